Background: an optimization exercise with open tools, aiming at a short achievable clock period and few clock cycles. Do not read the settings as production practice. Where RTL was checked, it was by simulation tests only, not by an equivalence proof against the original. The runs stand in the order in which they began. Some may have run side by side, so a run need not build on the results above it, and the first need not be the original design. Some runs may be left out. An edit can pass the tests and still lose a function that they never use. Function not checked in runs 2 to 6, 8, 10 and 12 to 17: the RTL went through the layout flow alone.

**flow/design.v**
```verilog
module ALU(A, B, ALUFun, Sign, Z);
    input [31:0] A, B;
    input [5:0] ALUFun;
    input Sign;
    output reg [31:0] Z;
    wire [31:0] add_out, logic_out, shift_out;
    wire cmp_out;
    wire z, lt;
    ADD add(A, B, ALUFun[0], Sign, z, lt, add_out);
    CMP cmp(A[31], z, lt, ALUFun[3:1], cmp_out);
    LOGIC lgc(A, B, ALUFun[3:2], logic_out);
    SHIFT shift(A[4:0], B, ALUFun[1:0], shift_out);
    always@*
        case (ALUFun[5:4])
            2'b00: Z <= add_out;
            2'b01: Z <= logic_out;
            2'b10: Z <= shift_out;
            default: Z <= {31'b0, cmp_out};
        endcase
endmodule
module ADD(A, B, Fun, Sign, Z, LT, out);
    input [31:0] A, B;
    input Fun;  
    input Sign;
    output Z;
    output LT;
    output [31:0] out;
    assign out = Fun? A - B : A + B;
    assign Z = ~(|out);
    assign LT = (~Sign & (A[31] ^ B[31]))? B[31] : out[31];
endmodule
module CMP(A_31, Z, LT, Fun, out);
    input A_31;
    input Z;
    input LT;
    input [2:0] Fun;  
    output out;
    assign out =
        (Fun[2:0] == 3'b001)? Z :  
        (Fun[2:0] == 3'b000)? ~Z :  
        (Fun[2:0] == 3'b010)? LT:
        (Fun[2:0] == 3'b110)? A_31 | Z :
        (Fun[2:0] == 3'b101)? A_31 :
        ~ (A_31 | Z);
endmodule
module LOGIC(A, B, Fun, out);
    input [31:0] A, B;
    input [1:0] Fun;  
    output [31:0] out;
    assign out =
        (Fun[1:0] == 2'b10)? A & B :
        (Fun[1:0] == 2'b11)? A | B :
        (Fun[1:0] == 2'b01)? A ^ B :
        ~(A | B);
endmodule
module SHIFT(Shamt, B, Fun, out);
    input [4:0] Shamt;  
    input [31:0] B;
    input [1:0] Fun;  
    output [31:0] out;
    wire [31:0] sll_1, sll_2, sll_4, sll_8, sll_16;
    wire [31:0] srl_1, srl_2, srl_4, srl_8, srl_16;
    wire [31:0] sra_1, sra_2, sra_4, sra_8, sra_16;
    assign sll_1 = Shamt[0]? {B[30:0], 1'b0} : B;
    assign sll_2 = Shamt[1]? {sll_1[29:0], 2'b0} : sll_1;
    assign sll_4 = Shamt[2]? {sll_2[27:0], 4'b0} : sll_2;
    assign sll_8 = Shamt[3]? {sll_4[23:0], 8'b0} : sll_4;
    assign sll_16 = Shamt[4]? {sll_8[15:0], 16'b0} : sll_8;
    assign srl_1 = Shamt[0]? {1'b0, B[31:1]} : B;
    assign srl_2 = Shamt[1]? {2'b0, srl_1[31:2]} : srl_1;
    assign srl_4 = Shamt[2]? {4'b0, srl_2[31:4]} : srl_2;
    assign srl_8 = Shamt[3]? {8'b0, srl_4[31:8]} : srl_4;
    assign srl_16 = Shamt[4]? {16'b0, srl_8[31:16]} : srl_8;
    assign sra_1 = Shamt[0]? {{1{B[31]}}, B[31:1]} : B;
    assign sra_2 = Shamt[1]? {{2{B[31]}}, sra_1[31:2]} : sra_1;
    assign sra_4 = Shamt[2]? {{4{B[31]}}, sra_2[31:4]} : sra_2;
    assign sra_8 = Shamt[3]? {{8{B[31]}}, sra_4[31:8]} : sra_4;
    assign sra_16 = Shamt[4]? {{16{B[31]}}, sra_8[31:16]} : sra_8;
    assign out =
        (Fun[1:0] == 2'b00)? sll_16 :
        (Fun[1:0] == 2'b01)? srl_16 :
        sra_16;
endmodule
module Control(OpCode, Funct, IRQ,
    PCSrc, Sign, RegWrite, RegDst, 
    MemRead, MemWrite, MemtoReg, 
    ALUSrc1, ALUSrc2, ExtOp, LuOp, B, J, ALUFun);
    input [5:0] OpCode;
    input [5:0] Funct;
    input IRQ;  
    output [2:0] PCSrc;
    output Sign;
    output RegWrite;
    output [1:0] RegDst;
    output MemRead;
    output MemWrite;
    output [1:0] MemtoReg;
    output ALUSrc1;
    output ALUSrc2;
    output ExtOp;
    output LuOp;
    output reg [5:0] ALUFun;
    output B;
    output J;
    wire exception;
    assign exception = 
        (OpCode == 6'h00 ||
         OpCode == 6'h01 ||
         OpCode == 6'h02 ||
         OpCode == 6'h03 ||
         OpCode == 6'h04 ||
         OpCode == 6'h05 ||
         OpCode == 6'h06 ||
         OpCode == 6'h07 ||
         OpCode == 6'h08 ||
         OpCode == 6'h09 ||
         OpCode == 6'h0a ||
         OpCode == 6'h0b ||
         OpCode == 6'h0c ||
         OpCode == 6'h0f ||
         OpCode == 6'h23 ||
         OpCode == 6'h2b) ? 1'b0 : 1'b1;
    assign PCSrc[2:0] =
        IRQ? 3'b100 :
        exception? 3'b101 :
        (OpCode == 6'h02 ||  
         OpCode == 6'h03)? 3'b010:  
        (OpCode == 6'h00 && (Funct == 6'h08 ||  
                             Funct == 6'h09))? 3'b011:  
        3'b000;
    assign B = 
        (OpCode == 6'h04 ||  
         OpCode == 6'h05 ||  
         OpCode == 6'h06 ||  
         OpCode == 6'h07 ||  
         OpCode == 6'h01);
    assign J = 
        (OpCode == 6'h02 ||  
         OpCode == 6'h03 ||  
        (OpCode == 6'h00 && (Funct == 6'h08 ||  
                             Funct == 6'h09)));  
    assign Sign = 
    	((OpCode == 6'h00 && Funct == 6'h2b) ||  
    	 OpCode == 6'h0b)? 1'b0:  
    	1'b1;
    assign RegWrite =
        (IRQ || exception)? 1'b1:
        (OpCode == 6'h2b ||  
         OpCode == 6'h04 ||  
         OpCode == 6'h05 ||  
         OpCode == 6'h06 ||  
         OpCode == 6'h07 ||  
         OpCode == 6'h01 ||  
         OpCode == 6'h02 ||  
        (OpCode == 6'h00 && Funct == 6'h08))? 1'b0:  
        1'b1;
    assign RegDst[1:0] =
        (IRQ || exception)? 2'b11:
        (OpCode == 6'h03)? 2'b10:  
        (OpCode == 6'h00)? 2'b01:  
        2'b00;
    assign MemRead =
        (OpCode == 6'h23)? 1'b1:  
        1'b0;
    assign MemWrite =
        (OpCode == 6'h2b)? 1'b1:  
        1'b0;
    assign MemtoReg =
        IRQ? 2'b11 :
        (exception ||
        OpCode == 6'h03 ||  
        (OpCode == 6'h00 && Funct == 6'h09))? 2'b10:  
        (OpCode == 6'h23)? 2'b01:  
        2'b00;
    assign ALUSrc1 = 
        (OpCode == 6'h00 && (Funct == 6'h00 ||  
                             Funct == 6'h02 ||  
                             Funct == 6'h03))? 1'b1:  
        1'b0;
    assign ALUSrc2 =
        (OpCode == 6'h00 ||  
         OpCode == 6'h04 ||  
         OpCode == 6'h05 ||  
         OpCode == 6'h06 ||  
         OpCode == 6'h07 ||  
         OpCode == 6'h01)? 1'b0:  
        1'b1;
    assign ExtOp =
        (OpCode == 6'h0c)? 1'b0:  
        1'b1;
    assign LuOp =
        (OpCode == 6'h0f)? 1'b1:  
        1'b0;
    reg [5:0] ALUFunTmp;
    always@(*)
        case(Funct)
            6'h22: ALUFunTmp[5:0] <= 6'b000001;  
            6'h23: ALUFunTmp[5:0] <= 6'b000001;  
            6'h24: ALUFunTmp[5:0] <= 6'b011000;  
            6'h25: ALUFunTmp[5:0] <= 6'b011110;  
            6'h26: ALUFunTmp[5:0] <= 6'b010110;  
            6'h27: ALUFunTmp[5:0] <= 6'b010001;  
            6'h00: ALUFunTmp[5:0] <= 6'b100000;  
            6'h02: ALUFunTmp[5:0] <= 6'b100001;  
            6'h03: ALUFunTmp[5:0] <= 6'b100011;  
            6'h2a: ALUFunTmp[5:0] <= 6'b110101;  
            6'h2b: ALUFunTmp[5:0] <= 6'b110101;  
            default: ALUFunTmp[5:0] <= 6'b000000;
        endcase
    always@(*)
        case(OpCode)
            6'h00: ALUFun[5:0] <= ALUFunTmp;  
            6'h0c: ALUFun[5:0] <= 6'b011000;  
            6'h0a: ALUFun[5:0] <= 6'b110101;  
            6'h0b: ALUFun[5:0] <= 6'b110101;  
            6'h04: ALUFun[5:0] <= 6'b110011;  
            6'h05: ALUFun[5:0] <= 6'b110001;  
            6'h06: ALUFun[5:0] <= 6'b111101;  
            6'h07: ALUFun[5:0] <= 6'b111111;  
            6'h01: ALUFun[5:0] <= 6'b111011;  
            default: ALUFun[5:0] <= 6'b000000;
        endcase
endmodule
module hazard_detection_unit(ID_EX_MemRead,
							ID_EX_RegisterRt,
							IF_ID_RegisterRs,
							IF_ID_RegisterRt,
							stall);
input ID_EX_MemRead;
input [4:0] ID_EX_RegisterRt,IF_ID_RegisterRs,IF_ID_RegisterRt;
output stall;
assign stall = ( ID_EX_MemRead & ( (ID_EX_RegisterRt == IF_ID_RegisterRs) | (ID_EX_RegisterRt == IF_ID_RegisterRt) ) )? 1'b0 : 1'b1;
endmodule
module bypassing_unit(ID_EX_RegisterRs,
					  ID_EX_RegisterRt,
					  EX_MEM_RegisterRd,
					  EX_MEM_RegWrite,
					  MEM_WB_RegisterRd,
					  MEM_WB_RegWrite,
					  ForwardA,
					  ForwardB);
input [4:0] ID_EX_RegisterRs,ID_EX_RegisterRt,EX_MEM_RegisterRd,MEM_WB_RegisterRd;
input EX_MEM_RegWrite,MEM_WB_RegWrite;
output [1:0] ForwardA,ForwardB;
assign ForwardA =    
					( EX_MEM_RegWrite & (EX_MEM_RegisterRd != 5'b0) & (EX_MEM_RegisterRd == ID_EX_RegisterRs) )? 2'b10:
					( MEM_WB_RegWrite & (MEM_WB_RegisterRd != 5'b0) 
						& (MEM_WB_RegisterRd == ID_EX_RegisterRs) )? 2'b01:
					2'b00;
assign ForwardB =	 
					( EX_MEM_RegWrite & (EX_MEM_RegisterRd != 5'b0) & (EX_MEM_RegisterRd == ID_EX_RegisterRt) )? 2'b10:
					( MEM_WB_RegWrite & (MEM_WB_RegisterRd != 5'b0) 
						& (MEM_WB_RegisterRd == ID_EX_RegisterRt) )? 2'b01: 
					2'b00;
endmodule
module RegFile (reset,clk,addr1,data1,addr2,data2,wr,addr3,data3);
input reset,clk;
input wr;
input [4:0] addr1,addr2,addr3;
output [31:0] data1,data2;
input [31:0] data3;
reg [31:0] RF_DATA[31:1];
integer i;
wire byp1 = wr && (addr3 != 5'b0) && (addr3 == addr1);
wire byp2 = wr && (addr3 != 5'b0) && (addr3 == addr2);
assign data1=(addr1==5'b0)?32'b0:byp1?data3:RF_DATA[addr1];	 
assign data2=(addr2==5'b0)?32'b0:byp2?data3:RF_DATA[addr2];
always@(negedge reset or posedge clk) begin
	if(~reset) begin
		for(i=1;i<32;i=i+1) RF_DATA[i]<=32'b0;
	end
	else begin
		if(wr && addr3) RF_DATA[addr3] <= data3;
	end
end
endmodule
module IF_ID_Register(sysclk,reset,IF_Flush,
					IF_ID_Write,IF_PC_plus_4,IF_Instruction,
					ID_Instruction,ID_PC_plus_4);
	input sysclk,reset;
	input IF_Flush;
	input IF_ID_Write;		 
	input [31:0] IF_Instruction;
	input [31:0] IF_PC_plus_4;
	output reg [31:0] ID_Instruction;
	output reg [31:0] ID_PC_plus_4;
	always @(posedge sysclk or negedge reset) begin
		if (~reset) begin
			ID_Instruction <= 32'b0;
		end
		else begin
			if(IF_Flush)	
				ID_Instruction <= 32'b0;
			else begin
				if(IF_ID_Write)		
					ID_Instruction <= IF_Instruction;
			end
			if(IF_ID_Write)
				ID_PC_plus_4 <= IF_PC_plus_4;
		end
	end
endmodule
module ID_EX_Register(sysclk,
					reset,
					wholeSignal,
					IF_ID_RegisterRs,
					IF_ID_RegisterRt,
					IF_ID_RegisterRd,
					input_DataBusA,
					ID_ConBA,
					ID_PC_plus_4,
					ID_DataBusB,
					ID_ALUSrc2,
					ID_LUOut,
					ID_IRQ,
					ID_branchIRQ,
					EX_ctrlSignal,
					WB_ctrlSignal,
					MEM_ctrlSignal,
					Rs,Rt,Rd,
					output_DataBusA,
					EX_ConBA,
					EX_PC_plus_4,
					EX_DataBusB,
					EX_ALUSrc2,
					EX_LUOut,
					EX_IRQ,
					EX_branchIRQ);
	input sysclk,reset;		
	input [15:0] wholeSignal;	 
	input [4:0] IF_ID_RegisterRs,IF_ID_RegisterRt,IF_ID_RegisterRd;
	input [31:0] input_DataBusA; 
	input [31:0] ID_ConBA,ID_PC_plus_4,ID_DataBusB;
	input ID_ALUSrc2;
	input [31:0] ID_LUOut;
	input ID_IRQ;
	input [1:0] ID_branchIRQ;
	output reg [31:0] EX_ConBA,EX_PC_plus_4;
	output reg [10:0] EX_ctrlSignal;
	output reg [1:0] MEM_ctrlSignal;
	output reg [2:0] WB_ctrlSignal;
	output reg [4:0] Rs,Rt,Rd;
	output reg [31:0] output_DataBusA,EX_DataBusB;
	output reg EX_ALUSrc2;
	output reg [31:0] EX_LUOut;
	output reg EX_IRQ;
	output reg [1:0] EX_branchIRQ;
	always @(posedge sysclk or negedge reset) begin
		if (~reset) begin
			EX_ctrlSignal <= 11'b0;
			MEM_ctrlSignal <= 2'b0;
			WB_ctrlSignal <= 3'b0;
			Rs <= 5'b0;
			Rt <= 5'b0; 
			Rd <= 5'b0;
			output_DataBusA <= 32'b0;
			EX_ConBA <= 32'b0;
			EX_DataBusB <= 32'b0;
			EX_ALUSrc2 <= 0;
			EX_LUOut <= 32'b0;
			EX_IRQ <= 1'b0;
			EX_branchIRQ <= 2'b0;
		end
		else begin
			EX_ctrlSignal <= wholeSignal[10:0];
			MEM_ctrlSignal <= wholeSignal[12:11];
			WB_ctrlSignal <= wholeSignal[15:13];
			Rs <= IF_ID_RegisterRs;
			Rt <= IF_ID_RegisterRt;
			Rd <= IF_ID_RegisterRd;
			output_DataBusA <= input_DataBusA;
			EX_ConBA <= ID_ConBA;
			EX_PC_plus_4 <= ID_PC_plus_4;
			EX_DataBusB <= ID_DataBusB;
			EX_ALUSrc2 <= ID_ALUSrc2;
			EX_LUOut <= ID_LUOut;
			EX_IRQ <= ID_IRQ;
			EX_branchIRQ <= ID_branchIRQ;
		end
	end
endmodule
module EX_MEM_Register(sysclk,
						reset,
						ID_EX_WB_ctrlSignal,
						ID_EX_MEM_ctrlSignal,
						EX_DataBusB,
						EX_ALUOut,
						EX_AddrC,
						EX_PC_plus_4,
						EX_IRQ,
						EX_branchIRQ,
						EX_B,
						MEM_ALUOut,
						WB_ctrlSignal,
						MEM_ctrlSignal,
						EX_MEM_RegisterRd,
						MEM_DataBusB,
						MEM_PC_plus_4,
						MEM_IRQ,
						MEM_branchIRQ,
						MEM_B);
	input sysclk,reset;		
	input [1:0] ID_EX_MEM_ctrlSignal;
	input [2:0] ID_EX_WB_ctrlSignal;
	input [31:0] EX_DataBusB,EX_ALUOut,EX_PC_plus_4;
	input [4:0] EX_AddrC;
	input EX_IRQ;
	input [1:0] EX_branchIRQ;
	input EX_B;
	output reg [31:0] MEM_ALUOut,MEM_DataBusB;
	output reg [31:0] MEM_PC_plus_4;
	output reg [1:0] MEM_ctrlSignal;
	output reg [2:0] WB_ctrlSignal;
	output reg [4:0] EX_MEM_RegisterRd;
	output reg MEM_IRQ;
	output reg [1:0] MEM_branchIRQ;
	output reg MEM_B;
	always @(posedge sysclk or negedge reset) begin
		if (~reset) begin
			EX_MEM_RegisterRd <= 5'b0;
			MEM_ALUOut <= 32'b0;
			MEM_DataBusB <= 32'b0;
			MEM_ctrlSignal <= 2'b0;
			WB_ctrlSignal <= 3'b0;
			MEM_IRQ <= 1'b0;
			MEM_branchIRQ <= 2'b0;
			MEM_B <= 1'b0;
		end
		else begin
			EX_MEM_RegisterRd <= EX_AddrC;
			MEM_ALUOut <= EX_ALUOut;
			MEM_DataBusB <= EX_DataBusB;
			MEM_ctrlSignal <= ID_EX_MEM_ctrlSignal;
			WB_ctrlSignal <= ID_EX_WB_ctrlSignal;
			MEM_PC_plus_4 <= EX_PC_plus_4;
			MEM_IRQ <= EX_IRQ;
			MEM_branchIRQ <= EX_branchIRQ;
			MEM_B <= EX_B;
		end
	end
endmodule
module MEM_WB_Register(sysclk,
						reset,
						MEM_RegWrite,
						MEM_DataBusC,
						EX_MEM_RegisterRd,
						MEM_IRQ,
						WB_RegWrite,
						WB_DataBusC,
						MEM_WB_RegisterRd,
						WB_IRQ);
	input sysclk,reset;	
	input MEM_RegWrite;
	input [31:0] MEM_DataBusC;
	input [4:0] EX_MEM_RegisterRd;
	input MEM_IRQ;
	output reg WB_RegWrite;
	output reg [31:0] WB_DataBusC;
	output reg [4:0] MEM_WB_RegisterRd;
	output reg WB_IRQ;
	always @(posedge sysclk or negedge reset) begin
		if (~reset) begin
			WB_RegWrite <= 1'b0;
			MEM_WB_RegisterRd <= 5'b0;
			WB_DataBusC <= 32'b0;
			WB_IRQ <= 0;
		end
		else begin
			WB_RegWrite <= MEM_RegWrite;
			MEM_WB_RegisterRd <= EX_MEM_RegisterRd;
			WB_DataBusC <= MEM_DataBusC;
			WB_IRQ <= MEM_IRQ;
		end
	end
endmodule
module PipelineCpu (reset, clk, PerData, IRQ, MEM_MemRead, MEM_MemWrite, MEM_ALUOut, MEM_DataBusB, PC_31,
                    PC, IF_Instruction);
    input reset;
    input clk;
    input IRQ;
    output [31:0] MEM_ALUOut;
    parameter ILLOP = 32'h80000004;  
    parameter XADR = 32'h80000008;  
    wire ID_Flush,IF_Flush;
    wire stall;   
    wire lu_go;   
    output reg [31:0] PC;
    reg [31:0] PC_next;
    always @(posedge clk or negedge reset) begin
        if (~reset)
            PC <= 32'h80000000;
        else if(stall)
            PC <= PC_next;
    end
    output PC_31;
    assign PC_31 = PC[31];
    wire [31:0] PC_plus_4;
    assign PC_plus_4 = {PC[31], PC[30:0] + 31'd4};
    input [31:0] IF_Instruction;
    wire [31:0] ID_Instruction;
    wire [31:0] ID_PC_plus_4;
    IF_ID_Register RegisterI(.sysclk(clk),
                            .reset(reset),
                            .IF_Flush(IF_Flush | IRQ),
                            .IF_ID_Write(stall),
                            .IF_PC_plus_4(PC_plus_4),
                            .IF_Instruction(IF_Instruction),
                            .ID_Instruction(ID_Instruction),
                            .ID_PC_plus_4(ID_PC_plus_4));
    wire [31:0] DataBusA;
    wire [31:0] DataBusB;
    wire [31:0] WB_DataBusC;
    wire [4:0] Rd;
    wire [4:0] Rt;
    wire [4:0] Rs;
    wire [4:0] Shamt;
    wire [15:0] Imm16;
    wire [25:0] ID_JT;
    wire [5:0] OpCode;
    wire [5:0] Funct;
    assign Rd = ID_Instruction[15:11];
    assign Rt = ID_Instruction[20:16];
    assign Rs = ID_Instruction[25:21];
    assign Imm16 = ID_Instruction[15:0];
    assign ID_JT = ID_Instruction[25:0];
    assign Shamt = ID_Instruction[10:6];
    assign OpCode = ID_Instruction[31:26];
    assign Funct = ID_Instruction[5:0];
    wire [2:0] Initial_PCSrc;
    wire [1:0] RegDst;
    wire RegWrite;
    wire ALUSrc1;
    wire ALUSrc2;
    wire [5:0] ALUFun;
    wire Sign;
    wire MemWrite;
    wire MemRead;
    wire [1:0] MemtoReg;
    wire ExtOp;
    wire LUOp;
    wire B;
    wire J;
    Control ctrl(
        .OpCode(OpCode),
        .Funct(Funct),
        .IRQ(IRQ),
        .PCSrc(Initial_PCSrc),
        .ALUSrc1(ALUSrc1),
        .ALUSrc2(ALUSrc2),
        .RegDst(RegDst),
        .RegWrite(RegWrite),
        .ALUFun(ALUFun),
        .Sign(Sign),
        .MemWrite(MemWrite),
        .MemRead(MemRead),
        .MemtoReg(MemtoReg),
        .ExtOp(ExtOp),
        .LuOp(LUOp),
        .B(B),
        .J(J));
    wire [2:0] WB_ctrlSignal;
    wire [1:0] MEM_ctrlSignal;
    wire [10:0] EX_ctrlSignal;
    wire [15:0] whole_ctrlSignal;
    assign EX_ctrlSignal = {B,J,Sign,ALUFun,RegDst};
    assign MEM_ctrlSignal = {MemRead,MemWrite};
    assign WB_ctrlSignal = {MemtoReg,RegWrite};
    assign whole_ctrlSignal = {WB_ctrlSignal,MEM_ctrlSignal,EX_ctrlSignal};
    wire [15:0] sent_to_Register_ctrlSignal;
    wire [4:0] ID_EX_RegisterRt;
    wire ID_EX_MemRead;
    hazard_detection_unit hazard_unit(.ID_EX_MemRead(ID_EX_MemRead),
                                    .ID_EX_RegisterRt(ID_EX_RegisterRt),
                                    .IF_ID_RegisterRs(Rs),
                                    .IF_ID_RegisterRt(Rt),
                                    .stall(lu_go));
    assign sent_to_Register_ctrlSignal = (~stall | ID_Flush | IRQ)?  16'b0 : whole_ctrlSignal;
    wire [4:0] MEM_WB_RegisterRd;
    wire MEM_WB_RegWrite;
    wire WB_IRQ;
    RegFile rgf(
        .reset(reset),
        .clk(clk),
        .addr1(Rs),
        .data1(DataBusA),
        .addr2(Rt),
        .data2(DataBusB),
        .wr(MEM_WB_RegWrite | WB_IRQ),
        .addr3(MEM_WB_RegisterRd),
        .data3(WB_DataBusC));
    wire [31:0] Ext_out;  
    assign Ext_out = {ExtOp? {16{Imm16[15]}} : 16'h0000, Imm16};
    wire [31:0] LUOut;  
    assign LUOut = (LUOp)? {Imm16, 16'h0000} : Ext_out;
    wire [31:0] ID_ConBA;
    assign ID_ConBA = {ID_PC_plus_4[31], ID_PC_plus_4[30:0] + {Ext_out[28:0], 2'b00}};
    wire [31:0] ID_processed_DataBusA; 
    assign ID_processed_DataBusA = (ALUSrc1)? {27'b0, Shamt} : DataBusA;
    wire [31:0] Branch;  
    wire [2:0] PCSrc;
    wire EX_B;
    wire EX_J;
    wire MEM_B;
    assign PCSrc = (EX_B & ALUOut[0] & ~IRQ)?3'b001 : Initial_PCSrc;
    always@*
        case (PCSrc[2:0])
            3'b100: PC_next <= ILLOP;                   
            3'b001: PC_next <= Branch;
            3'b000: PC_next <= PC_plus_4;
            3'b010: PC_next <= {PC_plus_4[31:28], ID_JT, 2'b00};
            3'b011: PC_next <= DataBusA;
            default: PC_next <= XADR;
        endcase
    wire [31:0] ALUOut;
    wire [1:0] ID_branchIRQ;
    assign ID_branchIRQ = (EX_B & ALUOut[0]) ? 2'b01 :
    						(EX_J | (MEM_B & MEM_ALUOut[0]) )? 2'b10 : 2'b00;
    wire [10:0] EX_EX_ctrlSignal;
    wire [1:0] EX_MEM_ctrlSignal;
    wire [2:0] EX_WB_ctrlSignal;
    wire [31:0] EX_processed_DataBusA; 
    wire [4:0] ID_EX_RegisterRs,ID_EX_RegisterRd;
    wire [31:0] EX_ConBA,EX_PC_plus_4;
    wire [31:0] EX_DataBusA,EX_DataBusB;
    wire EX_ALUSrc2;
    wire [31:0] EX_LUOut;
    wire EX_IRQ;
    wire [1:0] EX_branchIRQ;
    ID_EX_Register RegisterII(.sysclk(clk),
                              .reset(reset),
                              .wholeSignal(sent_to_Register_ctrlSignal),
                              .IF_ID_RegisterRs(Rs),
                              .IF_ID_RegisterRt(Rt),
                              .IF_ID_RegisterRd(Rd),
                              .input_DataBusA(ID_processed_DataBusA),
                              .ID_ConBA(ID_ConBA),
                              .ID_PC_plus_4(ID_PC_plus_4),
                              .ID_DataBusB(DataBusB),
                              .ID_ALUSrc2(ALUSrc2),      
                              .ID_LUOut(LUOut),
                              .ID_IRQ(IRQ),
                              .ID_branchIRQ(ID_branchIRQ),
                              .EX_ctrlSignal(EX_EX_ctrlSignal),
                              .WB_ctrlSignal(EX_WB_ctrlSignal),
                              .MEM_ctrlSignal(EX_MEM_ctrlSignal),
                              .Rs(ID_EX_RegisterRs),
                              .Rt(ID_EX_RegisterRt),
                              .Rd(ID_EX_RegisterRd),
                              .output_DataBusA(EX_processed_DataBusA),
                              .EX_ConBA(EX_ConBA),
                              .EX_PC_plus_4(EX_PC_plus_4),
                              .EX_DataBusB(EX_DataBusB),
                              .EX_ALUSrc2(EX_ALUSrc2),
                              .EX_LUOut(EX_LUOut),
                              .EX_IRQ(EX_IRQ),
                              .EX_branchIRQ(EX_branchIRQ));
    assign EX_J = EX_EX_ctrlSignal[9];
    assign EX_B = EX_EX_ctrlSignal[10];
    wire [1:0] EX_RegDst;
    assign EX_RegDst = EX_EX_ctrlSignal[1:0];
    wire [5:0] EX_ALUFun;
    assign EX_ALUFun = EX_EX_ctrlSignal[7:2];
    wire EX_Sign;
    assign EX_Sign = EX_EX_ctrlSignal[8];
    assign ID_EX_MemRead = EX_MEM_ctrlSignal[1];
    wire [1:0] ForwardA,ForwardB;
    wire [4:0] EX_MEM_RegisterRd;
    wire EX_MEM_RegWrite;
    bypassing_unit Bypassing(.ID_EX_RegisterRs(ID_EX_RegisterRs),
                             .ID_EX_RegisterRt(ID_EX_RegisterRt),
                             .EX_MEM_RegisterRd(EX_MEM_RegisterRd),
                             .EX_MEM_RegWrite(EX_MEM_RegWrite),
                             .MEM_WB_RegisterRd(MEM_WB_RegisterRd),
                             .MEM_WB_RegWrite(MEM_WB_RegWrite),
                             .ForwardA(ForwardA),
                             .ForwardB(ForwardB));
    wire EX_taken = EX_B & ALUOut[0];
    assign ID_Flush = EX_taken;
    assign IF_Flush = EX_taken | (stall & (J | Initial_PCSrc[2]));
    reg [31:0] input_A;
    wire [31:0] input_B;
    always@*
        case (ForwardA[1:0])
            2'b00: input_A <= EX_processed_DataBusA;
            2'b01: input_A <= WB_DataBusC;
            2'b10: input_A <= MEM_ALUOut;
            default: input_A <= 5'b0;
        endcase
    wire [31:0] forwarding_DataBusB;
    assign forwarding_DataBusB = 
        (ForwardB == 2'b00)? EX_DataBusB:
        (ForwardB == 2'b01)? WB_DataBusC:
        (ForwardB == 2'b10)? MEM_ALUOut:
        5'b0;
    assign input_B = (EX_ALUSrc2)? EX_LUOut : forwarding_DataBusB;
    assign Branch = ALUOut[0]? EX_ConBA : PC_plus_4;
    ALU alu(
    	.A(input_A),
    	.B(input_B),
    	.ALUFun(EX_ALUFun),
    	.Sign(EX_Sign),
    	.Z(ALUOut));
    parameter Xp = 5'd26;  
    parameter Ra = 5'd31;  
    reg [4:0] EX_AddrC;
    always@*
        case (EX_RegDst[1:0])
            2'b00: EX_AddrC <= EX_IRQ? Xp : ID_EX_RegisterRt; 
            2'b01: EX_AddrC <= ID_EX_RegisterRd;
            2'b10: EX_AddrC <= Ra;
            default: EX_AddrC <= Xp;
        endcase
    wire ID_JR = (OpCode == 6'h00) && (Funct == 6'h08 || Funct == 6'h09);
    wire jr_hazard = ID_JR && (Rs != 5'b0) &&
        ((EX_WB_ctrlSignal[0] && (EX_AddrC == Rs)) ||
         (EX_MEM_RegWrite && (EX_MEM_RegisterRd == Rs)));
    assign stall = lu_go & ~(jr_hazard & ~EX_taken);
    wire [2:0] MEM_WB_ctrlSignal;
    wire [1:0] MEM_MEM_ctrlSignal;
    output [31:0] MEM_DataBusB;
    wire [31:0] MEM_PC_plus_4;
    wire MEM_IRQ;
    wire [1:0] MEM_branchIRQ;
    EX_MEM_Register RegisterIII(.sysclk(clk),
                                .reset(reset),
                                .ID_EX_WB_ctrlSignal(EX_WB_ctrlSignal),
                                .ID_EX_MEM_ctrlSignal(EX_MEM_ctrlSignal),
                                .EX_ALUOut(ALUOut),
                                .EX_AddrC(EX_AddrC),
                                .EX_DataBusB(forwarding_DataBusB),
                                .EX_PC_plus_4(EX_PC_plus_4),
                                .EX_IRQ(EX_IRQ),
                                .EX_branchIRQ(EX_branchIRQ),
                                .EX_B(EX_B),
                                .MEM_ALUOut(MEM_ALUOut),
                                .WB_ctrlSignal(MEM_WB_ctrlSignal),
                                .MEM_ctrlSignal(MEM_MEM_ctrlSignal),
                                .EX_MEM_RegisterRd(EX_MEM_RegisterRd),       
                                .MEM_DataBusB(MEM_DataBusB),
                                .MEM_PC_plus_4(MEM_PC_plus_4),
                                .MEM_IRQ(MEM_IRQ),
                                .MEM_branchIRQ(MEM_branchIRQ),
                                .MEM_B(MEM_B));
    output MEM_MemWrite;
    assign MEM_MemWrite = MEM_MEM_ctrlSignal[0];
    output MEM_MemRead;
    assign MEM_MemRead = MEM_MEM_ctrlSignal[1];
    assign EX_MEM_RegWrite = MEM_WB_ctrlSignal[0];
    wire [31:0] DataOut;
    input [31:0] PerData;
    assign DataOut = PerData;
    reg [31:0] interruption_target;
    always@*
        case (MEM_branchIRQ[1:0])
            2'b00: interruption_target <= MEM_PC_plus_4 - 32'd4;
            2'b01: interruption_target <= MEM_PC_plus_4 - 32'd8;
            default: interruption_target <= EX_PC_plus_4 - 32'd4;
        endcase
    reg [31:0] DataBusC;
    wire [1:0] MEM_MemtoReg = MEM_WB_ctrlSignal[2:1];
    wire MEM_RegWrite = MEM_WB_ctrlSignal[0];
    always@*
        case (MEM_MemtoReg[1:0])
            2'b00: DataBusC <= MEM_IRQ? interruption_target : MEM_ALUOut;
            2'b01: DataBusC <= DataOut;
            2'b10: DataBusC <= MEM_PC_plus_4;
            default: DataBusC <= interruption_target;
        endcase
    MEM_WB_Register  RegisterIV(.sysclk(clk),
                                .reset(reset),
                                .MEM_RegWrite(MEM_RegWrite),
                                .MEM_DataBusC(DataBusC),
                                .EX_MEM_RegisterRd(EX_MEM_RegisterRd),
                                .MEM_IRQ(MEM_IRQ),
                                .WB_RegWrite(MEM_WB_RegWrite),
                                .WB_DataBusC(WB_DataBusC),
                                .MEM_WB_RegisterRd(MEM_WB_RegisterRd),
                                .WB_IRQ(WB_IRQ));
endmodule
module mips_cpu (
    input         clk,
    input         rst_n,
    output [31:0] imem_addr,
    input  [31:0] imem_data,
    output        dmem_re,
    output        dmem_we,
    output [31:0] dmem_addr,
    output [31:0] dmem_wdata,
    input  [31:0] dmem_rdata
);
    PipelineCpu cpu (
        .reset(rst_n),
        .clk(clk),
        .PerData(dmem_rdata),
        .IRQ(1'b0),
        .MEM_MemRead(dmem_re),
        .MEM_MemWrite(dmem_we),
        .MEM_ALUOut(dmem_addr),
        .MEM_DataBusB(dmem_wdata),
        .PC_31(),
        .PC(imem_addr),
        .IF_Instruction(imem_data));
endmodule
```
**flow/run.sh**
```bash
#!/bin/bash
# synth_recipe.tcl (not shown) runs the flow's synth.tcl, then flattens the netlist and writes it again
# the make line also repeats each setting of config.mk as NAME=value (left out here)
make -C /OpenROAD-flow-scripts/flow DESIGN_CONFIG=/design/flow/config.mk WORK_HOME=/design/flow/orfs CLKGATE_MAP_FILE= SYNTH_SCRIPT=/design/flow/synth_recipe.tcl finish
```
**flow/config.mk**
```make
export PLATFORM = sky130hd
export DESIGN_NAME = mips_cpu
export DESIGN_NICKNAME = mips_cpu
export VERILOG_FILES = /design/flow/design.v
export SDC_FILE = /design/flow/constraint.sdc
export NUM_CORES = 8
export LEC_CHECK = 0
export CAP_MARGIN = 20
export CORE_MARGIN = 2
export CORE_UTILIZATION = 40
export SLEW_MARGIN = 20
```
**flow/constraint.sdc**
```tcl
create_clock -name core_clock -period 10.5 [get_ports {clk}]
set_input_delay 2.1000 -clock core_clock [delete_from_list [all_inputs] [get_ports {clk}]]
set_output_delay 2.1000 -clock core_clock [all_outputs]
set_load 0.01 [all_outputs]
```
==> results of run 1 <==
==> registers in the layout, indices dropped and copies added, names as in the netlist, 11 cells and up <==
register / cells
cpu.RegisterII.EX_ConBA: 32
cpu.RegisterIII.MEM_ALUOut: 32
cpu.rgf.RF_DATA: 992
cpu.RegisterIV.WB_DataBusC: 32
cpu.RegisterII.EX_PC_plus_4: 32
cpu.RegisterI.ID_PC_plus_4: 32
cpu.RegisterII.EX_DataBusB: 32
cpu.RegisterIII.MEM_PC_plus_4: 32
cpu.RegisterII.output_DataBusA: 32
cpu.RegisterIII.MEM_DataBusB: 32
cpu.RegisterII.EX_ctrlSignal: 11
cpu.PC: 32
cpu.RegisterII.EX_LUOut: 32
cpu.RegisterI.ID_Instruction: 32
==> final timing paths <==
check                                                start  slack [ns]                               end  cells after the start
min reg2reg                cpu.RegisterII.WB_ctrlSignal[2]        0.35  cpu.RegisterIII.WB_ctrlSignal[2]                      0
max in group asynchronous                            rst_n        6.98  cpu.RegisterI.ID_Instruction[16]                      3
max                                   cpu.RegisterII.Rt[2]        0.54    cpu.RegisterI.ID_PC_plus_4[29]                     31
min in group asynchronous                            rst_n        1.15    cpu.RegisterIII.MEM_ALUOut[27]                      1
max reg2reg                           cpu.RegisterII.Rt[2]        0.54    cpu.RegisterI.ID_PC_plus_4[29]                     31
min                        cpu.RegisterII.WB_ctrlSignal[2]        0.35  cpu.RegisterIII.WB_ctrlSignal[2]                      0
==> per-stage QoR <==
step / setup slack (ns) / hold WS [ns] / std cells / utilization
6_report: 0.537 / 0.354 / 9854 / 0.456
5_1_grt: 0.0656 / 0.355 / 9833 / 0.456
4_1_cts: 0.123 / 0.353 / 9828 / 0.455
3_5_place_dp: 0.135 / 0.341 / 9535 / 0.427
3_3_place_gp: 0.152 / 0.334 / 9534 / 0.427
2_1_floorplan: 1.12 / 0.331 / 7245 / -
==> cell usage in the layout (no fill, tap or decap), types with 42 or more instances in the layout <==
master	instances
nand4_1	147
nor4_1	49
nor2_1	317
clkdlybuf4s50_1	162
nand3_1	197
mux2_2	1009
dfrtp_1	1324
xnor2_1	131
nor2b_1	45
o21ai_0	231
nor3_1	98
o21a_1	54
buf_4	252
a221oi_1	228
a22o_1	174
a31oi_1	46
a222oi_1	64
xor2_1	77
clkbuf_16	163
nor2_4	77
ha_1	127
inv_1	123
a22oi_1	566
edfxtp_1	96
a21oi_1	297
o22ai_1	42
and2_1	60
nand2_1	315
mux2i_1	181
==> routing by layer <==
layer / track usage / share of wire
met3: 0.127 / 0.14
met1: 0.483 / 0.38
met4: 0.257 / 0.090
met5: 0.000733 / 0.00018
met2: 0.502 / 0.40
==> cell families (layout without fill, tap and decap cells) <==
group,Yosys count,in the layout,share of synthesized area
adder cells (fa/ha/maj),129,129,0.0209
AND/OR/NAND/NOR,1502,1502,0.0940
multiplexers,1214,1214,0.176
buffers and inverters,800,845,0.0398
other,0,22,0
flip-flops,1429,1429,0.464
XOR/XNOR,209,209,0.0236
AO/OA/AOI/OAI,1962,1962,0.182
==> cell type report <==
cell class,count,area (um2),share of cell area
diodes,22,55.1,0.000621
clock buffers,229,4660,0.0525
inverters,130,488,0.00550
flip-flops and latches,1429,36300,0.409
clock inverters,64,865,0.00975
repair buffers,422,3670,0.0414
well taps,2542,3180,0.0359
multi-input cells,5016,39500,0.445
==> worst max-delay path, delay by kind of cell, from the launching register on <==
family          cells  cell delay [ns]
compound gates     10             3.37
xor+xnor            3             0.43
fa+ha+maj           1             0.37
buf+inv             3             0.97
flops               1             0.51
mux                 1             0.51
simple gates       13             3.44
==> repair_timing <==
| action | 4_1_cts | 5_1_grt |
|---|---|---|
| setup endpoints to repair | 0 | 99 |
| buffers inserted | 0 | 3 |
| gates resized for setup | 0 | 4 |
==> run summary, run 1 <==
- Status: timing/DRC/antenna clean
- Async set-reset flop share out of synthesis: 0.933
- Ratio of cells with drive above 1 in the final layout: 0.238
- # rows: 162
- Die width: 446 um
- Largest net degree at the start of global routing: about 170
- Critical Path Max Stage Delay: between 0.7 and 0.8 ns
- Routed vias/inst: 7.11
- Placed standard-cell area: between 80,000 and 90,000 um2
- CTS tree: done
- WL final: ~380,000 um
- CP Capture Type: flip-flop
- WL/cell: 38.1 um
- Clk Latency, worst-skew pair: around 0.85 ns
- HPWL Detailed: 228,000 um
- Drt first pass iters: 10
- Post-Syn Area: just under 80,000 um2
- Max-slew headroom: 0.133
- Core box area: 194,000 um2
- Starting DRT DRC Count: ~12,000
- Post-synth cell types: 101
- Worst-path clk slew: 0.06 ns
- Filler cells: about 18,000
- Setup CP Type: reg -> reg
- Root Driver: clkbuf_16
- DRT antenna net count: 0
- Die Y: approximately 450 um
- Max Cap Viol: 0
- Post-synth top area cell: dfrtp_1
- # DRC: 0
- Peak Freq: 0.100 GHz
- Initial Util: 0.402
- Ranking of synthesized cells by area: dfrtp_1, mux2_2, a22oi_1
- First-pass GRT wire length: between 500,000 and 600,000 um
- Syn_area_per_cell: ~11 um2
- Top-count cell post-synth: dfrtp_1
- Fin crit share: 0.949
- CTS HTree Levels: 4
- Slowest CP cell: o311ai_4
- Skew final: approximately 0.041 ns
- Layout area overhead: 13.6%
- Critical path launch point type: flip-flop
- Final hold violations: 0
- Min Tclk post-route: 9.96 ns
- CTS Buf Count: 159
- Max Slew Vio Count: 0
- Deepest clock path buffer count: 3
- Share of the synthesized area in the top cell type: 0.427
- Syn Inst Count: 7,245
- Initial antenna violation count: 27
- Nets: roughly 7,400
- Clk sinks: about 1,400
- Vias in the first global route: 66,222
- Crit path max fanout: 32
- Worst min path class: reg -> reg
- Setup_tns: 0 ns
- FF+latch count, synth: 1,429
- CTS Hold Bufs: 0
- Die area: just under 200,000 um2
- Post-synth EDFFs: between 90 and 100
- CP Data Arrival Time: about 10 ns
- CP required: 11.02 ns
- Placer Congestion: approximately 1
- Ys Warns: 9
- RSZ-0062 raised after global routing: no
- Io pins: 164
- Global route total overflow: 0
- Buffers on Ports: between 150 and 200
- Top FF cell, synth: dfrtp_1
- Setup violations, final: 0
- GRT Overall Usage: 0.367
- Via count: between 70,000 and 80,000
- Post-synth top cells: dfrtp_1, mux2_2, a22oi_1, clkbuf_1, nor2_1
- Worst-margin pin slew: approximately 1.3 ns
- Post-route design area: approximately 89,000 um2
- Seq/Total Area, Yosys: 0.464
Testbench counts, summed over its fixed seeds: cycles 655,351.
Power of run 1 is not shown: the default activity estimate is doubtful for this run.
==> inputs of run 2 (changes only) <==
==> flow/design.v (replaced) <==
module RegFile (
    input         clk,
    input         rst_n,
    input  [4:0]  ra,
    input  [4:0]  rb,
    output [31:0] da,
    output [31:0] db,
    input  [4:0]  wa,    
    input  [31:0] wd
);
    reg [31:0] r [1:31];
    reg [31:1] v;
    always @(posedge clk or negedge rst_n) begin
        if (!rst_n) v <= 31'b0;
        else if (wa != 5'd0) v[wa] <= 1'b1;
    end
    always @(posedge clk) begin
        if (wa != 5'd0) r[wa] <= wd;
    end
    assign da = (ra != 5'd0 && v[ra]) ? r[ra] : 32'h0;
    assign db = (rb != 5'd0 && v[rb]) ? r[rb] : 32'h0;
endmodule
module mips_cpu (
    input         clk,
    input         rst_n,
    output [31:0] imem_addr,
    input  [31:0] imem_data,
    output        dmem_re,
    output        dmem_we,
    output [31:0] dmem_addr,
    output [31:0] dmem_wdata,
    input  [31:0] dmem_rdata
);
    reg  [31:0] pc;             
    reg  [31:0] spec31, spec26;  
    reg         d_valid;
    reg  [31:0] d_ins;
    reg  [31:0] d_pc4;
    reg         d_ptaken;       
    reg  [31:0] d_xt;           
    reg         x_valid;
    reg  [31:0] x_A, x_B, x_S;  
    reg         x_fwdA, x_fwdB, x_fwdS;
    reg  [4:0]  x_sh;
    reg  [31:0] x_pc4;
    reg  [31:0] x_xt;
    reg  [4:0]  x_rd;           
    reg         x_load, x_store;
    reg         x_isjr;
    reg         x_m_eq, x_m_ne, x_m_lez, x_m_gtz, x_m_sg, x_m_nsg, x_m_jr;
    reg         x_sel_add, x_sel_sub, x_sel_and, x_sel_or, x_sel_xor, x_sel_nor;
    reg         x_sel_slt, x_sel_sltu, x_sel_sll, x_sel_srl, x_sel_sra, x_sel_link;
    reg  [31:0] m_res;          
    reg  [31:0] m_addr;         
    reg  [31:0] m_sdata;
    reg         m_we, m_re;
    reg  [4:0]  m_rd;           
    reg         m_load;
    assign imem_addr  = pc;
    assign dmem_addr  = m_addr;
    assign dmem_wdata = m_sdata;
    assign dmem_we    = m_we;
    assign dmem_re    = m_re;
    wire [31:0] m_wdata = m_load ? dmem_rdata : m_res;
    wire [31:0] rf_a, rf_b;
    wire [31:0] rf31, rf26;
    wire [4:0]  d_rs = d_ins[25:21];
    wire [4:0]  d_rt = d_ins[20:16];
    RegFile rgf(.clk(clk), .rst_n(rst_n),
                .ra(d_rs), .rb(d_rt), .da(rf_a), .db(rf_b),
                .wa(m_rd), .wd(m_wdata));
    wire [31:0] A = x_fwdA ? m_res : x_A;
    wire [31:0] B = x_fwdB ? m_res : x_B;
    wire [31:0] S = x_fwdS ? m_res : x_S;
    wire [31:0] sum_rr = x_A + x_B;
    wire [31:0] sum_mr = m_res + x_B;
    wire [31:0] sum_rm = x_A + m_res;
    wire [31:0] sum_mm = {m_res[30:0], 1'b0};
    wire [32:0] dif_rr = {1'b0, x_A} - {1'b0, x_B};
    wire [32:0] dif_mr = {1'b0, m_res} - {1'b0, x_B};
    wire [32:0] dif_rm = {1'b0, x_A} - {1'b0, m_res};
    reg  [31:0] sum;
    reg  [32:0] dif;
    always @* begin
        case ({x_fwdA, x_fwdB})
            2'b00: begin sum = sum_rr; dif = dif_rr; end
            2'b10: begin sum = sum_mr; dif = dif_mr; end
            2'b01: begin sum = sum_rm; dif = dif_rm; end
            default: begin sum = sum_mm; dif = 33'h0; end
        endcase
    end
    wire [31:0] shl = B << x_sh;
    wire [31:0] shr = B >> x_sh;
    wire [31:0] sha = $signed(B) >>> x_sh;
    wire [31:0] x_other =
        ({32{x_sel_and}}  & (A & B)) |
        ({32{x_sel_or}}   & (A | B)) |
        ({32{x_sel_xor}}  & (A ^ B)) |
        ({32{x_sel_nor}}  & ~(A | B)) |
        ({32{x_sel_sll}}  & shl) |
        ({32{x_sel_srl}}  & shr) |
        ({32{x_sel_sra}}  & sha) |
        ({32{x_sel_link}} & x_pc4);
    wire [31:0] x_res =
        ({32{x_sel_add}}  & sum) |
        ({32{x_sel_sub}}  & dif[31:0]) |
        {31'b0, (x_sel_slt & dif[31]) | (x_sel_sltu & dif[32])} |
        x_other;
    wire eq_rr = (x_A == x_B);
    wire eq_mr = (m_res == x_B);
    wire eq_rm = (x_A == m_res);
    reg  eq;
    always @* begin
        case ({x_fwdA, x_fwdB})
            2'b00: eq = eq_rr;
            2'b10: eq = eq_mr;
            2'b01: eq = eq_rm;
            default: eq = 1'b1;
        endcase
    end
    wire sg = x_fwdA ? m_res[31] : x_A[31];
    wire ne_r = (x_A != x_xt);
    wire ne_m = (m_res != x_xt);
    wire ne_jr = x_fwdA ? ne_m : ne_r;
    wire redirect = (x_m_eq & eq) | (x_m_ne & ~eq) | (x_m_lez & (sg | eq)) |
                    (x_m_gtz & ~(sg | eq)) | (x_m_sg & sg) | (x_m_nsg & ~sg) |
                    (x_m_jr & ne_jr);
    wire [31:0] redirect_pc = x_isjr ? A : x_xt;
    wire [5:0]  d_op = d_ins[31:26];
    wire [5:0]  d_fn = d_ins[5:0];
    wire [4:0]  d_rdf = d_ins[15:11];
    wire [15:0] d_imm = d_ins[15:0];
    wire d_rtype = (d_op == 6'h00);
    wire d_jr    = d_rtype & (d_fn == 6'h08);
    wire d_jalr  = d_rtype & (d_fn == 6'h09);
    wire d_jal   = (d_op == 6'h03);
    wire d_j     = (d_op == 6'h02);
    wire d_br    = (d_op == 6'h01) | (d_op == 6'h04) | (d_op == 6'h05) |
                   (d_op == 6'h06) | (d_op == 6'h07);
    wire d_iadd  = (d_op == 6'h08) | (d_op == 6'h09);
    wire d_slti  = (d_op == 6'h0a);
    wire d_sltiu = (d_op == 6'h0b);
    wire d_andi  = (d_op == 6'h0c);
    wire d_lui   = (d_op == 6'h0f);
    wire d_lw    = (d_op == 6'h23);
    wire d_sw    = (d_op == 6'h2b);
    wire d_undef = ~(d_rtype | d_j | d_jal | d_br | d_iadd | d_slti | d_sltiu |
                     d_andi | d_lui | d_lw | d_sw);
    wire d_imm_op = d_iadd | d_slti | d_sltiu | d_andi | d_lui | d_lw | d_sw;
    wire f_sub  = d_rtype & ((d_fn == 6'h22) | (d_fn == 6'h23));
    wire f_and  = d_rtype & (d_fn == 6'h24);
    wire f_or   = d_rtype & (d_fn == 6'h25);
    wire f_xor  = d_rtype & (d_fn == 6'h26);
    wire f_nor  = d_rtype & (d_fn == 6'h27);
    wire f_slt  = d_rtype & (d_fn == 6'h2a);
    wire f_sltu = d_rtype & (d_fn == 6'h2b);
    wire f_sll  = d_rtype & (d_fn == 6'h00);
    wire f_srl  = d_rtype & (d_fn == 6'h02);
    wire f_sra  = d_rtype & (d_fn == 6'h03);
    wire f_add  = d_rtype & ~(f_sub | f_and | f_or | f_xor | f_nor | f_slt | f_sltu |
                              f_sll | f_srl | f_sra | d_jr | d_jalr);
    wire [4:0] d_dest =
        d_rtype ? (d_jr ? 5'd0 : d_rdf) :
        d_jal   ? 5'd31 :
        d_undef ? 5'd26 :
        (d_imm_op & ~d_sw) ? d_rt : 5'd0;
    wire d_use_rs = ~(d_j | d_jal | d_undef);
    wire d_use_rt = (d_rtype & ~d_jr & ~d_jalr) | d_sw |
                    (d_op == 6'h04) | (d_op == 6'h05) | (d_op == 6'h06) | (d_op == 6'h07);
    wire m_hit_a = (m_rd != 5'd0) & (m_rd == d_rs);
    wire m_hit_b = (m_rd != 5'd0) & (m_rd == d_rt);
    wire [31:0] rv_a = m_hit_a ? m_wdata : rf_a;
    wire [31:0] rv_b = m_hit_b ? m_wdata : rf_b;
    wire x_hit_a = (x_rd != 5'd0) & (x_rd == d_rs);
    wire x_hit_b = (x_rd != 5'd0) & (x_rd == d_rt);
    wire stall = d_valid & x_load & ((d_use_rs & x_hit_a) | (d_use_rt & x_hit_b));
    wire [31:0] sext = {{16{d_imm[15]}}, d_imm};
    wire [31:0] d_bt = {d_pc4[31], d_pc4[30:0] + {sext[28:0], 2'b00}};   
    wire [31:0] d_immv = d_lui ? {d_imm, 16'h0000} : d_andi ? {16'h0000, d_imm} : sext;
    wire [31:0] ins = imem_data;
    wire [5:0]  i_op = ins[31:26];
    wire [5:0]  i_fn = ins[5:0];
    wire [4:0]  i_rs = ins[25:21];
    wire [4:0]  i_rt = ins[20:16];
    wire [4:0]  i_rd = ins[15:11];
    wire [31:0] f_pc4 = {pc[31], pc[30:0] + 31'd4};
    wire [29:0] f_bt_s = {pc[30:2], 1'b1} + {{13{ins[15]}}, ins[15:0], 1'b1};
    wire [31:0] f_bt  = {pc[31], f_bt_s[29:1], 2'b00};
    wire [31:0] f_jt  = {f_pc4[31:28], ins[25:0], 2'b00};
    wire i_j     = (i_op == 6'h02) | (i_op == 6'h03);
    wire i_jal   = (i_op == 6'h03);
    wire i_jr    = (i_op == 6'h00) & ((i_fn == 6'h08) | (i_fn == 6'h09));
    wire i_jalr  = (i_op == 6'h00) & (i_fn == 6'h09);
    wire i_br    = (i_op == 6'h01) | (i_op == 6'h04) | (i_op == 6'h05) |
                   (i_op == 6'h06) | (i_op == 6'h07);
    wire i_valid_op = (i_op <= 6'h0c) | (i_op == 6'h0f) | (i_op == 6'h23) | (i_op == 6'h2b);
    wire i_undef = ~i_valid_op;
    wire rs_eq_rt = (i_rs == i_rt);
    wire i_bpred = ins[15] | ((i_op == 6'h04) & rs_eq_rt) | ((i_op == 6'h05) & ~rs_eq_rt);
    wire i_br_t  = i_br & i_bpred;
    wire i_jr31  = i_jr & (i_rs == 5'd31);
    wire i_jr26  = i_jr & (i_rs == 5'd26);
    wire [31:0] f_other =
        ({32{i_j}} & f_jt) |
        ({32{i_undef}} & 32'h80000008) |
        ({32{i_jr31}} & spec31) |
        ({32{i_jr26 & ~i_jr31}} & spec26);
    wire f_other_t = i_j | i_undef | i_jr31 | i_jr26;
    wire [31:0] f_next = i_br_t ? f_bt : f_other_t ? f_other : f_pc4;
    wire f_adv = ~stall;    
    always @(posedge clk or negedge rst_n) begin
        if (!rst_n) begin
            pc <= 32'h80000000;
            spec31 <= 32'h0;
            spec26 <= 32'h0;
            d_valid <= 1'b0;
            x_valid <= 1'b0;
            x_rd <= 5'd0;
            x_load <= 1'b0;
            x_store <= 1'b0;
            x_isjr <= 1'b0;
            x_m_eq <= 1'b0; x_m_ne <= 1'b0; x_m_lez <= 1'b0; x_m_gtz <= 1'b0;
            x_m_sg <= 1'b0; x_m_nsg <= 1'b0; x_m_jr <= 1'b0;
            x_fwdA <= 1'b0;
            x_fwdB <= 1'b0;
            x_fwdS <= 1'b0;
            m_we <= 1'b0;
            m_re <= 1'b0;
            m_rd <= 5'd0;
            m_load <= 1'b0;
        end else begin
            if (redirect) pc <= redirect_pc;
            else if (f_adv) pc <= f_next;
            if (f_adv) begin
                if (i_jal | (i_jalr & (i_rd == 5'd31))) spec31 <= f_pc4;
                if (i_undef) spec26 <= f_pc4;
            end
            if (redirect) d_valid <= 1'b0;
            else if (f_adv) d_valid <= 1'b1;
            x_valid <= d_valid & ~redirect & ~stall;
            if (d_valid & ~redirect & ~stall) begin
                x_rd <= d_dest;
                x_load <= d_lw;
                x_store <= d_sw;
                x_isjr <= d_jr | d_jalr;
                x_m_eq  <= d_ptaken ? (d_op == 6'h05) : (d_op == 6'h04);
                x_m_ne  <= d_ptaken ? (d_op == 6'h04) : (d_op == 6'h05);
                x_m_lez <= d_ptaken ? (d_op == 6'h07) : (d_op == 6'h06);
                x_m_gtz <= d_ptaken ? (d_op == 6'h06) : (d_op == 6'h07);
                x_m_sg  <= ~d_ptaken & (d_op == 6'h01);
                x_m_nsg <= d_ptaken & (d_op == 6'h01);
                x_m_jr  <= d_jr | d_jalr;
                x_fwdA <= d_use_rs & x_hit_a;
                x_fwdB <= d_use_rt & ~d_sw & x_hit_b;
                x_fwdS <= d_sw & x_hit_b;
            end else begin
                x_rd <= 5'd0;
                x_load <= 1'b0;
                x_store <= 1'b0;
                x_isjr <= 1'b0;
                x_m_eq <= 1'b0; x_m_ne <= 1'b0; x_m_lez <= 1'b0; x_m_gtz <= 1'b0;
                x_m_sg <= 1'b0; x_m_nsg <= 1'b0; x_m_jr <= 1'b0;
                x_fwdA <= 1'b0;
                x_fwdB <= 1'b0;
                x_fwdS <= 1'b0;
            end
            m_we <= x_valid & x_store;
            m_re <= x_valid & x_load;
            m_load <= x_valid & x_load;
            m_rd <= x_valid ? x_rd : 5'd0;
        end
    end
    always @(posedge clk) begin
        if (f_adv) begin
            d_ins <= ins;
            d_pc4 <= f_pc4;
            d_ptaken <= i_br_t;
            d_xt <= f_other_t ? f_other : f_pc4;
        end
        if (~stall) begin
            x_A <= d_use_rs ? rv_a : 32'h0;
            x_B <= d_imm_op ? d_immv : rv_b;
            x_S <= rv_b;
            x_sh <= d_ins[10:6];
            x_pc4 <= d_pc4;
            x_xt <= d_br ? (d_ptaken ? d_pc4 : d_bt) : d_xt;
            x_sel_add  <= f_add | d_iadd | d_lui | d_lw | d_sw;
            x_sel_sub  <= f_sub;
            x_sel_and  <= f_and | d_andi;
            x_sel_or   <= f_or;
            x_sel_xor  <= f_xor;
            x_sel_nor  <= f_nor;
            x_sel_slt  <= f_slt | d_slti;
            x_sel_sltu <= f_sltu | d_sltiu;
            x_sel_sll  <= f_sll;
            x_sel_srl  <= f_srl;
            x_sel_sra  <= f_sra;
            x_sel_link <= d_jal | d_jalr | d_undef;
        end
        m_res <= x_res;
        m_addr <= x_res;
        m_sdata <= S;
    end
endmodule
--- a/flow/config.mk
+++ b/flow/config.mk
@@ -7,2 +7,3 @@
 export LEC_CHECK = 0
+export ABC_CLOCK_PERIOD_IN_PS = 3000
 export CAP_MARGIN = 20
@@ -10,2 +11,3 @@
 export CORE_UTILIZATION = 40
+export SETUP_SLACK_MARGIN = 5
 export SLEW_MARGIN = 20
==> run 2 against run 1 <==
  * Still clean
  * Global-route usage shrank 8.4 points
  * Clock-buffer cell count down 20
  * Synthesized cell count is 6.3% lower
  * Clock skew increased by 0.050 ns
  * Worst hold slack better by 0.11 ns
  * Maximum frequency grew 91%
  * Utilization is 0.55 points lower
  * Synthesized area up 12%
  * Worst setup slack better by 4.7 ns
  * Via count is 10% lower
  * Cell count fell by 0.21%
  * Critical endpoint is now m_addr[28]
  * Largest cell class is now sequential cells
==> run summary, run 2 <==
- Status: timing/DRC/antenna clean
- Starting DRT DRC Count: 7,970
- Buffers on Ports: ~160
- Post-synth top cells: edfxtp_1, mux4_2, nor2_1, nand2_1, a21oi_1
- Post-synth EDFFs: between 1,000 and 1,500
- Vias in the first global route: slightly above 60,000
- Min Tclk post-route: about 5.2 ns
- Async set-reset flop share out of synthesis: 0.102
- HPWL Detailed: 221,000 um
- Post-synth cell types: 100
- CP Capture Type: flip-flop
- Post-CTS resize count: 0
- Skew final: 0.0916 ns
- Ys Warns: 2
- CTS HTree Levels: 4
- Root Driver: clkbuf_16
- Max-slew headroom: 0.209
- Io pins: between 150 and 200
- CTS Hold Bufs: 0
- Seq/Total Area, Yosys: 0.497
- Worst r2r path cells: 16
- Initial Util: 0.402
- Clk Latency, worst-skew pair: approximately 0.86 ns
- R2r endpoint: m_addr[28]
- Drt first pass iters: 10
- Deepest clock path buffer count: 3
- RSZ-0062 raised after global routing: no
- Fin crit share: 0.498
- Ratio of cells with drive above 1 in the final layout: 0.175
- Final hold slack: 0.466 ns
- Critical path launch point type: flip-flop
- WL/cell: 32.6 um
- Max Slew Vio Count: 0
- Die width: roughly 470 um
- Post-synth top area cell: edfxtp_1
- Final hold violations: 0
- DRT antenna net count: 0
- Clk sinks: roughly 1,500
- Hold Path Stages: 1
- # DRC: 0
- Syn Inst Count: ~6,800
- First-pass GRT wire length: approximately 450,000 um
- FF+latch count, synth: ~1,500
- Routed vias/inst: 6.40
- Top FF cell, synth: edfxtp_1
- Nets: 7,209
- Post-Syn Area: about 87,000 um2
- Top-count cell post-synth: edfxtp_1
- Largest register FFs: around 990
- Layout area overhead: 12.2%
- Max Cap Viol: 0
- Setup_tns: 0 ns
- Worst Hold Path EP: m_we
- CP Data Arrival Time: slightly below 6 ns
- Global route total overflow: 0
- Peak Freq: 0.191 GHz
- Crit Reg-Reg Startpoint: x_fwdB
- Setup violations, final: 0
- GRT Overall Usage: 0.283
- Via count: ~63,000
- Share of the synthesized area in the top cell type: 0.436
- Reg2reg setup slack: ~5.3 ns
- Core box area: between 200,000 and 250,000 um2
- CTS Buf Count: 162
- Setup CP Type: reg -> reg
- HP Start: x_store
- CTS tree: done
- Most common cell after layout, fill and taps aside: edfxtp_1
- Worst-margin pin slew: 1.15 ns
- Die Y: between 400 and 500 um
- Largest net degree at the start of global routing: 94
- Worst-path clk slew: ~0.060 ns
- Die area: about 220,000 um2
- Final core occ: 0.451
- Ranking of synthesized cells by area: edfxtp_1, mux4_2, dfrtp_1
- CP required: between 10 and 15 ns
- Largest Register: rgf.r
- Syn_area_per_cell: 12.8 um2
- Worst min path class: reg -> reg
- Initial antenna violation count: 12
- # rows: 171
- Most frequent cells in the layout: edfxtp_1, mux4_2, nand2_1, nor2_1, a21oi_1
- Crit path max fanout: 65
- WL final: roughly 320,000 um
- Placer Congestion: 1.03
- Postcts setup bufs: 0
## run 2: cells by family after synthesis
| family | count (synthesis) | share of synthesized area |
|---|---|---|
| buf+inv | 741 | 0.0326 |
| xor+xnor | 264 | 0.0265 |
| mux | 1069 | 0.213 |
| fa+ha+maj | 300 | 0.0437 |
| simple gates | 1415 | 0.0759 |
| flops | 1493 | 0.497 |
| compound gates | 1505 | 0.112 |
## run 2: cell type report
class	instances	area, um2
diodes	5	12.5
clock buffers	209	4350
clock inverters	86	1040
fillers	19438	119000
inverters	292	1100
multi-input cells	4553	41300
flip-flops and latches	1493	43400
well taps	2854	3570
repair buffers	341	3040
## run 2: metal layers
metal,share of wire,track usage
met1,0.38,0.366
met2,0.46,0.447
met3,0.085,0.0538
met4,0.066,0.163
met5,0.00012,0
## run 2: metrics by stage
| stage | instances | cell area (um2) | setup WS (ns) |
|---|---|---|---|
| final | 9833 | 97800 | 5.27 |
| after global routing | 9830 | 97800 | 5.04 |
| after CTS | 9825 | 97700 | 5.16 |
| after detailed placement | 9530 | 92300 | 4.29 |
| after global placement | 9530 | 92300 | 4.35 |
| after floorplan | 6787 | 87100 | 5.55 |
## run 2: worst max path at each step
stage / start / to / slack (ns) / cells after the start
finish: x_fwdB / m_addr[28] / 5.27 / 16
global route: imem_data[0] / pc[28] / 5.04 / 15
CTS: imem_data[0] / pc[28] / 5.16 / 15
detailed placement: imem_data[0] / pc[28] / 4.29 / 15
global placement: imem_data[0] / pc[28] / 4.35 / 15
floorplan: imem_data[0] / pc[28] / 5.55 / 14
## run 2: worst max-delay path: stages (launching register included)
cell and delay [ns]:
dfrtp_4 0.83, inv_2 0.04, buf_4 0.29, nor2_4 0.12, buf_4 0.52, o21ai_0 0.17
ha_1 0.35, nor2b_1 0.17, o31a_1 0.29, o211a_1 0.26, o311ai_1 0.51, a21oi_1 0.25
a2bb2oi_1 0.41, o21ai_1 0.21, xnor2_1 0.17, o221ai_1 0.12, a211o_1 0.32
Power of run 2 is not shown: the default activity estimate is doubtful for this run.
==> inputs of run 3 (changes only) <==
--- a/flow/config.mk
+++ b/flow/config.mk
@@ -10,3 +10,4 @@
 export CORE_MARGIN = 2
-export CORE_UTILIZATION = 40
+export CORE_UTILIZATION = 55
+export GPL_TIMING_DRIVEN = 1
 export SETUP_SLACK_MARGIN = 5
==> run 3 against run 2 <==
  * Global-route usage grew 11 points
  * Via count grew 2.0%
  * First-iteration DRC count is 13% higher
  * Clock skew is 0.012 ns lower
  * Cell count down 7.8%
  * Register-to-register slack worse by 0.26 ns
  * Design area decreased by 0.90%
  * Critical path type unchanged
==> run summary, run 3 <==
- CP Capture Point: m_addr[28]
- Layout area overhead: 11.2%
- Global Route met2 Usage: 0.620
- Io pins: 164
- Post-synth top cells: edfxtp_1, mux4_2, nor2_1, nand2_1, a21oi_1
- Die Y: ~400 um
- Initial Util: 0.552
- Post-synth EDFFs: between 1,000 and 1,500
- Clk sinks: about 1,500
- Most common cell after layout, fill and taps aside: edfxtp_1
- Post-synth top area cell: edfxtp_1
- Global route hottest layer: met2
- Top FF cell, synth: edfxtp_1
- Drt first pass iters: 10
- Top-count cell post-synth: edfxtp_1
- Via count: ~64,000
- Crit Reg-Reg Startpoint: x_fwdA
- Ratio of cells with drive above 1 in the final layout: 0.176
- Die width: just over 400 um
- Die area: between 150,000 and 200,000 um2
- Largest net degree at the start of global routing: about 150
- Reg2reg setup slack: 5.02 ns
- CP Capture Type: flip-flop
- HPWL Detailed: ~220,000 um
- Nets: between 7,000 and 8,000
- Syn_area_per_cell: approximately 13 um2
- Crit path max fanout: 24
- Largest register FFs: 992
- Critical path launch point type: flip-flop
- CTS HTree Levels: 4
- Skew final: between 0.07 and 0.08 ns
- Filler cells: ~12,000
- Setup violations, final: 0
- Core box area: around 160,000 um2
- Ys Warns: 2
- Root Driver: clkbuf_16
- Max-slew headroom: 0.205
- Placer Congestion: roughly 1.1
- CTS Buf Count: 161
- CP required: approximately 11 ns
- Clk Latency, worst-skew pair: ~0.84 ns
- Max Cap Viol: 0
- CTS tree: done
- Max Slew Vio Count: 0
- Share of the synthesized area in the top cell type: 0.436
- FF+latch count, synth: 1,493
- Setup CP Type: reg -> reg
- Status: timing/DRC/antenna clean
- DRT antenna net count: 0
- HP Start: x_S[24]
- Fin crit share: 0.522
- Async set-reset flop share out of synthesis: 0.102
- Global route total overflow: 0
- GRT Overall Usage: 0.397
- Routed vias/inst: 7.08
- Initial antenna violation count: 20
- Ranking of synthesized cells by area: edfxtp_1, mux4_2, dfrtp_1
- Crit path from: x_fwdA
- Deepest clock path buffer count: 3
- Final hold violations: 0
- Buffers on Ports: approximately 160
- Worst r2r path cells: 16
- Syn Inst Count: a little under 7,000
- Worst-path clk slew: ~0.060 ns
- Vias in the first global route: about 60,000
- Met3 track demand over resource: 0.0922
- Worst-margin pin slew: roughly 1.2 ns
- WL/cell: around 36 um
- Most frequent cells in the layout: edfxtp_1, mux4_2, nand2_1, nor2_1, a21oi_1
- Peak Freq: between 0.15 and 0.2 GHz
- CTS Hold Bufs: 0
- Post-Syn Area: just under 90,000 um2
- # DRC: 0
- Post-synth cell types: 100
- Setup_tns: 0 ns
- Min Tclk post-route: ~5.5 ns
- Worst min path class: reg -> reg
- WL final: ~320,000 um
- RSZ-0062 raised after global routing: yes
- R2r endpoint: m_addr[28]
- CP Data Arrival Time: slightly above 6 ns
- Seq/Total Area, Yosys: 0.497
- Starting DRT DRC Count: about 9,000
- GR Util met1: 0.528
- # rows: about 150
- First-pass GRT wire length: 456,000 um
- Largest Register: rgf.r
[run 3: repair_timing]
item / in CTS / in global routing
setup buffers: 0 / 0
hold endpoints to repair: 0 / 0
setup endpoints to repair: 0 / 11
gates resized for setup: 0 / 5
[run 3: layer usage]
layer  wire (um)  part of all wire  vias up
met5         130           0.00040        -
met4       18900             0.058       22
met3       34700              0.11      838
met2      149000              0.46     3920
met1      122000              0.37    32769
li1            -                 -    26655
[run 3: worst min path at each step]
stage | to | slack [ns] | depth (start not counted)
after detailed placement | m_sdata[27] | 0.46 | 1
after CTS | m_sdata[24] | 0.48 | 1
after global placement | m_sdata[22] | 0.46 | 1
after floorplan | x_pc4[0] | 0.42 | 0
final | m_sdata[24] | 0.47 | 1
after global routing | m_sdata[27] | 0.49 | 1
[run 3: cell families (layout without fill, tap and decap cells)]
kind of cell,after synthesis,count (layout),share of synthesized area
muxes,1069,1069,0.213
and+or+nand+nor,1415,1415,0.0759
other,0,15,0
xor gates and xnor gates,264,264,0.0265
DFF,1493,1493,0.497
AOI/OAI and AO/OA,1505,1505,0.112
adders and majority gates,300,300,0.0437
buffers and inverters,741,931,0.0326
[run 3: area by class of cell]
class / instances / area [um2] / share of cell area
antenna: 15 / 37.5 / 0.000387
clock buffer: 208 / 4380 / 0.0452
clock inverter: 90 / 1110 / 0.0114
inverter: 292 / 1100 / 0.0114
multi-input combinational: 4553 / 41300 / 0.426
sequential: 1493 / 43400 / 0.448
tap: 2072 / 2590 / 0.0268
timing repair buffer: 341 / 3040 / 0.0313
[run 3: critical path, cell delays in order, from the launching register on]
cell and delay (ns):
dfrtp_4 0.85, inv_2 0.38, nand2_1 0.58, o21ai_0 0.19, ha_1 0.28, inv_1 0.10, fa_1 0.18, nor2b_1 0.07
o31a_1 0.30, o211a_1 0.29, o311ai_2 0.58, a21oi_1 0.28, a2bb2oi_1 0.41, o21ai_1 0.19, xnor2_1 0.18, o221ai_1 0.13
a211o_1 0.31
[run 3: per-stage QoR]
stage / area [um2] / hold slack (ns) / worst slack, ns / instances / util
final: 96900 / 0.474 / 5.02 / 9064 / 0.614
after global routing: 96900 / 0.492 / 4.94 / 9052 / 0.614
after CTS: 96800 / 0.476 / 5.01 / 9049 / 0.614
after detailed placement: 91400 / 0.462 / 4.38 / 8751 / 0.579
after global placement: 91400 / 0.457 / 4.38 / 8751 / 0.579
after floorplan: 87100 / 0.420 / 5.55 / 6787 / -
Power of run 3 is not shown: the default activity estimate is doubtful for this run.
==> inputs of run 4 (changes only) <==
--- a/flow/design.v
+++ b/flow/design.v
@@ -8,3 +8,4 @@
     input  [4:0]  wa,    
-    input  [31:0] wd
+    input  [31:0] wd,
+    output [31:0] sgn    
 );
@@ -21,2 +22,7 @@
     assign db = (rb != 5'd0 && v[rb]) ? r[rb] : 32'h0;
+    genvar i;
+    assign sgn[0] = 1'b0;
+    generate for (i = 1; i < 32; i = i + 1) begin : g_sgn
+        assign sgn[i] = v[i] & r[i][31];
+    end endgenerate
 endmodule
@@ -34,2 +40,3 @@
     reg  [31:0] pc;             
+    reg  [31:0] pc_out;         
     reg  [31:0] spec31, spec26;  
@@ -58,3 +65,3 @@
     reg         m_load;
-    assign imem_addr  = pc;
+    assign imem_addr  = pc_out;
     assign dmem_addr  = m_addr;
@@ -70,3 +77,3 @@
                 .ra(d_rs), .rb(d_rt), .da(rf_a), .db(rf_b),
-                .wa(m_rd), .wd(m_wdata));
+                .wa(m_rd), .wd(m_wdata), .sgn(rf_sgn));
     wire [31:0] A = x_fwdA ? m_res : x_A;
@@ -186,4 +193,11 @@
     wire [31:0] f_pc4 = {pc[31], pc[30:0] + 31'd4};
-    wire [29:0] f_bt_s = {pc[30:2], 1'b1} + {{13{ins[15]}}, ins[15:0], 1'b1};
-    wire [31:0] f_bt  = {pc[31], f_bt_s[29:1], 2'b00};
+    wire [16:0] f_bt_lo = {1'b0, pc[17:2]} + {1'b0, ins[15:0]} + 17'd1;
+    wire [12:0] pc_hi    = pc[30:18];
+    wire [12:0] pc_hi_p1 = pc[30:18] + 13'd1;
+    wire [12:0] pc_hi_m1 = pc[30:18] - 13'd1;
+    wire [12:0] f_bt_hi = ins[15] ? (f_bt_lo[16] ? pc_hi : pc_hi_m1)
+                                  : (f_bt_lo[16] ? pc_hi_p1 : pc_hi);
+    wire [31:0] f_bt  = {pc[31], f_bt_hi, f_bt_lo[15:0], 2'b00};
+    wire [31:0] rf_sgn;
+    wire i_sg = rf_sgn[i_rs];
     wire [31:0] f_jt  = {f_pc4[31:28], ins[25:0], 2'b00};
@@ -198,3 +212,4 @@
     wire rs_eq_rt = (i_rs == i_rt);
-    wire i_bpred = ins[15] | ((i_op == 6'h04) & rs_eq_rt) | ((i_op == 6'h05) & ~rs_eq_rt);
+    wire i_bpred = ins[15] | ((i_op == 6'h04) & rs_eq_rt) | ((i_op == 6'h05) & ~rs_eq_rt) |
+                   (((i_op == 6'h06) | (i_op == 6'h01)) & i_sg) | ((i_op == 6'h07) & ~i_sg);
     wire i_br_t  = i_br & i_bpred;
@@ -213,2 +228,4 @@
             pc <= 32'h80000000;
+            pc_out <= 32'h80000000;
+            m_addr <= 32'h0;
             spec31 <= 32'h0;
@@ -233,2 +250,4 @@
             else if (f_adv) pc <= f_next;
+            pc_out <= redirect ? redirect_pc : f_adv ? f_next : pc;
+            m_addr <= x_res;
             if (f_adv) begin
@@ -300,3 +319,2 @@
         m_res <= x_res;
-        m_addr <= x_res;
         m_sdata <= S;
==> flow/flow/run.sh (new file) <==
#!/bin/bash
set -euo pipefail
bash standard.sh SETUP_SLACK_MARGIN=7.5 finish > flow_standard.log 2>&1
==> flow/standard.sh (new file) <==
#!/bin/bash
# synth_recipe.tcl (not shown) runs the flow's synth.tcl, then flattens the netlist and writes it again
# the make line also repeats each setting of config.mk as NAME=value (left out here)
make -C /OpenROAD-flow-scripts/flow DESIGN_CONFIG=/design/flow/config.mk WORK_HOME=/design/flow/orfs CLKGATE_MAP_FILE= SYNTH_SCRIPT=/design/flow/synth_recipe.tcl "${@:-finish}"
--- a/flow/config.mk
+++ b/flow/config.mk
@@ -10,4 +10,3 @@
 export CORE_MARGIN = 2
-export CORE_UTILIZATION = 55
-export GPL_TIMING_DRIVEN = 1
+export CORE_UTILIZATION = 40
 export SETUP_SLACK_MARGIN = 5
removed: flow/run.sh
==> run 4 against run 3 <==
  * Clock skew is 0.022 ns lower
  * Wire length is 13% higher
  * Design area is 17% higher
  * Utilization is 10 points lower
  * Synthesized area is 1.9% higher
  * Non-clock buffer count is 562 higher
  * Global-route usage is 8.5 points lower
  * Register-to-register slack better by 1.2 ns
==> run summary, run 4 <==
- # DRC: 0
- Clk sinks: ~1,600
- Max-slew headroom: 0.0736
- Syn_area_per_cell: 13.1 um2
- Buffers on Ports: 163
- Ratio of cells with drive above 1 in the final layout: 0.374
- CTS tree: done
- CP Data Arrival Time: roughly 4.9 ns
- CP Capture Type: flip-flop
- Top FF cell, synth: edfxtp_1
- Adder-cell share of the synthesized area: 0.0432
- Worst-path clk slew: about 0.06 ns
- DRT antenna net count: 0
- GRT Overall Usage: 0.312
- Io pins: about 160
- CTS Hold Bufs: 0
- Root Driver: clkbuf_16
- Post-synthesis compound-gate area fraction: 0.104
- HPWL Detailed: roughly 220,000 um
- CP required: ~11 ns
- Async set-reset flop share out of synthesis: 0.119
- Seq/Total Area, Yosys: 0.508
- WL final: between 300,000 and 400,000 um
- Post-synth top cells: edfxtp_1, mux4_2, nand2_1, nor2_1, a21oi_1
- Worst-margin pin slew: between 1 and 1.5 ns
- Critical Path Max Stage Delay: between 0.5 and 0.6 ns
- Worst min path class: reg -> reg
- Routed vias/inst: between 6 and 7
- Initial antenna violation count: 15
- Slowest CP cell: dfrtp_4
- Largest family of logic cells by synthesized area: multiplexers
- Deepest clock path buffer count: 3
- Filler cells: roughly 18,000
- Max Slew Vio Count: 0
- Met3 track demand over resource: 0.0613
- Worst r2r path cells: 18
- Ys Warns: 2
- First-pass GRT wire length: 498,000 um
- Placer Congestion: 0.996
- RSZ-0062 raised after global routing: yes
- Post-synth top area cell: edfxtp_1
- Drt first pass iters: 9
- Vias in the first global route: 66,478
- Initial Util: 0.401
- Starting DRT DRC Count: between 10,000 and 15,000
- Global route hottest layer: met2
- Ranking of synthesized cells by area: edfxtp_1, mux4_2, dfrtp_1
- Setup CP Type: reg -> reg
- Top-count cell post-synth: edfxtp_1
- GR Util met1: 0.379
- Post-synth cell types: roughly 100
- Min Tclk post-route: ~4.2 ns
- Final hold violations: 0
- Nets: just under 8,000
- Max Cap Viol: 0
- WL/cell: between 30 and 40 um
- Crit. path cell count: 18
- Most common cell after layout, fill and taps aside: edfxtp_1
- Core box area: around 220,000 um2
- Worst path top cell family by delay: compound AO/OA/AOI/OAI gates
- Hold Path Stages: 1
- Largest net degree at the start of global routing: 153
- Syn Inst Count: 6,764
- # rows: between 150 and 200
- Post-Syn Area: 88,800 um2
- Die Y: between 400 and 500 um
- Largest Register: rgf.r
- Share of the synthesized area in the top cell type: 0.439
- CTS HTree Levels: 4
- FF+latch count, synth: about 1,600
- Critical path launch point type: flip-flop
- Status: timing/DRC/antenna clean
- Post-synth EDFFs: 1,298
- Layout area overhead: 27.1%
- Global Route met2 Usage: 0.490
- Post-Synth Simple-Gate Area: 0.0744
- Setup_tns: 0 ns
- Via count: 68,800
- Crit path max fanout: 6
- CP cell instances: buf_16 -> nor2b_4 -> buf_6 -> buf_6 -> buf_16 -> a21o_1 -> ha_4 -> a211oi_4 -> o211ai_1 -> nand3b_1 -> a21oi_4 -> a211oi_4 -> o31ai_4 -> o31a_1 -> and3b_1 -> a2111o_1 -> a211oi_2 -> nand2_2
- Global route total overflow: 0
- Buf/Inv on CP: 4
- Fin crit share: 0.404
- Peak Freq: between 0.2 and 0.25 GHz
- Largest register FFs: roughly 1,000
- Mux cell area share after synthesis: 0.212
- Clk Latency, worst-skew pair: a little under 0.9 ns
- CTS Buf Count: roughly 170
- Die width: approximately 480 um
- Most frequent cells in the layout: edfxtp_1, mux4_2, buf_4, nand2_1, nor2_1
- Die area: 226,000 um2
- Post-synthesis xor/xnor area fraction: 0.0260
- Setup violations, final: 0
- Skew final: 0.0570 ns
run 4: final timing paths:
check	startpoint	to	slack (ns)
hold / removal	x_S[23]	m_sdata[23]	0.47
setup reg to reg	x_fwdA	m_addr[29]	6.26
max in group asynchronous	rst_n	pc_out[25]	7.99
hold reg to reg	x_S[23]	m_sdata[23]	0.47
setup / recovery	x_fwdA	m_addr[29]	6.26
min in group asynchronous	rst_n	m_addr[4]	1.16
run 4: through the flow:
step,hold slack (ns),instances,area [um2],utilization,setup slack (ns)
global route,0.495,10595,113000,0.510,6.20
global placement,0.456,9647,94600,0.427,4.15
floorplan,0.426,6795,89800,-,6.00
CTS,0.471,10455,109000,0.494,6.29
detailed placement,0.458,9648,94600,0.427,4.11
finish,0.468,10601,113000,0.510,6.26
run 4: repair_timing:
action | 4_1_cts | 5_1_grt
hold endpoints to repair | 0 | 0
gates cloned | 84 | 22
gates resized for setup | 1541 | 475
pin swaps | 222 | 205
setup buffers | 409 | 117
setup endpoints to repair | 1858 | 1215
run 4: per-layer routing:
layer	share of wire	up-vias	wire, um
met5	0.00024	-	89
met4	0.095	12	34700
met1	0.35	35090	126000
met3	0.098	1147	35900
met2	0.46	4603	168000
li1	-	27948	-
run 4: cells by family (layout without fill, tap and decap cells):
family | count (synthesis) | after routing
other cells | 1 | 39
fa+ha+maj | 302 | 302
simple gates | 1445 | 1451
flops | 1557 | 1557
xor+xnor | 264 | 264
mux | 1018 | 1018
buf+inv | 737 | 1552
compound gates | 1440 | 1443
run 4: layout make-up:
type                       instances  area, um2  share of cell area
sequential                      1557      45200               0.401
tap                             2975       3720              0.0330
timing repair buffer             903       9970              0.0883
multi-input combinational       4510      46600               0.413
inverter                         295       1340              0.0119
clock inverter                   112       1200              0.0107
clock buffer                     202       4420              0.0391
antenna                            7       17.5            0.000155
timing repair inverter            40        380             0.00337
Power of run 4 is not shown: the default activity estimate is doubtful for this run.
==> inputs of run 5 (changes only) <==
==> flow/flow/run.sh (replaced) <==
#!/bin/bash
set -euo pipefail
bash standard.sh SETUP_SLACK_MARGIN=6.5 finish > flow_standard.log 2>&1
==> run 5 against run 4 <==
  * First-iteration DRC count down 25%
  * Still clean
  * Wire length shrank 9.8%
  * Worst setup slack worse by 0.017 ns
  * Global-route usage is 2.7 points lower
  * Die area is the same
  * Clock skew shrank 0.017 ns
  * Clock-buffer cell count increased by 5
  * Highest routed layer unchanged
  * Cell count shrank 4.0%
  * Register-to-register slack got worse by 0.02 ns
==> run summary, run 5 <==
- R2r endpoint: m_addr[29]
- Crit. path cell count: 21
- CP cell instances: buf_12 -> buf_16 -> nor2b_4 -> buf_6 -> buf_12 -> nor2_2 -> a21o_1 -> ha_4 -> a211oi_4 -> o211ai_1 -> nand3b_1 -> a21oi_4 -> buf_12 -> a211oi_2 -> buf_4 -> o31ai_4 -> o31a_1 -> and3b_1 -> a2111o_1 -> a211oi_2 -> nand2_1
- Filler cells: approximately 19,000
- Buf/Inv on CP: 6
- Worst Hold Path EP: m_sdata[23]
- DRT antenna net count: 0
- Max-slew headroom: 0.319
- Top-count cell post-synth: edfxtp_1
- Routed vias/inst: approximately 6.3
- Min Tclk post-route: ~4.3 ns
- Placer Congestion: between 1 and 1.5
- CTS HTree Levels: 4
- Die Y: 475 um
- CP Data Arrival Time: roughly 5 ns
- Initial antenna violation count: 13
- Largest Register: rgf.r
- Placed cell count: 9,653
- Buffers on Ports: roughly 160
- Worst-margin pin slew: ~1.0 ns
- Vias in the first global route: 62,537
- Clk sinks: around 1,600
- Final hold violations: 0
- # rows: 173
- Share of the synthesized area in the top cell type: 0.439
- Via count: 64,488
- Ranking of synthesized cells by area: edfxtp_1, mux4_2, dfrtp_1
- Status: timing/DRC/antenna clean
- Hold Path Stages: 1
- Drt first pass iters: 14
- HP Start: x_S[23]
- Seq/Total Area, Yosys: 0.508
- CTS Hold Bufs: 0
- Final hold slack: approximately 0.45 ns
- Worst r2r path cells: 21
- WL final: around 330,000 um
- Largest register FFs: between 1,000 and 1,500
- Max Slew Vio Count: 0
- Setup violations, final: 0
- Skew final: around 0.04 ns
- Syn_area_per_cell: around 13 um2
- Post-synth top cells: edfxtp_1, mux4_2, nand2_1, nor2_1, a21oi_1
- # DRC: 0
- Deepest clock path buffer count: 3
- Core box area: 221,000 um2
- Slowest CP cell: dfrtp_4
- Max Cap Viol: 0
- Worst-path clk slew: 0.06 ns
- Critical Path Max Stage Delay: slightly below 0.5 ns
- CTS tree: done
- CP required: between 10 and 15 ns
- Post-synth EDFFs: between 1,000 and 1,500
- Post-synth top area cell: edfxtp_1
- WL/cell: roughly 32 um
- FF+latch count, synth: around 1,600
- RSZ-0062 raised after global routing: yes
- Post-Syn Area: 88,800 um2
- Most common cell after layout, fill and taps aside: edfxtp_1
- Setup_tns: 0 ns
- Crit Reg-Reg Startpoint: x_fwdA
- Reg2reg setup slack: ~6.2 ns
- Ratio of cells with drive above 1 in the final layout: 0.247
- GRT Overall Usage: 0.285
- Async set-reset flop share out of synthesis: 0.119
- Peak Freq: 0.235 GHz
- Initial Util: 0.401
- Layout Cells excl Fill: between 10,000 and 15,000
- Setup CP Type: reg -> reg
- Ys Warns: 2
- Die width: around 480 um
- Clk Latency, worst-skew pair: between 0.8 and 0.9 ns
- Worst min path class: reg -> reg
- Post-synth cell types: a little over 100
- Largest net degree at the start of global routing: 122
- HPWL Detailed: 218,000 um
- Crit path max fanout: 6
- CP Capture Type: flip-flop
- Io pins: ~160
- Layout area overhead: 16.6%
- Starting DRT DRC Count: between 7,000 and 8,000
- Nets: around 7,400
- Most frequent cells in the layout: edfxtp_1, mux4_2, nand2_1, a21oi_1, nor2_1
- Most frequent CP cell: buf_12
- Critical path launch point type: flip-flop
- CTS Buf Count: between 150 and 200
- Die area: about 230,000 um2
- Global route total overflow: 0
- Top FF cell, synth: edfxtp_1
- Fin crit share: 0.405
- Worst path top cell family by delay: compound AO/OA/AOI/OAI gates
- Root Driver: clkbuf_16
- First-pass GRT wire length: 460,000 um
- Syn Inst Count: roughly 6,800
==> run 5: cell types whose count changed in the layout (fill, tap and decap cells not counted), moves of 49 or more <==
| cell | before | now |
|---|---|---|
| buf_12 | 73 | 23 |
| buf_4 | 492 | 290 |
| buf_6 | 165 | 20 |
| clkdlybuf4s50_1 | 36 | 122 |
| clkinvlp_4 | 84 | 7 |
| inv_1 | 219 | 279 |
| mux2i_1 | 151 | 239 |
| mux2i_4 | 63 | 7 |
| o21ai_0 | 190 | 319 |
| o21ai_1 | 96 | 32 |
| o21ai_2 | 62 | 13 |
| o22ai_1 | 27 | 91 |
==> run 5: per-stage QoR <==
stage | setup slack, ns | instance area (um2) | util
6_report | 6.25 | 104000 | 0.468
5_1_grt | 6.15 | 104000 | 0.468
4_1_cts | 6.32 | 102000 | 0.461
3_5_place_dp | 3.59 | 94400 | 0.426
3_3_place_gp | 3.61 | 94400 | 0.426
2_1_floorplan | 6.01 | 89200 | -
==> run 5: what timing repair did <==
action / CTS / global route
cloned: 14 / 7
pin swaps: 55 / 82
resized for setup: 363 / 206
setup endpoints to repair: 617 / 273
buffers inserted: 108 / 78
==> run 5: worst max path at each step <==
| stage | start | to | slack, ns |
|---|---|---|---|
| 5_1_grt | x_fwdA | m_addr[29] | 6.15 |
| 3_5_place_dp | imem_data[21] | pc_out[30] | 3.59 |
| 2_1_floorplan | imem_data[0] | pc_out[27] | 6.01 |
| 3_3_place_gp | imem_data[21] | pc_out[30] | 3.61 |
| 4_1_cts | x_fwdA | m_addr[29] | 6.32 |
| 6_report | x_fwdA | m_addr[29] | 6.25 |
==> run 5: layout make-up <==
| class | count | area, um2 | share of cell area |
|---|---|---|---|
| clock buffers | 207 | 4450 | 0.0429 |
| flip-flops and latches | 1557 | 45200 | 0.436 |
| diodes | 8 | 20.0 | 0.000193 |
| multi-input cells | 4506 | 42800 | 0.413 |
| well taps | 2975 | 3720 | 0.0359 |
| inverters | 295 | 1170 | 0.0113 |
| repair buffers | 526 | 5210 | 0.0502 |
| clock inverters | 106 | 1020 | 0.00987 |
| repair inverters | 2 | 20.0 | 0.000193 |
==> run 5: cells by family (layout without fill, tap and decap cells) <==
kind of cell               Yosys count  count (layout)  share of synthesized area
AOI/OAI and AO/OA                 1440            1442                      0.104
xor gates and xnor gates           264             264                     0.0260
adders and majority gates          302             302                     0.0432
buffers and inverters              737            1136                     0.0323
DFF                               1557            1557                      0.508
muxes                             1018            1018                      0.212
other                                1              40                  0.0000422
and+or+nand+nor                   1445            1448                     0.0744
==> run 5: worst register-to-register path: cells and delay by family (launching register included) <==
kind	cells	cell delay, ns
flip-flops	1	0.49
buffers and inverters	6	0.86
adder cells (fa/ha/maj)	1	0.24
AND/OR/NAND/NOR	5	0.68
AO/OA/AOI/OAI	9	1.86
==> run 5: per-layer routing <==
| metal | track usage | up-vias | wire length (um) |
|---|---|---|---|
| met4 | 0.186 | 2 | 25800 |
| li1 | - | 27091 | - |
| met2 | 0.455 | 3486 | 154000 |
| met5 | 0 | - | 13 |
| met3 | 0.0528 | 828 | 27800 |
| met1 | 0.354 | 33081 | 121000 |
Power of run 5 is not shown: the default activity estimate is doubtful for this run.
==> inputs of run 6 (changes only) <==
==> flow/design.v (replaced) <==
module XAlu (
    input  [31:0] x_A,
    input  [31:0] x_B,
    input  [31:0] m_res,
    input         x_fwdA, x_fwdA1, x_fwdA2,
    input         x_fwdB, x_fwdB1, x_fwdB2,
    input  [4:0]  x_sh,
    input  [31:0] x_pc4,
    input         x_s_add, x_s_sub, x_s_slt, x_s_sltu, x_s_lg,
    input  [3:0]  x_lt,
    input         x_sel_sll, x_sel_srl, x_sel_sra, x_sel_link,
    output [31:0] A,
    output [31:0] x_res
);
    wire [31:0] B;
    genvar gi;
    generate for (gi = 0; gi < 32; gi = gi + 1) begin : g_fwd
        wire fa = (gi < 11) ? x_fwdA : (gi < 22) ? x_fwdA1 : x_fwdA2;
        wire fb = (gi < 11) ? x_fwdB : (gi < 22) ? x_fwdB1 : x_fwdB2;
        assign A[gi] = fa ? m_res[gi] : x_A[gi];
        assign B[gi] = fb ? m_res[gi] : x_B[gi];
    end endgenerate
    wire [31:0] sum = A + B;
    wire [32:0] dif = {1'b0, A} - {1'b0, B};
    wire [31:0] lg;
    generate for (gi = 0; gi < 32; gi = gi + 1) begin : g_lg
        assign lg[gi] = x_lt[{A[gi], B[gi]}];
    end endgenerate
    wire [31:0] shl = B << x_sh;
    wire [31:0] shr = B >> x_sh;
    wire [31:0] sha = $signed(B) >>> x_sh;
    assign x_res =
        ({32{x_s_add}} & sum) |
        ({32{x_s_sub}} & dif[31:0]) |
        {31'b0, (x_s_slt & dif[31]) | (x_s_sltu & dif[32])} |
        ({32{x_s_lg}} & lg) |
        ({32{x_sel_sll}} & shl) |
        ({32{x_sel_srl}} & shr) |
        ({32{x_sel_sra}} & sha) |
        ({32{x_sel_link}} & x_pc4);
endmodule
module XBr (
    input  [31:0] x_A,
    input  [31:0] x_B,
    input  [31:0] m_res,
    input  [31:0] A,
    input         x_fwdA,
    input         x_fwdB,
    input  [31:0] x_xt,         
    input  [31:0] x_pc4,
    input  [31:0] x_bt,
    input         x_ptaken,
    input         x_isjr,
    input         x_m_eq, x_m_ne, x_m_lez, x_m_gtz, x_m_sg, x_m_nsg, x_m_jr,
    output        redirect,
    output [31:0] redirect_pc
);
    wire eq_rr = (x_A == x_B);
    wire eq_mr = (m_res == x_B);
    wire eq_rm = (x_A == m_res);
    reg  eq;
    always @* begin
        case ({x_fwdA, x_fwdB})
            2'b00: eq = eq_rr;
            2'b10: eq = eq_mr;
            2'b01: eq = eq_rm;
            default: eq = 1'b1;
        endcase
    end
    wire sg = x_fwdA ? m_res[31] : x_A[31];
    wire ne_r = (x_A != x_xt);
    wire ne_m = (m_res != x_xt);
    wire ne_jr = x_fwdA ? ne_m : ne_r;
    assign redirect = (x_m_eq & eq) | (x_m_ne & ~eq) | (x_m_lez & (sg | eq)) |
                      (x_m_gtz & ~(sg | eq)) | (x_m_sg & sg) | (x_m_nsg & ~sg) |
                      (x_m_jr & ne_jr);
    assign redirect_pc = x_isjr ? A : x_ptaken ? x_pc4 : x_bt;
endmodule
module FDec (
    input  [31:0] ins,
    input  [31:0] f_pc4,
    input  [31:0] spec31,
    input  [31:0] spec26,
    input         bt_hit,
    input  [31:0] bt_t,
    input  [4:0]  x_rd,
    input         x_load,
    output [4:0]  i_dest,
    output        use_rs,
    output        use_rt,
    output        i_imm_op,
    output [31:0] immv,
    output        x_hit_a,
    output        x_hit_b,
    output        stall,
    output        i_br,
    output        i_br_t,
    output        f1_set,
    output        f_other_t,
    output [31:0] f_other,
    output [31:0] f_next,
    output        i_spec31,
    output        i_spec26,
    output        i_lw,
    output        i_sw,
    output        i_isjr,
    output        m_eq, m_ne, m_lez, m_gtz, m_sg, m_nsg,
    output        s_add, s_sub, s_slt, s_sltu, s_lg,
    output [3:0]  lt,
    output        s_sll, s_srl, s_sra, s_link
);
    wire [5:0]  op  = ins[31:26];
    wire [5:0]  fn  = ins[5:0];
    wire [4:0]  rs  = ins[25:21];
    wire [4:0]  rt  = ins[20:16];
    wire [4:0]  rdf = ins[15:11];
    wire [15:0] imm = ins[15:0];
    wire i_rtype = (op == 6'h00);
    wire i_jr    = i_rtype & (fn == 6'h08);
    wire i_jalr  = i_rtype & (fn == 6'h09);
    wire i_jal   = (op == 6'h03);
    wire i_j     = (op == 6'h02) | i_jal;
    wire i_beq   = (op == 6'h04);
    wire i_bne   = (op == 6'h05);
    wire i_blez  = (op == 6'h06);
    wire i_bgtz  = (op == 6'h07);
    wire i_bltz  = (op == 6'h01);
    assign i_br  = i_beq | i_bne | i_blez | i_bgtz | i_bltz;
    wire i_iadd  = (op == 6'h08) | (op == 6'h09);
    wire i_slti  = (op == 6'h0a);
    wire i_sltiu = (op == 6'h0b);
    wire i_andi  = (op == 6'h0c);
    wire i_lui   = (op == 6'h0f);
    assign i_lw  = (op == 6'h23);
    assign i_sw  = (op == 6'h2b);
    wire i_undef = ~((op <= 6'h0c) | i_lui | i_lw | i_sw);
    assign i_imm_op = i_iadd | i_slti | i_sltiu | i_andi | i_lui | i_lw | i_sw;
    assign i_isjr = i_jr | i_jalr;
    wire f_sub  = i_rtype & ((fn == 6'h22) | (fn == 6'h23));
    wire f_and  = i_rtype & (fn == 6'h24);
    wire f_or   = i_rtype & (fn == 6'h25);
    wire f_xor  = i_rtype & (fn == 6'h26);
    wire f_nor  = i_rtype & (fn == 6'h27);
    wire f_slt  = i_rtype & (fn == 6'h2a);
    wire f_sltu = i_rtype & (fn == 6'h2b);
    wire f_sll  = i_rtype & (fn == 6'h00);
    wire f_srl  = i_rtype & (fn == 6'h02);
    wire f_sra  = i_rtype & (fn == 6'h03);
    wire f_add  = i_rtype & ~(f_sub | f_and | f_or | f_xor | f_nor | f_slt | f_sltu |
                              f_sll | f_srl | f_sra | i_jr | i_jalr);
    assign i_dest =
        i_rtype ? (i_jr ? 5'd0 : rdf) :
        i_jal   ? 5'd31 :
        i_undef ? 5'd26 :
        (i_imm_op & ~i_sw) ? rt : 5'd0;
    assign use_rs = ~(i_j | i_undef);
    assign use_rt = (i_rtype & ~i_jr & ~i_jalr) | i_sw | i_beq | i_bne | i_blez | i_bgtz;
    assign x_hit_a = (x_rd != 5'd0) & (x_rd == rs);
    assign x_hit_b = (x_rd != 5'd0) & (x_rd == rt);
    assign stall = x_load & ((use_rs & x_hit_a) | (use_rt & x_hit_b));
    wire [31:0] sext = {{16{imm[15]}}, imm};
    assign immv = i_lui ? {imm, 16'h0000} : i_andi ? {16'h0000, imm} : sext;
    wire [31:0] f_jt  = {f_pc4[31:28], ins[25:0], 2'b00};
    wire rs_eq_rt = (rs == rt);
    wire i_bpred = imm[15] | (i_beq & rs_eq_rt) | (i_bne & ~rs_eq_rt);
    assign i_br_t  = i_br & (i_bpred | bt_hit);
    wire i_jr31  = (i_jr | i_jalr) & (rs == 5'd31);
    wire i_jr26  = (i_jr | i_jalr) & (rs == 5'd26);
    assign f_other =
        ({32{i_j}} & f_jt) |
        ({32{i_undef}} & 32'h80000008) |
        ({32{i_jr31}} & spec31) |
        ({32{i_jr26}} & spec26);
    assign f_other_t = i_j | i_undef | i_jr31 | i_jr26;
    wire [31:0] f_seq = bt_hit ? bt_t : f_pc4;
    assign f_next = f_other_t ? f_other : f_seq;
    assign f1_set = i_br & i_bpred & ~bt_hit;
    assign i_spec31 = i_jal | (i_jalr & (rdf == 5'd31));
    assign i_spec26 = i_undef;
    assign m_eq  = i_br_t ? i_bne  : i_beq;
    assign m_ne  = i_br_t ? i_beq  : i_bne;
    assign m_lez = i_br_t ? i_bgtz : i_blez;
    assign m_gtz = i_br_t ? i_blez : i_bgtz;
    assign m_sg  = ~i_br_t & i_bltz;
    assign m_nsg = i_br_t & i_bltz;
    assign s_add  = f_add | i_iadd | i_lui | i_lw | i_sw;
    assign s_sub  = f_sub;
    assign s_slt  = f_slt | i_slti;
    assign s_sltu = f_sltu | i_sltiu;
    assign s_lg   = f_and | i_andi | f_or | f_xor | f_nor;
    assign lt     = (f_and | i_andi) ? 4'b1000 : f_or ? 4'b1110 : f_xor ? 4'b0110 : 4'b0001;
    assign s_sll  = f_sll;
    assign s_srl  = f_srl;
    assign s_sra  = f_sra;
    assign s_link = i_jal | i_jalr | i_undef;
endmodule
module PcNext (
    input         redirect,
    input  [31:0] redirect_pc,
    input         f1_redir,
    input  [31:0] f1_tgt,
    input         stall,
    input  [31:0] pc,
    input  [31:0] f_next,
    output [31:0] pc_d
);
    assign pc_d = redirect ? redirect_pc :
                  f1_redir ? f1_tgt :
                  stall    ? pc : f_next;
endmodule
module BrTgt (
    input  [31:0] pc4,
    input  [15:0] off,
    output [31:0] bt
);
    wire [30:0] s = pc4[30:0] + {{13{off[15]}}, off, 2'b00};
    assign bt = {pc4[31], s};
endmodule
module BtLook #(parameter NB = 4) (
    input  [31:0]      pc,
    input  [NB-1:0]    bt_v,
    input  [NB*30-1:0] bt_tag,
    input  [NB*32-1:0] bt_tgt,
    output             bt_hit,
    output [31:0]      bt_t
);
    reg  [NB-1:0] hv;
    reg  [31:0] t;
    integer k;
    always @* begin
        t = 32'h0;
        for (k = 0; k < NB; k = k + 1) begin
            hv[k] = bt_v[k] & (bt_tag[k*30 +: 30] == pc[31:2]);
            t = t | ({32{hv[k]}} & bt_tgt[k*32 +: 32]);
        end
    end
    assign bt_hit = |hv;
    assign bt_t = t;
endmodule
module RegFile (
    input         clk,
    input         rst_n,
    input  [4:0]  ra,
    input  [4:0]  rb,
    output [31:0] da,
    output [31:0] db,
    input  [4:0]  wa,    
    input  [31:0] wd
);
    reg [31:0] r [1:31];
    wire [31:0] q [0:31];
    genvar i;
    assign q[0] = 32'h0;
    generate for (i = 1; i < 32; i = i + 1) begin : g_r
        always @(posedge clk or negedge rst_n) begin
            if (!rst_n) r[i] <= 32'h0;
            else if (wa == i) r[i] <= wd;
        end
        assign q[i] = r[i];
    end endgenerate
    assign da = q[ra];
    assign db = q[rb];
endmodule
module mips_cpu (
    input         clk,
    input         rst_n,
    output [31:0] imem_addr,
    input  [31:0] imem_data,
    output        dmem_re,
    output        dmem_we,
    output [31:0] dmem_addr,
    output [31:0] dmem_wdata,
    input  [31:0] dmem_rdata
);
    localparam NB = 4;          
    reg  [31:0] pc_n;           
    reg  [31:0] pc_out;
    wire [31:0] pc = ~pc_n;
    reg  [31:0] spec31, spec26;  
    reg         f1_redir;       
    reg  [31:0] f1_pc4;         
    reg  [15:0] f1_off;
    wire [31:0] f1_tgt;
    reg  [29:0] f1_pc;          
    reg  [NB-1:0] bt_v;
    reg  [NB*30-1:0] bt_tag;
    reg  [NB*32-1:0] bt_tgt;
    reg  [1:0]  bt_ptr;
    reg         x_valid;
    reg  [31:0] x_A, x_B, x_S;  
    reg         x_fwdA, x_fwdA1, x_fwdA2;
    reg         x_fwdB, x_fwdB1, x_fwdB2;
    reg         x_fwdS;
    reg  [4:0]  x_sh;
    reg  [31:0] x_pc4;
    reg  [15:0] x_off;          
    wire [31:0] x_bt;           
    reg         x_ptaken;
    reg  [4:0]  x_rd;           
    reg         x_load, x_store;
    reg         x_isjr;
    reg         x_m_eq, x_m_ne, x_m_lez, x_m_gtz, x_m_sg, x_m_nsg, x_m_jr;
    reg         x_s_add, x_s_sub, x_s_slt, x_s_sltu, x_s_lg;
    reg  [3:0]  x_lt;           
    reg         x_sel_sll, x_sel_srl, x_sel_sra, x_sel_link;
    reg  [31:0] m_res;          
    reg  [31:0] m_addr;         
    reg  [31:0] m_wb;           
    reg  [31:0] m_sdata;
    reg         m_we, m_re;
    reg  [4:0]  m_rd;           
    reg         m_load;
    assign imem_addr  = pc_out;
    assign dmem_addr  = m_addr;
    assign dmem_wdata = m_sdata;
    assign dmem_we    = m_we;
    assign dmem_re    = m_re;
    wire [31:0] m_wdata = m_load ? dmem_rdata : m_wb;
    wire [31:0] ins = imem_data;
    wire [4:0]  rs  = ins[25:21];
    wire [4:0]  rt  = ins[20:16];
    wire [31:0] rf_a, rf_b;
    RegFile rgf(.clk(clk), .rst_n(rst_n),
                .ra(rs), .rb(rt), .da(rf_a), .db(rf_b),
                .wa(m_rd), .wd(m_wdata));
    wire m_hit_a = (m_rd != 5'd0) & (m_rd == rs);
    wire m_hit_b = (m_rd != 5'd0) & (m_rd == rt);
    wire [31:0] rv_a = m_hit_a ? m_wdata : rf_a;
    wire [31:0] rv_b = m_hit_b ? m_wdata : rf_b;
    wire [31:0] f_pc4 = {pc[31], pc[30:2] + 29'd1, 2'b00};
    BrTgt f1t(.pc4(f1_pc4), .off(f1_off), .bt(f1_tgt));
    BrTgt xbt(.pc4(x_pc4), .off(x_off), .bt(x_bt));
    wire bt_hit;
    wire [31:0] bt_t;
    BtLook #(.NB(NB)) btl(.pc(pc), .bt_v(bt_v), .bt_tag(bt_tag), .bt_tgt(bt_tgt),
                          .bt_hit(bt_hit), .bt_t(bt_t));
    wire [4:0]  i_dest;
    wire        use_rs, use_rt, i_imm_op, x_hit_a, x_hit_b, stall, i_br, i_br_t, f1_set;
    wire        f_other_t, i_spec31, i_spec26, i_lw, i_sw, i_isjr;
    wire [31:0] immv, f_other, f_next;
    wire        d_m_eq, d_m_ne, d_m_lez, d_m_gtz, d_m_sg, d_m_nsg;
    wire        d_s_add, d_s_sub, d_s_slt, d_s_sltu, d_s_lg;
    wire [3:0]  d_lt;
    wire        d_s_sll, d_s_srl, d_s_sra, d_s_link;
    FDec fdec(.ins(ins), .f_pc4(f_pc4), .spec31(spec31), .spec26(spec26),
              .bt_hit(bt_hit), .bt_t(bt_t), .x_rd(x_rd), .x_load(x_load),
              .i_dest(i_dest), .use_rs(use_rs), .use_rt(use_rt), .i_imm_op(i_imm_op),
              .immv(immv), .x_hit_a(x_hit_a), .x_hit_b(x_hit_b), .stall(stall),
              .i_br(i_br), .i_br_t(i_br_t), .f1_set(f1_set), .f_other_t(f_other_t),
              .f_other(f_other), .f_next(f_next), .i_spec31(i_spec31),
              .i_spec26(i_spec26), .i_lw(i_lw), .i_sw(i_sw), .i_isjr(i_isjr),
              .m_eq(d_m_eq), .m_ne(d_m_ne), .m_lez(d_m_lez), .m_gtz(d_m_gtz),
              .m_sg(d_m_sg), .m_nsg(d_m_nsg),
              .s_add(d_s_add), .s_sub(d_s_sub), .s_slt(d_s_slt), .s_sltu(d_s_sltu),
              .s_lg(d_s_lg), .lt(d_lt), .s_sll(d_s_sll), .s_srl(d_s_srl),
              .s_sra(d_s_sra), .s_link(d_s_link));
    wire [31:0] A, x_res;
    XAlu xalu(.x_A(x_A), .x_B(x_B), .m_res(m_res),
              .x_fwdA(x_fwdA), .x_fwdA1(x_fwdA1), .x_fwdA2(x_fwdA2),
              .x_fwdB(x_fwdB), .x_fwdB1(x_fwdB1), .x_fwdB2(x_fwdB2),
              .x_sh(x_sh), .x_pc4(x_pc4),
              .x_s_add(x_s_add), .x_s_sub(x_s_sub), .x_s_slt(x_s_slt),
              .x_s_sltu(x_s_sltu), .x_s_lg(x_s_lg), .x_lt(x_lt),
              .x_sel_sll(x_sel_sll), .x_sel_srl(x_sel_srl), .x_sel_sra(x_sel_sra),
              .x_sel_link(x_sel_link), .A(A), .x_res(x_res));
    wire [31:0] S = x_fwdS ? m_res : x_S;
    wire redirect;
    wire [31:0] redirect_pc;
    XBr xbr(.x_A(x_A), .x_B(x_B), .m_res(m_res), .A(A), .x_fwdA(x_fwdA), .x_fwdB(x_fwdB),
            .x_xt(pc), .x_pc4(x_pc4), .x_bt(x_bt), .x_ptaken(x_ptaken),
            .x_isjr(x_isjr), .x_m_eq(x_m_eq), .x_m_ne(x_m_ne), .x_m_lez(x_m_lez),
            .x_m_gtz(x_m_gtz), .x_m_sg(x_m_sg), .x_m_nsg(x_m_nsg), .x_m_jr(x_m_jr),
            .redirect(redirect), .redirect_pc(redirect_pc));
    wire [31:0] pc_d;
    PcNext pcn(.redirect(redirect), .redirect_pc(redirect_pc), .f1_redir(f1_redir),
               .f1_tgt(f1_tgt), .stall(stall), .pc(pc), .f_next(f_next), .pc_d(pc_d));
    wire f_go = ~redirect & ~f1_redir & ~stall;    
    always @(posedge clk or negedge rst_n) begin
        if (!rst_n) begin
            pc_n <= 32'h7fffffff;
            pc_out <= 32'h80000000;
            m_addr <= 32'h0;
            m_wb <= 32'hffffffff;
            spec31 <= 32'h0;
            spec26 <= 32'h0;
            f1_redir <= 1'b0;
            bt_v <= {NB{1'b0}};
            bt_ptr <= 2'd0;
            x_valid <= 1'b0;
            x_rd <= 5'd0;
            x_load <= 1'b0;
            x_store <= 1'b0;
            x_isjr <= 1'b0;
            x_m_eq <= 1'b0; x_m_ne <= 1'b0; x_m_lez <= 1'b0; x_m_gtz <= 1'b0;
            x_m_sg <= 1'b0; x_m_nsg <= 1'b0; x_m_jr <= 1'b0;
            x_fwdA <= 1'b0;
            x_fwdA1 <= 1'b1;
            x_fwdB <= 1'b0;
            x_fwdB1 <= 1'b1;
            x_fwdS <= 1'b0;
            m_we <= 1'b0;
            m_re <= 1'b0;
            m_rd <= 5'd0;
        end else begin
            pc_n <= ~pc_d;
            pc_out <= pc_d;
            m_addr <= x_res;
            m_wb <= x_res;
            if (~stall) begin
                if (i_spec31) spec31 <= f_pc4;
                if (i_spec26) spec26 <= f_pc4;
            end
            f1_redir <= f_go & f1_set;
            if (f1_redir) begin
                bt_v[bt_ptr] <= 1'b1;
                bt_ptr <= bt_ptr + 2'd1;
            end
            x_valid <= f_go;
            if (f_go) begin
                x_rd <= i_dest;
                x_load <= i_lw;
                x_store <= i_sw;
                x_isjr <= i_isjr;
                x_m_eq  <= d_m_eq;
                x_m_ne  <= d_m_ne;
                x_m_lez <= d_m_lez;
                x_m_gtz <= d_m_gtz;
                x_m_sg  <= d_m_sg;
                x_m_nsg <= d_m_nsg;
                x_m_jr  <= i_isjr;
                x_fwdA <= use_rs & x_hit_a;
                x_fwdA1 <= use_rs & x_hit_a;
                x_fwdB <= use_rt & ~i_sw & x_hit_b;
                x_fwdB1 <= use_rt & ~i_sw & x_hit_b;
                x_fwdS <= i_sw & x_hit_b;
            end else begin
                x_rd <= 5'd0;
                x_load <= 1'b0;
                x_store <= 1'b0;
                x_isjr <= 1'b0;
                x_m_eq <= 1'b0; x_m_ne <= 1'b0; x_m_lez <= 1'b0; x_m_gtz <= 1'b0;
                x_m_sg <= 1'b0; x_m_nsg <= 1'b0; x_m_jr <= 1'b0;
                x_fwdA <= 1'b0;
                x_fwdA1 <= 1'b0;
                x_fwdB <= 1'b0;
                x_fwdB1 <= 1'b0;
                x_fwdS <= 1'b0;
            end
            m_we <= x_valid & x_store;
            m_re <= x_valid & x_load;
            m_rd <= x_valid ? x_rd : 5'd0;
        end
    end
    always @(posedge clk) begin
        f1_pc4 <= f_pc4;
        f1_off <= ins[15:0];
        f1_pc <= pc[31:2];
        if (f1_redir) begin
            bt_tag[bt_ptr*30 +: 30] <= f1_pc;
            bt_tgt[bt_ptr*32 +: 32] <= f1_tgt;
        end
        x_fwdA2 <= f_go & use_rs & x_hit_a;
        x_fwdB2 <= f_go & use_rt & ~i_sw & x_hit_b;
        x_A <= rv_a;
        x_B <= i_imm_op ? immv : rv_b;
        x_S <= rv_b;
        x_sh <= ins[10:6];
        x_pc4 <= f_pc4;
        x_off <= ins[15:0];
        x_ptaken <= i_br_t;
        x_s_add  <= d_s_add;
        x_s_sub  <= d_s_sub;
        x_s_slt  <= d_s_slt;
        x_s_sltu <= d_s_sltu;
        x_s_lg   <= d_s_lg;
        x_lt     <= d_lt;
        x_sel_sll  <= d_s_sll;
        x_sel_srl  <= d_s_srl;
        x_sel_sra  <= d_s_sra;
        x_sel_link <= d_s_link;
        m_res <= x_res;
        m_sdata <= S;
        m_load <= x_valid & x_load;    
    end
endmodule
==> flow/flow/run.sh (replaced) <==
#!/bin/bash
set -euo pipefail
bash standard.sh SETUP_SLACK_MARGIN=7.5 finish > flow_standard.log 2>&1
--- a/flow/config.mk
+++ b/flow/config.mk
@@ -13 +13,2 @@
 export SLEW_MARGIN = 20
+export SYNTH_HIERARCHICAL = 1
==> run 6 against run 5 <==
  * Highest routed layer unchanged
  * Synthesized area rose by 12%
  * Critical endpoint is now pc_out[1]
  * Flip-flop and latch count rose by 157
  * Cell count rose by 35%
  * Worst hold slack improved by 0.0059 ns
  * Design area rose by 27%
  * Global-route usage rose by 14 points
  * Non-clock buffer count rose by 711
  * Die area rose by 12%
==> run summary, run 6 <==
- Initial antenna violation count: 75
- Crit path max fanout: 16
- CP required: ~11 ns
- Io pins: approximately 160
- CTS HTree Levels: 4
- Skew final: about 0.080 ns
- Post-Syn Area: between 90,000 and 100,000 um2
- HP Start: bt_v[3]
- Largest Register: rgf.r
- Max Slew Vio Count: 0
- RSZ-0062 raised after global routing: yes
- Core box area: between 200,000 and 250,000 um2
- Routed vias/inst: between 7 and 8
- Drt first pass iters: 15
- Deepest clock path buffer count: 3
- First-pass GRT wire length: around 750,000 um
- Max-slew headroom: 0.0256
- Reg2reg setup slack: ~6.2 ns
- Final core occ: 0.529
- CP Data Arrival Time: 4.98 ns
- Starting DRT DRC Count: 18,073
- Placed standard-cell area: around 110,000 um2
- Fin crit share: 0.406
- Vias in the first global route: ~93,000
- CP Capture Type: flip-flop
- Most frequent cells in the layout: dfrtp_1, mux2_2, nand3_1, buf_4, inv_1
- Worst-margin pin slew: ~1.5 ns
- Most frequent CP cell: buf_16
- Slowest CP cell: o41ai_4
- Clk Latency, worst-skew pair: around 0.91 ns
- Crit Reg-Reg Startpoint: x_fwdB
- Root Driver: clkbuf_16
- Ratio of cells with drive above 1 in the final layout: 0.397
- Ys Warns: 11
- CP cell instances: buf_12 -> buf_16 -> nor2b_4 -> a2111oi_1 -> a22oi_1 -> nand2_1 -> nand3_1 -> o41ai_4 -> mux2_4 -> nand3_4 -> buf_6 -> buf_16 -> nor3b_4 -> a211oi_2
- Critical Path Max Stage Delay: 0.73 ns
- Peak Freq: 0.235 GHz
- CTS tree: done
- GRT Overall Usage: 0.426
- # rows: between 150 and 200
- Worst-path clk slew: approximately 0.060 ns
- Global route total overflow: 0
- Max Cap Viol: 0
- Syn_area_per_cell: about 10 um2
- WL final: ~570,000 um
- HPWL Detailed: slightly above 300,000 um
- Clk sinks: roughly 1,700
- Setup violations, final: 0
- Largest net degree at the start of global routing: 150
- Setup_tns: 0 ns
- Hold Path Stages: 1
- Critical path launch point type: flip-flop
- Worst min path class: reg -> reg
- Min Tclk post-route: approximately 4.3 ns
- Die width: roughly 500 um
- Nets: slightly above 10,000
- Layout area overhead: 31.9%
- Buffers on Ports: 163
- Die Y: just over 500 um
- Syn Inst Count: 9,606
- Most common cell after layout, fill and taps aside: dfrtp_1
- WL/cell: 41.1 um
- Largest register FFs: a little under 1,000
- DRT antenna net count: 0
- Post-route design area: approximately 130,000 um2
- Worst r2r path cells: 14
- Initial Util: 0.401
- # DRC: 0
- R2r endpoint: pc_out[1]
- CTS Hold Bufs: 0
- Worst Hold Path EP: bt_v[3]
- CTS Buf Count: approximately 190
- Largest registers: rgf.r: 992 flops, bt_tgt: 128 flops, bt_tag: 120 flops
- Status: timing/DRC/antenna clean
- Placer Congestion: roughly 1.0
- Via count: 100,507
- Die area: 253,000 um2
- Final hold violations: 0
- Final hold slack: approximately 0.45 ns
- Setup CP Type: reg -> reg
==> run 6: cell count changes in the layout (fill, tap and decap cells not counted), sizes merged, moves of 326 or more <==
cell | before | now
mux2 | 73 | 1162
mux4 | 684 | 76
buf | 359 | 1139
and3 | 32 | 358
a22oi | 19 | 385
edfxtp | 1298 | 248
dfrtp | 184 | 1148
nand3 | 148 | 612
==> run 6: critical path: cells and delay by family (launching register included) <==
family	cells	cell delay, ns
compound gates	4	1.58
simple gates	5	1.06
buf+inv	4	0.71
flops	1	0.44
mux	1	0.30
==> run 6: final cells by class <==
cell class,instances,area (um2)
flip-flops and latches,1714,43100
clock buffers,273,5490
multi-input cells,6610,59500
well taps,3330,4170
clock inverters,74,967
diodes,108,270
fillers,21028,117000
repair inverters,1,5.00
inverters,442,1800
repair buffers,1237,16100
==> run 6: worst max path at each step <==
stage | startpoint | endpoint | slack, ns
final | x_fwdB | pc_out[1] | 6.24
after CTS | m_res[7] | pc_n[31] | 6.37
after global routing | x_fwdA | pc_n[5] | 6.25
after global placement | imem_data[19] | x_B[10] | 4.00
after detailed placement | imem_data[19] | x_B[15] | 3.93
after floorplan | imem_data[23] | x_A[25] | 6.43
==> run 6: layer usage <==
metal	GRT usage	vias up	wire [um]
met3	0.216	3789	89400
li1	-	37421	-
met2	0.577	10220	219000
met1	0.486	49002	189000
met4	0.376	75	66600
met5	0.0504	-	2100
==> run 6: what timing repair did <==
item / 4_1_cts / 5_1_grt
setup endpoints to repair: 1553 / 1229
pin swaps: 403 / 341
cloned: 127 / 22
gates resized for setup: 1886 / 606
setup buffers: 525 / 221
==> run 6: through the flow <==
stage / setup slack [ns] / std cells
4_1_cts: 6.37 / 13438
5_1_grt: 6.25 / 13729
3_3_place_gp: 4.00 / 12439
6_report: 6.24 / 13789
2_1_floorplan: 6.43 / 9619
3_5_place_dp: 3.93 / 12439
Power of run 6 is not shown: the default activity estimate is doubtful for this run.
==> inputs of run 7 (changes only) <==
--- a/flow/design.v
+++ b/flow/design.v
@@ -6,5 +6,6 @@
     input         x_fwdB, x_fwdB1, x_fwdB2,
+    input         x_inv,
     input  [4:0]  x_sh,
     input  [31:0] x_pc4,
-    input         x_s_add, x_s_sub, x_s_slt, x_s_sltu, x_s_lg,
+    input         x_s_arith, x_s_slt, x_s_sltu, x_s_lg,
     input  [3:0]  x_lt,
@@ -20,6 +21,7 @@
         assign A[gi] = fa ? m_res[gi] : x_A[gi];
-        assign B[gi] = fb ? m_res[gi] : x_B[gi];
+        assign B[gi] = fb ? (m_res[gi] ^ x_inv) : (x_B[gi] ^ x_inv);
     end endgenerate
-    wire [31:0] sum = A + B;
-    wire [32:0] dif = {1'b0, A} - {1'b0, B};
+    wire [33:0] s2 = {1'b0, A, x_inv} + {1'b0, B, x_inv};
+    wire [31:0] sum = s2[32:1];
+    wire cout = s2[33];
     wire [31:0] lg;
@@ -30,7 +32,5 @@
     wire [31:0] shr = B >> x_sh;
-    wire [31:0] sha = $signed(B) >>> x_sh;
-    assign x_res =
-        ({32{x_s_add}} & sum) |
-        ({32{x_s_sub}} & dif[31:0]) |
-        {31'b0, (x_s_slt & dif[31]) | (x_s_sltu & dif[32])} |
+    wire [31:0] sha = shr | ({32{B[31]}} & ~(32'hffffffff >> x_sh));
+    wire [31:0] other =
+        {31'b0, (x_s_slt & sum[31]) | (x_s_sltu & ~cout)} |
         ({32{x_s_lg}} & lg) |
@@ -40,2 +40,3 @@
         ({32{x_sel_link}} & x_pc4);
+    assign x_res = x_s_arith ? sum : other;
 endmodule
@@ -83,4 +84,5 @@
     input  [31:0] spec26,
-    input         bt_hit,
-    input  [31:0] bt_t,
+    input  [31:0] pc,
+    input  [24:0] pc_up_p1,     
+    input  [24:0] pc_up_m1,
     input  [4:0]  x_rd,
@@ -107,3 +109,3 @@
     output        m_eq, m_ne, m_lez, m_gtz, m_sg, m_nsg,
-    output        s_add, s_sub, s_slt, s_sltu, s_lg,
+    output        s_arith, s_inv, s_slt, s_sltu, s_lg,
     output [3:0]  lt,
@@ -165,3 +167,3 @@
     wire i_bpred = imm[15] | (i_beq & rs_eq_rt) | (i_bne & ~rs_eq_rt);
-    assign i_br_t  = i_br & (i_bpred | bt_hit);
+    assign i_br_t  = i_br & i_bpred;
     wire i_jr31  = (i_jr | i_jalr) & (rs == 5'd31);
@@ -174,5 +176,11 @@
     assign f_other_t = i_j | i_undef | i_jr31 | i_jr26;
-    wire [31:0] f_seq = bt_hit ? bt_t : f_pc4;
+    wire short = (imm[15:3] == 13'h0000) | (imm[15:3] == 13'h1fff);
+    wire [6:0] lo = {1'b0, pc[6:2], 1'b1} + {1'b0, imm[4:0], 1'b1};    
+    wire [24:0] up = lo[6] ? (imm[15] ? pc[31:7] : pc_up_p1)
+                           : (imm[15] ? pc_up_m1 : pc[31:7]);
+    wire [31:0] f_sbt = {up, lo[5:1], 2'b00};
+    wire take_s = i_br & i_bpred & short;
+    wire [31:0] f_seq = take_s ? f_sbt : f_pc4;
     assign f_next = f_other_t ? f_other : f_seq;
-    assign f1_set = i_br & i_bpred & ~bt_hit;
+    assign f1_set = i_br & i_bpred & ~short;
     assign i_spec31 = i_jal | (i_jalr & (rdf == 5'd31));
@@ -185,4 +193,4 @@
     assign m_nsg = i_br_t & i_bltz;
-    assign s_add  = f_add | i_iadd | i_lui | i_lw | i_sw;
-    assign s_sub  = f_sub;
+    assign s_arith = f_add | i_iadd | i_lui | i_lw | i_sw | f_sub;
+    assign s_inv  = f_sub | f_slt | i_slti | f_sltu | i_sltiu;
     assign s_slt  = f_slt | i_slti;
@@ -218,23 +226,2 @@
 endmodule
-module BtLook #(parameter NB = 4) (
-    input  [31:0]      pc,
-    input  [NB-1:0]    bt_v,
-    input  [NB*30-1:0] bt_tag,
-    input  [NB*32-1:0] bt_tgt,
-    output             bt_hit,
-    output [31:0]      bt_t
-);
-    reg  [NB-1:0] hv;
-    reg  [31:0] t;
-    integer k;
-    always @* begin
-        t = 32'h0;
-        for (k = 0; k < NB; k = k + 1) begin
-            hv[k] = bt_v[k] & (bt_tag[k*30 +: 30] == pc[31:2]);
-            t = t | ({32{hv[k]}} & bt_tgt[k*32 +: 32]);
-        end
-    end
-    assign bt_hit = |hv;
-    assign bt_t = t;
-endmodule
 module RegFile (
@@ -260,4 +247,16 @@
     end endgenerate
-    assign da = q[ra];
-    assign db = q[rb];
+    wire [31:0] a1 [0:7];
+    wire [31:0] b1 [0:7];
+    wire [31:0] a2 [0:1];
+    wire [31:0] b2 [0:1];
+    generate for (i = 0; i < 8; i = i + 1) begin : g_l1
+        assign a1[i] = ra[1] ? (ra[0] ? q[4*i+3] : q[4*i+2]) : (ra[0] ? q[4*i+1] : q[4*i]);
+        assign b1[i] = rb[1] ? (rb[0] ? q[4*i+3] : q[4*i+2]) : (rb[0] ? q[4*i+1] : q[4*i]);
+    end endgenerate
+    generate for (i = 0; i < 2; i = i + 1) begin : g_l2
+        assign a2[i] = ra[3] ? (ra[2] ? a1[4*i+3] : a1[4*i+2]) : (ra[2] ? a1[4*i+1] : a1[4*i]);
+        assign b2[i] = rb[3] ? (rb[2] ? b1[4*i+3] : b1[4*i+2]) : (rb[2] ? b1[4*i+1] : b1[4*i]);
+    end endgenerate
+    assign da = ra[4] ? a2[1] : a2[0];
+    assign db = rb[4] ? b2[1] : b2[0];
 endmodule
@@ -274,3 +273,2 @@
 );
-    localparam NB = 4;          
     reg  [31:0] pc_n;           
@@ -283,7 +281,2 @@
     wire [31:0] f1_tgt;
-    reg  [29:0] f1_pc;          
-    reg  [NB-1:0] bt_v;
-    reg  [NB*30-1:0] bt_tag;
-    reg  [NB*32-1:0] bt_tgt;
-    reg  [1:0]  bt_ptr;
     reg         x_valid;
@@ -302,3 +295,3 @@
     reg         x_m_eq, x_m_ne, x_m_lez, x_m_gtz, x_m_sg, x_m_nsg, x_m_jr;
-    reg         x_s_add, x_s_sub, x_s_slt, x_s_sltu, x_s_lg;
+    reg         x_s_arith, x_inv, x_s_slt, x_s_sltu, x_s_lg;
     reg  [3:0]  x_lt;           
@@ -330,8 +323,6 @@
     wire [31:0] f_pc4 = {pc[31], pc[30:2] + 29'd1, 2'b00};
+    wire [24:0] pc_up_p1 = {pc[31], pc[30:7] + 24'd1};
+    wire [24:0] pc_up_m1 = {pc[31], pc[30:7] - 24'd1};
     BrTgt f1t(.pc4(f1_pc4), .off(f1_off), .bt(f1_tgt));
     BrTgt xbt(.pc4(x_pc4), .off(x_off), .bt(x_bt));
-    wire bt_hit;
-    wire [31:0] bt_t;
-    BtLook #(.NB(NB)) btl(.pc(pc), .bt_v(bt_v), .bt_tag(bt_tag), .bt_tgt(bt_tgt),
-                          .bt_hit(bt_hit), .bt_t(bt_t));
     wire [4:0]  i_dest;
@@ -341,3 +332,3 @@
     wire        d_m_eq, d_m_ne, d_m_lez, d_m_gtz, d_m_sg, d_m_nsg;
-    wire        d_s_add, d_s_sub, d_s_slt, d_s_sltu, d_s_lg;
+    wire        d_s_arith, d_s_inv, d_s_slt, d_s_sltu, d_s_lg;
     wire [3:0]  d_lt;
@@ -345,3 +336,4 @@
     FDec fdec(.ins(ins), .f_pc4(f_pc4), .spec31(spec31), .spec26(spec26),
-              .bt_hit(bt_hit), .bt_t(bt_t), .x_rd(x_rd), .x_load(x_load),
+              .pc(pc), .pc_up_p1(pc_up_p1), .pc_up_m1(pc_up_m1),
+              .x_rd(x_rd), .x_load(x_load),
               .i_dest(i_dest), .use_rs(use_rs), .use_rt(use_rt), .i_imm_op(i_imm_op),
@@ -353,3 +345,3 @@
               .m_sg(d_m_sg), .m_nsg(d_m_nsg),
-              .s_add(d_s_add), .s_sub(d_s_sub), .s_slt(d_s_slt), .s_sltu(d_s_sltu),
+              .s_arith(d_s_arith), .s_inv(d_s_inv), .s_slt(d_s_slt), .s_sltu(d_s_sltu),
               .s_lg(d_s_lg), .lt(d_lt), .s_sll(d_s_sll), .s_srl(d_s_srl),
@@ -361,3 +353,3 @@
               .x_sh(x_sh), .x_pc4(x_pc4),
-              .x_s_add(x_s_add), .x_s_sub(x_s_sub), .x_s_slt(x_s_slt),
+              .x_inv(x_inv), .x_s_arith(x_s_arith), .x_s_slt(x_s_slt),
               .x_s_sltu(x_s_sltu), .x_s_lg(x_s_lg), .x_lt(x_lt),
@@ -386,4 +378,2 @@
             f1_redir <= 1'b0;
-            bt_v <= {NB{1'b0}};
-            bt_ptr <= 2'd0;
             x_valid <= 1'b0;
@@ -413,6 +403,2 @@
             f1_redir <= f_go & f1_set;
-            if (f1_redir) begin
-                bt_v[bt_ptr] <= 1'b1;
-                bt_ptr <= bt_ptr + 2'd1;
-            end
             x_valid <= f_go;
@@ -456,7 +442,2 @@
         f1_off <= ins[15:0];
-        f1_pc <= pc[31:2];
-        if (f1_redir) begin
-            bt_tag[bt_ptr*30 +: 30] <= f1_pc;
-            bt_tgt[bt_ptr*32 +: 32] <= f1_tgt;
-        end
         x_fwdA2 <= f_go & use_rs & x_hit_a;
@@ -470,4 +451,4 @@
         x_ptaken <= i_br_t;
-        x_s_add  <= d_s_add;
-        x_s_sub  <= d_s_sub;
+        x_s_arith <= d_s_arith;
+        x_inv    <= d_s_inv;
         x_s_slt  <= d_s_slt;
==> run 7 against run 6 <==
  * Cell count is 21% lower
  * Synthesized area is 12% lower
  * Global-route usage shrank 8.5 points
  * Utilization is 1.2 points lower
==> run summary, run 7 <==
- Final hold violations: 0
- HPWL Detailed: approximately 230,000 um
- Drt first pass iters: 6
- Worst Hold Path EP: x_pc4[2]
- Clk sinks: about 1,400
- WL/cell: approximately 36 um
- Placer Congestion: roughly 1.0
- Via count: about 72,000
- Initial antenna violation count: 25
- Largest register FFs: 992
- Setup_tns: 0 ns
- Min Tclk post-route: approximately 4.0 ns
- Syn_area_per_cell: roughly 12 um2
- Post-Syn Area: slightly below 90,000 um2
- GRT Overall Usage: 0.341
- CP cell instances: inv_1 -> a221o_1 -> a2111oi_4 -> nand4_1 -> o41ai_4 -> mux2_4 -> nand3_4 -> buf_12 -> nor2_4 -> buf_12 -> a211oi_4 -> inv_1
- Vias in the first global route: a little over 70,000
- CTS Buf Count: between 150 and 200
- Setup CP Type: reg -> reg
- Worst path top cell family by delay: compound AO/OA/AOI/OAI gates
- CP Capture Type: flip-flop
- Most frequent cells in the layout: dfrtp_1, mux2_2, mux4_2, buf_4, mux2i_1
- Starting DRT DRC Count: around 8,400
- Max Slew Vio Count: 0
- Core box area: ~220,000 um2
- Worst-margin pin slew: approximately 1.2 ns
- Crit Reg-Reg Startpoint: x_A[3]
- # DRC: 0
- Die Y: 472 um
- CTS HTree Levels: 4
- RSZ-0062 raised after global routing: yes
- Largest net degree at the start of global routing: approximately 160
- Layout area overhead: 28.3%
- WL final: just under 400,000 um
- Nets: between 8,000 and 9,000
- Fin crit share: 0.384
- CTS tree: done
- CP required: roughly 11 ns
- CTS Hold Bufs: 0
- # rows: approximately 170
- Hold Path Stages: 0
- Worst-path clk slew: ~0.06 ns
- DRT antenna net count: 0
- Syn Inst Count: 7,423
- Global route total overflow: 0
- Ratio of cells with drive above 1 in the final layout: 0.476
- Largest Register: rgf.r
- Max Cap Viol: 0
- Setup violations, final: 0
- Placed cell count: about 10,000
- Slowest CP cell: o41ai_4
- Status: timing/DRC/antenna clean
- Ys Warns: 10
- CP Data Arrival Time: 4.80 ns
- Routed vias/inst: ~6.6
- Worst min path class: reg -> reg
- Die width: around 470 um
- Crit path max fanout: 8
- Initial Util: 0.403
- Max-slew headroom: 0.220
- Critical Path Max Stage Delay: ~0.69 ns
- Die area: 223,000 um2
- Worst r2r path cells: 12
- First-pass GRT wire length: about 550,000 um
- Skew final: approximately 0.044 ns
- Io pins: ~160
- Deepest clock path buffer count: 3
- Critical path launch point type: flip-flop
- Layout Cells excl Fill: about 11,000
- Clk Latency, worst-skew pair: 0.86 ns
- Buf/Inv on CP: 4
- Buffers on Ports: between 150 and 200
- R2r endpoint: pc_n[2]
- Most common cell after layout, fill and taps aside: dfrtp_1
- Root Driver: clkbuf_16
- HP Start: pc_n[2]
- Reg2reg setup slack: around 6.5 ns
- Peak Freq: 0.248 GHz
## run 7: timing repair
action / 4_1_cts / 5_1_grt
pin swaps: 228 / 167
setup buffers: 419 / 113
cloned: 140 / 19
gates resized for setup: 1685 / 378
endpoints found under the setup margin: 2016 / 1359
## run 7: per-layer routing
layer  track usage  vias up  part of all wire
li1              -    29092                 -
met1         0.422    37231              0.37
met2         0.517     4573              0.44
met3        0.0817     1287             0.096
met4         0.254       12             0.089
met5             0        -           0.00025
## run 7: per-stage QoR
| stage | util | area (um2) | setup WS (ns) | hold slack, ns |
|---|---|---|---|---|
| after floorplan | - | 88700 | 6.37 | 0.417 |
| after global placement | 0.421 | 91600 | 4.56 | 0.432 |
| after detailed placement | 0.421 | 91600 | 4.47 | 0.429 |
| after CTS | 0.501 | 109000 | 6.55 | 0.446 |
| after global routing | 0.517 | 112000 | 6.42 | 0.439 |
| final | 0.517 | 112000 | 6.47 | 0.447 |
## run 7: worst reg2reg max path, delay by kind of cell, from the launching register on
kind                   cells  cell delay, ns
multiplexers               1            0.37
AND/OR/NAND/NOR            3            0.39
flip-flops                 1            0.65
AO/OA/AOI/OAI              4            1.85
buffers and inverters      4            0.68
## run 7: worst max-delay path by stage
| stage | depth (start not counted) | slack, ns | end | startpoint |
|---|---|---|---|---|
| 2_1_floorplan | 13 | 6.37 | pc_out[17] | imem_data[0] |
| 3_3_place_gp | 9 | 4.56 | x_fwdB | imem_data[5] |
| 3_5_place_dp | 11 | 4.47 | pc_n[28] | imem_data[3] |
| 4_1_cts | 13 | 6.55 | pc_out[1] | m_res[7] |
| 5_1_grt | 10 | 6.42 | pc_n[17] | pc_n[7] |
| 6_report | 12 | 6.47 | pc_n[2] | x_A[3] |
## run 7: cell type report
type	count	area [um2]
Antenna cell	8	20.0
Clock buffer	227	4600
Clock inverter	62	786
Fill cell	18260	105000
Inverter	192	886
Multi-Input combinational cell	5132	55100
Sequential cell	1431	34800
Tap cell	2854	3570
Timing Repair Buffer	954	12400
Timing Repair inverter	32	235
Testbench counts for the RTL of run 7, summed over its fixed seeds: cycles 528,967.
Power of run 7 is not shown: the default activity estimate is doubtful for this run.
==> inputs of run 8 (changes only) <==
--- a/flow/design.v
+++ b/flow/design.v
@@ -54,2 +54,3 @@
     input         x_isjr,
+    input         x_kill,
     input         x_m_eq, x_m_ne, x_m_lez, x_m_gtz, x_m_sg, x_m_nsg, x_m_jr,
@@ -74,5 +75,6 @@
     wire ne_jr = x_fwdA ? ne_m : ne_r;
-    assign redirect = (x_m_eq & eq) | (x_m_ne & ~eq) | (x_m_lez & (sg | eq)) |
-                      (x_m_gtz & ~(sg | eq)) | (x_m_sg & sg) | (x_m_nsg & ~sg) |
-                      (x_m_jr & ne_jr);
+    wire k = ~x_kill;
+    assign redirect = (k & x_m_eq & eq) | (k & x_m_ne & ~eq) | (k & x_m_lez & (sg | eq)) |
+                      (k & x_m_gtz & ~(sg | eq)) | (k & x_m_sg & sg) | (k & x_m_nsg & ~sg) |
+                      (k & x_m_jr & ne_jr);
     assign redirect_pc = x_isjr ? A : x_ptaken ? x_pc4 : x_bt;
@@ -85,4 +87,2 @@
     input  [31:0] pc,
-    input  [24:0] pc_up_p1,     
-    input  [24:0] pc_up_m1,
     input  [4:0]  x_rd,
@@ -176,11 +176,10 @@
     assign f_other_t = i_j | i_undef | i_jr31 | i_jr26;
-    wire short = (imm[15:3] == 13'h0000) | (imm[15:3] == 13'h1fff);
-    wire [6:0] lo = {1'b0, pc[6:2], 1'b1} + {1'b0, imm[4:0], 1'b1};    
-    wire [24:0] up = lo[6] ? (imm[15] ? pc[31:7] : pc_up_p1)
-                           : (imm[15] ? pc_up_m1 : pc[31:7]);
-    wire [31:0] f_sbt = {up, lo[5:1], 2'b00};
-    wire take_s = i_br & i_bpred & short;
+    wire short = (imm[15:5] == 11'h000) | (imm[15:5] == 11'h7ff);
+    wire [7:0] lo = {1'b0, pc[7:2], 1'b1} + {1'b0, imm[5:0], 1'b1};    
+    wire same_blk = imm[15] ? lo[7] : ~lo[7];
+    wire [31:0] f_sbt = {pc[31:8], lo[6:1], 2'b00};
+    wire take_s = i_br & i_bpred & short & same_blk;
     wire [31:0] f_seq = take_s ? f_sbt : f_pc4;
     assign f_next = f_other_t ? f_other : f_seq;
-    assign f1_set = i_br & i_bpred & ~short;
+    assign f1_set = i_br & i_bpred & ~(short & same_blk);
     assign i_spec31 = i_jal | (i_jalr & (rdf == 5'd31));
@@ -204,2 +203,48 @@
 endmodule
+module FPc (
+    input  [31:0] ins,
+    input  [31:0] pc,
+    input  [31:0] f_pc4,
+    input  [31:0] spec31,
+    input  [31:0] spec26,
+    input  [4:0]  x_rd,
+    input         x_load,
+    output        stall,
+    output [31:0] f_next
+);
+    wire [5:0]  op  = ins[31:26];
+    wire [5:0]  fn  = ins[5:0];
+    wire [4:0]  rs  = ins[25:21];
+    wire [4:0]  rt  = ins[20:16];
+    wire [15:0] imm = ins[15:0];
+    wire i_rtype = (op == 6'h00);
+    wire i_jrx   = i_rtype & (fn[5:1] == 5'b00100);       
+    wire i_j     = (op[5:1] == 5'b00001);                  
+    wire i_beq   = (op == 6'h04);
+    wire i_bne   = (op == 6'h05);
+    wire i_br    = (op[5:2] == 4'b0001) | (op == 6'h01);
+    wire i_undef = ~((op <= 6'h0c) | (op == 6'h0f) | (op == 6'h23) | (op == 6'h2b));
+    wire i_sw    = (op == 6'h2b);
+    wire use_rs  = ~(i_j | i_undef);
+    wire use_rt  = (i_rtype & ~i_jrx) | i_sw | (op[5:2] == 4'b0001);
+    wire x_hit_a = (x_rd != 5'd0) & (x_rd == rs);
+    wire x_hit_b = (x_rd != 5'd0) & (x_rd == rt);
+    assign stall = x_load & ((use_rs & x_hit_a) | (use_rt & x_hit_b));
+    wire rs_eq_rt = (rs == rt);
+    wire i_bpred = imm[15] | (i_beq & rs_eq_rt) | (i_bne & ~rs_eq_rt);
+    wire short = (imm[15:5] == 11'h000) | (imm[15:5] == 11'h7ff);
+    wire [7:0] lo = {1'b0, pc[7:2], 1'b1} + {1'b0, imm[5:0], 1'b1};    
+    wire same_blk = imm[15] ? lo[7] : ~lo[7];
+    wire take_s = i_br & i_bpred & short & same_blk;
+    wire i_jr31 = i_jrx & (rs == 5'd31);
+    wire i_jr26 = i_jrx & (rs == 5'd26);
+    wire [31:0] f_jt = {f_pc4[31:28], ins[25:0], 2'b00};
+    assign f_next =
+        ({32{i_j}} & f_jt) |
+        ({32{i_undef}} & 32'h80000008) |
+        ({32{i_jr31}} & spec31) |
+        ({32{i_jr26}} & spec26) |
+        ({32{take_s}} & {pc[31:8], lo[6:1], 2'b00}) |
+        ({32{~(i_j | i_undef | i_jr31 | i_jr26 | take_s)}} & f_pc4);
+endmodule
 module PcNext (
@@ -214,5 +259,5 @@
 );
-    assign pc_d = redirect ? redirect_pc :
-                  f1_redir ? f1_tgt :
-                  stall    ? pc : f_next;
+    wire sel_f = ~redirect & ~f1_redir & ~stall;
+    wire [31:0] rest = redirect ? redirect_pc : f1_redir ? f1_tgt : stall ? pc : 32'h0;
+    assign pc_d = ({32{sel_f}} & f_next) | rest;
 endmodule
@@ -281,3 +326,5 @@
     wire [31:0] f1_tgt;
-    reg         x_valid;
+    reg         x_valid;        
+    reg         x_kill;         
+    wire        x_live = x_valid & ~x_kill;
     reg  [31:0] x_A, x_B, x_S;  
@@ -323,4 +370,2 @@
     wire [31:0] f_pc4 = {pc[31], pc[30:2] + 29'd1, 2'b00};
-    wire [24:0] pc_up_p1 = {pc[31], pc[30:7] + 24'd1};
-    wire [24:0] pc_up_m1 = {pc[31], pc[30:7] - 24'd1};
     BrTgt f1t(.pc4(f1_pc4), .off(f1_off), .bt(f1_tgt));
@@ -336,4 +381,4 @@
     FDec fdec(.ins(ins), .f_pc4(f_pc4), .spec31(spec31), .spec26(spec26),
-              .pc(pc), .pc_up_p1(pc_up_p1), .pc_up_m1(pc_up_m1),
-              .x_rd(x_rd), .x_load(x_load),
+              .pc(pc),
+              .x_rd(x_live ? x_rd : 5'd0), .x_load(x_live & x_load),
               .i_dest(i_dest), .use_rs(use_rs), .use_rt(use_rt), .i_imm_op(i_imm_op),
@@ -358,13 +403,29 @@
     wire [31:0] S = x_fwdS ? m_res : x_S;
-    wire redirect;
-    wire [31:0] redirect_pc;
+    wire redirect, redirect2;
+    wire [31:0] redirect_pc, redirect_pc2;
+    XBr xbr2(.x_A(x_A), .x_B(x_B), .m_res(m_res), .A(A), .x_fwdA(x_fwdA), .x_fwdB(x_fwdB),
+            .x_xt(pc), .x_pc4(x_pc4), .x_bt(x_bt), .x_ptaken(x_ptaken),
+            .x_isjr(x_isjr), .x_kill(x_kill), .x_m_eq(x_m_eq), .x_m_ne(x_m_ne), .x_m_lez(x_m_lez),
+            .x_m_gtz(x_m_gtz), .x_m_sg(x_m_sg), .x_m_nsg(x_m_nsg), .x_m_jr(x_m_jr),
+            .redirect(redirect2), .redirect_pc(redirect_pc2));
     XBr xbr(.x_A(x_A), .x_B(x_B), .m_res(m_res), .A(A), .x_fwdA(x_fwdA), .x_fwdB(x_fwdB),
             .x_xt(pc), .x_pc4(x_pc4), .x_bt(x_bt), .x_ptaken(x_ptaken),
-            .x_isjr(x_isjr), .x_m_eq(x_m_eq), .x_m_ne(x_m_ne), .x_m_lez(x_m_lez),
+            .x_isjr(x_isjr), .x_kill(x_kill), .x_m_eq(x_m_eq), .x_m_ne(x_m_ne), .x_m_lez(x_m_lez),
             .x_m_gtz(x_m_gtz), .x_m_sg(x_m_sg), .x_m_nsg(x_m_nsg), .x_m_jr(x_m_jr),
             .redirect(redirect), .redirect_pc(redirect_pc));
-    wire [31:0] pc_d;
-    PcNext pcn(.redirect(redirect), .redirect_pc(redirect_pc), .f1_redir(f1_redir),
-               .f1_tgt(f1_tgt), .stall(stall), .pc(pc), .f_next(f_next), .pc_d(pc_d));
-    wire f_go = ~redirect & ~f1_redir & ~stall;    
+    wire stall_p, stall_p2;
+    wire [31:0] f_next_p, f_next_p2;
+    FPc fpc(.ins(ins), .pc(pc), .f_pc4(f_pc4), .spec31(spec31), .spec26(spec26),
+            .x_rd(x_live ? x_rd : 5'd0), .x_load(x_live & x_load),
+            .stall(stall_p), .f_next(f_next_p));
+    FPc fpc2(.ins(ins), .pc(pc), .f_pc4(f_pc4), .spec31(spec31), .spec26(spec26),
+            .x_rd(x_live ? x_rd : 5'd0), .x_load(x_live & x_load),
+            .stall(stall_p2), .f_next(f_next_p2));
+    wire [31:0] pc_d, pc_d2;
+    PcNext pcn(.redirect(redirect), .redirect_pc(redirect_pc), .f1_redir(f1_live),
+               .f1_tgt(f1_tgt), .stall(stall_p), .pc(pc), .f_next(f_next_p), .pc_d(pc_d));
+    PcNext pcn2(.redirect(redirect2), .redirect_pc(redirect_pc2), .f1_redir(f1_live),
+               .f1_tgt(f1_tgt), .stall(stall_p2), .pc(pc), .f_next(f_next_p2), .pc_d(pc_d2));
+    wire f1_live = f1_redir & ~x_kill;
+    wire f_go = ~f1_live & ~stall;
     always @(posedge clk or negedge rst_n) begin
@@ -379,2 +440,3 @@
             x_valid <= 1'b0;
+            x_kill <= 1'b0;
             x_rd <= 5'd0;
@@ -394,3 +456,3 @@
         end else begin
-            pc_n <= ~pc_d;
+            pc_n <= ~pc_d2;
             pc_out <= pc_d;
@@ -403,2 +465,3 @@
             f1_redir <= f_go & f1_set;
+            x_kill <= redirect;
             x_valid <= f_go;
@@ -434,5 +497,5 @@
             end
-            m_we <= x_valid & x_store;
-            m_re <= x_valid & x_load;
-            m_rd <= x_valid ? x_rd : 5'd0;
+            m_we <= x_live & x_store;
+            m_re <= x_live & x_load;
+            m_rd <= x_live ? x_rd : 5'd0;
         end
@@ -463,3 +526,3 @@
         m_sdata <= S;
-        m_load <= x_valid & x_load;    
+        m_load <= x_live & x_load;     
     end
--- a/flow/config.mk
+++ b/flow/config.mk
@@ -10,3 +10,4 @@
 export CORE_MARGIN = 2
-export CORE_UTILIZATION = 40
+export CORE_UTILIZATION = 65
+export PLACE_DENSITY = 0.8
 export SETUP_SLACK_MARGIN = 5
==> run 8 against run 7 <==
  * The run now fails in 5_1_grt
  * Synthesized cell count grew 6.4%
  * Synthesized area grew 3.5%
==> run summary, run 8 <==
- Syn_area_per_cell: 11.5 um2
- Initial antenna violation count: 63
- Largest net degree at the start of global routing: 126
- Placed standard-cell area: slightly above 90,000 um2
- Placer Congestion: about 1.0
- Post-Syn Area: approximately 90,000 um2
- WEP type: register input
- Syn Inst Count: approximately 8,000
- Status: aborted with a tool error
- # rows: roughly 140
- HPWL Detailed: roughly 230,000 um
- Stop err: [ERROR GRT-0232] Routing congestion too high. Check the congestion heatmap in the GUI.
- CTS Buf Count: roughly 150
- CTS Hold Bufs: 0
- Failed at: 5_1_grt
- Buffers on Ports: between 150 and 200
- Ys Warns: 10
- Die width: between 300 and 400 um
- Die Y: 378 um
- Io pins: ~160
- Deepest clock path buffer count: 3
- Initial Util: 0.652
- CTS HTree Levels: 4
- Global route total overflow: 136
- Root Driver: clkbuf_16
- Grt repair worst endpoint: pc_n[30]$_DFF_PN1_/D
- GRT Overall Usage: 0.797
run 8: worst max path at each step:
stage	slack, ns	cells after the start	end	startpoint
2_1_floorplan	6.21	13	pc_out[2]	imem_data[0]
3_3_place_gp	4.62	10	pc_n[31]	imem_data[28]
3_5_place_dp	4.57	10	pc_n[31]	imem_data[28]
4_1_cts	6.65	13	pc_out[14]	imem_data[22]
run 8: repair_timing:
action	CTS
resized for setup	1752
pin swaps	308
cloned	136
setup buffers	333
endpoints found under the setup margin	1349
endpoints found under the hold margin	0
run 8: per-stage QoR:
| step | hold slack, ns | util | cells | worst slack, ns |
|---|---|---|---|---|
| 2_1_floorplan | 0.421 | - | 7916 | 6.21 |
| 3_3_place_gp | 0.444 | 0.672 | 9397 | 4.62 |
| 4_1_cts | 0.456 | 0.795 | 10148 | 6.65 |
| 3_5_place_dp | 0.444 | 0.672 | 9397 | 4.57 |
run 8: metal layers:
| layer | GRT usage | overflow |
|---|---|---|
| met4 | 0.795 | 72 |
| met2 | 0.928 | 59 |
| met3 | 0.674 | 4 |
| met5 | 0.411 | 0 |
| met1 | 0.800 | 1 |
==> inputs of run 9 (changes only) <==
==> flow/design.v: back to that of run 7 <==
--- a/flow/config.mk
+++ b/flow/config.mk
@@ -10,4 +10,4 @@
 export CORE_MARGIN = 2
-export CORE_UTILIZATION = 65
-export PLACE_DENSITY = 0.8
+export CORE_UTILIZATION = 55
+export PLACE_DENSITY = 0.72
 export SETUP_SLACK_MARGIN = 5
==> run 9 against run 8 <==
  * The run now finishes clean
  * Synthesized area down 3.4%
  * Synthesized cell count down 6.0%
==> run summary, run 9 <==
- Nets: ~8,100
- Largest register FFs: between 900 and 1,000
- Die Y: roughly 400 um
- HPWL Detailed: roughly 210,000 um
- Deepest clock path buffer count: 3
- Die area: ~160,000 um2
- Crit path max fanout: 13
- HP Start: x_S[18]
- CP cell instances: bufbuf_16 -> mux2i_1 -> xnor2_1 -> nor4_1 -> nand4_1 -> o21ai_0 -> nand3_4 -> buf_12 -> buf_4 -> clkbuf_16 -> nor2b_4 -> a211oi_4 -> inv_1
- CP Data Arrival Time: about 4.7 ns
- First-pass GRT wire length: ~530,000 um
- Post-Syn Area: around 88,000 um2
- Clk Latency, worst-skew pair: ~0.85 ns
- Initial antenna violation count: 26
- Worst-margin pin slew: between 1 and 1.5 ns
- WL final: 386,000 um
- R2r endpoint: pc_n[24]
- Final hold violations: 0
- Worst min path class: reg -> reg
- Root Driver: clkbuf_16
- Max-slew headroom: 0.152
- Filler cells: 10,116
- Slowest CP cell: mux2i_1
- Starting DRT DRC Count: ~11,000
- Layout area overhead: 28.3%
- CTS tree: done
- Buf/Inv on CP: 5
- # rows: roughly 150
- Reg2reg setup slack: between 6 and 7 ns
- Io pins: 164
- Sequential Area: 34,800 um2
- Setup violations, final: 0
- Global route total overflow: 0
- Critical Path Max Stage Delay: roughly 0.8 ns
- Worst-path clk slew: 0.07 ns
- Worst r2r path cells: 13
- Setup CP Type: reg -> reg
- # DRC: 0
- Placer Congestion: approximately 1.1
- Placed cell count: a little over 9,000
- Ratio of cells with drive above 1 in the final layout: 0.488
- CTS Buf Count: ~160
- Syn Inst Count: roughly 7,400
- Most common cell after layout, fill and taps aside: dfrtp_1
- Buffers on Ports: 163
- Ys Warns: 10
- CTS HTree Levels: 4
- CP required: ~11 ns
- Setup_tns: 0 ns
- Fin crit share: 0.372
- Worst path top cell family by delay: buffers and inverters
- Max Cap Viol: 0
- Core box area: roughly 160,000 um2
- Clk sinks: between 1,000 and 1,500
- DRT antenna net count: 0
- Routed vias/inst: ~7.5
- Most frequent cells in the layout: dfrtp_1, mux2_2, buf_4, mux4_2, mux2i_1
- RSZ-0062 raised after global routing: yes
- CP Capture Type: flip-flop
- Crit Reg-Reg Startpoint: x_fwdA
- Syn_area_per_cell: 11.8 um2
- Largest net degree at the start of global routing: between 100 and 150
- GRT Overall Usage: 0.451
- Multi-input gate area: between 50,000 and 60,000 um2
- Drt first pass iters: 6
- CTS Hold Bufs: 0
- Largest Register: rgf.r
- Critical path launch point type: flip-flop
- Vias in the first global route: between 70,000 and 80,000
- Peak Freq: approximately 0.26 GHz
- Max Slew Vio Count: 0
- Initial Util: 0.554
- Die width: ~400 um
- Layout Cells excl Fill: 10,151
- Worst Hold Path EP: m_sdata[18]
- WL/cell: 38.0 um
- Hold Path Stages: 1
- Skew final: 0.0416 ns
- Min Tclk post-route: about 3.9 ns
- Via count: between 70,000 and 80,000
- Status: timing/DRC/antenna clean
-- run 9: final cells by class --
type,count,area share
clock buffers,227,0.0402
clock inverters,56,0.00643
inverters,192,0.00764
flip-flops and latches,1431,0.310
repair inverters,32,0.00189
multi-input cells,5132,0.494
repair buffers,997,0.116
well taps,2072,0.0231
diodes,12,0.000267
-- run 9: layer usage --
layer  vias to the layer above  routed length, um  track usage
met3                      2191              54800        0.164
met5                         -                314            0
met4                        28              39900        0.360
met1                     38151             128000        0.544
met2                      6766             163000        0.653
li1                      29122                  -            -
-- run 9: worst max-delay path by stage --
stage	to	start	slack, ns	depth (start not counted)
2_1_floorplan	pc_out[17]	imem_data[0]	6.37	13
3_3_place_gp	x_B[17]	imem_data[16]	4.48	9
3_5_place_dp	x_B[17]	imem_data[16]	4.44	9
4_1_cts	pc_n[24]	imem_data[20]	6.82	12
5_1_grt	m_res[21]	x_fwdB	6.60	14
6_report	pc_n[24]	x_fwdA	6.60	13
-- run 9: repair_timing --
item | 4_1_cts | 5_1_grt
setup endpoints to repair | 2109 | 1085
setup buffers | 381 | 180
pin swaps | 234 | 212
resized for setup | 1702 | 516
gates cloned | 153 | 23
-- run 9: through the flow --
step	instance area [um2]	hold slack, ns	setup WS [ns]	utilization
6_report	112000	0.434	6.60	0.710
5_1_grt	112000	0.456	6.60	0.710
4_1_cts	108000	0.440	6.82	0.680
3_5_place_dp	90500	0.443	4.44	0.572
3_3_place_gp	90500	0.436	4.48	0.572
2_1_floorplan	88700	0.417	6.37	-
Testbench counts for the RTL of run 9, summed over its fixed seeds: cycles 528,967.
Power of run 9 is not shown: the default activity estimate is doubtful for this run.
==> inputs of run 10 (changes only) <==
--- a/flow/design.v
+++ b/flow/design.v
@@ -3,25 +3,14 @@
     input  [31:0] x_B,
-    input  [31:0] m_res,
-    input         x_fwdA, x_fwdA1, x_fwdA2,
-    input         x_fwdB, x_fwdB1, x_fwdB2,
-    input         x_inv,
     input  [4:0]  x_sh,
     input  [31:0] x_pc4,
-    input         x_s_arith, x_s_slt, x_s_sltu, x_s_lg,
+    input         x_s_add, x_s_sub, x_s_slt, x_s_sltu, x_s_lg,
     input  [3:0]  x_lt,
     input         x_sel_sll, x_sel_srl, x_sel_sra, x_sel_link,
-    output [31:0] A,
     output [31:0] x_res
 );
-    wire [31:0] B;
+    wire [31:0] A = x_A;
+    wire [31:0] B = x_B;
     genvar gi;
-    generate for (gi = 0; gi < 32; gi = gi + 1) begin : g_fwd
-        wire fa = (gi < 11) ? x_fwdA : (gi < 22) ? x_fwdA1 : x_fwdA2;
-        wire fb = (gi < 11) ? x_fwdB : (gi < 22) ? x_fwdB1 : x_fwdB2;
-        assign A[gi] = fa ? m_res[gi] : x_A[gi];
-        assign B[gi] = fb ? (m_res[gi] ^ x_inv) : (x_B[gi] ^ x_inv);
-    end endgenerate
-    wire [33:0] s2 = {1'b0, A, x_inv} + {1'b0, B, x_inv};
-    wire [31:0] sum = s2[32:1];
-    wire cout = s2[33];
+    wire [31:0] sum = A + B;
+    wire [32:0] dif = {1'b0, A} - {1'b0, B};
     wire [31:0] lg;
@@ -34,3 +23,3 @@
     wire [31:0] other =
-        {31'b0, (x_s_slt & sum[31]) | (x_s_sltu & ~cout)} |
+        {31'b0, (x_s_slt & dif[31]) | (x_s_sltu & dif[32])} |
         ({32{x_s_lg}} & lg) |
@@ -40,3 +29,3 @@
         ({32{x_sel_link}} & x_pc4);
-    assign x_res = x_s_arith ? sum : other;
+    assign x_res = ({32{x_s_add}} & sum) | ({32{x_s_sub}} & dif[31:0]) | other;
 endmodule
@@ -45,35 +34,14 @@
     input  [31:0] x_B,
-    input  [31:0] m_res,
-    input  [31:0] A,
-    input         x_fwdA,
-    input         x_fwdB,
     input  [31:0] x_xt,         
-    input  [31:0] x_pc4,
-    input  [31:0] x_bt,
-    input         x_ptaken,
-    input         x_isjr,
+    input         x_kill,
     input         x_m_eq, x_m_ne, x_m_lez, x_m_gtz, x_m_sg, x_m_nsg, x_m_jr,
-    output        redirect,
-    output [31:0] redirect_pc
+    output        redirect
 );
-    wire eq_rr = (x_A == x_B);
-    wire eq_mr = (m_res == x_B);
-    wire eq_rm = (x_A == m_res);
-    reg  eq;
-    always @* begin
-        case ({x_fwdA, x_fwdB})
-            2'b00: eq = eq_rr;
-            2'b10: eq = eq_mr;
-            2'b01: eq = eq_rm;
-            default: eq = 1'b1;
-        endcase
-    end
-    wire sg = x_fwdA ? m_res[31] : x_A[31];
-    wire ne_r = (x_A != x_xt);
-    wire ne_m = (m_res != x_xt);
-    wire ne_jr = x_fwdA ? ne_m : ne_r;
-    assign redirect = (x_m_eq & eq) | (x_m_ne & ~eq) | (x_m_lez & (sg | eq)) |
-                      (x_m_gtz & ~(sg | eq)) | (x_m_sg & sg) | (x_m_nsg & ~sg) |
-                      (x_m_jr & ne_jr);
-    assign redirect_pc = x_isjr ? A : x_ptaken ? x_pc4 : x_bt;
+    wire eq = (x_A == x_B);
+    wire sg = x_A[31];
+    wire ne_jr = (x_A != x_xt);
+    wire k = ~x_kill;
+    assign redirect = (k & x_m_eq & eq) | (k & x_m_ne & ~eq) | (k & x_m_lez & (sg | eq)) |
+                      (k & x_m_gtz & ~(sg | eq)) | (k & x_m_sg & sg) | (k & x_m_nsg & ~sg) |
+                      (k & x_m_jr & ne_jr);
 endmodule
@@ -85,4 +53,2 @@
     input  [31:0] pc,
-    input  [24:0] pc_up_p1,     
-    input  [24:0] pc_up_m1,
     input  [4:0]  x_rd,
@@ -109,3 +75,3 @@
     output        m_eq, m_ne, m_lez, m_gtz, m_sg, m_nsg,
-    output        s_arith, s_inv, s_slt, s_sltu, s_lg,
+    output        s_add, s_sub, s_slt, s_sltu, s_lg,
     output [3:0]  lt,
@@ -176,11 +142,10 @@
     assign f_other_t = i_j | i_undef | i_jr31 | i_jr26;
-    wire short = (imm[15:3] == 13'h0000) | (imm[15:3] == 13'h1fff);
-    wire [6:0] lo = {1'b0, pc[6:2], 1'b1} + {1'b0, imm[4:0], 1'b1};    
-    wire [24:0] up = lo[6] ? (imm[15] ? pc[31:7] : pc_up_p1)
-                           : (imm[15] ? pc_up_m1 : pc[31:7]);
-    wire [31:0] f_sbt = {up, lo[5:1], 2'b00};
-    wire take_s = i_br & i_bpred & short;
+    wire short = (imm[15:5] == 11'h000) | (imm[15:5] == 11'h7ff);
+    wire [7:0] lo = {1'b0, pc[7:2], 1'b1} + {1'b0, imm[5:0], 1'b1};    
+    wire same_blk = (imm[15] ? lo[7] : ~lo[7]) & (pc[7:2] != 6'h3f);
+    wire [31:0] f_sbt = {pc[31:8], lo[6:1], 2'b00};
+    wire take_s = i_br & i_bpred & short & same_blk;
     wire [31:0] f_seq = take_s ? f_sbt : f_pc4;
     assign f_next = f_other_t ? f_other : f_seq;
-    assign f1_set = i_br & i_bpred & ~short;
+    assign f1_set = i_br & i_bpred & ~(short & same_blk);
     assign i_spec31 = i_jal | (i_jalr & (rdf == 5'd31));
@@ -193,4 +158,4 @@
     assign m_nsg = i_br_t & i_bltz;
-    assign s_arith = f_add | i_iadd | i_lui | i_lw | i_sw | f_sub;
-    assign s_inv  = f_sub | f_slt | i_slti | f_sltu | i_sltiu;
+    assign s_add  = f_add | i_iadd | i_lui | i_lw | i_sw;
+    assign s_sub  = f_sub;
     assign s_slt  = f_slt | i_slti;
@@ -204,15 +169,118 @@
 endmodule
-module PcNext (
+module FPc (
+    input  [31:0] ins,
+    input  [31:0] pc,
+    input         f1,           
+    output [31:0] f_pc4,
+    output [5:0]  lo,           
+    output        s_f1, s_hold, s_j, s_und, s_j31, s_j26, s_br, s_seq,
+    output        s_up          
+);
+    PcInc inc(.pc(pc), .pc4(f_pc4));
+    wire i_j, i_undef, i_jr31, i_jr26, seq;
+    FSel fsel(.ins(ins), .i_j(i_j), .i_undef(i_undef), .i_jr31(i_jr31), .i_jr26(i_jr26),
+              .seq(seq));
+    wire take_s;
+    FTake ftake(.ins(ins), .pc_lo(pc[7:2]), .take_s(take_s), .lo(lo));
+    wire go = ~f1;
+    assign s_f1   = f1;
+    assign s_hold = 1'b0;
+    assign s_j    = go & i_j;
+    assign s_und  = go & i_undef;
+    assign s_j31  = go & i_jr31;
+    assign s_j26  = go & i_jr26;
+    assign s_br   = go & seq & take_s;
+    assign s_seq  = go & seq & ~take_s;
+    assign s_up   = go & seq;
+endmodule
+module PcInc (
+    input  [31:0] pc,
+    output [31:0] pc4
+);
+    assign pc4 = {pc[31], pc[30:2] + 29'd1, 2'b00};
+endmodule
+module FSel (
+    input  [31:0] ins,
+    output        i_j,
+    output        i_undef,
+    output        i_jr31,
+    output        i_jr26,
+    output        seq
+);
+    wire [5:0] op = ins[31:26];
+    wire [5:0] fn = ins[5:0];
+    wire [4:0] rs = ins[25:21];
+    wire i_jrx = (op == 6'h00) & (fn[5:1] == 5'b00100);      
+    assign i_j     = (op[5:1] == 5'b00001);                 
+    assign i_undef = ~((op <= 6'h0c) | (op == 6'h0f) | (op == 6'h23) | (op == 6'h2b));
+    assign i_jr31  = i_jrx & (rs == 5'd31);
+    assign i_jr26  = i_jrx & (rs == 5'd26);
+    assign seq = ~(i_j | i_undef | i_jr31 | i_jr26);
+endmodule
+module FTake (
+    input  [31:0] ins,
+    input  [5:0]  pc_lo,        
+    output        take_s,
+    output [5:0]  lo
+);
+    wire [5:0]  op  = ins[31:26];
+    wire [4:0]  rs  = ins[25:21];
+    wire [4:0]  rt  = ins[20:16];
+    wire [15:0] imm = ins[15:0];
+    wire i_beq = (op == 6'h04);
+    wire i_bne = (op == 6'h05);
+    wire i_br  = (op[5:2] == 4'b0001) | (op == 6'h01);
+    wire rs_eq_rt = (rs == rt);
+    wire i_bpred = imm[15] | (i_beq & rs_eq_rt) | (i_bne & ~rs_eq_rt);
+    assign take_s = i_br & i_bpred & (pc_lo != 6'h3f);
+    wire [6:0] s = {pc_lo, 1'b1} + {imm[5:0], 1'b1};    
+    assign lo = s[6:1];
+endmodule
+module FStall (
+    input  [31:0] ins,
+    input  [4:0]  x_rd,
+    input         x_load,
+    output        stall
+);
+    wire [5:0] op = ins[31:26];
+    wire [5:0] fn = ins[5:0];
+    wire [4:0] rs = ins[25:21];
+    wire [4:0] rt = ins[20:16];
+    wire i_rtype = (op == 6'h00);
+    wire i_jrx   = i_rtype & (fn[5:1] == 5'b00100);
+    wire i_j     = (op[5:1] == 5'b00001);
+    wire i_undef = ~((op <= 6'h0c) | (op == 6'h0f) | (op == 6'h23) | (op == 6'h2b));
+    wire use_rs  = ~(i_j | i_undef);
+    wire use_rt  = (i_rtype & ~i_jrx) | (op == 6'h2b) | (op[5:2] == 4'b0001);
+    assign stall = x_load & (x_rd != 5'd0) &
+                   ((use_rs & (x_rd == rs)) | (use_rt & (x_rd == rt)));
+endmodule
+module PcMux #(parameter [31:0] INV = 32'h0) (
     input         redirect,
-    input  [31:0] redirect_pc,
-    input         f1_redir,
+    input  [31:0] A,            
+    input  [31:0] x_pc4,
+    input  [31:0] x_bt,
+    input         x_ptaken,
+    input         x_isjr,
+    input         s_f1, s_hold, s_j, s_und, s_j31, s_j26, s_br, s_seq, s_up,
     input  [31:0] f1_tgt,
-    input         stall,
     input  [31:0] pc,
-    input  [31:0] f_next,
+    input  [31:0] f_pc4,
+    input  [31:0] jt,
+    input  [31:0] spec31,
+    input  [31:0] spec26,
+    input  [5:0]  lo,
     output [31:0] pc_d
 );
-    assign pc_d = redirect ? redirect_pc :
-                  f1_redir ? f1_tgt :
-                  stall    ? pc : f_next;
+    wire [31:0] redirect_pc = x_isjr ? A : x_ptaken ? x_pc4 : x_bt;
+    wire [31:0] nrm =
+        ({32{s_f1}} & f1_tgt) |
+        ({32{s_hold}} & pc) |
+        ({32{s_j}} & jt) |
+        ({32{s_und}} & 32'h80000008) |
+        ({32{s_j31}} & spec31) |
+        ({32{s_j26}} & spec26) |
+        {{24{s_up}} & f_pc4[31:8], ({6{s_br}} & lo) | ({6{s_seq}} & f_pc4[7:2]), 2'b00};
+    wire [31:0] d = redirect ? redirect_pc : nrm;
+    assign pc_d = d ^ INV;
 endmodule
@@ -274,3 +342,3 @@
     reg  [31:0] pc_n;           
-    reg  [31:0] pc_out;
+    reg  [31:0] pc_out;         
     wire [31:0] pc = ~pc_n;
@@ -280,8 +348,9 @@
     reg  [15:0] f1_off;
-    wire [31:0] f1_tgt;
-    reg         x_valid;
+    reg         f1_rp;          
+    reg  [31:0] f1_rpc;
+    wire [31:0] f1_bt, f1_tgt;
+    reg         x_valid;        
+    reg         x_kill;         
+    wire        x_live = x_valid & ~x_kill;
     reg  [31:0] x_A, x_B, x_S;  
-    reg         x_fwdA, x_fwdA1, x_fwdA2;
-    reg         x_fwdB, x_fwdB1, x_fwdB2;
-    reg         x_fwdS;
     reg  [4:0]  x_sh;
@@ -292,2 +361,4 @@
     reg  [4:0]  x_rd;           
+    reg  [4:0]  x_rdl;          
+    reg         x_loadl;        
     reg         x_load, x_store;
@@ -295,6 +366,5 @@
     reg         x_m_eq, x_m_ne, x_m_lez, x_m_gtz, x_m_sg, x_m_nsg, x_m_jr;
-    reg         x_s_arith, x_inv, x_s_slt, x_s_sltu, x_s_lg;
+    reg         x_s_add, x_s_sub, x_s_slt, x_s_sltu, x_s_lg;
     reg  [3:0]  x_lt;           
     reg         x_sel_sll, x_sel_srl, x_sel_sra, x_sel_link;
-    reg  [31:0] m_res;          
     reg  [31:0] m_addr;         
@@ -305,3 +375,3 @@
     reg         m_load;
-    assign imem_addr  = pc_out;
+    assign imem_addr  = {~pc_out[31], pc_out[30:0]};
     assign dmem_addr  = m_addr;
@@ -320,8 +390,5 @@
     wire m_hit_b = (m_rd != 5'd0) & (m_rd == rt);
-    wire [31:0] rv_a = m_hit_a ? m_wdata : rf_a;
-    wire [31:0] rv_b = m_hit_b ? m_wdata : rf_b;
     wire [31:0] f_pc4 = {pc[31], pc[30:2] + 29'd1, 2'b00};
-    wire [24:0] pc_up_p1 = {pc[31], pc[30:7] + 24'd1};
-    wire [24:0] pc_up_m1 = {pc[31], pc[30:7] - 24'd1};
-    BrTgt f1t(.pc4(f1_pc4), .off(f1_off), .bt(f1_tgt));
+    BrTgt f1t(.pc4(f1_pc4), .off(f1_off), .bt(f1_bt));
+    assign f1_tgt = f1_rp ? f1_rpc : f1_bt;
     BrTgt xbt(.pc4(x_pc4), .off(x_off), .bt(x_bt));
@@ -332,3 +399,3 @@
     wire        d_m_eq, d_m_ne, d_m_lez, d_m_gtz, d_m_sg, d_m_nsg;
-    wire        d_s_arith, d_s_inv, d_s_slt, d_s_sltu, d_s_lg;
+    wire        d_s_add, d_s_sub, d_s_slt, d_s_sltu, d_s_lg;
     wire [3:0]  d_lt;
@@ -336,4 +403,4 @@
     FDec fdec(.ins(ins), .f_pc4(f_pc4), .spec31(spec31), .spec26(spec26),
-              .pc(pc), .pc_up_p1(pc_up_p1), .pc_up_m1(pc_up_m1),
-              .x_rd(x_rd), .x_load(x_load),
+              .pc(pc),
+              .x_rd(x_rdl), .x_load(x_loadl),
               .i_dest(i_dest), .use_rs(use_rs), .use_rt(use_rt), .i_imm_op(i_imm_op),
@@ -345,26 +412,50 @@
               .m_sg(d_m_sg), .m_nsg(d_m_nsg),
-              .s_arith(d_s_arith), .s_inv(d_s_inv), .s_slt(d_s_slt), .s_sltu(d_s_sltu),
+              .s_add(d_s_add), .s_sub(d_s_sub), .s_slt(d_s_slt), .s_sltu(d_s_sltu),
               .s_lg(d_s_lg), .lt(d_lt), .s_sll(d_s_sll), .s_srl(d_s_srl),
               .s_sra(d_s_sra), .s_link(d_s_link));
-    wire [31:0] A, x_res;
-    XAlu xalu(.x_A(x_A), .x_B(x_B), .m_res(m_res),
-              .x_fwdA(x_fwdA), .x_fwdA1(x_fwdA1), .x_fwdA2(x_fwdA2),
-              .x_fwdB(x_fwdB), .x_fwdB1(x_fwdB1), .x_fwdB2(x_fwdB2),
+    wire [31:0] x_res;
+    XAlu xalu(.x_A(x_A), .x_B(x_B),
               .x_sh(x_sh), .x_pc4(x_pc4),
-              .x_inv(x_inv), .x_s_arith(x_s_arith), .x_s_slt(x_s_slt),
+              .x_s_add(x_s_add), .x_s_sub(x_s_sub), .x_s_slt(x_s_slt),
               .x_s_sltu(x_s_sltu), .x_s_lg(x_s_lg), .x_lt(x_lt),
               .x_sel_sll(x_sel_sll), .x_sel_srl(x_sel_srl), .x_sel_sra(x_sel_sra),
-              .x_sel_link(x_sel_link), .A(A), .x_res(x_res));
-    wire [31:0] S = x_fwdS ? m_res : x_S;
-    wire redirect;
-    wire [31:0] redirect_pc;
-    XBr xbr(.x_A(x_A), .x_B(x_B), .m_res(m_res), .A(A), .x_fwdA(x_fwdA), .x_fwdB(x_fwdB),
-            .x_xt(pc), .x_pc4(x_pc4), .x_bt(x_bt), .x_ptaken(x_ptaken),
-            .x_isjr(x_isjr), .x_m_eq(x_m_eq), .x_m_ne(x_m_ne), .x_m_lez(x_m_lez),
+              .x_sel_link(x_sel_link), .x_res(x_res));
+    wire redirect, redirect2;
+    XBr xbr2(.x_A(x_A), .x_B(x_B),
+            .x_xt(pc), .x_kill(x_kill), .x_m_eq(x_m_eq), .x_m_ne(x_m_ne), .x_m_lez(x_m_lez),
+            .x_m_gtz(x_m_gtz), .x_m_sg(x_m_sg), .x_m_nsg(x_m_nsg), .x_m_jr(x_m_jr),
+            .redirect(redirect2));
+    XBr xbr(.x_A(x_A), .x_B(x_B),
+            .x_xt(pc), .x_kill(x_kill), .x_m_eq(x_m_eq), .x_m_ne(x_m_ne), .x_m_lez(x_m_lez),
             .x_m_gtz(x_m_gtz), .x_m_sg(x_m_sg), .x_m_nsg(x_m_nsg), .x_m_jr(x_m_jr),
-            .redirect(redirect), .redirect_pc(redirect_pc));
-    wire [31:0] pc_d;
-    PcNext pcn(.redirect(redirect), .redirect_pc(redirect_pc), .f1_redir(f1_redir),
-               .f1_tgt(f1_tgt), .stall(stall), .pc(pc), .f_next(f_next), .pc_d(pc_d));
-    wire f_go = ~redirect & ~f1_redir & ~stall;    
+            .redirect(redirect));
+    wire [31:0] f_pc4_p, f_pc4_p2;
+    wire [5:0] lo_p, lo_p2;
+    wire p_f1, p_hold, p_j, p_und, p_j31, p_j26, p_br, p_seq, p_up;
+    wire q_f1, q_hold, q_j, q_und, q_j31, q_j26, q_br, q_seq, q_up;
+    FPc fpc(.ins(ins), .pc(pc), .f1(f1_live),
+            .f_pc4(f_pc4_p), .lo(lo_p),
+            .s_f1(p_f1), .s_hold(p_hold), .s_j(p_j), .s_und(p_und), .s_j31(p_j31),
+            .s_j26(p_j26), .s_br(p_br), .s_seq(p_seq), .s_up(p_up));
+    FPc fpc2(.ins(ins), .pc(pc), .f1(f1_live),
+            .f_pc4(f_pc4_p2), .lo(lo_p2),
+            .s_f1(q_f1), .s_hold(q_hold), .s_j(q_j), .s_und(q_und), .s_j31(q_j31),
+            .s_j26(q_j26), .s_br(q_br), .s_seq(q_seq), .s_up(q_up));
+    wire [31:0] pc_d, pc_dn;
+    PcMux #(.INV(32'h80000000)) pcm(.redirect(redirect), .A(x_A), .x_pc4(x_pc4), .x_bt(x_bt),
+               .x_ptaken(x_ptaken), .x_isjr(x_isjr),
+               .s_f1(p_f1), .s_hold(p_hold), .s_j(p_j), .s_und(p_und), .s_j31(p_j31),
+               .s_j26(p_j26), .s_br(p_br), .s_seq(p_seq), .s_up(p_up),
+               .f1_tgt(f1_tgt), .pc(pc), .f_pc4(f_pc4_p),
+               .jt({f_pc4_p[31:28], ins[25:0], 2'b00}), .spec31(spec31), .spec26(spec26),
+               .lo(lo_p), .pc_d(pc_d));
+    PcMux #(.INV(32'hffffffff)) pcm2(.redirect(redirect2), .A(x_A), .x_pc4(x_pc4), .x_bt(x_bt),
+               .x_ptaken(x_ptaken), .x_isjr(x_isjr),
+               .s_f1(q_f1), .s_hold(q_hold), .s_j(q_j), .s_und(q_und), .s_j31(q_j31),
+               .s_j26(q_j26), .s_br(q_br), .s_seq(q_seq), .s_up(q_up),
+               .f1_tgt(f1_tgt), .pc(pc), .f_pc4(f_pc4_p2),
+               .jt({f_pc4_p2[31:28], ins[25:0], 2'b00}), .spec31(spec31), .spec26(spec26),
+               .lo(lo_p2), .pc_d(pc_dn));
+    wire f1_live = f1_redir & ~x_kill;
+    wire f_go = ~f1_live & ~stall;
     always @(posedge clk or negedge rst_n) begin
@@ -372,3 +463,3 @@
             pc_n <= 32'h7fffffff;
-            pc_out <= 32'h80000000;
+            pc_out <= 32'h0;
             m_addr <= 32'h0;
@@ -379,3 +470,6 @@
             x_valid <= 1'b0;
+            x_kill <= 1'b0;
             x_rd <= 5'd0;
+            x_rdl <= 5'd0;
+            x_loadl <= 1'b0;
             x_load <= 1'b0;
@@ -385,7 +479,2 @@
             x_m_sg <= 1'b0; x_m_nsg <= 1'b0; x_m_jr <= 1'b0;
-            x_fwdA <= 1'b0;
-            x_fwdA1 <= 1'b1;
-            x_fwdB <= 1'b0;
-            x_fwdB1 <= 1'b1;
-            x_fwdS <= 1'b0;
             m_we <= 1'b0;
@@ -394,3 +483,3 @@
         end else begin
-            pc_n <= ~pc_d;
+            pc_n <= pc_dn;
             pc_out <= pc_d;
@@ -402,4 +491,7 @@
             end
-            f1_redir <= f_go & f1_set;
+            f1_redir <= (f_go & f1_set) | (~f1_live & stall);
+            x_kill <= redirect;
             x_valid <= f_go;
+            x_rdl <= (f_go & ~redirect) ? i_dest : 5'd0;
+            x_loadl <= f_go & ~redirect & i_lw;
             if (f_go) begin
@@ -416,7 +508,2 @@
                 x_m_jr  <= i_isjr;
-                x_fwdA <= use_rs & x_hit_a;
-                x_fwdA1 <= use_rs & x_hit_a;
-                x_fwdB <= use_rt & ~i_sw & x_hit_b;
-                x_fwdB1 <= use_rt & ~i_sw & x_hit_b;
-                x_fwdS <= i_sw & x_hit_b;
             end else begin
@@ -428,11 +515,6 @@
                 x_m_sg <= 1'b0; x_m_nsg <= 1'b0; x_m_jr <= 1'b0;
-                x_fwdA <= 1'b0;
-                x_fwdA1 <= 1'b0;
-                x_fwdB <= 1'b0;
-                x_fwdB1 <= 1'b0;
-                x_fwdS <= 1'b0;
             end
-            m_we <= x_valid & x_store;
-            m_re <= x_valid & x_load;
-            m_rd <= x_valid ? x_rd : 5'd0;
+            m_we <= x_live & x_store;
+            m_re <= x_live & x_load;
+            m_rd <= x_live ? x_rd : 5'd0;
         end
@@ -441,8 +523,8 @@
         f1_pc4 <= f_pc4;
+        f1_rp <= stall;
+        f1_rpc <= pc;
         f1_off <= ins[15:0];
-        x_fwdA2 <= f_go & use_rs & x_hit_a;
-        x_fwdB2 <= f_go & use_rt & ~i_sw & x_hit_b;
-        x_A <= rv_a;
-        x_B <= i_imm_op ? immv : rv_b;
-        x_S <= rv_b;
+        x_A <= (use_rs & x_hit_a) ? x_res : m_hit_a ? m_wdata : rf_a;
+        x_B <= i_imm_op ? immv : (use_rt & x_hit_b) ? x_res : m_hit_b ? m_wdata : rf_b;
+        x_S <= x_hit_b ? x_res : m_hit_b ? m_wdata : rf_b;
         x_sh <= ins[10:6];
@@ -451,4 +533,4 @@
         x_ptaken <= i_br_t;
-        x_s_arith <= d_s_arith;
-        x_inv    <= d_s_inv;
+        x_s_add  <= d_s_add;
+        x_s_sub  <= d_s_sub;
         x_s_slt  <= d_s_slt;
@@ -461,5 +543,4 @@
         x_sel_link <= d_s_link;
-        m_res <= x_res;
-        m_sdata <= S;
-        m_load <= x_valid & x_load;    
+        m_sdata <= x_S;
+        m_load <= x_live & x_load;     
     end
==> run 10 against run 9 <==
  * Still clean
  * Die area rose by 2.8%
  * Via count rose by 13%
  * Clock skew grew 0.0093 ns
  * Register-to-register slack lost 0.35 ns
  * Wire length increased by 14%
  * Non-clock buffer count increased by 202
  * Flip-flop and latch count stayed put
  * First-iteration DRC count grew 54%
  * Utilization rose by 1.5 points
  * Critical path depth shrank 5
  * Sequential share of layout area decreased by 1.4 points
  * Critical path type unchanged
  * Highest routed layer unchanged
==> run summary, run 10 <==
- WL/cell: about 40 um
- Min Tclk post-route: 4.26 ns
- Deepest clock path buffer count: 3
- Reg2reg setup slack: 6.24 ns
- Most frequent cells in the layout: dfrtp_1, mux2_2, buf_4, mux4_2, nand2_1
- CTS Buf Count: about 160
- Largest net degree at the start of global routing: around 160
- Met3 routed WL: around 72,000 um
- Ys Warns: 9
- Highest metal used: met5
- HPWL Detailed: about 210,000 um
- Fin crit share: 0.405
- First-pass GRT wire length: just under 600,000 um
- Clk Latency, worst-skew pair: 0.92 ns
- Via count: ~86,000
- Starting DRT DRC Count: approximately 17,000
- Global route total overflow: 0
- Io pins: approximately 160
- Critical path launch point type: flip-flop
- Status: timing/DRC/antenna clean
- # rows: around 150
- Skew final: slightly above 0.05 ns
- Met2 Wirelength: approximately 180,000 um
- Buffers on Ports: ~160
- Peak Freq: roughly 0.23 GHz
- Placer Congestion: 0.983
- Ratio of cells with drive above 1 in the final layout: 0.477
- Max Cap Viol: 0
- Routed vias/inst: 7.87
- Worst r2r path cells: 8
- GRT Overall Usage: 0.485
- CTS tree: done
- Drt first pass iters: 28
- M1 WL: approximately 140,000 um
- CP Data Arrival Time: ~5.1 ns
- Crit path max fanout: 16
- Setup_tns: 0 ns
- Syn_area_per_cell: 11.3 um2
- CP Capture Type: flip-flop
- Die area: roughly 170,000 um2
- Initial Util: 0.554
- Max Slew Vio Count: 0
- Initial antenna violation count: 36
- Die Y: roughly 400 um
- R2r endpoint: pc_n[19]
- Syn Inst Count: 7,936
- Clk sinks: about 1,400
- Worst-margin pin slew: 1.46 ns
- Setup CP Type: reg -> reg
- Die width: just over 400 um
- RSZ-0062 raised after global routing: yes
- Setup violations, final: 0
- CP Capture Point: pc_n[19]
- WL final: around 440,000 um
- Most common cell after layout, fill and taps aside: dfrtp_1
- Worst-path clk slew: about 0.070 ns
- CTS Hold Bufs: 0
- Root Driver: clkbuf_16
- Worst min path class: reg -> reg
- CTS HTree Levels: 4
- Post-Syn Area: roughly 90,000 um2
- Crit path from: pc_n[3]
- Largest register FFs: just under 1,000
- Nets: 8,808
- Max-slew headroom: 0.0241
- Final hold violations: 0
- Layout area overhead: 30.9%
- Filler cells: slightly below 10,000
- # DRC: 0
- CP required: about 11 ns
- DRT antenna net count: 0
- Largest Register: rgf.r
- Vias in the first global route: about 82,000
- Core box area: ~160,000 um2
- Crit Reg-Reg Startpoint: pc_n[3]
run 10: worst min-delay path by stage:
stage | slack (ns) | endpoint | cells past startpoint | from
floorplan | 0.31 | m_sdata[0] | 0 | x_S[0]
global placement | 0.32 | m_sdata[14] | 0 | x_S[14]
detailed placement | 0.31 | m_sdata[12] | 0 | x_S[12]
CTS | 0.33 | m_sdata[12] | 0 | x_S[12]
global route | 0.34 | m_sdata[12] | 0 | x_S[12]
finish | 0.33 | m_sdata[12] | 0 | x_S[12]
run 10: area by class of cell:
cell class | instances | area, um2 | area share
multi-input cells | 5542 | 57700 | 0.490
flip-flops and latches | 1431 | 34900 | 0.296
repair buffers | 1199 | 15700 | 0.133
clock buffers | 235 | 4620 | 0.0393
well taps | 2175 | 2720 | 0.0231
inverters | 233 | 1090 | 0.00928
clock inverters | 54 | 774 | 0.00657
repair inverters | 33 | 245 | 0.00208
diodes | 21 | 52.6 | 0.000446
run 10: routing by layer:
metal	up-vias	global-route usage
met4	45	0.423
met5	-	0.0132
li1	31686	-
met1	41930	0.549
met3	3606	0.224
met2	8699	0.686
run 10: through the flow:
step	util	area, um2	std cells	hold slack (ns)	setup WS, ns
floorplan	-	90900	7957	0.310	6.67
global placement	0.572	93100	9726	0.318	4.89
detailed placement	0.572	93100	9726	0.312	4.86
CTS	0.696	113000	10694	0.331	6.93
global route	0.724	118000	10906	0.337	6.46
finish	0.725	118000	10923	0.329	6.24
run 10: what timing repair did:
action | 4_1_cts | 5_1_grt
resized for setup | 1946 | 498
endpoints found under the setup margin | 1687 | 1417
cloned | 174 | 16
setup buffers | 505 | 191
pin swaps | 374 | 256
run 10: worst max-delay path, cell delays in order, from the launching register on:
cell and delay [ns]:
dfstp_2 0.38, inv_1 0.64, and2_1 0.30, nand3_1 0.67, nor4_1 0.62, xnor2_1 0.17
a222oi_1 0.81, nand2_1 0.24, o221ai_2 0.27
Power of run 10 is not shown: the default activity estimate is doubtful for this run.
==> inputs of run 11 (changes only) <==
==> flow/design.v: back to that of run 7 <==
--- a/flow/config.mk
+++ b/flow/config.mk
@@ -8,3 +8,3 @@
 export ABC_CLOCK_PERIOD_IN_PS = 3000
-export CAP_MARGIN = 20
+export CAP_MARGIN = 50
 export CORE_MARGIN = 2
@@ -13,3 +13,3 @@
 export SETUP_SLACK_MARGIN = 5
-export SLEW_MARGIN = 20
+export SLEW_MARGIN = 75
 export SYNTH_HIERARCHICAL = 1
==> run 11 against run 10 <==
  * Register-to-register slack gained 0.32 ns
  * Via count shrank 9.2%
  * Sequential share of layout area grew 0.30 points
  * Cell count shrank 6.1%
  * Global-route usage shrank 2.7 points
  * Largest cell class unchanged
  * Worst hold slack gained 0.13 ns
  * Utilization grew 1.3 points
  * Worst setup slack gained 0.30 ns
  * Clock skew grew 0.018 ns
==> run summary, run 11 <==
- Status: timing/DRC/antenna clean
- Worst Hold Path EP: m_sdata[26]
- Ratio of cells with drive above 1 in the final layout: 0.525
- Root Driver: clkbuf_16
- Syn_area_per_cell: about 12 um2
- CP Data Arrival Time: approximately 4.7 ns
- Reg2reg setup slack: roughly 6.6 ns
- Initial antenna violation count: 20
- Setup violations, final: 0
- Max Cap Viol: 0
- Deepest clock path buffer count: 3
- Fin crit share: 0.377
- Setup CP Type: in -> reg
- Global route total overflow: 0
- Layout area overhead: 33.3%
- Final hold violations: 0
- Largest register FFs: between 900 and 1,000
- First-pass GRT wire length: roughly 540,000 um
- Initial Util: 0.554
- WL final: roughly 390,000 um
- Hold Path Stages: 1
- Crit Reg-Reg Startpoint: x_fwdB1
- Max-slew headroom: 0.643
- Most frequent cells in the layout: dfrtp_1, mux2_2, mux4_2, mux2i_1, buf_4
- DRT antenna net count: 0
- Nets: ~8,200
- Routed vias/inst: between 7 and 8
- CP cell instances: buf_2 -> and3_1 -> nand3_2 -> o31ai_4 -> buf_4 -> buf_4 -> buf_4 -> and3_4 -> a211o_1 -> mux2i_4 -> a211oi_4 -> inv_1
- Largest net degree at the start of global routing: 48
- Worst-path clk slew: around 0.060 ns
- R2r endpoint: m_addr[0]
- CP required: 11.24 ns
- # DRC: 0
- Ys Warns: 10
- Peak Freq: between 0.2 and 0.3 GHz
- Die width: 403 um
- Max Slew Vio Count: 0
- Buffers on Ports: about 160
- Setup_tns: 0 ns
- CTS tree: done
- Min Tclk post-route: approximately 4 ns
- CTS Hold Bufs: 0
- Core box area: 158,000 um2
- Critical path launch point type: input pin
- Placer Congestion: roughly 1.1
- # rows: about 150
- Worst r2r path cells: 16
- Most common cell after layout, fill and taps aside: dfrtp_1
- Vias in the first global route: 77,573
- Crit path max fanout: 8
- Die Y: 403 um
- CTS Buf Count: 155
- Most frequent CP cell: buf_4
- Syn Inst Count: ~7,400
- CTS HTree Levels: 4
- RSZ-0062 raised after global routing: yes
- Clk Latency, worst-skew pair: approximately 0.86 ns
- Drt first pass iters: 9
- Starting DRT DRC Count: between 10,000 and 15,000
- Die area: 162,000 um2
- Clk sinks: 1,431
- Worst min path class: reg -> reg
- Post-Syn Area: about 88,000 um2
- HP Start: x_S[26]
- Via count: 78,030
- HPWL Detailed: about 230,000 um
- CP Capture Type: flip-flop
- Worst-margin pin slew: around 0.54 ns
- Skew final: 0.0684 ns
- Io pins: ~160
- Largest Register: rgf.r
- GRT Overall Usage: 0.457
- Slowest CP cell: buf_2
- WL/cell: 38.4 um
- Critical Path Max Stage Delay: ~0.37 ns
-- run 11: routing by layer --
metal | share of wire | routed length [um] | global-route usage | vias up
li1 | - | - | - | 29370
met1 | 0.32 | 128000 | 0.539 | 38449
met2 | 0.43 | 168000 | 0.677 | 7384
met3 | 0.13 | 53000 | 0.149 | 2801
met4 | 0.11 | 44300 | 0.391 | 26
met5 | 0.00080 | 315 | 0 | -
-- run 11: per-stage QoR --
stage | hold slack (ns) | instance area, um2 | instances | worst slack (ns) | utilization
floorplan | 0.417 | 88700 | 7436 | 6.37 | -
global placement | 0.436 | 90500 | 9118 | 4.48 | 0.572
detailed placement | 0.442 | 97600 | 9359 | 5.26 | 0.617
CTS | 0.458 | 113000 | 10114 | 6.70 | 0.716
global route | 0.467 | 117000 | 10246 | 6.51 | 0.738
finish | 0.461 | 117000 | 10257 | 6.54 | 0.738
-- run 11: worst max-delay path by stage --
stage                  start    endpoint  slack [ns]  cells past startpoint
6_report       imem_data[13]    pc_n[24]        6.54                     12
5_1_grt               x_fwdA   pc_out[2]        6.51                     19
4_1_cts              x_A[15]   pc_out[2]        6.70                     14
3_5_place_dp   imem_data[21]      x_A[7]        5.26                     12
3_3_place_gp   imem_data[16]     x_B[17]        4.48                      9
2_1_floorplan   imem_data[0]  pc_out[17]        6.37                     13
-- run 11: worst max-delay path: cells and delay by family --
kind / cells / cell delay (ns)
simple gates: 3 / 0.75
mux: 1 / 0.10
compound gates: 3 / 0.84
buf+inv: 5 / 0.88
-- run 11: layout make-up --
| class | count | area (um2) |
|---|---|---|
| Multi-Input combinational cell | 5118 | 56900 |
| Fill cell | 9217 | 41400 |
| Sequential cell | 1431 | 35000 |
| Timing Repair Buffer | 1144 | 15900 |
| Clock buffer | 238 | 4720 |
| Tap cell | 2072 | 2590 |
| Inverter | 192 | 885 |
| Clock inverter | 51 | 721 |
| Antenna cell | 11 | 27.5 |
-- run 11: repair_timing --
action / CTS / global route
gates cloned: 102 / 5
resized for setup: 1374 / 333
hold endpoints to repair: 0 / 0
setup endpoints to repair: 576 / 566
pin swaps: 260 / 175
buffers inserted: 364 / 80
Testbench counts for the RTL of run 11, summed over its fixed seeds: cycles 528,967.
Power of run 11 is not shown: the default activity estimate is doubtful for this run.
==> inputs of run 12 (changes only) <==
--- a/flow/design.v
+++ b/flow/design.v
@@ -46,3 +46,2 @@
     input  [31:0] m_res,
-    input  [31:0] A,
     input         x_fwdA,
@@ -50,9 +49,4 @@
     input  [31:0] x_xt,         
-    input  [31:0] x_pc4,
-    input  [31:0] x_bt,
-    input         x_ptaken,
-    input         x_isjr,
     input         x_m_eq, x_m_ne, x_m_lez, x_m_gtz, x_m_sg, x_m_nsg, x_m_jr,
-    output        redirect,
-    output [31:0] redirect_pc
+    output        redirect
 );
@@ -77,2 +71,11 @@
                       (x_m_jr & ne_jr);
+endmodule
+module XTgt (
+    input  [31:0] A,
+    input  [31:0] x_pc4,
+    input  [31:0] x_bt,
+    input         x_ptaken,
+    input         x_isjr,
+    output [31:0] redirect_pc
+);
     assign redirect_pc = x_isjr ? A : x_ptaken ? x_pc4 : x_bt;
@@ -274,3 +277,3 @@
     reg  [31:0] pc_n;           
-    reg  [31:0] pc_out;
+    reg  [31:0] pc_out;         
     wire [31:0] pc = ~pc_n;
@@ -305,3 +308,3 @@
     reg         m_load;
-    assign imem_addr  = pc_out;
+    assign imem_addr  = {~pc_out[31], pc_out[30:0]};
     assign dmem_addr  = m_addr;
@@ -360,7 +363,8 @@
     wire [31:0] redirect_pc;
-    XBr xbr(.x_A(x_A), .x_B(x_B), .m_res(m_res), .A(A), .x_fwdA(x_fwdA), .x_fwdB(x_fwdB),
-            .x_xt(pc), .x_pc4(x_pc4), .x_bt(x_bt), .x_ptaken(x_ptaken),
-            .x_isjr(x_isjr), .x_m_eq(x_m_eq), .x_m_ne(x_m_ne), .x_m_lez(x_m_lez),
+    XBr xbr(.x_A(x_A), .x_B(x_B), .m_res(m_res), .x_fwdA(x_fwdA), .x_fwdB(x_fwdB),
+            .x_xt(pc), .x_m_eq(x_m_eq), .x_m_ne(x_m_ne), .x_m_lez(x_m_lez),
             .x_m_gtz(x_m_gtz), .x_m_sg(x_m_sg), .x_m_nsg(x_m_nsg), .x_m_jr(x_m_jr),
-            .redirect(redirect), .redirect_pc(redirect_pc));
+            .redirect(redirect));
+    XTgt xtgt(.A(A), .x_pc4(x_pc4), .x_bt(x_bt), .x_ptaken(x_ptaken), .x_isjr(x_isjr),
+              .redirect_pc(redirect_pc));
     wire [31:0] pc_d;
@@ -372,3 +376,3 @@
             pc_n <= 32'h7fffffff;
-            pc_out <= 32'h80000000;
+            pc_out <= 32'h0;
             m_addr <= 32'h0;
@@ -395,3 +399,3 @@
             pc_n <= ~pc_d;
-            pc_out <= pc_d;
+            pc_out <= {~pc_d[31], pc_d[30:0]};
             m_addr <= x_res;
==> run 12 against run 11 <==
  * Still clean
  * Utilization down 0.10 points
  * Non-clock buffer count up 30
  * Die area up 0.18%
  * Critical path type is now reg -> reg
  * Critical endpoint is now x_m_lez
==> run summary, run 12 <==
- Die Y: 403 um
- Io pins: roughly 160
- Die width: a little over 400 um
- Starting DRT DRC Count: about 11,000
- Most frequent cells in the layout: dfrtp_1, mux2_2, mux4_2, mux2i_1, buf_4
- Drt first pass iters: 8
- DRT antenna net count: 0
- Ratio of cells with drive above 1 in the final layout: 0.526
- CP Data Arrival Time: ~4.7 ns
- Deepest clock path buffer count: 3
- Syn_area_per_cell: between 10 and 15 um2
- CTS tree: done
- Nets: 8,236
- Setup_tns: 0 ns
- Worst min path class: reg -> reg
- Routed vias/inst: about 7.5
- Fin crit share: 0.376
- Min Tclk post-route: ~4 ns
- Crit path max fanout: 10
- Global route hottest layer: met2
- Global Route met2 Usage: 0.663
- # rows: ~150
- Status: timing/DRC/antenna clean
- Root Driver: clkbuf_16
- Most common cell after layout, fill and taps aside: dfrtp_1
- Critical path launch point type: flip-flop
- Largest net degree at the start of global routing: 47
- Clk sinks: ~1,400
- Skew final: between 0.04 and 0.05 ns
- Peak Freq: around 0.25 GHz
- Max Cap Viol: 0
- WL final: 384,000 um
- Via count: around 77,000
- # DRC: 0
- Core box area: about 160,000 um2
- Max Slew Vio Count: 0
- Largest register FFs: 992
- RSZ-0062 raised after global routing: yes
- Crit Reg-Reg Startpoint: x_fwdA
- First-pass GRT wire length: between 500,000 and 600,000 um
- Ys Warns: 10
- CTS Buf Count: ~160
- Syn Inst Count: between 7,000 and 8,000
- CP required: between 10 and 15 ns
- Post-Syn Area: between 80,000 and 90,000 um2
- Worst-path clk slew: around 0.06 ns
- HP Start: x_S[25]
- Crit path from: x_fwdA
- HPWL Detailed: approximately 230,000 um
- Max-slew headroom: 0.534
- Initial Util: 0.554
- GRT Overall Usage: 0.442
- Buffers on Ports: between 150 and 200
- Largest Register: rgf.r
- Final hold violations: 0
- Met3 track demand over resource: 0.134
- Global route total overflow: 0
- CTS HTree Levels: 4
- Initial antenna violation count: 18
- Setup CP Type: reg -> reg
- Die area: 163,000 um2
- Vias in the first global route: approximately 75,000
- Placer Congestion: 1.06
- GR Util met1: 0.535
- WL/cell: ~37 um
- Layout area overhead: 33.0%
- Clk Latency, worst-skew pair: between 0.8 and 0.9 ns
- CP Capture Type: flip-flop
- Setup violations, final: 0
- Worst-margin pin slew: between 0.6 and 0.7 ns
==> run 12: cell types whose count changed in the layout (fill, tap and decap cells not counted), sizes merged, moves of 8 or more <==
cell    change
buf        +50
bufbuf     -18
clkbuf     -11
clkinv     +17
mux2i       +8
nor2b       -8
==> run 12: worst max-delay path: stages (launching register included) <==
cell and delay, ns:
dfrtp_4 0.55, buf_4 0.18, buf_12 0.13, buf_4 0.17, mux2i_1 0.38, xnor2_1 0.16
nor4_2 0.16, buf_1 0.32, nand4_1 0.16, o21ai_2 0.27, nand4b_1 0.14, mux2_4 0.34
buf_12 0.17, buf_6 0.12, nor3_4 0.20, buf_4 0.16, buf_6 0.10, and2_4 0.16
==> run 12: metal layers <==
layer / part of all wire / vias to the layer above / wire (um)
li1: - / 29458 / -
met1: 0.33 / 38504 / 128000
met2: 0.43 / 6581 / 167000
met3: 0.13 / 2305 / 48700
met4: 0.10 / 14 / 40100
met5: 0.00027 / - / 105
==> run 12: path summary, 6_finish.rpt <==
kind / depth (start not counted) / slack (ns) / end
min: 1 / 0.46 / m_sdata[25]
min reg2reg: 1 / 0.46 / m_sdata[25]
max: 17 / 6.55 / x_m_lez
max in group asynchronous: 9 / 7.56 / rgf.r[28][1]
max reg2reg: 17 / 6.55 / x_m_lez
min in group asynchronous: 2 / 1.21 / pc_out[10]
==> run 12: area by class of cell <==
type | count | area [um2]
timing repair buffer | 1174 | 16200
tap | 2072 | 2590
fill | 9257 | 41700
multi-input combinational | 5119 | 56800
clock buffer | 226 | 4620
antenna | 14 | 35.0
inverter | 189 | 875
sequential | 1430 | 35000
clock inverter | 64 | 628
==> run 12: stage by stage <==
stage / area, um2 / hold slack, ns / std cells / utilization / setup slack [ns]
after floorplan: 88800 / 0.421 / 7434 / - / 6.37
after global placement: 90500 / 0.439 / 9113 / 0.571 / 4.46
after detailed placement: 97700 / 0.442 / 9353 / 0.617 / 4.96
after CTS: 112000 / 0.456 / 10082 / 0.707 / 6.72
after global routing: 117000 / 0.465 / 10274 / 0.737 / 6.52
final: 117000 / 0.457 / 10288 / 0.737 / 6.55
==> run 12: timing repair <==
item                                    in CTS  in global routing
endpoints found under the hold margin        0                  0
endpoints found under the setup margin     628                585
buffers inserted                           355                146
hold buffers                                 0                  0
pin swaps                                  309                222
resized for setup                         1311                417
gates cloned                                84                 20
Power of run 12 is not shown: the default activity estimate is doubtful for this run.
==> inputs of run 13 (changes only) <==
--- a/flow/config.mk
+++ b/flow/config.mk
@@ -8,3 +8,3 @@
 export ABC_CLOCK_PERIOD_IN_PS = 3000
-export CAP_MARGIN = 50
+export CAP_MARGIN = 20
 export CORE_MARGIN = 2
@@ -13,3 +13,3 @@
 export SETUP_SLACK_MARGIN = 5
-export SLEW_MARGIN = 75
+export SLEW_MARGIN = 20
 export SYNTH_HIERARCHICAL = 1
==> run 13 against run 12 <==
  * Clock skew fell by 0.00094 ns
  * Flip-flop and latch count is the same
  * Global-route usage is 1.7 points higher
  * Design area shrank 4.3%
  * Cell count decreased by 1.8%
  * Critical endpoint is now pc_n[18]
  * Critical path type is now in -> reg
  * Synthesized cell count did not move
  * Largest cell class unchanged
  * Clock-buffer cell count rose by 20
  * Still clean
==> run summary, run 13 <==
- Worst min path class: reg -> reg
- Max Cap Viol: 0
- Post-Syn Area: 87,700 um2
- Status: timing/DRC/antenna clean
- Placer Congestion: between 1 and 1.5
- Placed standard-cell area: slightly above 90,000 um2
- CTS Buf Count: approximately 160
- Root Driver: clkbuf_16
- Reg2reg setup slack: around 6.5 ns
- Die Y: just over 400 um
- Clk sinks: roughly 1,400
- CP cell instances: buf_4 -> inv_8 -> ha_4 -> nor2b_4 -> o31ai_2 -> buf_4 -> a21o_4 -> buf_6 -> buf_16 -> mux2i_4 -> a2111oi_4 -> a311o_1 -> mux2i_2 -> a211oi_2 -> inv_1
- Worst path top cell family by delay: compound AO/OA/AOI/OAI gates
- Syn_area_per_cell: approximately 12 um2
- # DRC: 0
- Vias in the first global route: about 74,000
- Routed vias/inst: 7.52
- First-pass GRT wire length: 538,000 um
- CP required: 11.26 ns
- Min Tclk post-route: around 4 ns
- CTS tree: done
- Core box area: around 160,000 um2
- Peak Freq: about 0.24 GHz
- Worst-path clk slew: ~0.06 ns
- Die width: between 400 and 500 um
- Buffers on Ports: 163
- Clk Latency, worst-skew pair: roughly 0.87 ns
- Final hold violations: 0
- Most frequent cells in the layout: mux2_2, dfrtp_1, mux4_2, mux2i_1, buf_4
- Via count: approximately 76,000
- Global route total overflow: 0
- GRT Overall Usage: 0.458
- Drt first pass iters: 11
- Fin crit share: 0.389
- Initial antenna violation count: 17
- WL/cell: around 38 um
- Syn Inst Count: ~7,400
- CTS HTree Levels: 4
- HPWL Detailed: ~210,000 um
- Setup CP Type: in -> reg
- Setup_tns: 0 ns
- Max-slew headroom: 0.182
- Largest Register: rgf.r
- Critical Path Max Stage Delay: roughly 0.41 ns
- Max Slew Vio Count: 0
- # rows: between 100 and 150
- Largest register FFs: 992
- DRT antenna net count: 0
- Critical path launch point type: input pin
- Ratio of cells with drive above 1 in the final layout: 0.475
- Final core occ: 0.705
- Post-route design area: 112,000 um2
- CTS Hold Bufs: 0
- Min setup slack post-route: 6.41 ns
- Slowest CP cell: a2111oi_4
- Crit path max fanout: 10
- RSZ-0062 raised after global routing: yes
- Initial Util: 0.554
- Ys Warns: 10
- Deepest clock path buffer count: 3
- Buf/Inv on CP: 6
- Dpl ws: 4.33 ns
- Skew final: between 0.04 and 0.05 ns
- CP Data Arrival Time: between 4 and 5 ns
- Worst-margin pin slew: 1.23 ns
- Layout area overhead: 27.3%
- Most frequent CP cell: buf_4
- WL final: slightly below 400,000 um
- Largest net degree at the start of global routing: approximately 180
- Io pins: 164
- CP Capture Type: flip-flop
- Setup violations, final: 0
- Nets: slightly above 8,000
- Die area: approximately 160,000 um2
- Starting DRT DRC Count: between 10,000 and 15,000
## run 13: area by class of cell
class	count	area, um2
Clock inverter	46	699
Clock buffer	246	4680
Sequential cell	1430	34800
Timing Repair inverter	32	223
Antenna cell	11	27.5
Inverter	189	855
Multi-Input combinational cell	5132	55100
Timing Repair Buffer	943	12600
Tap cell	2072	2590
Fill cell	10056	46700
## run 13: timing repair
item | 4_1_cts | 5_1_grt
setup endpoints to repair | 1985 | 1299
gates resized for setup | 1703 | 431
gates cloned | 154 | 7
buffers inserted | 389 | 134
pin swaps | 203 | 192
## run 13: per-stage QoR
| stage | instances | hold WS, ns |
|---|---|---|
| 5_1_grt | 10091 | 0.464 |
| 2_1_floorplan | 7434 | 0.421 |
| 3_3_place_gp | 9113 | 0.439 |
| 6_report | 10101 | 0.460 |
| 3_5_place_dp | 9113 | 0.442 |
| 4_1_cts | 9948 | 0.452 |
## run 13: path summary, 6_finish.rpt
path,cells past startpoint,start,end
hold / removal,0,pc_n[2],x_pc4[2]
setup / recovery,15,imem_data[0],pc_n[18]
min in group asynchronous,1,rst_n,pc_out[20]
hold reg to reg,0,pc_n[2],x_pc4[2]
max in group asynchronous,2,rst_n,rgf.r[15][4]
setup reg to reg,11,x_B[22],m_addr[31]
## run 13: per-layer routing
layer	share of wire	vias to the layer above	GRT usage
li1	-	29077	-
met1	0.33	38060	0.544
met2	0.42	6665	0.665
met3	0.14	2159	0.177
met4	0.10	8	0.366
met5	0.00031	-	0
Power of run 13 is not shown: the default activity estimate is doubtful for this run.
==> inputs of run 14 (changes only) <==
--- a/flow/config.mk
+++ b/flow/config.mk
@@ -10,4 +10,4 @@
 export CORE_MARGIN = 2
-export CORE_UTILIZATION = 55
-export PLACE_DENSITY = 0.72
+export CORE_UTILIZATION = 50
+export PLACE_DENSITY = 0.68
 export SETUP_SLACK_MARGIN = 5
==> run 14 against run 13 <==
  * Synthesized cell count unchanged
  * Wire length down 0.67%
  * Design area down 0.15%
  * Utilization down 6.5 points
  * First-iteration DRC count down 18%
  * Clock-buffer cell count down 8
  * Global-route usage down 4.5 points
  * Critical path depth down 1
  * Worst setup slack better by 0.091 ns
  * Worst hold slack about the same
  * Non-clock buffer count up 5
  * Register-to-register slack about the same
  * Critical path type is now reg -> reg
  * Highest routed layer unchanged
==> run summary, run 14 <==
- Global route total overflow: 0
- Largest net degree at the start of global routing: approximately 180
- Ys Warns: 10
- Vias in the first global route: ~73,000
- Syn Inst Count: 7,421
- HPWL Detailed: roughly 220,000 um
- Post-Syn Area: 87,700 um2
- Most frequent cells in the layout: dfrtp_1, mux2_2, mux4_2, buf_4, mux2i_1
- Final hold violations: 0
- CTS HTree Levels: 4
- Fin crit share: 0.381
- CTS tree: done
- Die Y: 423 um
- Initial Util: 0.504
- Crit path max fanout: 8
- Ratio of cells with drive above 1 in the final layout: 0.475
- Largest Register: rgf.r
- Most common cell after layout, fill and taps aside: dfrtp_1
- Skew final: roughly 0.062 ns
- Deepest clock path buffer count: 3
- Starting DRT DRC Count: 9,290
- Multi-input gate area: around 55,000 um2
- CTS Buf Count: about 160
- First-pass GRT wire length: between 500,000 and 600,000 um
- WL final: 386,000 um
- Setup_tns: 0 ns
- Io pins: 164
- GRT Overall Usage: 0.413
- RSZ-0062 raised after global routing: yes
- Peak Freq: around 0.25 GHz
- Worst min path class: reg -> reg
- CTS Hold Bufs: 0
- Min Tclk post-route: 4.00 ns
- Max-slew headroom: 0.229
- CP Data Arrival Time: around 4.8 ns
- Via count: roughly 74,000
- Layout area overhead: 27.1%
- Die area: roughly 180,000 um2
- Drt first pass iters: 11
- Max Cap Viol: 0
- Root Driver: clkbuf_16
- Routed vias/inst: 7.13
- Setup CP Type: reg -> reg
- WL/cell: 37.2 um
- Placer Congestion: about 1
- Clk Latency, worst-skew pair: around 0.87 ns
- CP Capture Type: flip-flop
- Min setup slack post-route: between 6 and 7 ns
- Setup violations, final: 0
- # rows: roughly 150
- CP required: roughly 11 ns
- Core box area: approximately 170,000 um2
- Clk sinks: 1,430
- Initial antenna violation count: 30
- Nets: 8,059
- Status: timing/DRC/antenna clean
- DRT antenna net count: 0
- Dpl ws: 4.15 ns
- Worst-margin pin slew: between 1 and 1.5 ns
- Die width: between 400 and 500 um
- # DRC: 0
- Max Slew Vio Count: 0
- Syn_area_per_cell: approximately 12 um2
- Critical path launch point type: flip-flop
- Worst-path clk slew: roughly 0.070 ns
- Filler cells: 12,685
- Sequential Area: roughly 35,000 um2
- Buffers on Ports: 163
- Reg2reg setup slack: 6.50 ns
- Largest register FFs: 992
==> run 14: timing repair <==
item | CTS | global route
pin swaps | 206 | 221
setup buffers | 364 | 151
cloned | 141 | 25
resized for setup | 1622 | 447
setup endpoints to repair | 1815 | 1245
==> run 14: area by class of cell <==
cell class	instances	area share
antenna	12	0.000269
multi-input combinational	5134	0.494
timing repair buffer	948	0.110
tap	2325	0.0261
sequential	1430	0.312
clock inverter	55	0.00470
timing repair inverter	32	0.00213
clock buffer	238	0.0424
inverter	189	0.00769
==> run 14: worst paths after layout <==
path	startpoint	end	depth (start not counted)
setup reg to reg	x_fwdA	pc_n[4]	14
setup / recovery	x_fwdA	pc_n[4]	14
hold / removal	x_S[29]	m_sdata[29]	1
min in group asynchronous	rst_n	pc_out[27]	1
hold reg to reg	x_S[29]	m_sdata[29]	1
max in group asynchronous	rst_n	rgf.r[13][16]	3
==> run 14: layer usage <==
metal,vias to the layer above,global-route usage,part of all wire
li1,29053,-,-
met2,5416,0.621,0.44
met4,18,0.324,0.097
met1,37754,0.502,0.35
met3,1640,0.114,0.11
met5,-,0.00242,0.00044
==> run 14: critical path, cell delays in order, from the launching register on <==
cell      delay, ns
dfrtp_4        0.55
buf_16         0.18
nor2b_4        0.17
buf_6          0.15
mux2i_1        0.21
xor2_1         0.48
nand4_1        0.23
nor4_4         0.33
a32oi_4        0.24
mux2_4         0.45
buf_6          0.17
buf_16         0.15
nor2b_4        0.14
a211oi_4       0.35
inv_1          0.08
==> run 14: stage by stage <==
step / instances / cell area (um2) / utilization / hold WS [ns]
global route: 10354 / 111000 / 0.640 / 0.477
global placement: 9376 / 90900 / 0.522 / 0.446
floorplan: 7434 / 88800 / - / 0.421
detailed placement: 9376 / 90900 / 0.522 / 0.445
finish: 10363 / 112000 / 0.640 / 0.460
CTS: 10174 / 107000 / 0.615 / 0.459
Power of run 14 is not shown: the default activity estimate is doubtful for this run.
==> inputs of run 15 (changes only) <==
--- a/flow/design.v
+++ b/flow/design.v
@@ -390,5 +390,3 @@
             x_fwdA <= 1'b0;
-            x_fwdA1 <= 1'b1;
             x_fwdB <= 1'b0;
-            x_fwdB1 <= 1'b1;
             x_fwdS <= 1'b0;
@@ -421,5 +419,3 @@
                 x_fwdA <= use_rs & x_hit_a;
-                x_fwdA1 <= use_rs & x_hit_a;
                 x_fwdB <= use_rt & ~i_sw & x_hit_b;
-                x_fwdB1 <= use_rt & ~i_sw & x_hit_b;
                 x_fwdS <= i_sw & x_hit_b;
@@ -433,5 +429,3 @@
                 x_fwdA <= 1'b0;
-                x_fwdA1 <= 1'b0;
                 x_fwdB <= 1'b0;
-                x_fwdB1 <= 1'b0;
                 x_fwdS <= 1'b0;
@@ -448,2 +442,6 @@
         x_fwdB2 <= f_go & use_rt & ~i_sw & x_hit_b;
+        if (~stall) begin
+            x_fwdA1 <= f_go & use_rs & x_hit_a;
+            x_fwdB1 <= f_go & use_rt & ~i_sw & x_hit_b;
+        end
         x_A <= rv_a;
--- a/flow/config.mk
+++ b/flow/config.mk
@@ -10,4 +10,4 @@
 export CORE_MARGIN = 2
-export CORE_UTILIZATION = 50
-export PLACE_DENSITY = 0.68
+export CORE_UTILIZATION = 55
+export PLACE_DENSITY = 0.72
 export SETUP_SLACK_MARGIN = 5
==> run 15 against run 14 <==
  * Worst hold slack worse by 0.0017 ns
  * Cell count down 1.8%
  * Global-route usage up 5.5 points
  * Critical path depth unchanged
  * Flip-flop and latch count unchanged
  * Design area up 1.5%
  * Non-clock buffer count up 86
  * Clock-buffer cell count down 11
==> run summary, run 15 <==
- Status: timing/DRC/antenna clean
- First-pass GRT wire length: around 550,000 um
- Layout area overhead: 29.1%
- Critical path launch point type: flip-flop
- Root Driver: clkbuf_16
- Critical Path Max Stage Delay: 0.59 ns
- GRT Overall Usage: 0.468
- Max-slew headroom: 0.272
- Die Y: approximately 400 um
- Largest register FFs: ~990
- CP required: roughly 11 ns
- WL/cell: roughly 39 um
- Vias in the first global route: ~75,000
- Ratio of cells with drive above 1 in the final layout: 0.490
- Worst min path class: reg -> reg
- Setup violations, final: 0
- Largest Register: rgf.r
- Crit path max fanout: 33
- WL final: about 400,000 um
- Worst path top cell family by delay: simple AND/OR/NAND/NOR gates
- Initial Util: 0.553
- Buf/Inv on CP: 5
- Placer Congestion: ~1.0
- CP Capture Type: flip-flop
- Routed vias/inst: ~7.6
- Via count: a little under 80,000
- Die width: 403 um
- Filler cells: roughly 10,000
- Min Tclk post-route: approximately 3.9 ns
- Final hold violations: 0
- Worst-path clk slew: approximately 0.060 ns
- Post-Syn Area: around 90,000 um2
- # DRC: 0
- CTS Hold Bufs: 0
- Die area: between 150,000 and 200,000 um2
- Core box area: roughly 160,000 um2
- Placed cell count: 9,114
- CTS Buf Count: between 150 and 200
- CP cell instances: buf_16 -> buf_12 -> mux2i_2 -> xnor2_1 -> nor4_1 -> nand4_1 -> o21ai_1 -> nand3_1 -> mux2_4 -> buf_12 -> buf_16 -> nor3b_1 -> a211oi_2 -> inv_1
- Multi-input gate area: 55,600 um2
- Max Cap Viol: 0
- Syn_area_per_cell: roughly 12 um2
- CTS HTree Levels: 4
- Layout Cells excl Fill: around 10,000
- # rows: between 100 and 150
- Clk sinks: between 1,000 and 1,500
- Clk Latency, worst-skew pair: about 0.86 ns
- Slowest CP cell: mux2i_2
- Nets: roughly 8,000
- RSZ-0062 raised after global routing: yes
- Peak Freq: roughly 0.25 GHz
- Starting DRT DRC Count: between 10,000 and 15,000
- CP Data Arrival Time: 4.70 ns
- Skew final: 0.0626 ns
- Syn Inst Count: roughly 7,400
- HPWL Detailed: 214,000 um
- Drt first pass iters: 9
- Max Slew Vio Count: 0
- Initial antenna violation count: 20
- Global route total overflow: 0
- Deepest clock path buffer count: 3
- Setup_tns: 0 ns
- Ys Warns: 10
- Buffers on Ports: between 150 and 200
- Fin crit share: 0.375
- CTS tree: done
- Largest net degree at the start of global routing: between 150 and 200
- Io pins: roughly 160
- Most common cell after layout, fill and taps aside: mux2_2
- Sequential Area: 34,800 um2
- Setup CP Type: reg -> reg
- Most frequent cells in the layout: mux2_2, dfrtp_1, buf_4, mux4_2, mux2i_1
- DRT antenna net count: 0
- Worst-margin pin slew: 1.09 ns
[run 15: worst paths after layout]
| kind | from | cells past startpoint | to | slack, ns |
|---|---|---|---|---|
| worst min-delay path | x_S[12] | 1 | m_sdata[12] | 0.46 |
| worst min register to register | x_S[12] | 1 | m_sdata[12] | 0.46 |
| worst max-delay path | x_fwdA | 14 | pc_n[12] | 6.56 |
| worst max register to register | x_fwdA | 14 | pc_n[12] | 6.56 |
| min in group asynchronous | rst_n | 1 | spec31[23] | 1.22 |
| max in group asynchronous | rst_n | 3 | rgf.r[18][15] | 7.71 |
[run 15: worst reg2reg max path, cell delays in order (launching register included)]
cell and delay [ns]:
dfrtp_2 0.49, buf_16 0.20, buf_12 0.16, mux2i_2 0.59, xnor2_1 0.15, nor4_1 0.37
nand4_1 0.14, o21ai_1 0.27, nand3_1 0.14, mux2_4 0.40, buf_12 0.17, buf_16 0.18
nor3b_1 0.44, a211oi_2 0.09, inv_1 0.09
[run 15: layer usage]
| layer | wire length (um) | vias to the layer above | global-route usage | part of all wire |
|---|---|---|---|---|
| li1 | - | 29205 | - | - |
| met1 | 134000 | 38365 | 0.561 | 0.33 |
| met2 | 168000 | 6984 | 0.677 | 0.42 |
| met3 | 53500 | 2393 | 0.162 | 0.13 |
| met4 | 44700 | 10 | 0.397 | 0.11 |
| met5 | 107 | - | 0 | 0.00027 |
[run 15: area by class of cell]
class,instances,share of cell area
well taps,2072,0.0229
flip-flops and latches,1430,0.308
repair buffers,1034,0.121
inverters,191,0.00783
repair inverters,30,0.00179
diodes,8,0.000177
multi-input cells,5129,0.492
clock inverters,56,0.00611
clock buffers,227,0.0410
[run 15: metrics by stage]
step | util | hold WS, ns | cell area, um2 | setup WS [ns]
final | 0.714 | 0.458 | 113000 | 6.56
after global routing | 0.714 | 0.480 | 113000 | 6.61
after CTS | 0.690 | 0.459 | 109000 | 6.77
after detailed placement | 0.572 | 0.443 | 90500 | 4.42
after global placement | 0.572 | 0.445 | 90500 | 4.46
after floorplan | - | 0.426 | 88700 | 6.37
[run 15: repair_timing]
action	in CTS	in global routing
gates resized for setup	1772	398
cloned	159	12
buffers inserted	440	160
endpoints found under the setup margin	2133	892
pin swaps	234	209
Power of run 15 is not shown: the default activity estimate is doubtful for this run.
==> inputs of run 16 (changes only) <==
==> flow/flow/run.sh (replaced) <==
#!/bin/bash
set -euo pipefail
bash standard.sh SETUP_SLACK_MARGIN=6.8 finish > flow_standard.log 2>&1
==> run 16 against run 15 <==
  * Register-to-register slack lost 0.02 ns
  * Sequential share of layout area grew 3.0 points
  * Global-route usage decreased by 5.1 points
  * Die area unchanged
  * Cell count down 4.7%
  * Highest routed layer unchanged
  * Worst setup slack worse by 0.020 ns
  * Wire length is 12% lower
  * Largest cell class unchanged
  * Maximum frequency is 0.50% lower
  * Clock-buffer cell count rose by 4
==> run summary, run 16 <==
- Largest net degree at the start of global routing: about 180
- Io pins: approximately 160
- Worst min path class: reg -> reg
- # rows: 146
- Crit Reg-Reg Startpoint: x_fwdA
- Deepest clock path buffer count: 3
- Peak Freq: ~0.25 GHz
- Core box area: between 150,000 and 200,000 um2
- Skew final: approximately 0.045 ns
- Max-slew headroom: 0.189
- Ratio of cells with drive above 1 in the final layout: 0.384
- Via count: 70,356
- Crit path from: x_fwdA
- CTS tree: done
- CTS Buf Count: between 150 and 200
- Status: timing/DRC/antenna clean
- Min Tclk post-route: between 3 and 4 ns
- HPWL Detailed: 217,000 um
- Max Slew Vio Count: 0
- DRT antenna net count: 0
- Final core occ: 0.649
- Post-Syn Area: around 88,000 um2
- Die width: just over 400 um
- Die Y: around 400 um
- # DRC: 0
- Initial antenna violation count: 20
- Die area: about 160,000 um2
- HP Start: x_S[18]
- Placer Congestion: ~1.1
- WL/cell: 36.1 um
- Setup violations, final: 0
- Max Cap Viol: 0
- Clk sinks: ~1,400
- Ys Warns: 10
- Critical path launch point type: flip-flop
- Root Driver: clkbuf_16
- Most common cell after layout, fill and taps aside: mux2_2
- Syn_area_per_cell: between 10 and 15 um2
- Initial Util: 0.553
- Vias in the first global route: 68,447
- First-pass GRT wire length: around 500,000 um
- Largest register FFs: between 900 and 1,000
- Layout area overhead: 17.3%
- Routed vias/inst: ~7.3
- Crit path max fanout: 13
- Setup_tns: 0 ns
- Worst-margin pin slew: around 1.2 ns
- RSZ-0062 raised after global routing: yes
- Syn Inst Count: 7,411
- CP required: 11.21 ns
- CTS HTree Levels: 4
- CP Data Arrival Time: ~4.7 ns
- WL final: about 350,000 um
- Setup CP Type: reg -> reg
- Global route total overflow: 0
- Drt first pass iters: 7
- CTS Hold Bufs: 0
- Fin crit share: 0.377
- Final hold violations: 0
- Largest Register: rgf.r
- Clk Latency, worst-skew pair: 0.85 ns
- Buffers on Ports: ~160
- Most frequent cells in the layout: mux2_2, dfrtp_1, mux4_2, mux2i_1, nand2_1
- CP Capture Type: flip-flop
- Nets: around 7,700
- Placed cell count: slightly above 9,000
- Layout Cells excl Fill: around 9,700
- GRT Overall Usage: 0.417
- Starting DRT DRC Count: 9,467
- Worst-path clk slew: around 0.07 ns
[run 16: area by class of cell]
cell class                      count  area, um2
Antenna cell                        6       15.0
Clock buffer                      231       4600
Clock inverter                     50        754
Fill cell                       11729      55500
Inverter                          191        797
Multi-Input combinational cell   5120      52000
Sequential cell                  1430      34800
Tap cell                         2072       2590
Timing Repair Buffer              585       7220
Timing Repair inverter              9       57.6
[run 16: timing repair]
item | in CTS | in global routing
pin swaps | 57 | 91
endpoints found under the setup margin | 624 | 949
resized for setup | 637 | 325
cloned | 58 | 16
endpoints found under the hold margin | 0 | 0
setup buffers | 124 | 80
[run 16: path summary, 6_finish.rpt]
kind	endpoint	slack, ns	cells after the start
max in group asynchronous	rgf.r[24][10]	7.16	3
hold / removal	m_sdata[18]	0.47	1
setup / recovery	pc_out[0]	6.54	16
min in group asynchronous	pc_out[23]	1.24	1
hold reg to reg	m_sdata[18]	0.47	1
setup reg to reg	pc_out[0]	6.54	16
[run 16: routing by layer]
metal | global-route usage | wire, um
met5 | 0 | 145
met4 | 0.284 | 27800
met3 | 0.118 | 40900
met2 | 0.618 | 155000
met1 | 0.533 | 126000
[run 16: through the flow]
step                      cell area (um2)  hold WS (ns)  setup WS (ns)
after floorplan                     88400         0.426           6.37
after global placement              90300         0.445           4.32
after detailed placement            90300         0.446           4.21
after CTS                          100000         0.464           6.66
after global routing               103000         0.471           6.55
final                              103000         0.469           6.54
[run 16: worst max-delay path, cell delays in order (launching register included)]
cell and delay, ns:
dfrtp_2 0.44, buf_4 0.17, buf_16 0.18, mux2i_1 0.40, xnor2_1 0.14, nor4_2 0.50, nand4_1 0.20, o21ai_0 0.32
nand4b_1 0.13, mux2_4 0.30, buf_12 0.17, buf_16 0.14, nor2_4 0.18, buf_6 0.14, buf_12 0.16, a211oi_4 0.08
buf_6 0.14
Power of run 16 is not shown: the default activity estimate is doubtful for this run.
==> inputs of run 17 (changes only) <==
==> flow/flow/run.sh (replaced) <==
#!/bin/bash
set -euo pipefail
bash standard.sh SETUP_SLACK_MARGIN=7.5 finish > flow_standard.log 2>&1
--- a/flow/config.mk
+++ b/flow/config.mk
@@ -10,4 +10,4 @@
 export CORE_MARGIN = 2
-export CORE_UTILIZATION = 55
-export PLACE_DENSITY = 0.72
+export CORE_UTILIZATION = 58
+export PLACE_DENSITY = 0.75
 export SETUP_SLACK_MARGIN = 5
==> run 17 against run 16 <==
  * Cell count is 4.2% higher
  * Synthesized area did not move
  * Critical path type unchanged
  * Die area shrank 5.1%
  * Utilization is 10 points higher
  * Clock skew grew 0.029 ns
  * Critical path depth fell by 3
==> run summary, run 17 <==
- Status: timing/DRC/antenna clean
- Largest register FFs: between 900 and 1,000
- CP Capture Type: flip-flop
- Met2 Wirelength: roughly 170,000 um
- CTS tree: done
- M1 WL: around 130,000 um
- Final hold violations: 0
- Drt first pass iters: 22
- Vias in the first global route: between 70,000 and 80,000
- Fin crit share: 0.387
- Via count: between 80,000 and 90,000
- Max Slew Vio Count: 0
- DRT antenna net count: 0
- CP Data Arrival Time: 4.80 ns
- Skew final: 0.0746 ns
- Post-Syn Area: 87,600 um2
- Max-slew headroom: 0.0428
- Most frequent CP cell: buf_12
- Clk Latency, worst-skew pair: 0.88 ns
- Critical path launch point type: flip-flop
- Buffers on Ports: around 160
- Multi-input gate area: about 56,000 um2
- Most frequent cells in the layout: dfrtp_1, mux2_2, mux4_2, buf_4, mux2i_1
- Layout area overhead: 29.0%
- Initial antenna violation count: 39
- Initial Util: 0.585
- Setup_tns: 0 ns
- Die area: ~150,000 um2
- Highest metal used: met5
- Clk sinks: between 1,000 and 1,500
- RSZ-0062 raised after global routing: yes
- Crit path max fanout: 13
- Ys Warns: 10
- CTS HTree Levels: 4
- CP required: approximately 11 ns
- Syn Inst Count: between 7,000 and 8,000
- Io pins: between 150 and 200
- # DRC: 0
- GRT Overall Usage: 0.496
- Core box area: around 150,000 um2
- Peak Freq: ~0.25 GHz
- Most common cell after layout, fill and taps aside: dfrtp_1
- Global route total overflow: 0
- Max Cap Viol: 0
- CP cell instances: buf_4 -> clkbuf_16 -> mux2i_1 -> xnor2_1 -> nor4_1 -> nand4_1 -> o21ai_2 -> nand3_1 -> mux2_4 -> buf_12 -> buf_12 -> nor3_4 -> and4b_1
- Largest net degree at the start of global routing: between 100 and 150
- Worst-margin pin slew: approximately 1.4 ns
- Root Driver: clkbuf_16
- Worst min path class: reg -> reg
- Hold Path Stages: 1
- Deepest clock path buffer count: 3
- Die Y: between 300 and 400 um
- Setup CP Type: reg -> reg
- Filler cells: around 8,500
- First-pass GRT wire length: approximately 550,000 um
- Placer Congestion: between 1 and 1.5
- Die width: around 390 um
- Final hold slack: roughly 0.46 ns
- Worst-path clk slew: approximately 0.06 ns
- Critical Path Max Stage Delay: between 0.6 and 0.7 ns
- WL final: ~420,000 um
- HPWL Detailed: between 200,000 and 250,000 um
- CTS Hold Bufs: 0
- Sequential Area: 34,800 um2
- Setup violations, final: 0
- Worst r2r path cells: 13
- Ratio of cells with drive above 1 in the final layout: 0.486
- Routed vias/inst: around 8
- Slowest CP cell: mux2i_1
- Largest Register: rgf.r
- Met3 routed WL: a little under 70,000 um
- Reg2reg setup slack: 6.44 ns
- # rows: between 100 and 150
- Nets: 8,105
- Syn_area_per_cell: approximately 12 um2
- CTS Buf Count: around 150
- WL/cell: around 40 um
- Min Tclk post-route: roughly 4.1 ns
- Starting DRT DRC Count: 14,125
==> run 17: metal layers <==
metal / global-route usage / vias up
met5: 0.0144 / -
li1: - / 29171
met2: 0.698 / 8652
met3: 0.222 / 3552
met1: 0.569 / 38860
met4: 0.436 / 44
==> run 17: timing repair <==
| item | CTS | global route |
|---|---|---|
| gates cloned | 158 | 21 |
| endpoints found under the setup margin | 1960 | 1202 |
| resized for setup | 1817 | 402 |
| buffers inserted | 428 | 151 |
| pin swaps | 245 | 217 |
==> run 17: final timing paths <==
path,startpoint,end
max in group asynchronous,rst_n,rgf.r[8][13]
min in group asynchronous,rst_n,spec26[10]
min reg2reg,x_S[29],m_sdata[29]
min,x_S[29],m_sdata[29]
max,x_fwdA,x_fwdB1
max reg2reg,x_fwdA,x_fwdB1
==> run 17: area by class of cell <==
cell class / instances / share of cell area
Inverter: 191 / 0.00784
Clock buffer: 220 / 0.0399
Timing Repair Buffer: 1002 / 0.119
Antenna cell: 17 / 0.000376
Sequential cell: 1430 / 0.308
Clock inverter: 65 / 0.00860
Multi-Input combinational cell: 5130 / 0.492
Tap cell: 2016 / 0.0223
Timing Repair inverter: 32 / 0.00186
==> run 17: critical path: cells and delay by family, from the launching register on <==
| family | cells | cell delay (ns) |
|---|---|---|
| AND/OR/NAND/NOR | 5 | 1.28 |
| XOR/XNOR | 1 | 0.15 |
| multiplexers | 2 | 0.99 |
| AO/OA/AOI/OAI | 1 | 0.35 |
| buffers and inverters | 4 | 0.66 |
| flip-flops | 1 | 0.47 |
==> run 17: metrics by stage <==
stage | instances | utilization | instance area, um2 | worst slack, ns
floorplan | 7424 | - | 88700 | 6.37
global placement | 9042 | 0.602 | 90300 | 4.55
detailed placement | 9042 | 0.602 | 90300 | 4.51
CTS | 9913 | 0.727 | 109000 | 6.78
global route | 10091 | 0.754 | 113000 | 6.50
finish | 10103 | 0.754 | 113000 | 6.44
Power of run 17 is not shown: the default activity estimate is doubtful for this run.

==> separate check: timing with driven ports <==
The flow's constraints put no driver on any port. The routed layouts listed below were extracted and timed again, unchanged, in two steps.
Step 1 sets driving cells, clkbuf_16 on the clock port and buf_2 on the other inputs (assumed; they add their load-dependent delay and slew).
Step 2 times the ports against the registers' clock, not the clock port: input delays grow and output delays shrink by t, the midpoint of the rising clock arrivals with the driver on.
Three values: no drivers, after step 1, after step 2; two values: the first two.
run	t (ns)	slack for setup (ns)	worst register clock-pin slew, ns
run 1	0.926	0.537 / 0.537 / 0.537	0.07 / 0.07
run 2	0.906	5.275 / 5.275 / 4.441	0.08 / 0.08
run 3	0.879	5.019 / 5.019 / 4.494	0.07 / 0.07
run 4	0.942	6.262 / 6.262 / 5.449	0.07 / 0.07
run 5	0.936	6.245 / 6.245 / 5.574	0.07 / 0.07
run 6	0.985	6.239 / 6.239 / 5.488	0.07 / 0.07
run 7	0.944	6.468 / 6.468 / 5.693	0.07 / 0.07
run 9	0.901	6.596 / 6.528 / 5.627	0.07 / 0.07
run 10	0.973	6.244 / 6.230 / 5.257	0.07 / 0.07
run 11	0.918	6.542 / 6.535 / 5.617	0.07 / 0.07
run 12	0.911	6.550 / 6.550 / 5.649	0.08 / 0.08
run 13	0.928	6.411 / 6.326 / 5.398	0.07 / 0.07
run 14	0.933	6.502 / 6.502 / 5.638	0.07 / 0.07
run 15	0.909	6.563 / 6.522 / 5.612	0.07 / 0.07
run 16	0.905	6.544 / 6.462 / 5.557	0.07 / 0.07
run 17	0.931	6.440 / 6.440 / 5.528	0.08 / 0.08
After both steps every run listed still meets setup and hold. The setup slack of run 13, which loses most, moves by -0.085 ns with the drivers and by -1.013 ns with both steps.
